What follows belongs to an exercise in optimizing a design on an open flow for small area and a short achievable clock period; a production flow would make more cautious choices. At most, simulation tests tie the RTL to the original design; equivalence was not proved. The runs stand in the order in which they began. Some may have run side by side, so a run need not build on the results above it, and the first need not be the original design. Not every run is shown, and edits may drop behaviour that the tests do not exercise. Function not checked in runs 2, 4 to 6, 8, 15 to 17 and 21: the RTL went through the layout flow alone. Power is estimated from default activity; no workload was simulated.

--- constraint.sdc ---
create_clock -name core_clock -period 5.0 [get_ports {clk}]
set_input_delay 1.0000 -clock core_clock [delete_from_list [all_inputs] [get_ports {clk}]]
set_output_delay 1.0000 -clock core_clock [all_outputs]
set_load 0.01 [all_outputs]
--- run.sh ---
#!/bin/bash
# synth_recipe.tcl (not shown) runs the flow's synth.tcl, then flattens the netlist and writes it again
# the make line also repeats each setting of config.mk as NAME=value (left out here)
make -C /OpenROAD-flow-scripts/flow DESIGN_CONFIG=/design/flow/config.mk WORK_HOME=/design/flow/orfs CLKGATE_MAP_FILE= SYNTH_SCRIPT=/design/flow/synth_recipe.tcl finish
--- config.mk ---
export PLATFORM = sky130hd
export DESIGN_NAME = bsmac_array
export DESIGN_NICKNAME = bsmac_array
export VERILOG_FILES = /design/flow/design.v
export SDC_FILE = /design/flow/constraint.sdc
export NUM_CORES = 4
export LEC_CHECK = 0
export CAP_MARGIN = 20
export CORE_MARGIN = 2
export CORE_UTILIZATION = 40
export SLEW_MARGIN = 20
--- design.v ---
`timescale 1ns / 1ps
module fullAdder(Sum,Cout,Cin,In1,In2);
   input wire In1,In2,Cin;
   output wire Sum,Cout;
   assign Cout = (In1&In2)|(In1&Cin)|(In2&Cin);
   assign Sum = In1^In2^Cin;
endmodule
module j_mac #(
  parameter WEIGHT_RESET_VAL = 8'b00100011,
  parameter SHARED_W         = 0
) (
  input             clk               ,
  input             reset             ,
  input             accumulation      ,
  input             plus_one          ,
  input             clear_accu_control,
  input             dataflow_in       ,  
  input             control1          ,  
  input             update_w          ,
  input             mac_en            ,
  input       [7:0] shared_W          ,
  output reg        result            ,
  output wire       input_accu_adder
);
  wire       dd2        ;
  wire       dd1,dd3,dd4;
  wire [7:0] Sum        ;
  wire [7:0] B          ;
  wire [7:0] transferC  ;
  wire       Cout,cc_in;
  reg  [7:0] W          ;
  reg        p0         ;
  reg        p1         ;
  reg        p2         ;
  reg        p3         ;
  reg        p4         ;
  reg        p5         ;
  reg        p6         ;
  reg        p7         ;
  reg        f_in       ;
  reg        q2         ;
  reg        Sum0_reg   ;
  reg        result_d   ;
  reg        Cin_adder  ;
  reg        Cin_adder_d;
  wire       z0,z1,z2,z3,z4,z5,z6,z7;
  wire       Sum0_dummy ;
  generate if(SHARED_W == 0) begin: g_W
      always @(posedge clk) begin : proc_W
        if(reset) begin
          W <= WEIGHT_RESET_VAL;
        end else if(update_w) begin
          W <= {dataflow_in, W[7:1]};
        end
      end
    end
    else begin
      always @(*) begin : proc_W
        W = shared_W;
      end
    end
  endgenerate
  assign cc_in = f_in;
  assign Sum0_dummy = Sum0_reg;
  assign dd1        = ~dd2;
  assign dd2        = Sum[0];
  assign dd3        = dd2;
  wire Cin_adder_d_mask = Cin_adder_d & ~clear_accu_control;
  assign dd4 = mac_en ? (dd1 ^ plus_one ^ Cin_adder_d_mask) : 1'b0;
  assign z0 = W[0] & dataflow_in  ;
  assign z1 = W[1] & dataflow_in  ;
  assign z2 = W[2] & dataflow_in  ;
  assign z3 = W[3] & dataflow_in  ;
  assign z4 = W[4] & dataflow_in  ;
  assign z5 = W[5] & dataflow_in  ;
  assign z6 = W[6] & dataflow_in  ;
  assign z7 = W[7] & dataflow_in  ;
  assign B[0] = p0 & ~clear_accu_control;
  assign B[1] = p1 & ~clear_accu_control;
  assign B[2] = p2 & ~clear_accu_control;
  assign B[3] = p3 & ~clear_accu_control;
  assign B[4] = p4 & ~clear_accu_control;
  assign B[5] = p5 & ~clear_accu_control;
  assign B[6] = p6 & ~clear_accu_control;
  assign B[7] = p7 & ~clear_accu_control;
  assign input_accu_adder = (~control1&dd4)|(control1&dd3);
  fullAdder FA1 (
    .In1 (z0          ),
    .In2 (B[0]        ),
    .Cin (1'b0        ),
    .Sum (Sum[0]      ),
    .Cout(transferC[0])
  );
  fullAdder FA2 (
    .In1 (z1          ),
    .In2 (B[1]        ),
    .Cin (transferC[0]),
    .Sum (Sum[1]      ),
    .Cout(transferC[1])
  );
  fullAdder FA3 (
    .In1 (z2          ),
    .In2 (B[2]        ),
    .Cin (transferC[1]),
    .Sum (Sum[2]      ),
    .Cout(transferC[2])
  );
  fullAdder FA4 (
    .In1 (z3          ),
    .In2 (B[3]        ),
    .Cin (transferC[2]),
    .Sum (Sum[3]      ),
    .Cout(transferC[3])
  );
  fullAdder FA5 (
    .In1 (z4          ),
    .In2 (B[4]        ),
    .Cin (transferC[3]),
    .Sum (Sum[4]      ),
    .Cout(transferC[4])
  );
  fullAdder FA6 (
    .In1 (z5          ),
    .In2 (B[5]        ),
    .Cin (transferC[4]),
    .Sum (Sum[5]      ),
    .Cout(transferC[5])
  );
  fullAdder FA7 (
    .In1 (z6          ),
    .In2 (B[6]        ),
    .Cin (transferC[5]),
    .Sum (Sum[6]      ),
    .Cout(transferC[6])
  );
  fullAdder FA8 (
    .In1 (z7          ),
    .In2 (B[7]        ),
    .Cin (transferC[6]),
    .Sum (Sum[7]      ),
    .Cout(Cout        )
  );
  always@(posedge clk)
    if(reset) begin
      p0   <= 0;
      p1   <= 0;
      p2   <= 0;
      p3   <= 0;
      p4   <= 0;
      p5   <= 0;
      p6   <= 0;
      p7   <= 0;
      f_in <= 0;
    end
    else if(mac_en) begin
      p0   <= Sum[1];
      p1   <= Sum[2];
      p2   <= Sum[3];
      p3   <= Sum[4];
      p4   <= Sum[5];
      p5   <= Sum[6];
      p6   <= Sum[7];
      p7   <= Cout;
      f_in <= dataflow_in;
    end
  always@(posedge clk) begin
    if(reset) begin
      q2       <= 0;
      Sum0_reg <= 0;
    end
    else if(mac_en) begin
      q2       <= dd2;
      Sum0_reg <= Sum[0];
    end
  end
  wire Cin_adder_mask = Cin_adder & ~clear_accu_control                                                                          ;
  wire result_nxt     = input_accu_adder ^ accumulation ^ (Cin_adder_mask)                                                       ;  
  wire Cin_adder_nxt  = (input_accu_adder & Cin_adder_mask) | (accumulation & Cin_adder_mask) | (input_accu_adder & accumulation);
  always@(posedge clk)
    if(reset) begin
      Cin_adder <= 0;
    end
    else if(mac_en) begin
      Cin_adder <= Cin_adder_nxt;   
    end
  always@(posedge clk)
    if(reset) begin
      result <= 0;
    end
    else if(mac_en) begin
      result <= result_nxt;
    end
  wire Cin_adder_d_nxt = (dd1 & Cin_adder_d_mask) | (plus_one & Cin_adder_d_mask) | (dd1 & plus_one);
  always@(posedge clk)
    if(reset) begin
      result_d    <= 0;
      Cin_adder_d <= 0;
    end
    else if (mac_en) begin
      result_d    <= dd1 ^ plus_one ^ Cin_adder_d_mask;   
      Cin_adder_d <= Cin_adder_d_nxt;   
    end
  reg  [5:0] timer    ;
  wire [5:0] timer_nxt;
  assign timer_nxt = mac_en             ? timer + 1 :
    0;
  always @(posedge clk) begin : proc_timer
    if(reset) begin
      timer <= 0;
    end else begin
      timer <= timer_nxt;
    end
  end
endmodule
`timescale 1ns / 1ps
module bsmac_array #(
  parameter ROWS = 8,
  parameter COLS = 8
) (
  input             clk               ,
  input             reset             ,
  input  [ROWS-1:0] data_in           ,
  input  [COLS-1:0] acc_in            ,
  input             plus_one          ,
  input             clear_accu_control,
  input             control1          ,
  input             update_w          ,
  input             mac_en            ,
  output [COLS-1:0] acc_out
);
  wire [ROWS*COLS-1:0]     data_w;
  reg  [ROWS*COLS-1:0]     data_r;
  wire [(ROWS+1)*COLS-1:0] acc_w;
  wire [7:0]               unused_w = 8'b0;
  assign acc_w[COLS-1:0] = acc_in;
  assign acc_out         = acc_w[ROWS*COLS +: COLS];
  genvar r, c;
  generate
    for (r = 0; r < ROWS; r = r + 1) begin : g_row
      for (c = 0; c < COLS; c = c + 1) begin : g_col
        if (c == 0) begin : g_first
          assign data_w[r*COLS+c] = data_in[r];
        end else begin : g_next
          assign data_w[r*COLS+c] = data_r[r*COLS+c-1];
        end
        always @(posedge clk) begin
          if (reset) begin
            data_r[r*COLS+c] <= 1'b0;
          end else begin
            data_r[r*COLS+c] <= data_w[r*COLS+c];
          end
        end
        j_mac #(.WEIGHT_RESET_VAL(8'b00100011), .SHARED_W(0)) u_mac (
          .clk               (clk               ),
          .reset             (reset             ),
          .accumulation      (acc_w[r*COLS+c]       ),
          .plus_one          (plus_one          ),
          .clear_accu_control(clear_accu_control),
          .dataflow_in       (data_w[r*COLS+c]      ),
          .control1          (control1          ),
          .update_w          (update_w          ),
          .mac_en            (mac_en            ),
          .shared_W          (unused_w          ),
          .result            (acc_w[(r+1)*COLS+c]     ),
          .input_accu_adder  (                  )
        );
      end
    end
  endgenerate
endmodule
==> results by group, run 1 <==
Placement
  – Worst setup timing slack at the placement stage: 0.209 ns
  – Total half-perimeter wirelength after legalization and detailed placement: 71600 µm
  – Number of port buffers: 30
  – RePlAce Congestion: 0.725

Clock network
  – Reg clk slew, reported paths: 0.06 ns
  – Clock sink count: 1272
  – CTS Hold Bufs: 0
  – H-tree level count: 4
  – Post-CTS sizing: 0
  – Cell at the root of the clock tree: sky130_fd_sc_hd__clkbuf_16
  – Number of buffers created by CTS: 146
  – Insertion delay to the later sink of the worst-skew pair: 0.77 ns
  – Post CTS Setup Buffer Count: 0
  – Clk buf depth: 3
  – CTS tree: built

Logic synthesis
  – Proportion of synthesized area in mux cells: 8.85%
  – Portion of the post-synthesis area used by sequential elements: 39.1%
  – Number of instances in the synthesized netlist: 6370
  – Flip-flop and latch count after synthesis: 1272
  – Synthesized area: 65100 µm²
  – Dominant combinational cell family by area after synthesis: adder cells
  – Yosys warns: 2
  – Total nets after synthesis: 7033
  – Netlist cell types: 21
  – Area fraction in compound gates after synthesis: 8.61%
  – Arithmetic-cell share of the synthesized area counting full adders, half adders and majority gates: 18.9%
  – Area fraction in and, or, nand and nor cells after synthesis: 18.6%
  – Parity-gate share of the synthesized area counting xor and xnor cells: 0%
  – Post-synthesis average cell area: 10.2 µm²

Timing
  – RSZ-0062 raised after global routing: no
  – Post-layout minimum cycle time: 3.99 ns
  – Final number of max-transition violations: 0
  – Final Hold Violating Endpoints: 0
  – Final Setup Violations: 0
  – Slew of the pin with the lowest slew margin: 1.03 ns
  – Highest achievable clock rate: 0.251 GHz
  – Post-route fraction of the period consumed by the critical path: 79.8%
  – Setup skew after layout: 0.0324 ns
  – Worst-case headroom to the max-slew limit: 31.6%
  – Final-layout setup total negative slack: 0 ns
  – Crit path setup slack, layout: 1.01 ns

Die
  – Initial core utilization: 40.1%
  – Die area: 166000 µm²
  – I/O pin total: 31
  – Placeable core region: 162000 µm²
  – Floorplan die height: 407 µm
  – Horizontal die dimension: 407 µm
  – Num rows: 148

Worst setup path
  – Critical path startpoint category: input pin
  – Ordered list of cells on the worst path: buf_8, buf_12, buf_4, nand2b_1, fa_1, fa_1, inv_1, fa_1, fa_1, fa_1, fa_1, inv_1, fa_1, a211oi_1
  – Crit path buffers/inverters: 5
  – Delay of the slowest cell on the worst path: 0.40 ns
  – CP startpoint: clear_accu_control
  – Worst Reg-to-Reg Cells: 13
  – Stages on the worst setup path: 14
  – Maximum fanout along the worst path: 46
  – Launch instance of the worst register-to-register path: g_row[3].g_col[1].u_mac.dataflow_in$_SDFF_PP0_
  – Cell seen most often among critical-path stages: sky130_fd_sc_hd__fa_1
  – Kind of cell adding the most delay to the critical path: adder cells
  – Reg2reg setup slack: 1.36 ns
  – Worst setup path class: input pin to flip-flop
  – Required time of the worst setup path: 5.66 ns
  – Sort of element at the end of the critical path: flip-flop
  – Endpoint of the most critical register-to-register path: g_row[3].g_col[1].u_mac.p6$_SDFFE_PP0P_
  – Critical path destination: g_row[0].g_col[3].u_mac.p6$_SDFFE_PP0P_
  – Slowest-stage cell, CP: sky130_fd_sc_hd__fa_1
  – Arr. time, crit path: 4.65 ns

Layout
  – Commonest cells after routing, fill and taps aside: 1272 x sky130_fd_sc_hd__dfxtp_1, 1024 x sky130_fd_sc_hd__nor2_1, 576 x sky130_fd_sc_hd__mux2i_1, 576 x sky130_fd_sc_hd__fa_1, 564 x sky130_fd_sc_hd__nor2b_1
  – Fraction of layout cells with a size suffix above 1: 5.89%
  – Final core utilization: 44.2%
  – Synthesis-to-layout area growth: 10.1%
  – Leading cell type in the layout, fill and taps excluded: sky130_fd_sc_hd__dfxtp_1
  – Nets: 6848

Min path
  – Worst min path class: flip-flop to flip-flop
  – Hold Crit Depth: 2

Pwr
  – Maximum ir drop on the vdd rail: 322 µV
  – Static leakage: 28.7 nW
  – Power density over the cells: 333 nW/µm²

Route
  – Via/cell ratio: 4.78
  – Avg WL per Cell: 13.4 µm
  – Drt initial violations: 1894
  – Detailed Routing Iterations Pass 1: 5
  – Final ANT Viol Nets: 0
  – DRC violation count after routing: 0
  – Vias: 40500
  – Drt total wl: 114000 µm

Global route
  – Initial antenna violation count: 2
  – Global route overflow: 0
  – Total global-route track usage: 14.1%
  – Global-route wire length before repair: 200000 µm
  – Maximum number of pins on one net before global-route repair: 172
  – Via count of the first global-routing pass: 40700

Status
  – Status: no timing/DRC/antenna violations

Job
  – Maximum capacitance violations: 0
cell type report:
class / count / area [µm²]
Sequential cell: 1272 / 25500
Timing Repair Buffer: 163 / 1730
Fill cell: 15400 / 90500
Multi-Input combinational cell: 4345 / 35800
Inverter: 257 / 968
Clock buffer: 213 / 4300
Clock inverter: 50 / 646
Tap cell: 2175 / 2720
Antenna cell: 1 / 2.50
metal layers:
metal  part of all wire, %  global-route usage [%]  up-vias  wire length [µm]
li1                      -                       -    20400                 -
met1                    50                    19.1    19700             56500
met2                    46                    23.2      284             52100
met3                   2.8                    2.33      153              3160
met4                   1.9                    3.84        0              2190
met5                     0                       0        -                 0
logic make-up after synthesis:
group                    after synthesis
AO/OA/AOI/OAI                        704
adder cells (fa/ha/maj)              640
buffers and inverters                753
flip-flops                          1272
multiplexers                         576
AND/OR/NAND/NOR                     2425
state kept, by name, summed over array words and instances (netlist names):
register and cells:
g_row.g_col.u_mac.W 512, g_row.g_col.u_mac.Cin_adder 64, g_row.g_col.u_mac.Cin_adder_d 64, g_row.g_col.u_mac.p0 64
g_row.g_col.u_mac.p1 64, g_row.g_col.u_mac.p2 64, g_row.g_col.u_mac.p3 64, g_row.g_col.u_mac.p4 64
g_row.g_col.u_mac.p5 64, g_row.g_col.u_mac.p6 64, g_row.g_col.u_mac.p7 64, g_row.g_col.u_mac.result 64
g_row.g_col.u_mac.dataflow_in 56
where the power goes:
part | switching (mW) | internal, mW
clock | 4.33 | 6.55
sequential | 0.279 | 10.6
combinational | 1.18 | 0.940
worst min-delay path by stage:
stage / slack (ns) / from / end
after floorplan: 0.45 / g_row[4].g_col[5].u_mac.W[6]$_SDFFE_PP0P_ / g_row[4].g_col[5].u_mac.W[5]$_SDFFE_PP1P_
after global placement: 0.46 / g_row[3].g_col[0].u_mac.p0$_SDFFE_PP0P_ / g_row[3].g_col[0].u_mac.p0$_SDFFE_PP0P_
after detailed placement: 0.46 / g_row[7].g_col[6].u_mac.p6$_SDFFE_PP0P_ / g_row[7].g_col[6].u_mac.p6$_SDFFE_PP0P_
after CTS: 0.47 / g_row[3].g_col[3].u_mac.p0$_SDFFE_PP0P_ / g_row[3].g_col[3].u_mac.p0$_SDFFE_PP0P_
after global routing: 0.48 / g_row[3].g_col[3].u_mac.p0$_SDFFE_PP0P_ / g_row[3].g_col[3].u_mac.p0$_SDFFE_PP0P_
final: 0.47 / g_row[5].g_col[4].u_mac.p6$_SDFFE_PP0P_ / g_row[5].g_col[4].u_mac.p6$_SDFFE_PP0P_
synthesized netlist by cell type:
library cell,number,area [µm²]
sky130_fd_sc_hd__nor2_1,1024,3840
sky130_fd_sc_hd__nand2b_1,321,2010
sky130_fd_sc_hd__buf_1,21,78.8
sky130_fd_sc_hd__nand2_1,192,721
sky130_fd_sc_hd__fa_1,576,11500
sky130_fd_sc_hd__a211oi_1,448,3360
sky130_fd_sc_hd__buf_6,21,236
sky130_fd_sc_hd__mux2i_1,576,5770
sky130_fd_sc_hd__nor2b_1,564,3530
sky130_fd_sc_hd__buf_8,4,60.1
sky130_fd_sc_hd__buf_12,29,581
sky130_fd_sc_hd__and2_1,320,2000
sky130_fd_sc_hd__a211o_1,192,1680
sky130_fd_sc_hd__buf_4,39,293
sky130_fd_sc_hd__inv_1,257,965
sky130_fd_sc_hd__ha_1,64,801
sky130_fd_sc_hd__clkbuf_1,251,942
sky130_fd_sc_hd__and2b_1,4,30.0
sky130_fd_sc_hd__buf_2,131,656
sky130_fd_sc_hd__dfxtp_1,1272,25500
sky130_fd_sc_hd__a2bb2oi_1,64,561
worst reg2reg max path, delay by kind of cell, from the launching register on:
family | cells | cell delay (ns)
AOI/OAI and AO/OA | 1 | 0.24
buffers and inverters | 3 | 0.19
and+or+nand+nor | 1 | 0.22
DFF | 1 | 0.42
adders and majority gates | 8 | 2.49
stage by stage:
stage               instance area, µm²  hold slack (ns)  total power [mW]  cells
floorplan                        65100            0.452              12.8   6370
global placement                 66700            0.459              13.2   8212
detailed placement               66700            0.464              13.3   8212
CTS                              71700            0.472              24.3   8475
global route                     71700            0.481              25.0   8475
finish                           71700            0.471              23.9   8476
==> run 2: changes to the inputs <==
==> design.v (replaced) <==
`timescale 1ns / 1ps
module fullAdder(Sum,Cout,Cin,In1,In2);
   input wire In1,In2,Cin;
   output wire Sum,Cout;
   assign Cout = (In1&In2)|(In1&Cin)|(In2&Cin);
   assign Sum = In1^In2^Cin;
endmodule
`timescale 1ns / 1ps
module j_mac #(
  parameter WEIGHT_RESET_VAL = 8'b00100011
) (
  input      clk     ,
  input      reset   ,
  input      acc     ,   
  input      din     ,   
  input      plus_one,
  input      clr     ,   
  input      control1,
  input      update_w,
  input      mac_en  ,
  output reg result
);
  reg  [7:0] W;
  reg  [7:0] P;
  reg        C, Cd;
  always @(posedge clk) begin
    if (reset)
      W <= WEIGHT_RESET_VAL;
    else if (update_w)
      W <= {din, W[7:1]};
  end
  wire [8:0] sum_w = {1'b0, P} + {1'b0, W};
  wire [8:0] sum   = din ? sum_w : {1'b0, P};
  wire [8:0] z     = {1'b0, W & {8{din}}};
  wire [8:0] s     = clr ? z : sum;
  wire prod  = s[0];                
  wire Cm    = C & ~clr;
  wire Cdm   = Cd & ~clr;
  wire nprod = ~prod;
  wire iaa   = control1 ? prod : (nprod ^ plus_one ^ Cdm);
  always @(posedge clk) begin
    if (mac_en) begin
      P  <= s[8:1];
      C  <= (iaa & Cm) | (acc & Cm) | (iaa & acc);
      Cd <= (nprod & Cdm) | (plus_one & Cdm) | (nprod & plus_one);
    end
  end
  always @(posedge clk) begin
    if (reset)
      result <= 1'b0;
    else if (mac_en)
      result <= iaa ^ acc ^ Cm;
  end
endmodule
`timescale 1ns / 1ps
module bsmac_array #(
  parameter ROWS = 8,
  parameter COLS = 8
) (
  input             clk               ,
  input             reset             ,
  input  [ROWS-1:0] data_in           ,
  input  [COLS-1:0] acc_in            ,
  input             plus_one          ,
  input             clear_accu_control,
  input             control1          ,
  input             update_w          ,
  input             mac_en            ,
  output [COLS-1:0] acc_out
);
  wire [ROWS*COLS-1:0]     data_w;
  reg  [ROWS*COLS-1:0]     data_r;
  wire [(ROWS+1)*COLS-1:0] acc_w;
  reg  zero_pc;
  always @(posedge clk) begin
    if (reset)
      zero_pc <= 1'b1;
    else if (mac_en)
      zero_pc <= 1'b0;
  end
  wire clr = clear_accu_control | zero_pc;
  assign acc_w[COLS-1:0] = acc_in;
  assign acc_out         = acc_w[ROWS*COLS +: COLS];
  genvar r, c;
  generate
    for (r = 0; r < ROWS; r = r + 1) begin : g_row
      for (c = 0; c < COLS; c = c + 1) begin : g_col
        if (c == 0) begin : g_first
          assign data_w[r*COLS+c] = data_in[r];
        end else begin : g_next
          assign data_w[r*COLS+c] = data_r[r*COLS+c-1];
        end
        always @(posedge clk) begin
          if (reset) begin
            data_r[r*COLS+c] <= 1'b0;
          end else begin
            data_r[r*COLS+c] <= data_w[r*COLS+c];
          end
        end
        j_mac #(.WEIGHT_RESET_VAL(8'b00100011)) u_mac (
          .clk     (clk                ),
          .reset   (reset              ),
          .acc     (acc_w[r*COLS+c]    ),
          .din     (data_w[r*COLS+c]   ),
          .plus_one(plus_one           ),
          .clr     (clr                ),
          .control1(control1           ),
          .update_w(update_w           ),
          .mac_en  (mac_en             ),
          .result  (acc_w[(r+1)*COLS+c])
        );
      end
    end
  endgenerate
endmodule
==> run 2 against run 1 <==
Effect of this change: first-iteration DRC count increased by 79%; sequential share of layout area grew 2.3 points; routed wire length is 48% higher; register-to-register slack better by 0.56 ns; maximum frequency increased by 13%; synthesized cell count rose by 26%; non-clock buffer count shrank 3; via count grew 42%; flip-flop and latch count increased by 1; cell count rose by 24%; combinational power up 75%; sequential power increased by 11%.
==> results by group, run 2 <==
Global route
  – Total global-route track usage: 17.2% (+3.2 points)
  – Global-route wire length before repair: 284000 µm (+42%)
  – Initial antenna violation count: 1 (-1)
  – Maximum number of pins on one net before global-route repair: 139 (-19%)
  – Global route overflow: 0 (unchanged)
  – Via count of the first global-routing pass: 55500 (+36%)

Layout
  – FF/Latch Area: 31900 µm² (+25%)
  – Non-filler cells in the finished layout: 10500 (+24%)
  – Number of antenna diodes: 0 (-1)
  – Number of filler cells placed in the layout: 17800 (+15%)
  – Nets: 8587 (+25%)
  – Leading cell type in the layout, fill and taps excluded: sky130_fd_sc_hd__nand2_1
  – Final core utilization: 44.4% (+0.25 points)
  – Fraction of layout cells with a size suffix above 1: 4.81% (-1.1 points)
  – Post-layout instance area: 84300 µm² (+18%)
  – Commonest cells after routing, fill and taps aside: 1246 x sky130_fd_sc_hd__nand2_1, 896 x sky130_fd_sc_hd__nor2_1, 640 x sky130_fd_sc_hd__edfxtp_1, 633 x sky130_fd_sc_hd__dfxtp_1, 574 x sky130_fd_sc_hd__mux2i_1
  – Registers with the most flip-flops: g_row.g_col.u_mac.P (512), g_row.g_col.u_mac.W (512)
  – Synthesis-to-layout area growth: 10.7%
  – Multi-input logic area: 42100 µm² (+17%)

Pwr
  – Total Power: 27.7 mW (+16%)
  – Maximum ir drop on the vdd rail: 344 µV (+6.7%)
  – Static leakage: 34.7 nW (+21%)
  – Power density over the cells: 328 nW/µm² (-1.6%)

Die
  – Placeable core region: 190000 µm² (+17%)
  – Horizontal die dimension: 440 µm (+8.1%)
  – Die area: 194000 µm² (+17%)
  – Initial core utilization: 40.2% (about the same)
  – Num rows: 160 (+8.1%)
  – Floorplan die height: 440 µm (+8.1%)
  – I/O pin total: 31 (unchanged)

Timing
  – Final Hold Violating Endpoints: 0 (unchanged)
  – Minimum hold slack: 0.504 ns (+0.0336 ns)
  – RSZ-0062 raised after global routing: no
  – Final Setup Violations: 0 (unchanged)
  – Crit path setup slack, layout: 1.47 ns (+0.464 ns)
  – Post-layout minimum cycle time: 3.53 ns (-0.464 ns)
  – Final-layout setup total negative slack: 0 ns (unchanged)
  – Slew of the pin with the lowest slew margin: 0.959 ns (-0.0673 ns)
  – Highest achievable clock rate: 0.284 GHz (+13%)
  – Setup skew after layout: 0.0257 ns (-0.00672 ns)
  – Worst-case headroom to the max-slew limit: 36.1% (+4.5 points)
  – Final number of max-transition violations: 0 (unchanged)
  – Post-route fraction of the period consumed by the critical path: 70.5% (-9.3 points)

Logic synthesis
  – Most repeated cell in the gate-level netlist after synthesis: sky130_fd_sc_hd__nand2_1
  – Cells taking the most area after synthesis: sky130_fd_sc_hd__edfxtp_1 25%, sky130_fd_sc_hd__dfxtp_1 17%, sky130_fd_sc_hd__ha_1 8.4%
  – Flip-flop and latch count after synthesis: 1273 (+0.079%)
  – Post-synthesis average cell area: 9.49 µm² (-7.1%)
  – Top cell types by occurrence after synthesis: 1246 x sky130_fd_sc_hd__nand2_1, 896 x sky130_fd_sc_hd__nor2_1, 640 x sky130_fd_sc_hd__edfxtp_1
  – Most area-hungry cell type in the Yosys netlist: sky130_fd_sc_hd__edfxtp_1
  – Post-synth top area share: 25.2% (-14 points)
  – Number of instances in the synthesized netlist: 8027 (+26%)
  – Netlist cell types: 41 (+95%)
  – Share of flip-flops with an asynchronous set or reset after synthesis: 0% (unchanged)
  – Main flop type after synthesis: sky130_fd_sc_hd__edfxtp_1
  – Yosys warns: 2 (unchanged)
  – Portion of the post-synthesis area used by sequential elements: 41.9% (+2.7 points)
  – Total nets after synthesis: 8754 (+24%)
  – Synthesized area: 76200 µm² (+17%)
  – Number of enable-type register cells in the synthesized netlist: 640 (+640)

Clock network
  – CTS Hold Bufs: 0 (unchanged)
  – Number of buffers created by CTS: 154 (+5.5%)
  – Post CTS Setup Buffer Count: 0 (unchanged)
  – Cell at the root of the clock tree: sky130_fd_sc_hd__clkbuf_16
  – H-tree level count: 4 (unchanged)
  – Clk buf depth: 3 (unchanged)
  – Clock sink count: 1273 (+0.079%)
  – Post-CTS sizing: 0 (unchanged)
  – CTS tree: built
  – Reg clk slew, reported paths: 0.06 ns (about the same)
  – Insertion delay to the later sink of the worst-skew pair: 0.77 ns (about the same)

Status
  – Status: no timing/DRC/antenna violations

Placement
  – Placed Cells: 10200 (+24%)
  – Worst setup timing slack at the placement stage: 0.658 ns (+0.449 ns)
  – Total half-perimeter wirelength after legalization and detailed placement: 106000 µm (+48%)
  – DP Area: 78900 µm² (+18%)
  – RePlAce Congestion: 0.800 (+10%)
  – Number of port buffers: 30 (unchanged)

Worst setup path
  – Arr. time, crit path: 4.15 ns (-0.50 ns)
  – Sort of element at the end of the critical path: flip-flop
  – Required time of the worst setup path: 5.63 ns (-0.03 ns)
  – Worst setup path class: input pin to flip-flop
  – Maximum fanout along the worst path: 64 (+39%)
  – Critical path startpoint category: input pin

Route
  – DRC violation count after routing: 0 (unchanged)
  – Vias: 57700 (+42%)
  – Final ANT Viol Nets: 0 (unchanged)
  – Drt total wl: 169000 µm (+48%)
  – Via/cell ratio: 5.50 (+15%)
  – Drt initial violations: 3398 (+79%)
  – Detailed Routing Iterations Pass 1: 6 (+1)
  – Avg WL per Cell: 16.1 µm (+20%)

Job
  – Maximum capacitance violations: 0 (unchanged)

Min path
  – Worst min path class: flip-flop to flip-flop
[run 2: cell count changes after synthesis, moves of 241 or more]
cell / previous run / this run
sky130_fd_sc_hd__nor2b_1: 564 / 58
sky130_fd_sc_hd__nand2_1: 192 / 1246
sky130_fd_sc_hd__a21oi_1: 0 / 390
sky130_fd_sc_hd__edfxtp_1: 0 / 640
sky130_fd_sc_hd__nand2b_1: 321 / 0
sky130_fd_sc_hd__dfxtp_1: 1272 / 633
sky130_fd_sc_hd__o21ai_0: 0 / 354
sky130_fd_sc_hd__fa_1: 576 / 192
sky130_fd_sc_hd__a31oi_1: 0 / 378
sky130_fd_sc_hd__inv_1: 257 / 16
sky130_fd_sc_hd__a211oi_1: 448 / 128
sky130_fd_sc_hd__ha_1: 64 / 512
[run 2: final cells by class]
type                            count  area share [%]
Multi-Input combinational cell   6255            49.9
Sequential cell                  1273            37.8
Clock buffer                      227            5.42
Tap cell                         2511            3.73
Timing Repair Buffer              160            2.10
Clock inverter                     60           0.962
Inverter                           16          0.0801
[run 2: path summary, 6_finish.rpt]
path,startpoint,to,slack [ns],cells after the start
min,g_row[4].g_col[6].u_mac.W[0]$_SDFFE_PP1P_,g_row[4].g_col[6].u_mac.W[0]$_SDFFE_PP1P_,0.50,2
max reg2reg,zero_pc$_SDFFE_PP1P_,g_row[1].g_col[5].u_mac.result$_SDFFE_PP0P_,1.92,12
max,clear_accu_control,g_row[1].g_col[2].u_mac.result$_SDFFE_PP0P_,1.47,12
min reg2reg,g_row[4].g_col[6].u_mac.W[0]$_SDFFE_PP1P_,g_row[4].g_col[6].u_mac.W[0]$_SDFFE_PP1P_,0.50,2
[run 2: where the power goes]
group	switching (mW)	internal, mW
Combinational	2.14	1.58
Sequential	0.531	11.6
Clock	4.56	7.27
[run 2: metal layers]
metal	up-vias	global-route usage (%)	part of all wire, %
met5	-	0	0
met4	0	4.31	1.9
met3	228	2.18	3.1
met2	753	29.4	47
met1	27700	23.1	48
li1	29000	-	-
[run 2: logic make-up (layout without fill, tap and decap cells)]
| family | after synthesis | count (layout) | synth area share (%) |
|---|---|---|---|
| compound gates | 1807 | 1807 | 14.8 |
| xor+xnor | 128 | 128 | 1.47 |
| fa+ha+maj | 704 | 704 | 13.5 |
| buf+inv | 499 | 463 | 2.95 |
| flops | 1273 | 1273 | 41.9 |
| mux | 574 | 574 | 7.54 |
| simple gates | 3042 | 3042 | 17.9 |
[run 2: critical path, cell delays in order]
cell and delay (ns):
sky130_fd_sc_hd__clkdlybuf4s50_1 0.60, sky130_fd_sc_hd__or2_4 0.46, sky130_fd_sc_hd__buf_12 0.39, sky130_fd_sc_hd__nand2_1 0.09
sky130_fd_sc_hd__a21oi_1 0.15, sky130_fd_sc_hd__a31oi_1 0.09, sky130_fd_sc_hd__fa_1 0.51, sky130_fd_sc_hd__nor2_1 0.04
sky130_fd_sc_hd__a21oi_1 0.15, sky130_fd_sc_hd__fa_1 0.43, sky130_fd_sc_hd__mux2i_1 0.14, sky130_fd_sc_hd__nor2_1 0.05
==> run 3: changes to the inputs <==
==> design.v: back to that of run 1 <==
--- a/config.mk
+++ b/config.mk
@@ -8,4 +8,5 @@
 export CAP_MARGIN = 20
 export CORE_MARGIN = 2
 export CORE_UTILIZATION = 40
+export SETUP_SLACK_MARGIN = 2.5
 export SLEW_MARGIN = 20
==> run 3 against run 2 <==
Effect of this change: still clean on timing, DRC and antenna; clock skew increased by 0.0030 ns; hold slack got worse by 0.032 ns; total power decreased by 12%; combinational power decreased by 25%; synthesized area decreased by 15%; core utilization increased by 4.1 points.
==> results by group, run 3 <==
Status
  – Status: no timing/DRC/antenna violations

Timing
  – Minimum hold slack: 0.472 ns (-0.0322 ns)
  – Worst-case headroom to the max-slew limit: 39.4% (+3.3 points)
  – Post-layout minimum cycle time: 3.64 ns (+0.117 ns)
  – Final-layout setup total negative slack: 0 ns (unchanged)
  – Highest achievable clock rate: 0.274 GHz (-3.2%)
  – Crit path setup slack, layout: 1.36 ns (-0.117 ns)
  – Final number of max-transition violations: 0 (unchanged)
  – RSZ-0062 raised after global routing: yes
  – Setup skew after layout: 0.0287 ns (+0.00304 ns)
  – Post-route fraction of the period consumed by the critical path: 72.9% (+2.3 points)
  – Final Hold Violating Endpoints: 0 (unchanged)
  – Slew of the pin with the lowest slew margin: 0.910 ns (-0.0489 ns)
  – Final Setup Violations: 0 (unchanged)

Clock network
  – Number of buffers created by CTS: 148 (-3.9%)
  – Cell at the root of the clock tree: sky130_fd_sc_hd__clkbuf_16
  – Reg clk slew, reported paths: 0.06 ns (about the same)
  – Clk buf depth: 3 (unchanged)
  – Insertion delay to the later sink of the worst-skew pair: 0.78 ns (about the same)
  – Clock sink count: 1272 (-0.079%)
  – H-tree level count: 4 (unchanged)
  – CTS tree: built

Layout
  – Nets: 7024 (-18%)
  – FF/Latch Area: 25600 µm² (-20%)
  – Fraction of layout cells with a size suffix above 1: 27.2% (+22 points)
  – Commonest cells after routing, fill and taps aside: 1226 x sky130_fd_sc_hd__dfxtp_1, 1024 x sky130_fd_sc_hd__nor2_1, 576 x sky130_fd_sc_hd__mux2i_1, 506 x sky130_fd_sc_hd__nor2b_1, 497 x sky130_fd_sc_hd__fa_2
  – Reg with most FFs: g_row.g_col.u_mac.W
  – Synthesis-to-layout area growth: 21.0%
  – Number of filler cells placed in the layout: 14800 (-17%)
  – Multi-input logic area: 40300 µm² (-4.1%)
  – Non-filler cells in the finished layout: 8646 (-18%)
  – Number of flip-flops under the largest register name: 512
  – Post-layout instance area: 78800 µm² (-6.6%)
  – Leading cell type in the layout, fill and taps excluded: sky130_fd_sc_hd__dfxtp_1
  – Final core utilization: 48.6% (+4.1 points)

Worst setup path
  – Arr. time, crit path: 4.34 ns (+0.19 ns)
  – Sort of element at the end of the critical path: flip-flop
  – Worst Reg-to-Reg Cells: 13 (+1)
  – Required time of the worst setup path: 5.69 ns (+0.06 ns)
  – Launch instance of the worst register-to-register path: g_row[7].g_col[2].u_mac.dataflow_in$_SDFF_PP0_
  – Reg2reg setup slack: 1.54 ns (-0.38 ns)
  – Worst setup path class: input pin to flip-flop
  – Critical path startpoint category: input pin
  – Maximum fanout along the worst path: 9 (-86%)
  – Endpoint of the most critical register-to-register path: g_row[7].g_col[2].u_mac.p6$_SDFFE_PP0P_

Die
  – Die area: 166000 µm² (-14%)
  – Placeable core region: 162000 µm² (-15%)
  – I/O pin total: 31 (unchanged)
  – Horizontal die dimension: 407 µm (-7.5%)
  – Num rows: 148 (-7.5%)
  – Floorplan die height: 407 µm (-7.5%)
  – Initial core utilization: 40.1% (about the same)

Min path
  – Hold Crit Depth: 1 (-1)
  – Origin of the worst min-delay path: g_row[6].g_col[4].u_mac.W[6]$_SDFFE_PP0P_
  – Capture endpoint of the worst hold path: g_row[6].g_col[4].u_mac.W[5]$_SDFFE_PP1P_
  – Worst min path class: flip-flop to flip-flop

Route
  – Vias: 42000 (-27%)
  – Final ANT Viol Nets: 0 (unchanged)
  – DRC violation count after routing: 0 (unchanged)
  – Via/cell ratio: 4.86 (-12%)
  – Drt total wl: 129000 µm (-24%)
  – Drt initial violations: 1789 (-47%)
  – Avg WL per Cell: 14.9 µm (-7.5%)
  – Detailed Routing Iterations Pass 1: 4 (-2)

Placement
  – DP Area: 67800 µm² (-14%)
  – Placed Cells: 8199 (-20%)
  – Worst setup timing slack at the placement stage: 0.121 ns (-0.537 ns)
  – Number of port buffers: 30 (unchanged)
  – RePlAce Congestion: 0.704 (-12%)
  – Total half-perimeter wirelength after legalization and detailed placement: 72500 µm (-31%)

Logic synthesis
  – Total nets after synthesis: 7033 (-20%)
  – Cells taking the most area after synthesis: sky130_fd_sc_hd__dfxtp_1 39%, sky130_fd_sc_hd__fa_1 18%, sky130_fd_sc_hd__mux2i_1 8.9%
  – Number of instances in the synthesized netlist: 6370 (-21%)
  – Portion of the post-synthesis area used by sequential elements: 39.1% (-2.7 points)
  – Most repeated cell in the gate-level netlist after synthesis: sky130_fd_sc_hd__dfxtp_1
  – Number of enable-type register cells in the synthesized netlist: 0 (-100%)
  – Synthesized area: 65100 µm² (-15%)
  – Main flop type after synthesis: sky130_fd_sc_hd__dfxtp_1
  – Top cell types by occurrence after synthesis: 1272 x sky130_fd_sc_hd__dfxtp_1, 1024 x sky130_fd_sc_hd__nor2_1, 576 x sky130_fd_sc_hd__fa_1, 576 x sky130_fd_sc_hd__mux2i_1, 564 x sky130_fd_sc_hd__nor2b_1
  – Share of flip-flops with an asynchronous set or reset after synthesis: 0% (unchanged)
  – Post-synthesis average cell area: 10.2 µm² (+7.7%)
  – Flip-flop and latch count after synthesis: 1272 (-0.079%)
  – Yosys warns: 2 (unchanged)
  – Most area-hungry cell type in the Yosys netlist: sky130_fd_sc_hd__dfxtp_1
  – Post-synth top area share: 39.1% (+14 points)
  – Netlist cell types: 21 (-49%)

Global route
  – Met1 demand-to-capacity share in global routing: 21.0% (-2.2 points)
  – Global Route met2 Usage: 24.8% (-4.6 points)
  – Global-route wire length before repair: 213000 µm (-25%)
  – Met3 layer usage reported by global route: 2.44% (+0.26 points)
  – Initial antenna violation count: 4 (+3)
  – Via count of the first global-routing pass: 41800 (-25%)
  – GRT Max-Usage Layer: met2
  – Global route overflow: 0 (unchanged)
  – Total global-route track usage: 15.2% (-2.0 points)
  – Maximum number of pins on one net before global-route repair: 204 (+47%)

Pwr
  – Maximum ir drop on the vdd rail: 330 µV (-3.9%)
  – Switching power: 6.13 mW (-15%)
  – Part of the power in registers: 44.9% (+1.1 points)
  – Total Power: 24.3 mW (-12%)
  – Power density over the cells: 309 nW/µm² (-6.0%)
  – Share of total power in combinational logic: 11.5% (-1.9 points)
  – Internal Pwr Total: 18.2 mW (-11%)
  – Static leakage: 30.2 nW (-13%)
  – Fraction of power consumed by the clock network: 43.6% (+0.9 points)
  – Share of total power consumed by net switching: 25.2% (-0.90 points)

Job
  – Maximum capacitance violations: 0 (unchanged)
==> run 3: layer usage <==
layer	up-vias	wire (µm)
li1	20800	-
met3	179	3580
met4	0	2570
met1	20700	62500
met5	-	0
met2	328	60000
==> run 3: kinds of logic (layout without fill, tap and decap cells) <==
| group | Yosys count | in the layout | synth area share (%) |
|---|---|---|---|
| and+or+nand+nor | 2425 | 2425 | 18.6 |
| DFF | 1272 | 1272 | 39.1 |
| buffers and inverters | 753 | 853 | 5.85 |
| AOI/OAI and AO/OA | 704 | 704 | 8.61 |
| adders and majority gates | 640 | 640 | 18.9 |
| muxes | 576 | 576 | 8.85 |
| other | 0 | 1 | 0 |
==> run 3: final cells by class <==
type | instances | area share [%]
well taps | 2175 | 3.46
clock inverters | 39 | 0.527
inverters | 257 | 1.23
diodes | 1 | 0.00318
multi-input cells | 4345 | 51.2
clock buffers | 220 | 5.58
repair buffers | 337 | 5.53
flip-flops and latches | 1272 | 32.5
==> run 3: worst max-delay path, stage by stage <==
cell	delay, ns
sky130_fd_sc_hd__buf_16	0.15
sky130_fd_sc_hd__buf_4	0.14
sky130_fd_sc_hd__buf_4	0.12
sky130_fd_sc_hd__buf_16	0.13
sky130_fd_sc_hd__buf_6	0.13
sky130_fd_sc_hd__nand2b_4	0.13
sky130_fd_sc_hd__fa_2	0.20
sky130_fd_sc_hd__fa_2	0.19
sky130_fd_sc_hd__inv_2	0.04
sky130_fd_sc_hd__fa_2	0.34
sky130_fd_sc_hd__fa_2	0.34
sky130_fd_sc_hd__fa_2	0.34
sky130_fd_sc_hd__fa_1	0.36
sky130_fd_sc_hd__inv_1	0.08
sky130_fd_sc_hd__fa_2	0.43
sky130_fd_sc_hd__a211oi_2	0.21
==> run 3: power by group through the flow <==
stage               registers [mW]  clock network [mW]  logic [mW]
floorplan                     11.0                   0        1.90
global placement              11.1                   0        2.24
detailed placement            11.1                   0        2.29
CTS                           10.9                11.0        2.58
global route                  11.0                11.4        3.09
finish                        10.9                10.6        2.80
==> run 3: repair_timing <==
item | CTS | global route
pin swaps | 156 | 209
buffers inserted | 76 | 85
cloned | 19 | 7
hold buffers | 0 | 0
resized for setup | 619 | 560
endpoints found under the setup margin | 509 | 493
==> run 3: worst max path at each step <==
stage / to / start / cells after the start
after global placement: g_row[7].g_col[0].u_mac.p6$_SDFFE_PP0P_ / data_in[7] / 14
after detailed placement: g_row[7].g_col[0].u_mac.p6$_SDFFE_PP0P_ / data_in[7] / 14
after floorplan: g_row[0].g_col[7].u_mac.p6$_SDFFE_PP0P_ / clear_accu_control / 14
after CTS: g_row[3].g_col[7].u_mac.p6$_SDFFE_PP0P_ / clear_accu_control / 14
final: g_row[2].g_col[7].u_mac.p6$_SDFFE_PP0P_ / clear_accu_control / 16
after global routing: g_row[6].g_col[3].u_mac.p6$_SDFFE_PP0P_ / clear_accu_control / 17
==> run 4: changes to the inputs <==
==> design.v: back to that of run 2 <==
==> run 4 against run 3 <==
Effect of this change: still clean; via count rose by 41%; first-iteration DRC count is 95% higher; design area is 12% higher; flip-flop and latch count grew 1; critical path type unchanged; critical endpoint is now g_row[0].g_col[4].u_mac.result$_SDFFE_PP0P_; largest power group unchanged.
==> results by group, run 4 <==
Placement
  – Placed Cells: 10200 (+24%)
  – Number of port buffers: 30 (unchanged)
  – Total half-perimeter wirelength after legalization and detailed placement: 105000 µm (+44%)
  – RePlAce Congestion: 0.799 (+13%)
  – Worst setup timing slack at the placement stage: 0.796 ns (+0.675 ns)

Min path
  – Hold Crit Depth: 2 (+1)
  – Origin of the worst min-delay path: g_row[2].g_col[7].u_mac.W[0]$_SDFFE_PP1P_
  – Capture endpoint of the worst hold path: g_row[2].g_col[7].u_mac.W[0]$_SDFFE_PP1P_
  – Worst min path class: flip-flop to flip-flop

Layout
  – Leading cell type in the layout, fill and taps excluded: sky130_fd_sc_hd__nand2_1
  – Synthesis-to-layout area growth: 15.8%
  – Fraction of layout cells with a size suffix above 1: 10.5% (-17 points)
  – Registers with the most flip-flops: g_row.g_col.u_mac.P (512), g_row.g_col.u_mac.W (512)
  – Nets: 8742 (+24%)
  – FF/Latch Area: 31900 µm² (+25%)
  – Number of filler cells placed in the layout: 17500 (+18%)
  – Number of antenna diodes: 0 (-1)
  – Final core utilization: 46.5% (-2.1 points)
  – Non-filler cells in the finished layout: 10700 (+23%)
  – Multi-input logic area: 43600 µm² (+8.0%)
  – Commonest cells after routing, fill and taps aside: 1161 x sky130_fd_sc_hd__nand2_1, 850 x sky130_fd_sc_hd__nor2_1, 640 x sky130_fd_sc_hd__edfxtp_1, 625 x sky130_fd_sc_hd__dfxtp_1, 574 x sky130_fd_sc_hd__mux2i_1

Worst setup path
  – Kind of cell adding the most delay to the critical path: adder cells
  – Required time of the worst setup path: 5.65 ns (-0.04 ns)
  – Endpoint of the most critical register-to-register path: g_row[0].g_col[4].u_mac.result$_SDFFE_PP0P_
  – Maximum fanout along the worst path: 12 (+3)
  – Worst setup path class: input pin to flip-flop
  – Ordered list of cells on the worst path: buf_6, nor2_4, buf_12, buf_12, buf_16, clkbuf_16, nand2_1, nand2_4, a21oi_4, fa_1, nor2_1, a21oi_1, fa_2, mux2i_1, nor2_1
  – Worst Reg-to-Reg Cells: 14 (+1)
  – Critical path startpoint category: input pin
  – Crit path buffers/inverters: 5 (-2)
  – Sort of element at the end of the critical path: flip-flop
  – Slowest-stage cell, CP: sky130_fd_sc_hd__fa_1
  – Delay of the slowest cell on the worst path: 0.57 ns (+0.14 ns)
  – Arr. time, crit path: 3.51 ns (-0.83 ns)
  – Reg2reg setup slack: 2.16 ns (+0.62 ns)
  – Launch instance of the worst register-to-register path: zero_pc$_SDFFE_PP1P_

Global route
  – Global-route wire length before repair: 296000 µm (+39%)
  – Total global-route track usage: 18.3% (+3.1 points)
  – Global route overflow: 0 (unchanged)
  – Maximum number of pins on one net before global-route repair: 122 (-40%)
  – Initial antenna violation count: 0 (-4)
  – Via count of the first global-routing pass: 56700 (+36%)

Die
  – Placeable core region: 190000 µm² (+17%)
  – I/O pin total: 31 (unchanged)
  – Die area: 194000 µm² (+17%)
  – Num rows: 160 (+8.1%)
  – Horizontal die dimension: 440 µm (+8.1%)
  – Floorplan die height: 440 µm (+8.1%)
  – Initial core utilization: 40.2% (about the same)

Logic synthesis
  – Netlist cell types: 41 (+95%)
  – Share of flip-flops with an asynchronous set or reset after synthesis: 0% (unchanged)
  – Most repeated cell in the gate-level netlist after synthesis: sky130_fd_sc_hd__nand2_1
  – Portion of the post-synthesis area used by sequential elements: 41.9% (+2.7 points)
  – Total nets after synthesis: 8754 (+24%)
  – Top cell types by occurrence after synthesis: 1246 x sky130_fd_sc_hd__nand2_1, 896 x sky130_fd_sc_hd__nor2_1, 640 x sky130_fd_sc_hd__edfxtp_1
  – Cells taking the most area after synthesis: sky130_fd_sc_hd__edfxtp_1 25%, sky130_fd_sc_hd__dfxtp_1 17%, sky130_fd_sc_hd__ha_1 8.4%
  – Main flop type after synthesis: sky130_fd_sc_hd__edfxtp_1
  – Number of enable-type register cells in the synthesized netlist: 640 (+640)
  – Post-synth top area share: 25.2% (-14 points)
  – Number of instances in the synthesized netlist: 8027 (+26%)
  – Post-synthesis average cell area: 9.49 µm² (-7.1%)
  – Most area-hungry cell type in the Yosys netlist: sky130_fd_sc_hd__edfxtp_1
  – Flip-flop and latch count after synthesis: 1273 (+0.079%)
  – Synthesized area: 76200 µm² (+17%)
  – Yosys warns: 2 (unchanged)

Route
  – DRC violation count after routing: 0 (unchanged)
  – Detailed Routing Iterations Pass 1: 6 (+2)
  – Avg WL per Cell: 17.5 µm (+17%)
  – Vias: 59400 (+41%)
  – Final ANT Viol Nets: 0 (unchanged)
  – Drt initial violations: 3496 (+95%)
  – Via/cell ratio: 5.57 (+15%)
  – Drt total wl: 186000 µm (+44%)

Timing
  – Worst-case headroom to the max-slew limit: 30.5% (-8.9 points)
  – Slew of the pin with the lowest slew margin: 1.04 ns (+0.134 ns)
  – Setup skew after layout: 0.0318 ns (+0.00310 ns)
  – Final-layout setup total negative slack: 0 ns (unchanged)
  – Final Hold Violating Endpoints: 0 (unchanged)
  – Crit path setup slack, layout: 2.14 ns (+0.784 ns)
  – Final number of max-transition violations: 0 (unchanged)
  – RSZ-0062 raised after global routing: yes
  – Post-route fraction of the period consumed by the critical path: 57.2% (-16 points)
  – Minimum hold slack: 0.504 ns (+0.0323 ns)
  – Highest achievable clock rate: 0.350 GHz (+27%)
  – Post-layout minimum cycle time: 2.86 ns (-0.784 ns)
  – Final Setup Violations: 0 (unchanged)

Pwr
  – Internal Pwr Total: 20.2 mW (+11%)
  – Fraction of power consumed by the clock network: 40.9% (-2.7 points)
  – Power density over the cells: 314 nW/µm² (+1.6%)
  – Static leakage: 36.1 nW (+20%)
  – Share of total power consumed by net switching: 27.0% (+1.8 points)
  – Switching power: 7.48 mW (+22%)
  – Part of the power in registers: 44.0% (-0.9 points)
  – Maximum ir drop on the vdd rail: 371 µV (+12%)
  – Share of total power in combinational logic: 15.2% (+3.7 points)

Clock network
  – Clock sink count: 1273 (+0.079%)
  – Reg clk slew, reported paths: 0.06 ns (about the same)
  – Number of buffers created by CTS: 149 (+0.68%)
  – Cell at the root of the clock tree: sky130_fd_sc_hd__clkbuf_16
  – H-tree level count: 4 (unchanged)
  – CTS tree: built
  – Insertion delay to the later sink of the worst-skew pair: 0.80 ns (+0.02 ns)
  – Clk buf depth: 3 (unchanged)

Status
  – Status: no timing/DRC/antenna violations

Job
  – Maximum capacitance violations: 0 (unchanged)
run 4: changes by cell type in the layout (fill, tap and decap cells not counted), moves of 278 or more:
cell | previous run | this run
sky130_fd_sc_hd__edfxtp_1 | 0 | 640
sky130_fd_sc_hd__nor2b_1 | 506 | 58
sky130_fd_sc_hd__dfxtp_1 | 1226 | 625
sky130_fd_sc_hd__nand2_1 | 191 | 1161
sky130_fd_sc_hd__o21ai_0 | 0 | 353
sky130_fd_sc_hd__a21oi_1 | 0 | 278
sky130_fd_sc_hd__fa_2 | 497 | 62
sky130_fd_sc_hd__a31oi_1 | 0 | 376
sky130_fd_sc_hd__ha_1 | 4 | 512
run 4: power by group through the flow:
stage               logic (mW)  clock network, mW  registers, mW
CTS                       3.99               11.6           12.2
global route              4.72               12.0           12.2
global placement          3.62                  0           12.4
finish                    4.20               11.3           12.2
floorplan                 2.91                  0           12.1
detailed placement        3.74                  0           12.4
run 4: metrics by stage:
step	instance area, µm²	power (mW)
after floorplan	76600	15.1
after global placement	79100	16.0
after detailed placement	79100	16.1
after CTS	86200	27.8
after global routing	88200	28.9
final	88200	27.7
run 4: cells by family after synthesis:
family	share of synthesized area, %
AOI/OAI and AO/OA	14.8
xor gates and xnor gates	1.47
adders and majority gates	13.5
buffers and inverters	2.95
DFF	41.9
muxes	7.54
and+or+nand+nor	17.9
run 4: how the worst max path moves through the flow:
stage	startpoint	to	slack [ns]	depth (start not counted)
final	clear_accu_control	g_row[0].g_col[4].u_mac.result$_SDFFE_PP0P_	2.14	15
after global routing	zero_pc$_SDFFE_PP1P_	g_row[1].g_col[2].u_mac.result$_SDFFE_PP0P_	2.06	14
after CTS	zero_pc$_SDFFE_PP1P_	g_row[3].g_col[4].u_mac.result$_SDFFE_PP0P_	2.22	13
after detailed placement	clear_accu_control	g_row[6].g_col[5].u_mac.result$_SDFFE_PP0P_	0.80	12
after global placement	clear_accu_control	g_row[0].g_col[4].u_mac.result$_SDFFE_PP0P_	0.85	13
after floorplan	clear_accu_control	g_row[6].g_col[5].u_mac.result$_SDFFE_PP0P_	1.76	13
run 4: metal layers:
layer  up-vias  GRT usage, %  routed length (µm)  share of wire, %
met2       850          31.0               87800                47
met3       273          2.29                6310               3.4
li1      29300             -                   -                 -
met1     28900          24.7               87300                47
met4         0          4.90                4530               2.4
met5         -             0                   0                 0
run 4: worst reg2reg max path, stage by stage, from the launching register on:
cell	delay, ns
sky130_fd_sc_hd__dfxtp_4	0.35
sky130_fd_sc_hd__nor2_4	0.09
sky130_fd_sc_hd__buf_12	0.16
sky130_fd_sc_hd__buf_12	0.12
sky130_fd_sc_hd__buf_16	0.15
sky130_fd_sc_hd__clkbuf_16	0.18
sky130_fd_sc_hd__nand2_1	0.10
sky130_fd_sc_hd__nand2_4	0.08
sky130_fd_sc_hd__a21oi_4	0.06
sky130_fd_sc_hd__fa_1	0.57
sky130_fd_sc_hd__nor2_1	0.04
sky130_fd_sc_hd__a21oi_1	0.17
sky130_fd_sc_hd__fa_2	0.45
sky130_fd_sc_hd__mux2i_1	0.13
sky130_fd_sc_hd__nor2_1	0.05
run 4: timing repair:
action	4_1_cts	5_1_grt
hold buffers	0	0
gates resized for setup	146	256
cloned	33	20
pin swaps	42	107
setup buffers	63	63
endpoints found under the setup margin	173	132
run 4: cell type report:
cell class	count	area share (%)
flip-flops and latches	1273	36.2
well taps	2511	3.56
clock inverters	60	0.804
multi-input cells	6256	49.4
repair buffers	319	5.08
clock buffers	218	4.92
inverters	16	0.0766
==> run 5: changes to the inputs <==
--- a/design.v
+++ b/design.v
@@ -15,7 +15,8 @@
   input      din     ,   
   input      plus_one,
   input      clr     ,   
-  input      control1,
+  input      m_0     ,   
+  input      m_1     ,   
   input      update_w,
   input      mac_en  ,
   output reg result
@@ -29,27 +30,47 @@
     else if (update_w)
       W <= {din, W[7:1]};
   end
-  wire [8:0] sum_w = {1'b0, P} + {1'b0, W};
-  wire [8:0] sum   = din ? sum_w : {1'b0, P};
-  wire [8:0] z     = {1'b0, W & {8{din}}};
-  wire [8:0] s     = clr ? z : sum;
-  wire prod  = s[0];                
-  wire Cm    = C & ~clr;
-  wire Cdm   = Cd & ~clr;
-  wire nprod = ~prod;
-  wire iaa   = control1 ? prod : (nprod ^ plus_one ^ Cdm);
+  wire [7:0] z = W & {8{din}};
+  wire [7:0] g = P & z;
+  wire [7:0] p = P ^ z;
+  wire G10 = g[1] | (p[1] & g[0]);
+  wire G32 = g[3] | (p[3] & g[2]);  wire P32 = p[3] & p[2];
+  wire G54 = g[5] | (p[5] & g[4]);  wire P54 = p[5] & p[4];
+  wire G76 = g[7] | (p[7] & g[6]);  wire P76 = p[7] & p[6];
+  wire G20 = g[2] | (p[2] & G10);
+  wire G30 = G32  | (P32  & G10);
+  wire G64 = g[6] | (p[6] & G54);   wire P64 = p[6] & P54;
+  wire G74 = G76  | (P76  & G54);   wire P74 = P76  & P54;
+  wire G40 = g[4] | (p[4] & G30);
+  wire G50 = G54  | (P54  & G30);
+  wire G60 = G64  | (P64  & G30);
+  wire G70 = G74  | (P74  & G30);
+  wire [8:0] c = {G70, G60, G50, G40, G30, G20, G10, g[0], 1'b0};
+  wire [7:0] s = p ^ c[7:0];
+  wire [7:0] p_nxt = clr ? {1'b0, z[7:1]} : {c[8], s[7:1]};
+  wire prod_0 = z[0] ^ P[0];           
+  wire prod_1 = z[0];                  
+  wire m_c0   = Cd ? m_1 : m_0;        
+  wire iaa_0  = prod_0 ^ m_c0;
+  wire iaa_1  = prod_1 ^ m_0;          
+  wire r_0    = iaa_0 ^ acc ^ C;
+  wire r_1    = iaa_1 ^ acc;
+  wire c_0    = (iaa_0 & acc) | (iaa_0 & C) | (acc & C);
+  wire c_1    = iaa_1 & acc;
+  wire cd_0   = (~prod_0 & plus_one) | (~prod_0 & Cd) | (plus_one & Cd);
+  wire cd_1   = ~prod_1 & plus_one;
   always @(posedge clk) begin
     if (mac_en) begin
-      P  <= s[8:1];
-      C  <= (iaa & Cm) | (acc & Cm) | (iaa & acc);
-      Cd <= (nprod & Cdm) | (plus_one & Cdm) | (nprod & plus_one);
+      P  <= p_nxt;
+      C  <= clr ? c_1 : c_0;
+      Cd <= clr ? cd_1 : cd_0;
     end
   end
   always @(posedge clk) begin
     if (reset)
       result <= 1'b0;
     else if (mac_en)
-      result <= iaa ^ acc ^ Cm;
+      result <= clr ? r_1 : r_0;
   end
 endmodule
 `timescale 1ns / 1ps
@@ -79,6 +100,8 @@
       zero_pc <= 1'b0;
   end
   wire clr = clear_accu_control | zero_pc;
+  wire m_0 = ~control1 & ~plus_one;
+  wire m_1 = ~control1 &  plus_one;
   assign acc_w[COLS-1:0] = acc_in;
   assign acc_out         = acc_w[ROWS*COLS +: COLS];
   genvar r, c;
@@ -104,7 +127,8 @@
           .din     (data_w[r*COLS+c]   ),
           .plus_one(plus_one           ),
           .clr     (clr                ),
-          .control1(control1           ),
+          .m_0     (m_0                ),
+          .m_1     (m_1                ),
           .update_w(update_w           ),
           .mac_en  (mac_en             ),
           .result  (acc_w[(r+1)*COLS+c])
--- a/config.mk
+++ b/config.mk
@@ -8,5 +8,5 @@
 export CAP_MARGIN = 20
 export CORE_MARGIN = 2
 export CORE_UTILIZATION = 40
-export SETUP_SLACK_MARGIN = 2.5
+export SETUP_SLACK_MARGIN = 2.6
 export SLEW_MARGIN = 20
==> run 5 against run 4 <==
Effect of this change: critical path depth fell by 8; first-iteration DRC count fell by 27%; flip-flop and latch count did not move; largest cell class unchanged; total power fell by 7.3%; cell count fell by 7.1%; synthesized area fell by 1.3%; non-clock buffer count fell by 217; still clean; highest routed layer is now met5; worst setup slack improved by 0.46 ns; global-route usage fell by 2.6 points; sequential power barely moved.
==> results by group, run 5 <==
Status
  – Status: no timing/DRC/antenna violations

Logic synthesis
  – Cells taking the most area after synthesis: sky130_fd_sc_hd__edfxtp_1 26%, sky130_fd_sc_hd__dfxtp_1 17%, sky130_fd_sc_hd__ha_1 8.5%
  – Number of instances in the synthesized netlist: 7430 (-7.4%)
  – Synthesized area: 75200 µm² (-1.3%)
  – Portion of the post-synthesis area used by sequential elements: 42.4% (+0.57 points)
  – Yosys warns: 2 (unchanged)
  – Post-synthesis average cell area: 10.1 µm² (+6.6%)
  – Top cell types by occurrence after synthesis: 641 x sky130_fd_sc_hd__inv_1, 640 x sky130_fd_sc_hd__edfxtp_1, 633 x sky130_fd_sc_hd__dfxtp_1
  – Share of flip-flops with an asynchronous set or reset after synthesis: 0% (unchanged)
  – Netlist cell types: 40 (-2.4%)
  – Main flop type after synthesis: sky130_fd_sc_hd__edfxtp_1
  – Number of enable-type register cells in the synthesized netlist: 640 (unchanged)
  – Post-synth top area share: 25.6% (+0.34 points)
  – Most area-hungry cell type in the Yosys netlist: sky130_fd_sc_hd__edfxtp_1
  – Flip-flop and latch count after synthesis: 1273 (unchanged)
  – Total nets after synthesis: 8221 (-6.1%)
  – Most repeated cell in the gate-level netlist after synthesis: sky130_fd_sc_hd__inv_1

Global route
  – Global route overflow: 0 (unchanged)
  – Initial antenna violation count: 2 (+2)
  – Total global-route track usage: 15.7% (-2.6 points)
  – Maximum number of pins on one net before global-route repair: 128 (+4.9%)
  – Global-route wire length before repair: 255000 µm (-14%)
  – Via count of the first global-routing pass: 52000 (-8.4%)

Layout
  – Post-layout instance area: 83900 µm² (-4.9%)
  – Final core utilization: 44.8% (-1.7 points)
  – Commonest cells after routing, fill and taps aside: 640 x sky130_fd_sc_hd__edfxtp_1, 633 x sky130_fd_sc_hd__inv_1, 601 x sky130_fd_sc_hd__nor2_1, 572 x sky130_fd_sc_hd__dfxtp_1, 518 x sky130_fd_sc_hd__nand2_1
  – Synthesis-to-layout area growth: 11.6%
  – Non-filler cells in the finished layout: 9899 (-7.1%)
  – Fraction of layout cells with a size suffix above 1: 11.2% (+0.67 points)
  – Number of filler cells placed in the layout: 17400 (-0.49%)
  – Nets: 8066 (-7.7%)
  – Leading cell type in the layout, fill and taps excluded: sky130_fd_sc_hd__edfxtp_1
  – Registers with the most flip-flops: g_row.g_col.u_mac.P (512), g_row.g_col.u_mac.W (512)

Worst setup path
  – Worst setup path class: input pin to flip-flop
  – Kind of cell adding the most delay to the critical path: buffers and inverters
  – Ordered list of cells on the worst path: clkbuf_8, nor2_4, buf_16, xnor2_1, ha_1, a21oi_2, a211oi_2
  – Slowest-stage cell, CP: sky130_fd_sc_hd__buf_16
  – Arr. time, crit path: 3.05 ns (-0.46 ns)
  – Delay of the slowest cell on the worst path: 0.49 ns (-0.08 ns)
  – Critical path startpoint category: input pin
  – Sort of element at the end of the critical path: flip-flop
  – Required time of the worst setup path: 5.65 ns (about the same)
  – Maximum fanout along the worst path: 62 (+50)
  – Crit path buffers/inverters: 2 (-3)

Die
  – Initial core utilization: 40.2% (about the same)
  – Horizontal die dimension: 438 µm (-0.67%)
  – Placeable core region: 187000 µm² (-1.4%)
  – Die area: 191000 µm² (-1.3%)
  – Num rows: 159 (-0.63%)
  – I/O pin total: 31 (unchanged)
  – Floorplan die height: 438 µm (-0.67%)

Placement
  – DP Area: 78000 µm² (-1.5%)
  – RePlAce Congestion: 0.762 (-4.6%)
  – Placed Cells: 9606 (-5.8%)
  – Worst setup timing slack at the placement stage: 1.40 ns (+0.604 ns)
  – Number of port buffers: 30 (unchanged)
  – Total half-perimeter wirelength after legalization and detailed placement: 93500 µm (-11%)

Clock network
  – CTS tree: built
  – H-tree level count: 4 (unchanged)
  – Number of buffers created by CTS: 148 (-0.67%)
  – Clk buf depth: 3 (unchanged)
  – Reg clk slew, reported paths: 0.06 ns (about the same)
  – Clock sink count: 1273 (unchanged)
  – CTS Hold Bufs: 0 (unchanged)
  – Cell at the root of the clock tree: sky130_fd_sc_hd__clkbuf_16
  – Insertion delay to the later sink of the worst-skew pair: 0.79 ns (about the same)

Route
  – Final ANT Viol Nets: 0 (unchanged)
  – Drt initial violations: 2543 (-27%)
  – Met1 wire length: 70500 µm (-19%)
  – Detail Route met2 WL: 71000 µm (-19%)
  – Via/cell ratio: 5.13 (-8.0%)
  – DRC violation count after routing: 0 (unchanged)
  – Avg WL per Cell: 15.1 µm (-13%)
  – Drt total wl: 150000 µm (-20%)
  – Wire length on met3: 4910 µm (-22%)
  – Detailed Routing Iterations Pass 1: 5 (-1)
  – Vias: 50700 (-15%)
  – Top routing layer in use: met5

Timing
  – Minimum hold slack: 0.469 ns (-0.0351 ns)
  – Final number of max-transition violations: 0 (unchanged)
  – Crit path setup slack, layout: 2.60 ns (+0.456 ns)
  – Final Setup Violations: 0 (unchanged)
  – Highest achievable clock rate: 0.416 GHz (+19%)
  – Slew of the pin with the lowest slew margin: 0.742 ns (-0.301 ns)
  – Post-route fraction of the period consumed by the critical path: 48.1% (-9.1 points)
  – Post-layout minimum cycle time: 2.40 ns (-0.456 ns)
  – Worst-case headroom to the max-slew limit: 50.5% (+20 points)
  – Final-layout setup total negative slack: 0 ns (unchanged)
  – Final Hold Violating Endpoints: 0 (unchanged)
  – Setup skew after layout: 0.0289 ns (-0.00293 ns)
  – RSZ-0062 raised after global routing: yes

Pwr
  – Power density over the cells: 305 nW/µm² (-2.6%)
  – Maximum ir drop on the vdd rail: 385 µV (+3.8%)
  – Total Power: 25.6 mW (-7.3%)
  – Static leakage: 35.4 nW (-1.9%)

Min path
  – Worst min path class: flip-flop to flip-flop

Job
  – Maximum capacitance violations: 0 (unchanged)
==> run 5: changes by cell type after synthesis, sizes merged, moves of 131 or more <==
cell / change
a31oi: -378
and2: +191
mux2i: -254
o211ai: -131
nand3: -200
nor2: -267
nand2: -668
a21oi: -134
inv: +625
nor2b: +190
==> run 5: kinds of logic (layout without fill, tap and decap cells) <==
logic type | count (synthesis) | in the layout | synth area share (%)
simple gates | 2152 | 2154 | 13.9
compound gates | 1419 | 1419 | 12.8
flops | 1273 | 1273 | 42.4
buf+inv | 1050 | 1021 | 5.77
fa+ha+maj | 832 | 832 | 16.2
mux | 384 | 384 | 5.22
xor+xnor | 320 | 320 | 3.73
other cells | 0 | 1 | 0
==> run 5: final cells by class <==
| cell class | count | area (µm²) | area share [%] |
|---|---|---|---|
| Multi-Input combinational cell | 5109 | 40100 | 47.8 |
| Tap cell | 2495 | 3120 | 3.72 |
| Inverter | 641 | 2410 | 2.87 |
| Sequential cell | 1273 | 32000 | 38.1 |
| Clock inverter | 49 | 460 | 0.549 |
| Clock buffer | 229 | 4480 | 5.33 |
| Timing Repair Buffer | 102 | 1340 | 1.60 |
| Antenna cell | 1 | 2.50 | 0.00298 |
==> run 5: metal layers <==
layer / GRT usage, % / up-vias
met1: 20.5 / 24600
li1: - / 25400
met3: 2.49 / 203
met5: 0 / -
met4: 4.28 / 2
met2: 27.0 / 586
==> run 5: where the power goes <==
group / internal (mW) / total (mW) / switching, mW
Combinational: 1.20 / 2.84 / 1.64
Sequential: 11.6 / 11.9 / 0.369
Clock: 6.32 / 10.8 / 4.52
==> run 5: what timing repair did <==
item                       CTS  global route
setup buffers                8             3
cloned                       2             1
setup endpoints to repair  445           294
hold endpoints to repair     0             0
pin swaps                    3             9
gates resized for setup    173           200
==> run 5: path summary, 6_finish.rpt <==
kind	startpoint	endpoint	slack [ns]	cells past startpoint
setup / recovery	control1	g_row[6].g_col[7].u_mac.result$_SDFFE_PP0P_	2.60	7
hold / removal	g_row[7].g_col[4].u_mac.W[1]$_SDFFE_PP1P_	g_row[7].g_col[4].u_mac.W[0]$_SDFFE_PP1P_	0.47	1
setup reg to reg	g_row[0].g_col[7].u_mac.din$_SDFF_PP0_	g_row[0].g_col[7].u_mac.P[3]$_DFFE_PP_	2.69	8
hold reg to reg	g_row[7].g_col[4].u_mac.W[1]$_SDFFE_PP1P_	g_row[7].g_col[4].u_mac.W[0]$_SDFFE_PP1P_	0.47	1
==> run 6: changes to the inputs <==
--- a/design.v
+++ b/design.v
@@ -15,8 +15,7 @@
   input      din     ,   
   input      plus_one,
   input      clr     ,   
-  input      m_0     ,   
-  input      m_1     ,   
+  input      control1,
   input      update_w,
   input      mac_en  ,
   output reg result
@@ -48,29 +47,23 @@
   wire [8:0] c = {G70, G60, G50, G40, G30, G20, G10, g[0], 1'b0};
   wire [7:0] s = p ^ c[7:0];
   wire [7:0] p_nxt = clr ? {1'b0, z[7:1]} : {c[8], s[7:1]};
-  wire prod_0 = z[0] ^ P[0];           
-  wire prod_1 = z[0];                  
-  wire m_c0   = Cd ? m_1 : m_0;        
-  wire iaa_0  = prod_0 ^ m_c0;
-  wire iaa_1  = prod_1 ^ m_0;          
-  wire r_0    = iaa_0 ^ acc ^ C;
-  wire r_1    = iaa_1 ^ acc;
-  wire c_0    = (iaa_0 & acc) | (iaa_0 & C) | (acc & C);
-  wire c_1    = iaa_1 & acc;
-  wire cd_0   = (~prod_0 & plus_one) | (~prod_0 & Cd) | (plus_one & Cd);
-  wire cd_1   = ~prod_1 & plus_one;
+  wire prod  = z[0] ^ (P[0] & ~clr);   
+  wire Cm    = C & ~clr;
+  wire Cdm   = Cd & ~clr;
+  wire nprod = ~prod;
+  wire iaa   = control1 ? prod : (nprod ^ plus_one ^ Cdm);
   always @(posedge clk) begin
     if (mac_en) begin
       P  <= p_nxt;
-      C  <= clr ? c_1 : c_0;
-      Cd <= clr ? cd_1 : cd_0;
+      C  <= (iaa & Cm) | (acc & Cm) | (iaa & acc);
+      Cd <= (nprod & Cdm) | (plus_one & Cdm) | (nprod & plus_one);
     end
   end
   always @(posedge clk) begin
     if (reset)
       result <= 1'b0;
     else if (mac_en)
-      result <= clr ? r_1 : r_0;
+      result <= iaa ^ acc ^ Cm;
   end
 endmodule
 `timescale 1ns / 1ps
@@ -100,8 +93,6 @@
       zero_pc <= 1'b0;
   end
   wire clr = clear_accu_control | zero_pc;
-  wire m_0 = ~control1 & ~plus_one;
-  wire m_1 = ~control1 &  plus_one;
   assign acc_w[COLS-1:0] = acc_in;
   assign acc_out         = acc_w[ROWS*COLS +: COLS];
   genvar r, c;
@@ -127,8 +118,7 @@
           .din     (data_w[r*COLS+c]   ),
           .plus_one(plus_one           ),
           .clr     (clr                ),
-          .m_0     (m_0                ),
-          .m_1     (m_1                ),
+          .control1(control1           ),
           .update_w(update_w           ),
           .mac_en  (mac_en             ),
           .result  (acc_w[(r+1)*COLS+c])
==> run 6 against run 5 <==
Effect of this change: hold slack improved by 0.00057 ns; combinational power decreased by 8.5%; via count shrank 4.9%; non-clock buffer count is 107 higher; synthesized cell count shrank 6.7%; routed wire length decreased by 0.29%; design area fell by 0.58%.
==> results by group, run 6 <==
Status
  – Status: no timing/DRC/antenna violations

Worst setup path
  – CP startpoint: clear_accu_control
  – Worst Reg-to-Reg Cells: 14 (+6)
  – Maximum fanout along the worst path: 8 (-87%)
  – Critical path destination: g_row[3].g_col[0].u_mac.result$_SDFFE_PP0P_
  – Arr. time, crit path: 3.65 ns (+0.60 ns)
  – Endpoint of the most critical register-to-register path: g_row[3].g_col[0].u_mac.result$_SDFFE_PP0P_
  – Required time of the worst setup path: 5.71 ns (+0.06 ns)
  – Critical path startpoint category: input pin
  – Sort of element at the end of the critical path: flip-flop
  – Launch instance of the worst register-to-register path: zero_pc$_SDFFE_PP1P_
  – Reg2reg setup slack: 2.11 ns (-0.58 ns)
  – Worst setup path class: input pin to flip-flop

Die
  – Num rows: 156 (-1.9%)
  – Die area: 184000 µm² (-3.7%)
  – I/O pin total: 31 (unchanged)
  – Horizontal die dimension: 429 µm (-1.8%)
  – Initial core utilization: 40.1% (about the same)
  – Placeable core region: 180000 µm² (-3.7%)
  – Floorplan die height: 429 µm (-1.8%)

Logic synthesis
  – Synthesized area: 72400 µm² (-3.7%)
  – Arithmetic-cell share of the synthesized area counting full adders, half adders and majority gates: 15.5% (-0.71 points)
  – Proportion of synthesized area in mux cells: 7.37% (+2.2 points)
  – Share of flip-flops with an asynchronous set or reset after synthesis: 0% (unchanged)
  – Portion of the post-synthesis area used by sequential elements: 44.0% (+1.6 points)
  – Yosys warns: 2 (unchanged)
  – Number of enable-type register cells in the synthesized netlist: 640 (unchanged)
  – Main flop type after synthesis: sky130_fd_sc_hd__edfxtp_1
  – Flip-flop and latch count after synthesis: 1273 (unchanged)
  – Top cell types by occurrence after synthesis: 640 x sky130_fd_sc_hd__edfxtp_1, 640 x sky130_fd_sc_hd__nand2_1, 633 x sky130_fd_sc_hd__dfxtp_1
  – Total nets after synthesis: 7662 (-6.8%)
  – Post-synth top area share: 26.5% (+0.98 points)
  – Most area-hungry cell type in the Yosys netlist: sky130_fd_sc_hd__edfxtp_1
  – Cells taking the most area after synthesis: sky130_fd_sc_hd__edfxtp_1 27%, sky130_fd_sc_hd__dfxtp_1 18%, sky130_fd_sc_hd__fa_1 8.8%
  – Parity-gate share of the synthesized area counting xor and xnor cells: 2.32% (-1.4 points)
  – Area fraction in and, or, nand and nor cells after synthesis: 15.0% (+1.1 points)
  – Dominant combinational cell family by area after synthesis: adder cells
  – Netlist cell types: 36 (-10%)
  – Area fraction in compound gates after synthesis: 10.7% (-2.0 points)
  – Number of instances in the synthesized netlist: 6935 (-6.7%)
  – Post-synthesis average cell area: 10.4 µm² (+3.2%)

Pwr
  – Part of the power in registers: 46.8% (+0.2 points)
  – Static leakage: 35.9 nW (+1.3%)
  – Power density over the cells: 307 nW/µm² (+0.60%)
  – Maximum ir drop on the vdd rail: 250 µV (-35%)
  – Switching power: 6.30 mW (-3.6%)
  – Fraction of power consumed by the clock network: 43.1% (+0.8 points)
  – Share of total power consumed by net switching: 24.6% (-0.91 points)
  – Share of total power in combinational logic: 10.1% (-1.0 points)
  – Internal Pwr Total: 19.3 mW (+1.2%)

Timing
  – Post-route fraction of the period consumed by the critical path: 58.7% (+11 points)
  – Final Hold Violating Endpoints: 0 (unchanged)
  – Post-layout minimum cycle time: 2.94 ns (+0.533 ns)
  – Highest achievable clock rate: 0.340 GHz (-18%)
  – Minimum hold slack: 0.470 ns (+0.000574 ns)
  – Setup skew after layout: 0.0271 ns (-0.00183 ns)
  – Final Setup Violations: 0 (unchanged)
  – RSZ-0062 raised after global routing: yes
  – Final-layout setup total negative slack: 0 ns (unchanged)
  – Slew of the pin with the lowest slew margin: 0.966 ns (+0.224 ns)
  – Final number of max-transition violations: 0 (unchanged)
  – Worst-case headroom to the max-slew limit: 35.6% (-15 points)

Route
  – Final ANT Viol Nets: 0 (unchanged)
  – Via/cell ratio: 5.12 (about the same)
  – Drt total wl: 149000 µm (-0.29%)
  – Vias: 48300 (-4.9%)
  – Detailed Routing Iterations Pass 1: 7 (+2)
  – DRC violation count after routing: 0 (unchanged)
  – Drt initial violations: 2342 (-7.9%)
  – Avg WL per Cell: 15.8 µm (+4.8%)

Clock network
  – Cell at the root of the clock tree: sky130_fd_sc_hd__clkbuf_16
  – H-tree level count: 4 (unchanged)
  – Reg clk slew, reported paths: 0.06 ns (about the same)
  – Clk buf depth: 3 (unchanged)
  – Clock sink count: 1273 (unchanged)
  – Insertion delay to the later sink of the worst-skew pair: 0.79 ns (about the same)
  – CTS tree: built
  – Number of buffers created by CTS: 148 (unchanged)

Global route
  – Maximum number of pins on one net before global-route repair: 121 (-5.5%)
  – Global route overflow: 0 (unchanged)
  – GRT Max-Usage Layer: met2
  – Initial antenna violation count: 1 (-1)
  – Met1 demand-to-capacity share in global routing: 20.9% (+0.36 points)
  – Global-route wire length before repair: 252000 µm (-1.1%)
  – Via count of the first global-routing pass: 49800 (-4.2%)
  – Total global-route track usage: 16.3% (+0.58 points)
  – Global Route met2 Usage: 28.7% (+1.7 points)
  – Met3 layer usage reported by global route: 2.19% (-0.30 points)

Layout
  – Post-layout instance area: 83400 µm² (-0.58%)
  – Registers with the most flip-flops: g_row.g_col.u_mac.P (512), g_row.g_col.u_mac.W (512)
  – Synthesis-to-layout area growth: 15.2%
  – Commonest cells after routing, fill and taps aside: 640 x sky130_fd_sc_hd__edfxtp_1, 594 x sky130_fd_sc_hd__dfxtp_1, 561 x sky130_fd_sc_hd__nand2_1, 505 x sky130_fd_sc_hd__inv_1, 497 x sky130_fd_sc_hd__nor2_1
  – Leading cell type in the layout, fill and taps excluded: sky130_fd_sc_hd__edfxtp_1
  – Nets: 7653 (-5.1%)
  – Fraction of layout cells with a size suffix above 1: 13.1% (+1.9 points)

Placement
  – RePlAce Congestion: 0.773 (+1.5%)
  – Number of port buffers: 30 (unchanged)
  – Total half-perimeter wirelength after legalization and detailed placement: 91400 µm (-2.3%)
  – DP Area: 75500 µm² (-3.1%)

Job
  – Maximum capacitance violations: 0 (unchanged)

Min path
  – Worst min path class: flip-flop to flip-flop
## run 6: worst min-delay path by stage
stage | start | endpoint | slack [ns] | cells after the start
4_1_cts | g_row[0].g_col[2].u_mac.W[1]$_SDFFE_PP1P_ | g_row[0].g_col[2].u_mac.W[0]$_SDFFE_PP1P_ | 0.47 | 1
6_report | g_row[2].g_col[2].u_mac.W[1]$_SDFFE_PP1P_ | g_row[2].g_col[2].u_mac.W[0]$_SDFFE_PP1P_ | 0.47 | 1
2_1_floorplan | g_row[0].g_col[3].u_mac.W[1]$_SDFFE_PP1P_ | g_row[0].g_col[3].u_mac.W[0]$_SDFFE_PP1P_ | 0.45 | 1
5_1_grt | g_row[0].g_col[2].u_mac.W[1]$_SDFFE_PP1P_ | g_row[0].g_col[2].u_mac.W[0]$_SDFFE_PP1P_ | 0.49 | 1
3_5_place_dp | g_row[0].g_col[6].u_mac.W[1]$_SDFFE_PP1P_ | g_row[0].g_col[6].u_mac.W[0]$_SDFFE_PP1P_ | 0.46 | 1
3_3_place_gp | g_row[4].g_col[3].u_mac.W[1]$_SDFFE_PP1P_ | g_row[4].g_col[3].u_mac.W[0]$_SDFFE_PP1P_ | 0.46 | 1
## run 6: repair_timing
item | in CTS | in global routing
hold buffers | 0 | 0
resized for setup | 209 | 236
pin swaps | 12 | 38
cloned | 21 | 4
endpoints found under the setup margin | 251 | 268
endpoints found under the hold margin | 0 | 0
buffers inserted | 34 | 32
## run 6: per-stage QoR
step / power (mW) / cells / utilization, % / setup slack (ns)
floorplan: 13.8 / 6935 / - / 0.767
global placement: 14.5 / 9055 / 41.9 / 0.605
detailed placement: 14.6 / 9055 / 41.9 / 0.533
CTS: 25.9 / 9385 / 45.5 / 2.08
global route: 26.8 / 9422 / 46.3 / 2.01
finish: 25.6 / 9422 / 46.3 / 2.06
## run 6: metal layers
metal,vias up,wire length (µm)
li1,23900,-
met1,23700,68100
met2,427,74100
met3,198,3740
met4,0,3210
met5,-,0
## run 6: area by class of cell
cell class	instances	area, µm²
tap	2370	2970
multi-input combinational	4780	38700
fill	16700	96900
antenna	1	2.50
clock inverter	49	518
timing repair buffer	209	2860
inverter	514	1930
clock buffer	226	4500
sequential	1273	32000
## run 6: logic make-up after synthesis
kind of cell / count (synthesis)
AOI/OAI and AO/OA: 1168
xor gates and xnor gates: 192
adders and majority gates: 704
buffers and inverters: 882
DFF: 1273
muxes: 512
and+or+nand+nor: 2204
## run 6: worst max-delay path: stages
cell and delay, ns:
sky130_fd_sc_hd__buf_2 0.12, sky130_fd_sc_hd__nor2_4 0.12, sky130_fd_sc_hd__buf_12 0.11, sky130_fd_sc_hd__buf_16 0.14
sky130_fd_sc_hd__buf_16 0.17, sky130_fd_sc_hd__buf_8 0.14, sky130_fd_sc_hd__buf_12 0.10, sky130_fd_sc_hd__nand2_1 0.07
sky130_fd_sc_hd__xor2_2 0.18, sky130_fd_sc_hd__fa_1 0.52, sky130_fd_sc_hd__inv_1 0.04, sky130_fd_sc_hd__mux2_4 0.26
sky130_fd_sc_hd__fa_2 0.52, sky130_fd_sc_hd__mux2i_1 0.06, sky130_fd_sc_hd__nor2_1 0.09
## run 6: power groups by stage
stage,Clock (mW),Combinational (mW),Sequential [mW]
finish,11.0,2.60,12.0
global route,11.8,2.95,12.1
CTS,11.4,2.54,12.0
detailed placement,0,2.38,12.2
global placement,0,2.27,12.2
floorplan,0,1.80,12.0
==> run 7: changes to the inputs <==
--- a/design.v
+++ b/design.v
@@ -47,23 +47,33 @@
   wire [8:0] c = {G70, G60, G50, G40, G30, G20, G10, g[0], 1'b0};
   wire [7:0] s = p ^ c[7:0];
   wire [7:0] p_nxt = clr ? {1'b0, z[7:1]} : {c[8], s[7:1]};
-  wire prod  = z[0] ^ (P[0] & ~clr);   
-  wire Cm    = C & ~clr;
-  wire Cdm   = Cd & ~clr;
-  wire nprod = ~prod;
-  wire iaa   = control1 ? prod : (nprod ^ plus_one ^ Cdm);
+  wire prod_0 = z[0] ^ P[0];
+  wire x_0    = prod_0 ^ acc ^ C;      
+  wire y_0    = x_0 ^ Cd;              
+  wire r_0    = control1 ? x_0 : (plus_one ? y_0 : ~y_0);
+  wire w_0    = prod_0 ^ Cd;           
+  wire u_0    = acc & C;
+  wire v_0    = acc | C;
+  wire iaa_0  = control1 ? prod_0 : (plus_one ? w_0 : ~w_0);
+  wire c_0    = u_0 | (iaa_0 & v_0);
+  wire cd_0   = plus_one ? (~prod_0 | Cd) : (~prod_0 & Cd);
+  wire x_1    = z[0] ^ acc;
+  wire r_1    = (control1 | plus_one) ? x_1 : ~x_1;
+  wire iaa_1  = (control1 | plus_one) ? z[0] : ~z[0];
+  wire c_1    = iaa_1 & acc;
+  wire cd_1   = ~z[0] & plus_one;
   always @(posedge clk) begin
     if (mac_en) begin
       P  <= p_nxt;
-      C  <= (iaa & Cm) | (acc & Cm) | (iaa & acc);
-      Cd <= (nprod & Cdm) | (plus_one & Cdm) | (nprod & plus_one);
+      C  <= clr ? c_1 : c_0;
+      Cd <= clr ? cd_1 : cd_0;
     end
   end
   always @(posedge clk) begin
     if (reset)
       result <= 1'b0;
     else if (mac_en)
-      result <= iaa ^ acc ^ Cm;
+      result <= clr ? r_1 : r_0;
   end
 endmodule
 `timescale 1ns / 1ps
==> run 7 against run 6 <==
Effect of this change: sequential power barely moved; clock-buffer cell count fell by 2; combinational power rose by 16%; hold slack improved by 0.0044 ns; synthesized cell count rose by 12%; die area rose by 6.4%; critical path depth fell by 8; first-iteration DRC count rose by 23%; core utilization fell by 0.94 points; register-to-register slack improved by 0.52 ns; largest cell class unchanged.
==> results by group, run 7 <==
Layout
  – Synthesis-to-layout area growth: 12.9%
  – Registers with the most flip-flops: g_row.g_col.u_mac.P (512), g_row.g_col.u_mac.W (512)
  – Commonest cells after routing, fill and taps aside: 691 x sky130_fd_sc_hd__nand2_1, 640 x sky130_fd_sc_hd__edfxtp_1, 571 x sky130_fd_sc_hd__dfxtp_1, 484 x sky130_fd_sc_hd__inv_1, 483 x sky130_fd_sc_hd__nor2_1
  – FF/Latch Area: 32100 µm² (+0.32%)
  – Final core utilization: 45.3% (-0.94 points)
  – Nets: 8267 (+8.0%)
  – Fraction of layout cells with a size suffix above 1: 12.3% (-0.81 points)
  – Leading cell type in the layout, fill and taps excluded: sky130_fd_sc_hd__nand2_1
  – Number of filler cells placed in the layout: 17800 (+6.3%)
  – Multi-input logic area: 42600 µm² (+10%)

Min path
  – Worst min path class: flip-flop to flip-flop

Logic synthesis
  – Arithmetic-cell share of the synthesized area counting full adders, half adders and majority gates: 12.1% (-3.4 points)
  – Area fraction in compound gates after synthesis: 13.9% (+3.2 points)
  – Share of flip-flops with an asynchronous set or reset after synthesis: 0% (unchanged)
  – Post-synthesis average cell area: 9.95 µm² (-4.7%)
  – Proportion of synthesized area in mux cells: 5.09% (-2.3 points)
  – Dominant combinational cell family by area after synthesis: simple AND/OR/NAND/NOR gates
  – Number of instances in the synthesized netlist: 7744 (+12%)
  – Cells taking the most area after synthesis: sky130_fd_sc_hd__edfxtp_1 25%, sky130_fd_sc_hd__dfxtp_1 16%, sky130_fd_sc_hd__ha_1 6.2%
  – Parity-gate share of the synthesized area counting xor and xnor cells: 6.37% (+4.0 points)
  – Top cell types by occurrence after synthesis: 698 x sky130_fd_sc_hd__nand2_1, 640 x sky130_fd_sc_hd__edfxtp_1, 633 x sky130_fd_sc_hd__dfxtp_1
  – Area fraction in and, or, nand and nor cells after synthesis: 16.3% (+1.3 points)
  – Total nets after synthesis: 8343 (+8.9%)
  – Yosys warns: 2 (unchanged)
  – Main flop type after synthesis: sky130_fd_sc_hd__edfxtp_1
  – Portion of the post-synthesis area used by sequential elements: 41.4% (-2.7 points)
  – Flip-flop and latch count after synthesis: 1273 (unchanged)
  – Most repeated cell in the gate-level netlist after synthesis: sky130_fd_sc_hd__nand2_1
  – Synthesized area: 77100 µm² (+6.4%)
  – Netlist cell types: 53 (+47%)
  – Most area-hungry cell type in the Yosys netlist: sky130_fd_sc_hd__edfxtp_1
  – Number of enable-type register cells in the synthesized netlist: 640 (unchanged)
  – Post-synth top area share: 24.9% (-1.6 points)

Pwr
  – Static leakage: 36.4 nW (+1.4%)
  – Maximum ir drop on the vdd rail: 391 µV (+56%)
  – Total Power: 26.2 mW (+2.2%)
  – Power density over the cells: 301 nW/µm² (-1.9%)

Die
  – Horizontal die dimension: 443 µm (+3.1%)
  – Placeable core region: 192000 µm² (+6.4%)
  – Initial core utilization: 40.1% (about the same)
  – I/O pin total: 31 (unchanged)
  – Num rows: 161 (+3.2%)
  – Floorplan die height: 443 µm (+3.1%)
  – Die area: 196000 µm² (+6.4%)

Timing
  – Post-route fraction of the period consumed by the critical path: 47.4% (-11 points)
  – Worst-case headroom to the max-slew limit: 33.6% (-2.0 points)
  – Post-layout minimum cycle time: 2.37 ns (-0.566 ns)
  – Highest achievable clock rate: 0.422 GHz (+24%)
  – Final-layout setup total negative slack: 0 ns (unchanged)
  – Slew of the pin with the lowest slew margin: 0.996 ns (+0.0297 ns)
  – Final number of max-transition violations: 0 (unchanged)
  – RSZ-0062 raised after global routing: yes
  – Final Hold Violating Endpoints: 0 (unchanged)
  – Setup skew after layout: 0.0406 ns (+0.0136 ns)
  – Final Setup Violations: 0 (unchanged)

Clock network
  – Cell at the root of the clock tree: sky130_fd_sc_hd__clkbuf_16
  – CTS tree: built
  – Insertion delay to the later sink of the worst-skew pair: 0.80 ns (about the same)
  – Number of buffers created by CTS: 150 (+1.4%)
  – Clk buf depth: 3 (unchanged)
  – Clock sink count: 1273 (unchanged)
  – H-tree level count: 4 (unchanged)
  – Reg clk slew, reported paths: 0.06 ns (about the same)

Global route
  – Global-route wire length before repair: 272000 µm (+7.7%)
  – Initial antenna violation count: 1 (unchanged)
  – Via count of the first global-routing pass: 54800 (+10%)
  – Maximum number of pins on one net before global-route repair: 134 (+11%)
  – Global route overflow: 0 (unchanged)
  – Total global-route track usage: 16.3% (-0.062 points)

Placement
  – RePlAce Congestion: 0.768 (-0.65%)
  – Total half-perimeter wirelength after legalization and detailed placement: 100000 µm (+9.6%)
  – Number of port buffers: 30 (unchanged)

Worst setup path
  – Maximum fanout along the worst path: 3 (-5)
  – Sort of element at the end of the critical path: flip-flop
  – Critical path startpoint category: flip-flop
  – Worst setup path class: flip-flop to flip-flop
  – Arr. time, crit path: 2.89 ns (-0.76 ns)
  – Delay of the slowest cell on the worst path: 0.46 ns (-0.06 ns)
  – Required time of the worst setup path: 5.52 ns (-0.19 ns)
  – Slowest-stage cell, CP: sky130_fd_sc_hd__a2111o_1
  – Ordered list of cells on the worst path: and3_4, fa_2, a21o_1, a21o_1, a2111o_1, and3_4, o21a_1

Route
  – Detailed Routing Iterations Pass 1: 8 (+1)
  – Drt total wl: 162000 µm (+8.6%)
  – Via/cell ratio: 5.28 (+3.1%)
  – DRC violation count after routing: 0 (unchanged)
  – Final ANT Viol Nets: 0 (unchanged)
  – Avg WL per Cell: 15.7 µm (-0.91%)
  – Drt initial violations: 2882 (+23%)
  – Vias: 54500 (+13%)

Job
  – Maximum capacitance violations: 0 (unchanged)

Status
  – Status: no timing/DRC/antenna violations
run 7: cell families after synthesis:
family,count (synthesis)
buf+inv,951
compound gates,1596
simple gates,2452
mux,384
fa+ha+maj,640
flops,1273
xor+xnor,448
run 7: worst paths after layout:
path	slack [ns]	end	start	cells after the start
worst max-delay path	2.63	g_row[3].g_col[5].u_mac.P[7]$_SDFFCE_PN0P_	g_row[3].g_col[5].u_mac.P[0]$_DFFE_PP_	7
worst min-delay path	0.47	g_row[3].g_col[7].u_mac.W[0]$_SDFFE_PP1P_	g_row[3].g_col[7].u_mac.W[1]$_SDFFE_PP1P_	1
worst max register to register	2.63	g_row[3].g_col[5].u_mac.P[7]$_SDFFCE_PN0P_	g_row[3].g_col[5].u_mac.P[0]$_DFFE_PP_	7
worst min register to register	0.47	g_row[3].g_col[7].u_mac.W[0]$_SDFFE_PP1P_	g_row[3].g_col[7].u_mac.W[1]$_SDFFE_PP1P_	1
run 7: area by class of cell:
cell class	count	area share [%]
multi-input combinational	5522	48.9
sequential	1273	36.8
clock buffer	224	5.16
tap	2526	3.63
timing repair buffer	235	2.62
inverter	486	2.10
clock inverter	56	0.706
antenna	2	0.00575
run 7: through the flow:
stage          worst slack (ns)  instances  hold WS (ns)  cell area, µm²
3_3_place_gp               1.23       9933         0.457           80100
4_1_cts                    2.60      10300         0.473           86100
6_report                   2.63      10300         0.474           87000
5_1_grt                    2.56      10300         0.492           87000
2_1_floorplan              2.15       7744         0.445           77800
3_5_place_dp               1.20       9933         0.462           80100
run 7: where the power goes:
group          switching [mW]  internal [mW]  leakage [nW]
clock network            4.68           6.51          2.51
registers               0.438           11.6          11.8
logic                    1.67           1.35          22.1
total                    6.79           19.4          36.4
run 7: timing repair:
action | 4_1_cts | 5_1_grt
setup endpoints to repair | 672 | 153
gates resized for setup | 202 | 152
pin swaps | 30 | 113
hold endpoints to repair | 0 | 0
buffers inserted | 60 | 46
cloned | 2 | 1
hold buffers | 0 | 0
run 7: routing by layer:
layer,vias up,global-route usage (%),part of all wire [%]
li1,27200,-,-
met1,26500,21.2,47
met2,633,28.2,48
met3,220,2.32,3.0
met4,0,4.09,2.0
met5,-,0,0
run 7: critical path, delay by kind of cell, from the launching register on:
family | cells | cell delay, ns
AND/OR/NAND/NOR | 2 | 0.40
AO/OA/AOI/OAI | 4 | 0.96
adder cells (fa/ha/maj) | 1 | 0.36
flip-flops | 1 | 0.40
==> run 8: changes to the inputs <==
--- a/design.v
+++ b/design.v
@@ -15,7 +15,8 @@
   input      din     ,   
   input      plus_one,
   input      clr     ,   
-  input      control1,
+  input      m_0     ,   
+  input      m_1     ,   
   input      update_w,
   input      mac_en  ,
   output reg result
@@ -47,21 +48,17 @@
   wire [8:0] c = {G70, G60, G50, G40, G30, G20, G10, g[0], 1'b0};
   wire [7:0] s = p ^ c[7:0];
   wire [7:0] p_nxt = clr ? {1'b0, z[7:1]} : {c[8], s[7:1]};
-  wire prod_0 = z[0] ^ P[0];
-  wire x_0    = prod_0 ^ acc ^ C;      
-  wire y_0    = x_0 ^ Cd;              
-  wire r_0    = control1 ? x_0 : (plus_one ? y_0 : ~y_0);
-  wire w_0    = prod_0 ^ Cd;           
-  wire u_0    = acc & C;
-  wire v_0    = acc | C;
-  wire iaa_0  = control1 ? prod_0 : (plus_one ? w_0 : ~w_0);
-  wire c_0    = u_0 | (iaa_0 & v_0);
-  wire cd_0   = plus_one ? (~prod_0 | Cd) : (~prod_0 & Cd);
-  wire x_1    = z[0] ^ acc;
-  wire r_1    = (control1 | plus_one) ? x_1 : ~x_1;
-  wire iaa_1  = (control1 | plus_one) ? z[0] : ~z[0];
+  wire prod_0 = z[0] ^ P[0];           
+  wire prod_1 = z[0];                  
+  wire m_c0   = Cd ? m_1 : m_0;        
+  wire iaa_0  = prod_0 ^ m_c0;
+  wire iaa_1  = prod_1 ^ m_0;          
+  wire r_0    = iaa_0 ^ acc ^ C;
+  wire r_1    = iaa_1 ^ acc;
+  wire c_0    = (iaa_0 & acc) | (iaa_0 & C) | (acc & C);
   wire c_1    = iaa_1 & acc;
-  wire cd_1   = ~z[0] & plus_one;
+  wire cd_0   = (~prod_0 & plus_one) | (~prod_0 & Cd) | (plus_one & Cd);
+  wire cd_1   = ~prod_1 & plus_one;
   always @(posedge clk) begin
     if (mac_en) begin
       P  <= p_nxt;
@@ -103,6 +100,8 @@
       zero_pc <= 1'b0;
   end
   wire clr = clear_accu_control | zero_pc;
+  wire m_0 = ~control1 & ~plus_one;
+  wire m_1 = ~control1 &  plus_one;
   assign acc_w[COLS-1:0] = acc_in;
   assign acc_out         = acc_w[ROWS*COLS +: COLS];
   genvar r, c;
@@ -128,7 +127,8 @@
           .din     (data_w[r*COLS+c]   ),
           .plus_one(plus_one           ),
           .clr     (clr                ),
-          .control1(control1           ),
+          .m_0     (m_0                ),
+          .m_1     (m_1                ),
           .update_w(update_w           ),
           .mac_en  (mac_en             ),
           .result  (acc_w[(r+1)*COLS+c])
--- a/config.mk
+++ b/config.mk
@@ -5,8 +5,11 @@
 export SDC_FILE = /design/flow/constraint.sdc
 export NUM_CORES = 4
 export LEC_CHECK = 0
+export ABC_AREA = 1
 export CAP_MARGIN = 20
 export CORE_MARGIN = 2
 export CORE_UTILIZATION = 40
+export CTS_CLUSTER_DIAMETER = 100
+export CTS_CLUSTER_SIZE = 22
 export SETUP_SLACK_MARGIN = 2.6
 export SLEW_MARGIN = 20
==> run 8 against run 7 <==
Effect of this change: hold slack worse by 0.012 ns; clock skew is 0.015 ns lower; still clean; largest power group unchanged; synthesized cell count is 17% higher; total power is 19% lower; global-route usage is 0.46 points higher.
==> results by group, run 8 <==
Status
  – Status: no timing/DRC/antenna violations

Pwr
  – Power density over the cells: 267 nW/µm² (-11%)
  – Fraction of power consumed by the clock network: 29.5% (-13 points)
  – Share of total power in combinational logic: 13.4% (+1.9 points)
  – Part of the power in registers: 57.1% (+11 points)
  – Internal Pwr Total: 15.4 mW (-21%)
  – Maximum ir drop on the vdd rail: 270 µV (-31%)
  – Static leakage: 37.4 nW (+2.7%)
  – Switching power: 5.78 mW (-15%)
  – Share of total power consumed by net switching: 27.3% (+1.4 points)

Logic synthesis
  – Most repeated cell in the gate-level netlist after synthesis: sky130_fd_sc_hd__nand2_1
  – Post-synthesis average cell area: 8.18 µm² (-18%)
  – Number of enable-type register cells in the synthesized netlist: 640 (unchanged)
  – Netlist cell types: 26 (-51%)
  – Post-synth top area share: 25.9% (+0.95 points)
  – Share of flip-flops with an asynchronous set or reset after synthesis: 0% (unchanged)
  – Portion of the post-synthesis area used by sequential elements: 43.0% (+1.6 points)
  – Total nets after synthesis: 9862 (+18%)
  – Flip-flop and latch count after synthesis: 1273 (unchanged)
  – Top cell types by occurrence after synthesis: 2351 x sky130_fd_sc_hd__nand2_1, 1353 x sky130_fd_sc_hd__inv_1, 774 x sky130_fd_sc_hd__nor2_1, 774 x sky130_fd_sc_hd__o21ai_0, 640 x sky130_fd_sc_hd__edfxtp_1
  – Synthesized area: 74200 µm² (-3.7%)
  – Cells taking the most area after synthesis: sky130_fd_sc_hd__edfxtp_1 26%, sky130_fd_sc_hd__dfxtp_1 17%, sky130_fd_sc_hd__nand2_1 12%
  – Yosys warns: 2 (unchanged)
  – Main flop type after synthesis: sky130_fd_sc_hd__edfxtp_1
  – Most area-hungry cell type in the Yosys netlist: sky130_fd_sc_hd__edfxtp_1
  – Number of instances in the synthesized netlist: 9071 (+17%)

Timing
  – Final number of max-transition violations: 0 (unchanged)
  – Final Hold Violating Endpoints: 0 (unchanged)
  – Minimum hold slack: 0.462 ns (-0.0119 ns)
  – RSZ-0062 raised after global routing: yes
  – Final-layout setup total negative slack: 0 ns (unchanged)
  – Worst-case headroom to the max-slew limit: 37.1% (+3.5 points)
  – Highest achievable clock rate: 0.407 GHz (-3.5%)
  – Post-route fraction of the period consumed by the critical path: 49.1% (+1.7 points)
  – Slew of the pin with the lowest slew margin: 0.944 ns (-0.0520 ns)
  – Post-layout minimum cycle time: 2.46 ns (+0.0849 ns)
  – Final Setup Violations: 0 (unchanged)
  – Setup skew after layout: 0.0255 ns (-0.0151 ns)

Clock network
  – Cell at the root of the clock tree: sky130_fd_sc_hd__clkbuf_16
  – CTS tree: built
  – Clk buf depth: 3 (unchanged)
  – Number of buffers created by CTS: 67 (-55%)
  – Clock sink count: 1273 (unchanged)
  – Insertion delay to the later sink of the worst-skew pair: 0.69 ns (-0.11 ns)
  – H-tree level count: 3 (-1)
  – Reg clk slew, reported paths: 0.09 ns (+0.03 ns)

Worst setup path
  – Arr. time, crit path: 2.86 ns (-0.03 ns)
  – Crit path buffers/inverters: 3 (+3)
  – Slowest-stage cell, CP: sky130_fd_sc_hd__buf_4
  – Sort of element at the end of the critical path: flip-flop
  – Delay of the slowest cell on the worst path: 0.47 ns (about the same)
  – Launch instance of the worst register-to-register path: g_row[2].g_col[6].u_mac.din$_SDFF_PP0_
  – Ordered list of cells on the worst path: clkdlybuf4s50_1, nor2_4, buf_4, buf_16, o21ai_0
  – Maximum fanout along the worst path: 68 (+65)
  – Kind of cell adding the most delay to the critical path: buffers and inverters
  – CP startpoint: clear_accu_control
  – Required time of the worst setup path: 5.41 ns (-0.11 ns)
  – Critical path startpoint category: input pin
  – Reg2reg setup slack: 2.68 ns (+0.05 ns)
  – Worst setup path class: input pin to flip-flop

Min path
  – Worst min path class: flip-flop to flip-flop
  – Origin of the worst min-delay path: g_row[2].g_col[3].u_mac.W[0]$_SDFFE_PP1P_

Global route
  – Global-route wire length before repair: 269000 µm (-1.1%)
  – Maximum number of pins on one net before global-route repair: 208 (+55%)
  – Via count of the first global-routing pass: 54500 (-0.53%)
  – Initial antenna violation count: 3 (+2)
  – Total global-route track usage: 16.7% (+0.46 points)
  – Global route overflow: 0 (unchanged)

Placement
  – Number of port buffers: 30 (unchanged)
  – RePlAce Congestion: 0.764 (-0.53%)
  – DP Area: 76900 µm² (-4.1%)
  – Total half-perimeter wirelength after legalization and detailed placement: 98400 µm (-1.8%)

Die
  – Placeable core region: 185000 µm² (-3.7%)
  – Num rows: 158 (-1.9%)
  – I/O pin total: 31 (unchanged)
  – Die area: 189000 µm² (-3.6%)
  – Initial core utilization: 40.2% (about the same)
  – Horizontal die dimension: 435 µm (-1.8%)
  – Floorplan die height: 435 µm (-1.8%)

Route
  – Detailed Routing Iterations Pass 1: 6 (-2)
  – Drt total wl: 163000 µm (+0.65%)
  – Vias: 55100 (+1.1%)
  – Drt initial violations: 3326 (+15%)
  – DRC violation count after routing: 0 (unchanged)
  – Final ANT Viol Nets: 0 (unchanged)
  – Avg WL per Cell: 14.4 µm (-8.3%)
  – Via/cell ratio: 4.87 (-7.8%)

Layout
  – Post-layout instance area: 79300 µm² (-8.9%)
  – Fraction of layout cells with a size suffix above 1: 4.51% (-7.8 points)
  – Commonest cells after routing, fill and taps aside: 2334 x sky130_fd_sc_hd__nand2_1, 1342 x sky130_fd_sc_hd__inv_1, 774 x sky130_fd_sc_hd__nor2_1, 741 x sky130_fd_sc_hd__o21ai_0, 640 x sky130_fd_sc_hd__edfxtp_1
  – Number of filler cells placed in the layout: 18100 (+2.1%)
  – Leading cell type in the layout, fill and taps excluded: sky130_fd_sc_hd__nand2_1
  – Registers with the most flip-flops: g_row.g_col.u_mac.P (512), g_row.g_col.u_mac.W (512)
  – Multi-input logic area: 35800 µm² (-16%)
  – Synthesis-to-layout area growth: 6.81%
  – Nets: 9588 (+16%)
  – FF/Latch Area: 32000 µm² (about the same)

Job
  – Maximum capacitance violations: 0 (unchanged)
==> run 8: changes by cell type in the layout (fill, tap and decap cells not counted), moves of 158 or more <==
cell                      delta
sky130_fd_sc_hd__nand2_1  +1643
sky130_fd_sc_hd__inv_1     +858
sky130_fd_sc_hd__nand3_1   +488
sky130_fd_sc_hd__mux2i_1   -320
sky130_fd_sc_hd__and2_1    -306
sky130_fd_sc_hd__o21ai_0   +300
sky130_fd_sc_hd__nor2_1    +291
sky130_fd_sc_hd__nor2b_1   -248
sky130_fd_sc_hd__a211o_1   -193
sky130_fd_sc_hd__xor2_1    -158
==> run 8: final cells by class <==
cell class	count	share of cell area, %
clock buffer	118	2.48
multi-input combinational	6000	45.1
tap	2480	3.91
clock inverter	1	0.0110
sequential	1273	40.4
inverter	1356	6.46
antenna	1	0.00316
timing repair buffer	99	1.62
==> run 8: path summary, 6_finish.rpt <==
path,to,cells past startpoint
hold reg to reg,g_row[2].g_col[3].u_mac.W[0]$_SDFFE_PP1P_,2
hold / removal,g_row[2].g_col[3].u_mac.W[0]$_SDFFE_PP1P_,2
setup / recovery,g_row[1].g_col[3].u_mac.P[0]$_DFFE_PP_,5
setup reg to reg,g_row[2].g_col[6].u_mac.P[3]$_DFFE_PP_,9
==> run 8: repair_timing <==
action                                  CTS  global route
gates cloned                              1             6
hold buffers                              0             0
setup buffers                             1             0
resized for setup                        70           107
pin swaps                                 1             0
endpoints found under the setup margin  281           424
==> run 8: power by group through the flow <==
stage          clock, mW  sequential (mW)  combinational (mW)
2_1_floorplan          0             12.2                2.13
3_3_place_gp           0             12.3                2.68
3_5_place_dp           0             12.3                2.79
4_1_cts             6.52             12.1                2.83
5_1_grt             6.81             12.2                3.29
6_report            6.25             12.1                2.83
==> run 8: cells by family after synthesis <==
group	synth area share [%]
and+or+nand+nor	20.8
buffers and inverters	9.49
DFF	43.0
AOI/OAI and AO/OA	8.24
adders and majority gates	15.5
xor gates and xnor gates	3.02
==> run 8: routing by layer <==
metal | GRT usage [%] | vias to the layer above | share of wire, %
li1 | - | 28200 | -
met1 | 22.2 | 26200 | 47
met2 | 29.5 | 646 | 48
met3 | 1.40 | 151 | 3.0
met4 | 3.71 | 0 | 1.9
met5 | 0 | - | 0
==> run 8: stage by stage <==
stage	util, %	setup slack [ns]	std cells	total power [mW]
2_1_floorplan	-	2.40	9071	14.3
3_3_place_gp	41.6	1.54	11200	15.0
3_5_place_dp	41.6	1.47	11200	15.1
4_1_cts	42.7	2.47	11300	21.5
5_1_grt	42.9	2.49	11300	22.3
6_report	42.9	2.54	11300	21.2
==> run 8: worst register-to-register path, cell delays in order (launching register included) <==
cell and delay, ns:
sky130_fd_sc_hd__dfxtp_2 0.41, sky130_fd_sc_hd__nand2_1 0.14, sky130_fd_sc_hd__inv_1 0.07, sky130_fd_sc_hd__ha_1 0.20, sky130_fd_sc_hd__fa_1 0.44, sky130_fd_sc_hd__nand2_1 0.08
sky130_fd_sc_hd__nand2_1 0.09, sky130_fd_sc_hd__nand2_1 0.11, sky130_fd_sc_hd__fa_1 0.42, sky130_fd_sc_hd__o21ai_0 0.20
==> run 9: changes to the inputs <==
--- a/design.v
+++ b/design.v
@@ -15,8 +15,7 @@
   input      din     ,   
   input      plus_one,
   input      clr     ,   
-  input      m_0     ,   
-  input      m_1     ,   
+  input      control1,
   input      update_w,
   input      mac_en  ,
   output reg result
@@ -48,17 +47,21 @@
   wire [8:0] c = {G70, G60, G50, G40, G30, G20, G10, g[0], 1'b0};
   wire [7:0] s = p ^ c[7:0];
   wire [7:0] p_nxt = clr ? {1'b0, z[7:1]} : {c[8], s[7:1]};
-  wire prod_0 = z[0] ^ P[0];           
-  wire prod_1 = z[0];                  
-  wire m_c0   = Cd ? m_1 : m_0;        
-  wire iaa_0  = prod_0 ^ m_c0;
-  wire iaa_1  = prod_1 ^ m_0;          
-  wire r_0    = iaa_0 ^ acc ^ C;
-  wire r_1    = iaa_1 ^ acc;
-  wire c_0    = (iaa_0 & acc) | (iaa_0 & C) | (acc & C);
+  wire prod_0 = z[0] ^ P[0];
+  wire x_0    = prod_0 ^ acc ^ C;      
+  wire y_0    = x_0 ^ Cd;              
+  wire r_0    = control1 ? x_0 : (plus_one ? y_0 : ~y_0);
+  wire w_0    = prod_0 ^ Cd;           
+  wire u_0    = acc & C;
+  wire v_0    = acc | C;
+  wire iaa_0  = control1 ? prod_0 : (plus_one ? w_0 : ~w_0);
+  wire c_0    = u_0 | (iaa_0 & v_0);
+  wire cd_0   = plus_one ? (~prod_0 | Cd) : (~prod_0 & Cd);
+  wire x_1    = z[0] ^ acc;
+  wire r_1    = (control1 | plus_one) ? x_1 : ~x_1;
+  wire iaa_1  = (control1 | plus_one) ? z[0] : ~z[0];
   wire c_1    = iaa_1 & acc;
-  wire cd_0   = (~prod_0 & plus_one) | (~prod_0 & Cd) | (plus_one & Cd);
-  wire cd_1   = ~prod_1 & plus_one;
+  wire cd_1   = ~z[0] & plus_one;
   always @(posedge clk) begin
     if (mac_en) begin
       P  <= p_nxt;
@@ -100,8 +103,6 @@
       zero_pc <= 1'b0;
   end
   wire clr = clear_accu_control | zero_pc;
-  wire m_0 = ~control1 & ~plus_one;
-  wire m_1 = ~control1 &  plus_one;
   assign acc_w[COLS-1:0] = acc_in;
   assign acc_out         = acc_w[ROWS*COLS +: COLS];
   genvar r, c;
@@ -127,8 +128,7 @@
           .din     (data_w[r*COLS+c]   ),
           .plus_one(plus_one           ),
           .clr     (clr                ),
-          .m_0     (m_0                ),
-          .m_1     (m_1                ),
+          .control1(control1           ),
           .update_w(update_w           ),
           .mac_en  (mac_en             ),
           .result  (acc_w[(r+1)*COLS+c])
==> run 9 against run 8 <==
Effect of this change: critical endpoint is now g_row[4].g_col[2].u_mac.C$_DFFE_PP_; routed wire length increased by 3.7%; largest cell class unchanged; critical path type unchanged; highest routed layer is now met5; hold slack worse by 0.0023 ns; die area is 1.5% higher; clock skew is 0.013 ns higher; still clean on timing, DRC and antenna.
==> results by group, run 9 <==
Status
  – Status: no timing/DRC/antenna violations

Global route
  – Via count of the first global-routing pass: 57500 (+5.5%)
  – Initial antenna violation count: 3 (unchanged)
  – Global-route wire length before repair: 283000 µm (+5.2%)
  – Global route overflow: 0 (unchanged)
  – Maximum number of pins on one net before global-route repair: 185 (-11%)
  – Total global-route track usage: 17.4% (+0.66 points)

Worst setup path
  – Slowest-stage cell, CP: sky130_fd_sc_hd__clkdlybuf4s50_1
  – Required time of the worst setup path: 5.44 ns (+0.03 ns)
  – Ordered list of cells on the worst path: clkdlybuf4s50_1, nor2_4, buf_12, inv_16, buf_16, nor2_1, o21ai_0, o21ai_1
  – Sort of element at the end of the critical path: flip-flop
  – Worst setup path class: input pin to flip-flop
  – Critical path startpoint category: input pin
  – Arr. time, crit path: 2.83 ns (-0.03 ns)
  – Delay of the slowest cell on the worst path: 0.55 ns (+0.08 ns)
  – Maximum fanout along the worst path: 79 (+16%)

Logic synthesis
  – Synthesized area: 75300 µm² (+1.5%)
  – Yosys warns: 2 (unchanged)
  – Post-synth top area share: 25.5% (-0.38 points)
  – Portion of the post-synthesis area used by sequential elements: 42.3% (-0.63 points)
  – Main flop type after synthesis: sky130_fd_sc_hd__edfxtp_1
  – Flip-flop and latch count after synthesis: 1273 (unchanged)
  – Share of flip-flops with an asynchronous set or reset after synthesis: 0% (unchanged)
  – Netlist cell types: 30 (+15%)
  – Cells taking the most area after synthesis: sky130_fd_sc_hd__edfxtp_1 26%, sky130_fd_sc_hd__dfxtp_1 17%, sky130_fd_sc_hd__nand2_1 11%
  – Top cell types by occurrence after synthesis: 2304 x sky130_fd_sc_hd__nand2_1, 1472 x sky130_fd_sc_hd__inv_1, 1022 x sky130_fd_sc_hd__nor2_1
  – Post-synthesis average cell area: 7.78 µm² (-4.9%)
  – Number of instances in the synthesized netlist: 9680 (+6.7%)
  – Number of enable-type register cells in the synthesized netlist: 640 (unchanged)
  – Total nets after synthesis: 10300 (+4.2%)
  – Most repeated cell in the gate-level netlist after synthesis: sky130_fd_sc_hd__nand2_1
  – Most area-hungry cell type in the Yosys netlist: sky130_fd_sc_hd__edfxtp_1

Placement
  – Total half-perimeter wirelength after legalization and detailed placement: 102000 µm (+3.6%)
  – RePlAce Congestion: 0.777 (+1.6%)
  – Worst setup timing slack at the placement stage: 1.37 ns (-0.0952 ns)
  – Number of port buffers: 30 (unchanged)

Clock network
  – Cell at the root of the clock tree: sky130_fd_sc_hd__clkbuf_16
  – Clk buf depth: 3 (unchanged)
  – Reg clk slew, reported paths: 0.09 ns (about the same)
  – Clock sink count: 1273 (unchanged)
  – CTS tree: built
  – CTS Hold Bufs: 0 (unchanged)
  – Number of buffers created by CTS: 69 (+3.0%)
  – Insertion delay to the later sink of the worst-skew pair: 0.70 ns (about the same)
  – H-tree level count: 3 (unchanged)

Timing
  – Setup skew after layout: 0.0389 ns (+0.0134 ns)
  – Post-layout minimum cycle time: 2.39 ns (-0.0635 ns)
  – Slew of the pin with the lowest slew margin: 1.09 ns (+0.143 ns)
  – RSZ-0062 raised after global routing: yes
  – Worst-case headroom to the max-slew limit: 27.5% (-9.5 points)
  – Crit path setup slack, layout: 2.61 ns (+0.0635 ns)
  – Final Setup Violations: 0 (unchanged)
  – Minimum hold slack: 0.460 ns (-0.00227 ns)
  – Final number of max-transition violations: 0 (unchanged)
  – Highest achievable clock rate: 0.418 GHz (+2.7%)
  – Final-layout setup total negative slack: 0 ns (unchanged)
  – Post-route fraction of the period consumed by the critical path: 47.9% (-1.3 points)
  – Final Hold Violating Endpoints: 0 (unchanged)

Route
  – Met1 wire length: 81300 µm (+5.0%)
  – Drt total wl: 169000 µm (+3.7%)
  – Final ANT Viol Nets: 0 (unchanged)
  – DRC violation count after routing: 0 (unchanged)
  – Top routing layer in use: met5
  – Vias: 59100 (+7.2%)
  – Detail Route met2 WL: 78800 µm (+1.7%)
  – Wire length on met3: 6070 µm (+23%)
  – Avg WL per Cell: 14.2 µm (-1.5%)
  – Detailed Routing Iterations Pass 1: 6 (unchanged)
  – Drt initial violations: 3387 (+1.8%)
  – Via/cell ratio: 4.95 (+1.7%)

Die
  – Floorplan die height: 438 µm (+0.73%)
  – Num rows: 159 (+0.63%)
  – Horizontal die dimension: 438 µm (+0.73%)
  – Initial core utilization: 40.2% (about the same)
  – Placeable core region: 187000 µm² (+1.4%)
  – Die area: 192000 µm² (+1.5%)
  – I/O pin total: 31 (unchanged)

Min path
  – Worst min path class: flip-flop to flip-flop

Pwr
  – Power density over the cells: 267 nW/µm² (+0.15%)
  – Maximum ir drop on the vdd rail: 206 µV (-24%)
  – Total Power: 21.5 mW (+1.7%)
  – Static leakage: 38.6 nW (+3.2%)

Layout
  – Synthesis-to-layout area growth: 6.89% (about the same)
  – Leading cell type in the layout, fill and taps excluded: sky130_fd_sc_hd__nand2_1
  – Fraction of layout cells with a size suffix above 1: 4.20% (-0.31 points)
  – Commonest cells after routing, fill and taps aside: 2254 x sky130_fd_sc_hd__nand2_1, 1441 x sky130_fd_sc_hd__inv_1, 1012 x sky130_fd_sc_hd__nor2_1, 956 x sky130_fd_sc_hd__o21ai_0, 640 x sky130_fd_sc_hd__edfxtp_1
  – Registers with the most flip-flops: g_row.g_col.u_mac.P (512), g_row.g_col.u_mac.W (512)
  – Number of filler cells placed in the layout: 18500 (+2.1%)
  – Nets: 9981 (+4.1%)

Job
  – Maximum capacitance violations: 0 (unchanged)
[run 9: worst paths after layout]
check                                               to                                      start  cells past startpoint  slack (ns)
min reg2reg  g_row[4].g_col[1].u_mac.W[0]$_SDFFE_PP1P_  g_row[4].g_col[1].u_mac.W[0]$_SDFFE_PP1P_                      2        0.46
max reg2reg     g_row[7].g_col[3].u_mac.P[4]$_DFFE_PP_     g_row[7].g_col[3].u_mac.din$_SDFF_PP0_                     11        2.73
max                g_row[4].g_col[2].u_mac.C$_DFFE_PP_                         clear_accu_control                      8        2.61
min          g_row[4].g_col[1].u_mac.W[0]$_SDFFE_PP1P_  g_row[4].g_col[1].u_mac.W[0]$_SDFFE_PP1P_                      2        0.46
[run 9: kinds of logic (layout without fill, tap and decap cells)]
group,after synthesis,in the layout,synth area share (%)
XOR/XNOR,312,312,3.63
buffers and inverters,1939,1693,10.2
AND/OR/NAND/NOR,3919,3919,20.5
other,0,1,0
flip-flops,1273,1273,42.3
adder cells (fa/ha/maj),576,576,11.5
AO/OA/AOI/OAI,1661,1661,11.8
[run 9: timing repair]
item | CTS | global route
gates resized for setup | 83 | 106
setup buffers | 3 | 3
gates cloned | 2 | 4
pin swaps | 1 | 0
endpoints found under the setup margin | 568 | 285
[run 9: per-layer routing]
layer  global-route usage (%)  vias up
li1                         -    30300
met1                     23.3    27900
met2                     30.3      782
met3                     1.80      156
met4                     3.41        2
met5                        0        -
[run 9: through the flow]
stage / utilization, % / instances / area (µm²)
floorplan: - / 9680 / 76100
global placement: 41.6 / 11800 / 78000
detailed placement: 41.6 / 11800 / 78000
CTS: 42.8 / 11900 / 80200
global route: 43.0 / 11900 / 80500
finish: 43.0 / 11900 / 80500
[run 9: area by class of cell]
cell class                 count  area, µm²  area share (%)
timing repair buffer          92       1280            1.59
inverter                    1477       5620            6.98
timing repair inverter         1       8.76          0.0109
tap                         2495       3120            3.88
clock buffer                 117       2010            2.50
sequential                  1273      32000            39.8
multi-input combinational   6468      36400            45.2
antenna                        1       2.50         0.00311
clock inverter                 6       55.1          0.0684
[run 9: report_power, final]
group / switching, mW / internal, mW
sequential: 0.485 / 11.7
clock: 3.62 / 2.80
combinational: 1.94 / 1.05
[run 9: worst max-delay path: cells and delay by family]
family / cells / cell delay [ns]
buf+inv: 4 / 1.34
compound gates: 2 / 0.17
simple gates: 2 / 0.16
==> run 10: changes to the inputs <==
==> flow/run.sh (new file) <==
#!/bin/bash
# Layout flow: the standard flow (standard.sh) with two changes made
# through ORFS's own hooks: strong port buffers, and a fan-out limit for the
# resizer's repair_design so that the shared control nets get buffer trees.
F=$(pwd)/flow
export BUFFER_PORTS_ARGS="-buffer_cell sky130_fd_sc_hd__buf_6"
export PRE_RESIZE_TCL=$F/pre_resize.tcl
bash standard.sh > standard.log 2>&1
==> flow/pre_resize.tcl (new file) <==
set_max_fanout 16 [current_design]
==> standard.sh (new file) <==
#!/bin/bash
# synth_recipe.tcl (not shown) runs the flow's synth.tcl, then flattens the netlist and writes it again
# the make line also repeats each setting of config.mk as NAME=value (left out here)
make -C /OpenROAD-flow-scripts/flow DESIGN_CONFIG=/design/flow/config.mk WORK_HOME=/design/flow/orfs CLKGATE_MAP_FILE= SYNTH_SCRIPT=/design/flow/synth_recipe.tcl "${@:-finish}"
removed: run.sh
==> run 10 against run 9 <==
Effect of this change: total power rose by 2.1%; cell count rose by 2.5%; highest routed layer is now met4; non-clock buffer count rose by 303; synthesized area did not move; critical endpoint is now g_row[0].g_col[3].u_mac.W[3]$_SDFFE_PP0P_; hold slack improved by 0.0033 ns; largest cell class unchanged; die area did not move.
==> results by group, run 10 <==
Die
  – Die area: 192000 µm² (unchanged)
  – I/O pin total: 31 (unchanged)
  – Num rows: 159 (unchanged)
  – Floorplan die height: 438 µm (unchanged)
  – Horizontal die dimension: 438 µm (unchanged)
  – Initial core utilization: 40.2% (unchanged)
  – Placeable core region: 187000 µm² (unchanged)

Timing
  – Highest achievable clock rate: 0.421 GHz (+0.67%)
  – Final number of max-transition violations: 0 (unchanged)
  – Worst-case headroom to the max-slew limit: 41.9% (+14 points)
  – Final-layout setup total negative slack: 0 ns (unchanged)
  – Final Hold Violating Endpoints: 0 (unchanged)
  – Setup skew after layout: 0.0504 ns (+0.0115 ns)
  – Post-layout minimum cycle time: 2.38 ns (-0.0159 ns)
  – Final Setup Violations: 0 (unchanged)
  – Slew of the pin with the lowest slew margin: 0.869 ns (-0.218 ns)
  – RSZ-0062 raised after global routing: yes
  – Post-route fraction of the period consumed by the critical path: 47.5% (-0.32 points)

Pwr
  – Share of total power in combinational logic: 14.7% (+0.9 points)
  – Internal Pwr Total: 15.7 mW (+1.4%)
  – Static leakage: 40.1 nW (+4.0%)
  – Share of total power consumed by net switching: 28.5% (+0.48 points)
  – Part of the power in registers: 55.3% (-1.0 points)
  – Power density over the cells: 265 nW/µm² (-1.0%)
  – Maximum ir drop on the vdd rail: 241 µV (+17%)
  – Switching power: 6.27 mW (+3.8%)
  – Fraction of power consumed by the clock network: 30.0% (+0.2 points)

Logic synthesis
  – Area fraction in and, or, nand and nor cells after synthesis: 20.5% (unchanged)
  – Total nets after synthesis: 10300 (unchanged)
  – Proportion of synthesized area in mux cells: 0% (unchanged)
  – Number of instances in the synthesized netlist: 9680 (unchanged)
  – Yosys warns: 2 (unchanged)
  – Share of flip-flops with an asynchronous set or reset after synthesis: 0% (unchanged)
  – Most area-hungry cell type in the Yosys netlist: sky130_fd_sc_hd__edfxtp_1
  – Arithmetic-cell share of the synthesized area counting full adders, half adders and majority gates: 11.5% (unchanged)
  – Flip-flop and latch count after synthesis: 1273 (unchanged)
  – Area fraction in compound gates after synthesis: 11.8% (unchanged)
  – Number of enable-type register cells in the synthesized netlist: 640 (unchanged)
  – Dominant combinational cell family by area after synthesis: simple AND/OR/NAND/NOR gates
  – Synthesized area: 75300 µm² (unchanged)
  – Most repeated cell in the gate-level netlist after synthesis: sky130_fd_sc_hd__nand2_1
  – Post-synthesis average cell area: 7.78 µm² (unchanged)
  – Post-synth top area share: 25.5% (unchanged)
  – Main flop type after synthesis: sky130_fd_sc_hd__edfxtp_1
  – Top cell types by occurrence after synthesis: 2304 x sky130_fd_sc_hd__nand2_1, 1472 x sky130_fd_sc_hd__inv_1, 1022 x sky130_fd_sc_hd__nor2_1
  – Netlist cell types: 30 (unchanged)
  – Portion of the post-synthesis area used by sequential elements: 42.3% (unchanged)
  – Cells taking the most area after synthesis: sky130_fd_sc_hd__edfxtp_1 26%, sky130_fd_sc_hd__dfxtp_1 17%, sky130_fd_sc_hd__nand2_1 11%
  – Parity-gate share of the synthesized area counting xor and xnor cells: 3.63% (unchanged)

Placement
  – Total half-perimeter wirelength after legalization and detailed placement: 135000 µm (+32%)
  – DP Area: 81100 µm² (+4.0%)
  – Number of port buffers: 30 (unchanged)
  – RePlAce Congestion: 0.768 (-1.1%)

Worst setup path
  – Sort of element at the end of the critical path: flip-flop
  – Ordered list of cells on the worst path: buf_8, buf_2, inv_8, buf_4, buf_6, buf_12, clkdlybuf4s18_2, buf_2, nor2_1, nor2_1
  – Critical path startpoint category: input pin
  – Kind of cell adding the most delay to the critical path: buffers and inverters
  – Arr. time, crit path: 3.05 ns (+0.22 ns)
  – Maximum fanout along the worst path: 16 (-80%)
  – Crit path buffers/inverters: 8 (+4)
  – Worst setup path class: input pin to flip-flop
  – Required time of the worst setup path: 5.67 ns (+0.23 ns)
  – Slowest-stage cell, CP: sky130_fd_sc_hd__clkdlybuf4s18_2
  – Delay of the slowest cell on the worst path: 0.39 ns (-0.16 ns)

Layout
  – Post-layout instance area: 83100 µm² (+3.1%)
  – Final core utilization: 44.3% (+1.3 points)
  – Registers with the most flip-flops: g_row.g_col.u_mac.P (512), g_row.g_col.u_mac.W (512)
  – Nets: 10300 (+3.0%)
  – Fraction of layout cells with a size suffix above 1: 7.08% (+2.9 points)
  – Leading cell type in the layout, fill and taps excluded: sky130_fd_sc_hd__nand2_1
  – Number of filler cells placed in the layout: 18600 (+0.55%)
  – Synthesis-to-layout area growth: 10.2%
  – Commonest cells after routing, fill and taps aside: 2249 x sky130_fd_sc_hd__nand2_1, 1439 x sky130_fd_sc_hd__inv_1, 1010 x sky130_fd_sc_hd__nor2_1, 956 x sky130_fd_sc_hd__o21ai_0, 640 x sky130_fd_sc_hd__edfxtp_1

Clock network
  – Clk buf depth: 3 (unchanged)
  – CTS tree: built
  – H-tree level count: 3 (unchanged)
  – Reg clk slew, reported paths: 0.09 ns (about the same)
  – Cell at the root of the clock tree: sky130_fd_sc_hd__clkbuf_16
  – Clock sink count: 1273 (unchanged)
  – Number of buffers created by CTS: 70 (+1.4%)
  – CTS Hold Bufs: 0 (unchanged)
  – Insertion delay to the later sink of the worst-skew pair: 0.74 ns (+0.04 ns)

Global route
  – Via count of the first global-routing pass: 59200 (+3.1%)
  – Maximum number of pins on one net before global-route repair: 24 (-87%)
  – Total global-route track usage: 19.3% (+1.9 points)
  – Initial antenna violation count: 9 (+6)
  – Global-route wire length before repair: 306000 µm (+8.2%)
  – Global route overflow: 0 (unchanged)

Route
  – Vias: 60800 (+2.9%)
  – Drt total wl: 186000 µm (+9.9%)
  – Detailed Routing Iterations Pass 1: 5 (-1)
  – DRC violation count after routing: 0 (unchanged)
  – Final ANT Viol Nets: 0 (unchanged)
  – Avg WL per Cell: 15.2 µm (+7.2%)
  – Drt initial violations: 3854 (+14%)
  – Via/cell ratio: 4.97 (+0.31%)

Job
  – Maximum capacitance violations: 0 (unchanged)

Status
  – Status: no timing/DRC/antenna violations

Min path
  – Worst min path class: flip-flop to flip-flop
[run 10: power by group through the flow]
stage	combinational [mW]	clock, mW	sequential [mW]
floorplan	2.29	0	12.2
global placement	2.86	0	12.4
detailed placement	3.29	0	12.4
CTS	3.27	6.84	12.2
global route	3.72	7.14	12.2
finish	3.24	6.60	12.2
[run 10: worst min-delay path: stages, from the launching register on]
cell and delay [ns]:
sky130_fd_sc_hd__dfxtp_1 0.34, sky130_fd_sc_hd__nand2_1 0.05, sky130_fd_sc_hd__nand3_1 0.05
[run 10: metal layers]
layer	GRT usage (%)	vias to the layer above	wire, µm
met2	33.1	919	87700
met1	26.1	28800	87400
li1	-	30900	-
met4	4.67	0	4100
met3	1.94	200	6630
met5	0	-	0
[run 10: cell families (layout without fill, tap and decap cells)]
| logic type | Yosys count | after routing |
|---|---|---|
| adder cells (fa/ha/maj) | 576 | 576 |
| AND/OR/NAND/NOR | 3919 | 3919 |
| flip-flops | 1273 | 1273 |
| other | 0 | 1 |
| buffers and inverters | 1939 | 1997 |
| AO/OA/AOI/OAI | 1661 | 1661 |
| XOR/XNOR | 312 | 312 |
[run 10: cell type report]
type	count	area, µm²	share of cell area [%]
antenna	1	2.50	0.00301
clock buffer	115	2050	2.46
clock inverter	10	115	0.139
inverter	1477	5590	6.73
multi-input combinational	6468	36400	43.9
sequential	1273	32000	38.5
tap	2495	3120	3.76
timing repair buffer	395	3750	4.51
[run 10: through the flow]
| step | std cells | hold WS (ns) | total power, mW | worst slack [ns] |
|---|---|---|---|---|
| floorplan | 9680 | 0.429 | 14.5 | 2.53 |
| global placement | 11800 | 0.437 | 15.2 | 1.74 |
| detailed placement | 12100 | 0.443 | 15.7 | -2.47 |
| CTS | 12200 | 0.466 | 22.3 | 2.35 |
| global route | 12200 | 0.486 | 23.1 | 2.56 |
| finish | 12200 | 0.463 | 22.0 | 2.62 |
[run 10: final timing paths]
kind / end / start / slack [ns] / depth (start not counted)
worst max register to register: g_row[6].g_col[1].u_mac.P[0]$_DFFE_PP_ / zero_pc$_SDFFE_PP1P_ / 2.69 / 7
worst min-delay path: g_row[5].g_col[3].u_mac.W[0]$_SDFFE_PP1P_ / g_row[5].g_col[3].u_mac.W[0]$_SDFFE_PP1P_ / 0.46 / 2
worst max-delay path: g_row[0].g_col[3].u_mac.W[3]$_SDFFE_PP0P_ / update_w / 2.62 / 10
worst min register to register: g_row[5].g_col[3].u_mac.W[0]$_SDFFE_PP1P_ / g_row[5].g_col[3].u_mac.W[0]$_SDFFE_PP1P_ / 0.46 / 2
[run 10: timing repair]
action / CTS / global route
setup endpoints to repair: 1745 / 1217
setup buffers: 0 / 2
gates resized for setup: 1072 / 421
==> run 11: changes to the inputs <==
--- a/design.v
+++ b/design.v
@@ -15,7 +15,8 @@
   input      din     ,   
   input      plus_one,
   input      clr     ,   
-  input      control1,
+  input      m_0     ,   
+  input      m_1     ,   
   input      update_w,
   input      mac_en  ,
   output reg result
@@ -47,21 +48,17 @@
   wire [8:0] c = {G70, G60, G50, G40, G30, G20, G10, g[0], 1'b0};
   wire [7:0] s = p ^ c[7:0];
   wire [7:0] p_nxt = clr ? {1'b0, z[7:1]} : {c[8], s[7:1]};
-  wire prod_0 = z[0] ^ P[0];
-  wire x_0    = prod_0 ^ acc ^ C;      
-  wire y_0    = x_0 ^ Cd;              
-  wire r_0    = control1 ? x_0 : (plus_one ? y_0 : ~y_0);
-  wire w_0    = prod_0 ^ Cd;           
-  wire u_0    = acc & C;
-  wire v_0    = acc | C;
-  wire iaa_0  = control1 ? prod_0 : (plus_one ? w_0 : ~w_0);
-  wire c_0    = u_0 | (iaa_0 & v_0);
-  wire cd_0   = plus_one ? (~prod_0 | Cd) : (~prod_0 & Cd);
-  wire x_1    = z[0] ^ acc;
-  wire r_1    = (control1 | plus_one) ? x_1 : ~x_1;
-  wire iaa_1  = (control1 | plus_one) ? z[0] : ~z[0];
-  wire c_1    = iaa_1 & acc;
-  wire cd_1   = ~z[0] & plus_one;
+  wire prod  = z[0] ^ (P[0] & ~clr);   
+  wire Cm    = C & ~clr;
+  wire Cdm   = Cd & ~clr;
+  wire m     = Cdm ? m_1 : m_0;        
+  wire iaa   = prod ^ m;
+  wire c_0   = (iaa & Cm) | (acc & Cm) | (iaa & acc);
+  wire c_1   = c_0;
+  wire cd_0  = (~prod & Cdm) | (plus_one & Cdm) | (~prod & plus_one);
+  wire cd_1  = cd_0;
+  wire r_0   = iaa ^ acc ^ Cm;
+  wire r_1   = r_0;
   always @(posedge clk) begin
     if (mac_en) begin
       P  <= p_nxt;
@@ -103,6 +100,8 @@
       zero_pc <= 1'b0;
   end
   wire clr = clear_accu_control | zero_pc;
+  wire m_0 = ~control1 & ~plus_one;
+  wire m_1 = ~control1 &  plus_one;
   assign acc_w[COLS-1:0] = acc_in;
   assign acc_out         = acc_w[ROWS*COLS +: COLS];
   genvar r, c;
@@ -128,7 +127,8 @@
           .din     (data_w[r*COLS+c]   ),
           .plus_one(plus_one           ),
           .clr     (clr                ),
-          .control1(control1           ),
+          .m_0     (m_0                ),
+          .m_1     (m_1                ),
           .update_w(update_w           ),
           .mac_en  (mac_en             ),
           .result  (acc_w[(r+1)*COLS+c])
==> run.sh (new file) <==
#!/bin/bash
# synth_recipe.tcl (not shown) runs the flow's synth.tcl, then flattens the netlist and writes it again
# the make line also repeats each setting of config.mk as NAME=value (left out here)
make -C /OpenROAD-flow-scripts/flow DESIGN_CONFIG=/design/flow/config.mk WORK_HOME=/design/flow/orfs CLKGATE_MAP_FILE= SYNTH_SCRIPT=/design/flow/synth_recipe.tcl finish
removed: flow/run.sh
removed: flow/pre_resize.tcl
removed: standard.sh
==> run 11 against run 10 <==
Effect of this change: still clean on timing, DRC and antenna; routed wire length shrank 13%; via count shrank 11%; core utilization shrank 0.38 points.
==> results by group, run 11 <==
Worst setup path
  – Reg2reg setup slack: 2.63 ns (-0.06 ns)
  – Cell seen most often among critical-path stages: sky130_fd_sc_hd__buf_12
  – Kind of cell adding the most delay to the critical path: buffers and inverters
  – Worst setup path class: input pin to flip-flop
  – Sort of element at the end of the critical path: flip-flop
  – Maximum fanout along the worst path: 7 (-9)
  – Worst Reg-to-Reg Cells: 13 (+6)
  – Delay of the slowest cell on the worst path: 0.45 ns (+0.06 ns)
  – Endpoint of the most critical register-to-register path: g_row[4].g_col[0].u_mac.result$_SDFFE_PP0P_
  – Launch instance of the worst register-to-register path: zero_pc$_SDFFE_PP1P_
  – Critical path startpoint category: input pin
  – Crit path buffers/inverters: 7 (-1)
  – Arr. time, crit path: 3.05 ns (about the same)
  – Ordered list of cells on the worst path: buf_12, nor2_4, buf_6, buf_16, buf_12, clkbuf_16, buf_12, nand2_2, o21ai_2, xor2_1, inv_1, fa_1, nor2_1, nor2_1
  – Required time of the worst setup path: 5.58 ns (-0.09 ns)
  – Slowest-stage cell, CP: sky130_fd_sc_hd__fa_1

Die
  – I/O pin total: 31 (unchanged)
  – Floorplan die height: 428 µm (-2.3%)
  – Placeable core region: 179000 µm² (-4.7%)
  – Initial core utilization: 40.3% (+0.081 points)
  – Horizontal die dimension: 428 µm (-2.3%)
  – Num rows: 155 (-2.5%)
  – Die area: 183000 µm² (-4.5%)

Logic synthesis
  – Most area-hungry cell type in the Yosys netlist: sky130_fd_sc_hd__edfxtp_1
  – Share of flip-flops with an asynchronous set or reset after synthesis: 0% (unchanged)
  – Flip-flop and latch count after synthesis: 1273 (unchanged)
  – Post-synth top area share: 26.7% (+1.2 points)
  – Yosys warns: 2 (unchanged)
  – Main flop type after synthesis: sky130_fd_sc_hd__edfxtp_1
  – Synthesized area: 72000 µm² (-4.5%)
  – Number of instances in the synthesized netlist: 8917 (-7.9%)
  – Total nets after synthesis: 9580 (-6.8%)
  – Top cell types by occurrence after synthesis: 2365 x sky130_fd_sc_hd__nand2_1, 1272 x sky130_fd_sc_hd__inv_1, 1030 x sky130_fd_sc_hd__nor2_1
  – Portion of the post-synthesis area used by sequential elements: 44.3% (+2.0 points)
  – Most repeated cell in the gate-level netlist after synthesis: sky130_fd_sc_hd__nand2_1
  – Cells taking the most area after synthesis: sky130_fd_sc_hd__edfxtp_1 27%, sky130_fd_sc_hd__dfxtp_1 18%, sky130_fd_sc_hd__nand2_1 12%
  – Netlist cell types: 23 (-23%)
  – Number of enable-type register cells in the synthesized netlist: 640 (unchanged)
  – Post-synthesis average cell area: 8.07 µm² (+3.7%)

Timing
  – Final-layout setup total negative slack: 0 ns (unchanged)
  – Final Hold Violating Endpoints: 0 (unchanged)
  – Worst-case headroom to the max-slew limit: 30.4% (-12 points)
  – Post-layout minimum cycle time: 2.47 ns (+0.0898 ns)
  – Final Setup Violations: 0 (unchanged)
  – Crit path setup slack, layout: 2.53 ns (-0.0898 ns)
  – RSZ-0062 raised after global routing: yes
  – Post-route fraction of the period consumed by the critical path: 49.3% (+1.8 points)
  – Slew of the pin with the lowest slew margin: 1.04 ns (+0.176 ns)
  – Highest achievable clock rate: 0.405 GHz (-3.6%)
  – Minimum hold slack: 0.462 ns (-0.00189 ns)
  – Final number of max-transition violations: 0 (unchanged)
  – Setup skew after layout: 0.0260 ns (-0.0244 ns)

Pwr
  – Static leakage: 37.2 nW (-7.2%)
  – Power density over the cells: 269 nW/µm² (+1.6%)
  – Maximum ir drop on the vdd rail: 205 µV (-15%)

Clock network
  – Number of buffers created by CTS: 68 (-2.9%)
  – CTS tree: built
  – Cell at the root of the clock tree: sky130_fd_sc_hd__clkbuf_16
  – Clock sink count: 1273 (unchanged)
  – Reg clk slew, reported paths: 0.10 ns (about the same)
  – Clk buf depth: 3 (unchanged)
  – H-tree level count: 3 (unchanged)
  – Insertion delay to the later sink of the worst-skew pair: 0.69 ns (-0.05 ns)

Layout
  – Registers with the most flip-flops: g_row.g_col.u_mac.P (512), g_row.g_col.u_mac.W (512)
  – Leading cell type in the layout, fill and taps excluded: sky130_fd_sc_hd__nand2_1
  – Synthesis-to-layout area growth: 9.07%
  – Number of antenna diodes: 0 (-1)
  – Commonest cells after routing, fill and taps aside: 2302 x sky130_fd_sc_hd__nand2_1, 1246 x sky130_fd_sc_hd__inv_1, 1021 x sky130_fd_sc_hd__nor2_1, 690 x sky130_fd_sc_hd__o21ai_0, 640 x sky130_fd_sc_hd__edfxtp_1
  – Nets: 9378 (-8.8%)
  – Fraction of layout cells with a size suffix above 1: 6.08% (-1.0 points)

Placement
  – Total half-perimeter wirelength after legalization and detailed placement: 97700 µm (-28%)
  – Number of port buffers: 30 (unchanged)
  – Worst setup timing slack at the placement stage: 1.09 ns (+3.56 ns)
  – RePlAce Congestion: 0.787 (+2.4%)

Global route
  – Initial antenna violation count: 2 (-7)
  – Maximum number of pins on one net before global-route repair: 158 (+560%)
  – Total global-route track usage: 17.4% (-1.9 points)
  – Via count of the first global-routing pass: 53000 (-11%)
  – Global route overflow: 0 (unchanged)
  – Global-route wire length before repair: 267000 µm (-13%)

Min path
  – Hold Crit Depth: 2 (unchanged)
  – Worst min path class: flip-flop to flip-flop
  – Capture endpoint of the worst hold path: g_row[2].g_col[1].u_mac.W[0]$_SDFFE_PP1P_
  – Origin of the worst min-delay path: g_row[2].g_col[1].u_mac.W[0]$_SDFFE_PP1P_

Job
  – Maximum capacitance violations: 0 (unchanged)

Route
  – Drt total wl: 163000 µm (-13%)
  – Via/cell ratio: 4.85 (-2.3%)
  – Detailed Routing Iterations Pass 1: 5 (unchanged)
  – Final ANT Viol Nets: 0 (unchanged)
  – Drt initial violations: 3248 (-16%)
  – Wire length on met3: 5480 µm (-17%)
  – Vias: 54000 (-11%)
  – Detail Route met2 WL: 76600 µm (-13%)
  – Top routing layer in use: met5
  – DRC violation count after routing: 0 (unchanged)
  – Met1 wire length: 76900 µm (-12%)
  – Avg WL per Cell: 14.6 µm (-3.8%)

Status
  – Status: no timing/DRC/antenna violations
run 11: logic make-up after synthesis:
kind of cell,Yosys count,share of synthesized area (%)
AO/OA/AOI/OAI,1020,7.09
adder cells (fa/ha/maj),640,13.8
XOR/XNOR,256,3.12
AND/OR/NAND/NOR,4030,22.5
buffers and inverters,1698,9.22
flip-flops,1273,44.3
run 11: area by class of cell:
cell class	instances	area (µm²)
clock inverters	4	31.3
fillers	17400	100000
repair buffers	149	2250
well taps	2355	2950
inverters	1276	4830
clock buffers	118	2000
multi-input cells	5947	34500
flip-flops and latches	1273	32000
run 11: what timing repair did:
action / in CTS / in global routing
buffers inserted: 14 / 17
pin swaps: 3 / 37
gates resized for setup: 91 / 150
cloned: 14 / 13
hold buffers: 0 / 0
setup endpoints to repair: 492 / 177
run 11: worst max-delay path by stage:
| stage | from | to | cells past startpoint |
|---|---|---|---|
| after global placement | clear_accu_control | g_row[7].g_col[0].u_mac.result$_SDFFE_PP0P_ | 11 |
| after detailed placement | clear_accu_control | g_row[7].g_col[2].u_mac.result$_SDFFE_PP0P_ | 11 |
| final | clear_accu_control | g_row[4].g_col[0].u_mac.result$_SDFFE_PP0P_ | 14 |
| after global routing | clear_accu_control | g_row[4].g_col[6].u_mac.result$_SDFFE_PP0P_ | 14 |
| after CTS | clear_accu_control | g_row[4].g_col[1].u_mac.P[2]$_DFFE_PP_ | 8 |
| after floorplan | clear_accu_control | g_row[0].g_col[7].u_mac.result$_SDFFE_PP0P_ | 9 |
run 11: per-stage QoR:
stage | cell area (µm²) | utilization, % | instances | power [mW]
floorplan | 72800 | - | 8917 | 14.1
global placement | 74800 | 41.9 | 10900 | 14.8
detailed placement | 74800 | 41.9 | 10900 | 14.9
CTS | 77500 | 43.4 | 11100 | 21.3
global route | 78500 | 43.9 | 11100 | 22.2
finish | 78500 | 43.9 | 11100 | 21.1
run 11: worst min-delay path, delay by kind of cell (launching register included):
family / cells / cell delay (ns)
flip-flops: 1 / 0.33
AND/OR/NAND/NOR: 2 / 0.10
run 11: routing by layer:
layer / track usage [%] / up-vias
li1: - / 27500
met1: 23.3 / 25700
met4: 3.67 / 2
met5: 0 / -
met3: 2.04 / 161
met2: 30.2 / 670
run 11: report_power, final:
group / switching (mW) / internal [mW]
clock: 3.55 / 2.76
sequential: 0.470 / 11.7
combinational: 1.67 / 0.986
==> run 12: changes to the inputs <==
==> flow/run.sh (new file) <==
#!/bin/bash
# Layout flow: the standard flow (standard.sh), with the port buffers
# made strong drivers (buf_6) instead of the resizer's default choice.
export BUFFER_PORTS_ARGS="-buffer_cell sky130_fd_sc_hd__buf_6"
bash standard.sh > standard.log 2>&1
==> standard.sh (new file) <==
#!/bin/bash
# synth_recipe.tcl (not shown) runs the flow's synth.tcl, then flattens the netlist and writes it again
# the make line also repeats each setting of config.mk as NAME=value (left out here)
make -C /OpenROAD-flow-scripts/flow DESIGN_CONFIG=/design/flow/config.mk WORK_HOME=/design/flow/orfs CLKGATE_MAP_FILE= SYNTH_SCRIPT=/design/flow/synth_recipe.tcl "${@:-finish}"
--- a/config.mk
+++ b/config.mk
@@ -8,7 +8,7 @@
 export ABC_AREA = 1
 export CAP_MARGIN = 20
 export CORE_MARGIN = 2
-export CORE_UTILIZATION = 40
+export CORE_UTILIZATION = 60
 export CTS_CLUSTER_DIAMETER = 100
 export CTS_CLUSTER_SIZE = 22
 export SETUP_SLACK_MARGIN = 2.6
removed: run.sh
==> run 12 against run 11 <==
Effect of this change: still clean; flip-flop and latch count did not move; combinational power fell by 2%; synthesized cell count did not move; design area fell by 2.2%; clock skew barely moved; critical path type unchanged; critical endpoint is now g_row[4].g_col[1].u_mac.result$_SDFFE_PP0P_; largest power group unchanged; highest routed layer is now met4.
==> results by group, run 12 <==
Min path
  – Worst min path class: flip-flop to flip-flop
  – Origin of the worst min-delay path: g_row[6].g_col[7].u_mac.W[0]$_SDFFE_PP1P_
  – Hold Crit Depth: 2 (unchanged)

Logic synthesis
  – Most area-hungry cell type in the Yosys netlist: sky130_fd_sc_hd__edfxtp_1
  – Number of instances in the synthesized netlist: 8917 (unchanged)
  – Area fraction in and, or, nand and nor cells after synthesis: 22.5% (unchanged)
  – Parity-gate share of the synthesized area counting xor and xnor cells: 3.12% (unchanged)
  – Post-synth top area share: 26.7% (unchanged)
  – Netlist cell types: 23 (unchanged)
  – Number of enable-type register cells in the synthesized netlist: 640 (unchanged)
  – Cells taking the most area after synthesis: sky130_fd_sc_hd__edfxtp_1 27%, sky130_fd_sc_hd__dfxtp_1 18%, sky130_fd_sc_hd__nand2_1 12%
  – Arithmetic-cell share of the synthesized area counting full adders, half adders and majority gates: 13.8% (unchanged)
  – Main flop type after synthesis: sky130_fd_sc_hd__edfxtp_1
  – Most repeated cell in the gate-level netlist after synthesis: sky130_fd_sc_hd__nand2_1
  – Post-synthesis average cell area: 8.07 µm² (unchanged)
  – Portion of the post-synthesis area used by sequential elements: 44.3% (unchanged)
  – Dominant combinational cell family by area after synthesis: simple AND/OR/NAND/NOR gates
  – Area fraction in compound gates after synthesis: 7.09% (unchanged)
  – Top cell types by occurrence after synthesis: 2365 x sky130_fd_sc_hd__nand2_1, 1272 x sky130_fd_sc_hd__inv_1, 1030 x sky130_fd_sc_hd__nor2_1
  – Yosys warns: 2 (unchanged)
  – Flip-flop and latch count after synthesis: 1273 (unchanged)
  – Synthesized area: 72000 µm² (unchanged)
  – Share of flip-flops with an asynchronous set or reset after synthesis: 0% (unchanged)
  – Proportion of synthesized area in mux cells: 0% (unchanged)
  – Total nets after synthesis: 9580 (unchanged)

Clock network
  – Number of buffers created by CTS: 67 (-1.5%)
  – Reg clk slew, reported paths: 0.10 ns (about the same)
  – CTS Hold Bufs: 0 (unchanged)
  – Clk buf depth: 3 (unchanged)
  – Clock sink count: 1273 (unchanged)
  – Cell at the root of the clock tree: sky130_fd_sc_hd__clkbuf_16
  – Insertion delay to the later sink of the worst-skew pair: 0.67 ns (-0.02 ns)
  – CTS tree: built
  – H-tree level count: 3 (unchanged)

Route
  – Drt total wl: 159000 µm (-2.1%)
  – Detailed Routing Iterations Pass 1: 6 (+1)
  – Via/cell ratio: 5.21 (+7.4%)
  – Vias: 54000 (-0.059%)
  – DRC violation count after routing: 0 (unchanged)
  – Avg WL per Cell: 15.4 µm (+5.2%)
  – Drt initial violations: 4039 (+24%)
  – Final ANT Viol Nets: 0 (unchanged)

Timing
  – Post-route fraction of the period consumed by the critical path: 48.3% (-1.1 points)
  – Highest achievable clock rate: 0.414 GHz (+2.2%)
  – Worst-case headroom to the max-slew limit: 28.7% (-1.6 points)
  – Final Setup Violations: 0 (unchanged)
  – RSZ-0062 raised after global routing: yes
  – Post-layout minimum cycle time: 2.41 ns (-0.0535 ns)
  – Final Hold Violating Endpoints: 0 (unchanged)
  – Setup skew after layout: 0.0263 ns (+0.000217 ns)
  – Final-layout setup total negative slack: 0 ns (unchanged)
  – Slew of the pin with the lowest slew margin: 1.07 ns (+0.0245 ns)
  – Final number of max-transition violations: 0 (unchanged)

Die
  – Initial core utilization: 60.2% (+20 points)
  – Num rows: 127 (-18%)
  – Placeable core region: 119000 µm² (-33%)
  – Horizontal die dimension: 350 µm (-18%)
  – Die area: 123000 µm² (-33%)
  – I/O pin total: 31 (unchanged)
  – Floorplan die height: 350 µm (-18%)

Placement
  – Number of port buffers: 30 (unchanged)
  – RePlAce Congestion: 0.784 (-0.39%)
  – DP Area: 73800 µm² (-1.4%)
  – Total half-perimeter wirelength after legalization and detailed placement: 91600 µm (-6.3%)

Global route
  – Global-route wire length before repair: 256000 µm (-4.1%)
  – Total global-route track usage: 25.3% (+7.9 points)
  – Maximum number of pins on one net before global-route repair: 182 (+15%)
  – Initial antenna violation count: 4 (+2)
  – Via count of the first global-routing pass: 51800 (-2.2%)
  – Global route overflow: 0 (unchanged)

Pwr
  – Power density over the cells: 274 nW/µm² (+1.6%)
  – Maximum ir drop on the vdd rail: 282 µV (+37%)
  – Static leakage: 36.9 nW (-0.95%)

Worst setup path
  – Worst setup path class: input pin to flip-flop
  – Worst Reg-to-Reg Cells: 9 (-4)
  – Ordered list of cells on the worst path: buf_6, nor2_4, buf_4, buf_12, clkbuf_16, nand2_1, xor2_1, xor2_1, inv_1, fa_1, nor2_1, nor2_1
  – CP startpoint: clear_accu_control
  – Launch instance of the worst register-to-register path: g_row[1].g_col[5].u_mac.din$_SDFF_PP0_
  – Critical path startpoint category: input pin
  – Required time of the worst setup path: 5.57 ns (about the same)
  – Arr. time, crit path: 2.98 ns (-0.07 ns)
  – Sort of element at the end of the critical path: flip-flop
  – Maximum fanout along the worst path: 12 (+5)
  – Delay of the slowest cell on the worst path: 0.46 ns (about the same)
  – Slowest-stage cell, CP: sky130_fd_sc_hd__fa_1

Job
  – Maximum capacitance violations: 0 (unchanged)

Status
  – Status: no timing/DRC/antenna violations

Layout
  – Post-layout instance area: 76800 µm² (-2.2%)
  – Commonest cells after routing, fill and taps aside: 2315 x sky130_fd_sc_hd__nand2_1, 1246 x sky130_fd_sc_hd__inv_1, 1021 x sky130_fd_sc_hd__nor2_1, 691 x sky130_fd_sc_hd__o21ai_0, 640 x sky130_fd_sc_hd__edfxtp_1
  – Number of filler cells placed in the layout: 10400 (-40%)
  – Leading cell type in the layout, fill and taps excluded: sky130_fd_sc_hd__nand2_1
  – Fraction of layout cells with a size suffix above 1: 5.20% (-0.88 points)
  – Number of antenna diodes: 0 (unchanged)
  – Synthesis-to-layout area growth: 6.70%
  – Nets: 9350 (-0.30%)
  – Registers with the most flip-flops: g_row.g_col.u_mac.P (512), g_row.g_col.u_mac.W (512)
==> run 12: cell counts after synthesis <==
No cell type changed its count.
==> run 12: logic make-up (layout without fill, tap and decap cells) <==
group,after synthesis,count (layout)
and+or+nand+nor,4030,4033
buffers and inverters,1698,1515
DFF,1273,1273
AOI/OAI and AO/OA,1020,1020
adders and majority gates,640,640
xor gates and xnor gates,256,256
==> run 12: stage by stage <==
stage / setup slack (ns) / util (%) / hold slack (ns) / power, mW / instances
global placement: 1.25 / 61.7 / 0.438 / 14.7 / 10200
global route: 2.54 / 64.3 / 0.481 / 22.0 / 10300
floorplan: 2.43 / - / 0.429 / 14.1 / 8917
finish: 2.59 / 64.3 / 0.464 / 21.0 / 10300
detailed placement: 1.12 / 61.7 / 0.442 / 14.8 / 10200
CTS: 2.55 / 63.7 / 0.466 / 21.1 / 10300
==> run 12: report_power, final <==
group	switching (mW)	internal, mW	total (mW)
clock	3.49	2.76	6.25
sequential	0.459	11.7	12.1
combinational	1.67	0.942	2.61
==> run 12: area by class of cell <==
cell class	count	area, µm²	share of cell area, %
clock buffer	119	2010	2.62
inverter	1276	4840	6.30
tap	1612	2020	2.63
multi-input combinational	5949	34300	44.6
timing repair inverter	3	31.3	0.0407
timing repair buffer	117	1680	2.19
sequential	1273	31900	41.6
==> run 12: layer usage <==
metal	routed length [µm]	track usage, %	share of wire [%]
met1	75700	35.2	48
met2	73000	42.8	46
met3	7430	2.87	4.7
met4	2910	5.14	1.8
met5	0	0	0
==> run 12: final timing paths <==
check                                                                   end  slack, ns
worst max-delay path            g_row[4].g_col[1].u_mac.result$_SDFFE_PP0P_       2.59
worst min-delay path              g_row[6].g_col[7].u_mac.W[0]$_SDFFE_PP1P_       0.46
worst max register to register       g_row[1].g_col[5].u_mac.P[4]$_DFFE_PP_       2.66
worst min register to register    g_row[6].g_col[7].u_mac.W[0]$_SDFFE_PP1P_       0.46
==> run 12: repair_timing <==
item	CTS	global route
gates cloned	8	16
endpoints found under the hold margin	0	0
gates resized for setup	15	89
buffers inserted	8	9
pin swaps	3	4
setup endpoints to repair	175	157
==> run 12: worst max-delay path, delay by kind of cell <==
family        cells  cell delay (ns)
buf+inv           5             0.71
fa+ha+maj         1             0.46
xor+xnor          2             0.40
simple gates      4             0.37
==> run 13: changes to the inputs <==
--- a/config.mk
+++ b/config.mk
@@ -8,7 +8,7 @@
 export ABC_AREA = 1
 export CAP_MARGIN = 20
 export CORE_MARGIN = 2
-export CORE_UTILIZATION = 60
+export CORE_UTILIZATION = 40
 export CTS_CLUSTER_DIAMETER = 100
 export CTS_CLUSTER_SIZE = 22
 export SETUP_SLACK_MARGIN = 2.6
==> run 13 against run 12 <==
Effect of this change: still clean on timing, DRC and antenna; total power is 0.19% lower; clock power hardly changed; non-clock buffer count is 17 lower; design area is 0.82% higher; register-to-register slack worse by 0.02 ns; via count is 0.22% lower; sequential share of layout area is 0.30 points lower; critical path depth stayed put; die area is 49% higher; sequential power hardly changed; largest cell class unchanged; highest routed layer is now met5.
==> results by group, run 13 <==
Worst setup path
  – Maximum fanout along the worst path: 16 (+4)
  – Cell seen most often among critical-path stages: sky130_fd_sc_hd__nor2_1
  – Reg2reg setup slack: 2.64 ns (-0.02 ns)
  – CP startpoint: clear_accu_control
  – Worst Reg-to-Reg Cells: 11 (+2)
  – Arr. time, crit path: 3.06 ns (+0.08 ns)
  – Required time of the worst setup path: 5.63 ns (+0.06 ns)
  – Ordered list of cells on the worst path: buf_6, nor2_4, buf_4, clkbuf_16, buf_16, nand2_1, o21ai_1, xor2_1, inv_1, fa_1, nor2_1, nor2_1
  – Endpoint of the most critical register-to-register path: g_row[4].g_col[6].u_mac.result$_SDFFE_PP0P_
  – Delay of the slowest cell on the worst path: 0.54 ns (+0.08 ns)
  – Slowest-stage cell, CP: sky130_fd_sc_hd__fa_1
  – Critical path startpoint category: input pin
  – Launch instance of the worst register-to-register path: zero_pc$_SDFFE_PP1P_
  – Worst setup path class: input pin to flip-flop
  – Sort of element at the end of the critical path: flip-flop

Placement
  – Number of port buffers: 30 (unchanged)
  – RePlAce Congestion: 0.777 (-0.84%)
  – Total half-perimeter wirelength after legalization and detailed placement: 96500 µm (+5.3%)

Pwr
  – Static leakage: 36.7 nW (-0.42%)
  – Maximum ir drop on the vdd rail: 180 µV (-36%)
  – Switching power: 5.64 mW (+0.39%)
  – Power density over the cells: 271 nW/µm² (-1.0%)
  – Share of total power in combinational logic: 12.2% (-0.2 points)
  – Part of the power in registers: 57.9% (about the same)
  – Share of total power consumed by net switching: 26.9% (+0.15 points)
  – Fraction of power consumed by the clock network: 29.9% (about the same)
  – Internal Pwr Total: 15.3 mW (-0.40%)

Clock network
  – Reg clk slew, reported paths: 0.09 ns (about the same)
  – CTS Hold Bufs: 0 (unchanged)
  – Clock sink count: 1273 (unchanged)
  – Clk buf depth: 3 (unchanged)
  – Cell at the root of the clock tree: sky130_fd_sc_hd__clkbuf_16
  – Insertion delay to the later sink of the worst-skew pair: 0.69 ns (+0.02 ns)
  – H-tree level count: 3 (unchanged)
  – CTS tree: built
  – Number of buffers created by CTS: 68 (+1.5%)

Layout
  – Leading cell type in the layout, fill and taps excluded: sky130_fd_sc_hd__nand2_1
  – FF/Latch Area: 32000 µm² (about the same)
  – Registers with the most flip-flops: g_row.g_col.u_mac.P (512), g_row.g_col.u_mac.W (512)
  – Nets: 9329 (-0.22%)
  – Fraction of layout cells with a size suffix above 1: 5.12% (-0.080 points)
  – Multi-input logic area: 34200 µm² (-0.19%)
  – Synthesis-to-layout area growth: 7.58%
  – Final core utilization: 43.3% (-21 points)
  – Commonest cells after routing, fill and taps aside: 2310 x sky130_fd_sc_hd__nand2_1, 1246 x sky130_fd_sc_hd__inv_1, 1022 x sky130_fd_sc_hd__nor2_1, 691 x sky130_fd_sc_hd__o21ai_0, 640 x sky130_fd_sc_hd__edfxtp_1
  – Number of antenna diodes: 0 (unchanged)
  – Number of filler cells placed in the layout: 17600 (+70%)

Timing
  – Worst-case headroom to the max-slew limit: 35.0% (+6.2 points)
  – Final Setup Violations: 0 (unchanged)
  – Highest achievable clock rate: 0.412 GHz (-0.62%)
  – Post-route fraction of the period consumed by the critical path: 48.6% (+0.30 points)
  – Final number of max-transition violations: 0 (unchanged)
  – Final Hold Violating Endpoints: 0 (unchanged)
  – Slew of the pin with the lowest slew margin: 0.975 ns (-0.0936 ns)
  – Setup skew after layout: 0.0270 ns (+0.000703 ns)
  – Final-layout setup total negative slack: 0 ns (unchanged)
  – Post-layout minimum cycle time: 2.43 ns (+0.0149 ns)
  – RSZ-0062 raised after global routing: yes

Die
  – Die area: 183000 µm² (+49%)
  – Placeable core region: 179000 µm² (+49%)
  – Horizontal die dimension: 428 µm (+22%)
  – Floorplan die height: 428 µm (+22%)
  – Initial core utilization: 40.3% (-20 points)
  – Num rows: 155 (+22%)
  – I/O pin total: 31 (unchanged)

Global route
  – Initial antenna violation count: 1 (-3)
  – Via count of the first global-routing pass: 52800 (+1.9%)
  – Global route overflow: 0 (unchanged)
  – Global-route wire length before repair: 262000 µm (+2.2%)
  – Maximum number of pins on one net before global-route repair: 182 (unchanged)
  – Total global-route track usage: 16.9% (-8.4 points)

Logic synthesis
  – Flip-flop and latch count after synthesis: 1273 (unchanged)
  – Post-synth top area share: 26.7% (unchanged)
  – Number of instances in the synthesized netlist: 8917 (unchanged)
  – Synthesized area: 72000 µm² (unchanged)
  – Share of flip-flops with an asynchronous set or reset after synthesis: 0% (unchanged)
  – Top cell types by occurrence after synthesis: 2365 x sky130_fd_sc_hd__nand2_1, 1272 x sky130_fd_sc_hd__inv_1, 1030 x sky130_fd_sc_hd__nor2_1
  – Post-synthesis average cell area: 8.07 µm² (unchanged)
  – Number of enable-type register cells in the synthesized netlist: 640 (unchanged)
  – Netlist cell types: 23 (unchanged)
  – Cells taking the most area after synthesis: sky130_fd_sc_hd__edfxtp_1 27%, sky130_fd_sc_hd__dfxtp_1 18%, sky130_fd_sc_hd__nand2_1 12%
  – Main flop type after synthesis: sky130_fd_sc_hd__edfxtp_1
  – Total nets after synthesis: 9580 (unchanged)
  – Yosys warns: 2 (unchanged)
  – Most area-hungry cell type in the Yosys netlist: sky130_fd_sc_hd__edfxtp_1
  – Portion of the post-synthesis area used by sequential elements: 44.3% (unchanged)
  – Most repeated cell in the gate-level netlist after synthesis: sky130_fd_sc_hd__nand2_1

Route
  – Final ANT Viol Nets: 0 (unchanged)
  – Detailed Routing Iterations Pass 1: 6 (unchanged)
  – Drt total wl: 159000 µm (about the same)
  – Drt initial violations: 3611 (-11%)
  – Vias: 53800 (-0.22%)
  – Avg WL per Cell: 14.4 µm (-6.5%)
  – DRC violation count after routing: 0 (unchanged)
  – Via/cell ratio: 4.86 (-6.7%)

Min path
  – Capture endpoint of the worst hold path: g_row[6].g_col[3].u_mac.W[0]$_SDFFE_PP1P_
  – Origin of the worst min-delay path: g_row[6].g_col[3].u_mac.W[0]$_SDFFE_PP1P_
  – Hold Crit Depth: 2 (unchanged)
  – Worst min path class: flip-flop to flip-flop

Job
  – Maximum capacitance violations: 0 (unchanged)

Status
  – Status: no timing/DRC/antenna violations
==> run 13: logic make-up after synthesis <==
kind of cell               share of synthesized area [%]
and+or+nand+nor                                     22.5
buffers and inverters                               9.22
DFF                                                 44.3
AOI/OAI and AO/OA                                   7.09
adders and majority gates                           13.8
xor gates and xnor gates                            3.12
==> run 13: how the worst max path moves through the flow <==
stage                                                       end  slack [ns]
floorplan           g_row[0].g_col[7].u_mac.result$_SDFFE_PP0P_        2.43
CTS                 g_row[4].g_col[6].u_mac.result$_SDFFE_PP0P_        2.56
global route        g_row[3].g_col[3].u_mac.result$_SDFFE_PP0P_        2.48
detailed placement  g_row[4].g_col[6].u_mac.result$_SDFFE_PP0P_        1.37
finish              g_row[4].g_col[6].u_mac.result$_SDFFE_PP0P_        2.57
global placement    g_row[0].g_col[5].u_mac.result$_SDFFE_PP0P_        1.45
==> run 13: layout make-up <==
type / count / share of cell area [%]
clock buffer: 119 / 2.54
clock inverter: 3 / 0.0469
tap: 2355 / 3.81
timing repair buffer: 100 / 1.89
sequential: 1273 / 41.3
multi-input combinational: 5947 / 44.2
inverter: 1276 / 6.24
==> run 13: routing by layer <==
metal  GRT usage (%)  vias up  share of wire, %
met4            3.37        2               1.9
li1                -    27400                 -
met3            1.67      145               2.9
met2            29.2      636                47
met1            22.9    25600                48
met5               0        -            0.0082
==> run 13: critical path, delay by kind of cell <==
family	cells	cell delay, ns
AO/OA/AOI/OAI	1	0.20
AND/OR/NAND/NOR	4	0.43
XOR/XNOR	1	0.19
buffers and inverters	5	0.69
adder cells (fa/ha/maj)	1	0.54
==> run 13: through the flow <==
stage	total power [mW]	hold WS, ns	worst slack, ns	cell area, µm²	std cells
2_1_floorplan	14.1	0.429	2.43	72800	8917
3_3_place_gp	14.8	0.437	1.45	74700	10900
3_5_place_dp	14.9	0.442	1.37	74700	10900
4_1_cts	21.2	0.467	2.56	76900	11100
5_1_grt	22.0	0.488	2.48	77400	11100
6_report	21.0	0.462	2.57	77400	11100
==> run 13: power by group through the flow <==
stage | sequential (mW) | combinational, mW | clock (mW)
floorplan | 12.2 | 1.90 | 0
detailed placement | 12.4 | 2.50 | 0
global route | 12.2 | 2.97 | 6.84
finish | 12.1 | 2.56 | 6.26
CTS | 12.2 | 2.54 | 6.53
global placement | 12.4 | 2.41 | 0
==> run 13: what timing repair did <==
item / in CTS / in global routing
gates resized for setup: 15 / 91
pin swaps: 1 / 5
setup endpoints to repair: 163 / 209
gates cloned: 2 / 10
buffers inserted: 3 / 5
==> run 14: changes to the inputs <==
--- a/config.mk
+++ b/config.mk
@@ -8,8 +8,8 @@
 export ABC_AREA = 1
 export CAP_MARGIN = 20
 export CORE_MARGIN = 2
-export CORE_UTILIZATION = 40
-export CTS_CLUSTER_DIAMETER = 100
-export CTS_CLUSTER_SIZE = 22
-export SETUP_SLACK_MARGIN = 2.6
+export CORE_UTILIZATION = 50
+export CTS_CLUSTER_DIAMETER = 80
+export CTS_CLUSTER_SIZE = 24
+export SETUP_SLACK_MARGIN = 2.7
 export SLEW_MARGIN = 20
==> run 14 against run 13 <==
Effect of this change: still clean; worst setup slack improved by 0.0087 ns; total power up 7.4%; design area increased by 3.4%; cell count fell by 3.1%; critical path depth rose by 1; clock skew shrank 0.0012 ns; maximum frequency rose by 0.36%; critical path type unchanged.
==> results by group, run 14 <==
Status
  – Status: no timing/DRC/antenna violations

Layout
  – Commonest cells after routing, fill and taps aside: 2242 x sky130_fd_sc_hd__nand2_1, 1238 x sky130_fd_sc_hd__inv_1, 1009 x sky130_fd_sc_hd__nor2_1, 675 x sky130_fd_sc_hd__o21ai_0, 640 x sky130_fd_sc_hd__edfxtp_1
  – Leading cell type in the layout, fill and taps excluded: sky130_fd_sc_hd__nand2_1
  – Synthesis-to-layout area growth: 11.2%
  – Number of antenna diodes: 0 (unchanged)
  – Fraction of layout cells with a size suffix above 1: 8.83% (+3.7 points)
  – Nets: 9423 (+1.0%)
  – Non-filler cells in the finished layout: 10700 (-3.1%)
  – Registers with the most flip-flops: g_row.g_col.u_mac.P (512), g_row.g_col.u_mac.W (512)

Placement
  – Placed Cells: 10500 (-4.2%)
  – RePlAce Congestion: 0.769 (-1.0%)
  – Total half-perimeter wirelength after legalization and detailed placement: 92300 µm (-4.3%)
  – Number of port buffers: 30 (unchanged)
  – Worst setup timing slack at the placement stage: 1.26 ns (-0.108 ns)

Die
  – Initial core utilization: 50.2% (+9.9 points)
  – Placeable core region: 143000 µm² (-20%)
  – I/O pin total: 31 (unchanged)
  – Num rows: 139 (-10%)
  – Floorplan die height: 383 µm (-10%)
  – Horizontal die dimension: 383 µm (-10%)
  – Die area: 147000 µm² (-20%)

Worst setup path
  – Arr. time, crit path: 3.05 ns (about the same)
  – Slowest-stage cell, CP: sky130_fd_sc_hd__fa_1
  – Cell seen most often among critical-path stages: sky130_fd_sc_hd__buf_12
  – Endpoint of the most critical register-to-register path: g_row[4].g_col[0].u_mac.result$_SDFFE_PP0P_
  – Worst Reg-to-Reg Cells: 12 (+1)
  – Ordered list of cells on the worst path: buf_8, nor2_4, buf_12, buf_12, buf_12, buf_16, nand2_2, xor2_2, xor2_1, inv_1, fa_1, nor2_1, nor2_1
  – Maximum fanout along the worst path: 6 (-10)
  – Required time of the worst setup path: 5.63 ns (about the same)
  – Worst setup path class: input pin to flip-flop
  – Reg2reg setup slack: 2.65 ns (about the same)
  – Critical path startpoint category: input pin
  – Launch instance of the worst register-to-register path: zero_pc$_SDFFE_PP1P_
  – Delay of the slowest cell on the worst path: 0.53 ns (about the same)
  – Sort of element at the end of the critical path: flip-flop

Clock network
  – CTS tree: built
  – Insertion delay to the later sink of the worst-skew pair: 0.70 ns (about the same)
  – Reg clk slew, reported paths: 0.09 ns (about the same)
  – Clock sink count: 1273 (unchanged)
  – H-tree level count: 3 (unchanged)
  – Number of buffers created by CTS: 79 (+16%)
  – Clk buf depth: 3 (unchanged)
  – Cell at the root of the clock tree: sky130_fd_sc_hd__clkbuf_16
  – CTS Hold Bufs: 0 (unchanged)

Logic synthesis
  – Most area-hungry cell type in the Yosys netlist: sky130_fd_sc_hd__edfxtp_1
  – Share of flip-flops with an asynchronous set or reset after synthesis: 0% (unchanged)
  – Flip-flop and latch count after synthesis: 1273 (unchanged)
  – Cells taking the most area after synthesis: sky130_fd_sc_hd__edfxtp_1 27%, sky130_fd_sc_hd__dfxtp_1 18%, sky130_fd_sc_hd__nand2_1 12%
  – Post-synthesis average cell area: 8.07 µm² (unchanged)
  – Most repeated cell in the gate-level netlist after synthesis: sky130_fd_sc_hd__nand2_1
  – Top cell types by occurrence after synthesis: 2365 x sky130_fd_sc_hd__nand2_1, 1272 x sky130_fd_sc_hd__inv_1, 1030 x sky130_fd_sc_hd__nor2_1
  – Portion of the post-synthesis area used by sequential elements: 44.3% (unchanged)
  – Number of enable-type register cells in the synthesized netlist: 640 (unchanged)
  – Post-synth top area share: 26.7% (unchanged)
  – Synthesized area: 72000 µm² (unchanged)
  – Main flop type after synthesis: sky130_fd_sc_hd__edfxtp_1
  – Netlist cell types: 23 (unchanged)
  – Number of instances in the synthesized netlist: 8917 (unchanged)
  – Total nets after synthesis: 9580 (unchanged)
  – Yosys warns: 2 (unchanged)

Global route
  – Global route overflow: 0 (unchanged)
  – Met1 demand-to-capacity share in global routing: 30.1% (+7.2 points)
  – GRT Max-Usage Layer: met2
  – Global-route wire length before repair: 263000 µm (+0.41%)
  – Initial antenna violation count: 3 (+2)
  – Met3 layer usage reported by global route: 2.31% (+0.64 points)
  – Maximum number of pins on one net before global-route repair: 204 (+12%)
  – Global Route met2 Usage: 36.4% (+7.2 points)
  – Via count of the first global-routing pass: 52300 (-0.83%)
  – Total global-route track usage: 21.6% (+4.7 points)

Timing
  – Post-layout minimum cycle time: 2.42 ns (-0.00869 ns)
  – Worst-case headroom to the max-slew limit: 29.2% (-5.7 points)
  – Crit path setup slack, layout: 2.58 ns (+0.00869 ns)
  – Highest achievable clock rate: 0.413 GHz (+0.36%)
  – Post-route fraction of the period consumed by the critical path: 48.4% (-0.17 points)
  – Slew of the pin with the lowest slew margin: 1.06 ns (+0.0861 ns)
  – Setup skew after layout: 0.0258 ns (-0.00115 ns)
  – Final Hold Violating Endpoints: 0 (unchanged)
  – Final Setup Violations: 0 (unchanged)
  – Final-layout setup total negative slack: 0 ns (unchanged)
  – Final number of max-transition violations: 0 (unchanged)
  – RSZ-0062 raised after global routing: yes

Route
  – Vias: 54200 (+0.73%)
  – Drt total wl: 164000 µm (+2.8%)
  – Detailed Routing Iterations Pass 1: 6 (unchanged)
  – Final ANT Viol Nets: 0 (unchanged)
  – Via/cell ratio: 5.05 (+4.0%)
  – DRC violation count after routing: 0 (unchanged)
  – Drt initial violations: 3190 (-12%)
  – Avg WL per Cell: 15.2 µm (+6.1%)

Pwr
  – Maximum ir drop on the vdd rail: 354 µV (+97%)
  – Power density over the cells: 281 nW/µm² (+3.9%)
  – Static leakage: 38.3 nW (+4.1%)

Job
  – Maximum capacitance violations: 0 (unchanged)

Min path
  – Hold Crit Depth: 2 (unchanged)
  – Capture endpoint of the worst hold path: g_row[4].g_col[2].u_mac.W[0]$_SDFFE_PP1P_
  – Worst min path class: flip-flop to flip-flop
  – Origin of the worst min-delay path: g_row[4].g_col[2].u_mac.W[0]$_SDFFE_PP1P_
-- run 14: cell counts after synthesis --
No cell type changed its count.
-- run 14: layout make-up --
class	instances	area (µm²)
repair inverters	2	22.5
repair buffers	181	2800
inverters	1276	4840
fillers	13000	63300
flip-flops and latches	1273	32000
clock inverters	47	574
clock buffers	101	2260
well taps	1903	2380
multi-input cells	5947	35100
-- run 14: per-layer routing --
metal,share of wire (%),up-vias,wire length [µm]
met4,2.0,2,3320
li1,-,27600,-
met3,3.9,158,6360
met1,48,25700,78400
met2,46,772,75400
met5,0.0067,-,11
-- run 14: timing repair --
action,CTS,global route
pin swaps,5,156
endpoints found under the setup margin,292,286
cloned,16,19
resized for setup,85,305
setup buffers,23,49
-- run 14: cells by family after synthesis --
group	count (synthesis)	synth area share, %
AO/OA/AOI/OAI	1020	7.09
XOR/XNOR	256	3.12
adder cells (fa/ha/maj)	640	13.8
buffers and inverters	1698	9.22
flip-flops	1273	44.3
AND/OR/NAND/NOR	4030	22.5
-- run 14: per-stage QoR --
step,power [mW],utilization (%),area [µm²],hold slack (ns)
after floorplan,14.1,-,72800,0.429
after global placement,14.8,51.7,74100,0.437
after detailed placement,14.9,51.7,74100,0.442
after CTS,22.6,54.4,78000,0.462
after global routing,23.6,55.9,80000,0.484
final,22.5,55.9,80000,0.460
-- run 14: power by group --
part | total [mW] | internal [mW] | switching [mW]
clock | 7.60 | 3.54 | 4.06
sequential | 12.1 | 11.7 | 0.475
combinational | 2.77 | 1.05 | 1.72
-- run 14: worst max path at each step --
| stage | startpoint | end | slack, ns | cells after the start |
|---|---|---|---|---|
| after detailed placement | plus_one | g_row[2].g_col[7].u_mac.result$_SDFFE_PP0P_ | 1.26 | 10 |
| after global routing | clear_accu_control | g_row[3].g_col[6].u_mac.result$_SDFFE_PP0P_ | 2.50 | 13 |
| after floorplan | clear_accu_control | g_row[0].g_col[7].u_mac.result$_SDFFE_PP0P_ | 2.43 | 9 |
| after CTS | zero_pc$_SDFFE_PP1P_ | g_row[0].g_col[4].u_mac.result$_SDFFE_PP0P_ | 2.60 | 9 |
| final | clear_accu_control | g_row[4].g_col[0].u_mac.result$_SDFFE_PP0P_ | 2.58 | 13 |
| after global placement | plus_one | g_row[2].g_col[2].u_mac.result$_SDFFE_PP0P_ | 1.31 | 10 |
-- run 14: critical path, delay by kind of cell --
family | cells | cell delay [ns]
buf+inv | 6 | 0.73
fa+ha+maj | 1 | 0.53
simple gates | 4 | 0.40
xor+xnor | 2 | 0.36
==> run 15: changes to the inputs <==
--- a/design.v
+++ b/design.v
@@ -52,25 +52,19 @@
   wire Cm    = C & ~clr;
   wire Cdm   = Cd & ~clr;
   wire m     = Cdm ? m_1 : m_0;        
-  wire iaa   = prod ^ m;
-  wire c_0   = (iaa & Cm) | (acc & Cm) | (iaa & acc);
-  wire c_1   = c_0;
-  wire cd_0  = (~prod & Cdm) | (plus_one & Cdm) | (~prod & plus_one);
-  wire cd_1  = cd_0;
-  wire r_0   = iaa ^ acc ^ Cm;
-  wire r_1   = r_0;
+  wire iaa   = prod ^ m;               
   always @(posedge clk) begin
     if (mac_en) begin
       P  <= p_nxt;
-      C  <= clr ? c_1 : c_0;
-      Cd <= clr ? cd_1 : cd_0;
+      C  <= (iaa & Cm) | (acc & Cm) | (iaa & acc);
+      Cd <= (~prod & Cdm) | (plus_one & Cdm) | (~prod & plus_one);
     end
   end
   always @(posedge clk) begin
     if (reset)
       result <= 1'b0;
     else if (mac_en)
-      result <= clr ? r_1 : r_0;
+      result <= iaa ^ acc ^ Cm;
   end
 endmodule
 `timescale 1ns / 1ps
==> config.mk (replaced) <==
export PLATFORM = sky130hd
export DESIGN_NAME = bsmac_array
export DESIGN_NICKNAME = bsmac_array
export VERILOG_FILES = /design/flow/design.v
export SDC_FILE = /design/flow/constraint.sdc
export NUM_CORES = 4
export LEC_CHECK = 0
export CAP_MARGIN = 20
export CORE_MARGIN = 2
export CORE_UTILIZATION = 40
export CTS_CLUSTER_DIAMETER = 100
export CTS_CLUSTER_SIZE = 22
export SETUP_SLACK_MARGIN = 2.6
export SLEW_MARGIN = 20
==> run 15 against run 14 <==
Effect of this change: via count is 1.7% lower; maximum frequency is 5.0% lower; non-clock buffer count grew 102; clock skew is 0.015 ns higher; hold slack better by 0.017 ns; core utilization is 11 points lower; clock-buffer cell count grew 16; combinational power increased by 5%; first-iteration DRC count grew 6.8%; flip-flop and latch count unchanged; clock power shrank 14%; critical path type unchanged; critical endpoint is now g_row[1].g_col[4].u_mac.result$_SDFFE_PP0P_; largest cell class unchanged.
==> results by group, run 15 <==
Logic synthesis
  – Yosys warns: 2 (unchanged)
  – Number of instances in the synthesized netlist: 7451 (-16%)
  – Area fraction in compound gates after synthesis: 14.8% (+7.7 points)
  – Area fraction in and, or, nand and nor cells after synthesis: 15.7% (-6.8 points)
  – Synthesized area: 74300 µm² (+3.2%)
  – Flip-flop and latch count after synthesis: 1273 (unchanged)
  – Portion of the post-synthesis area used by sequential elements: 42.9% (-1.4 points)
  – Netlist cell types: 41 (+78%)
  – Dominant combinational cell family by area after synthesis: simple AND/OR/NAND/NOR gates
  – Post-synthesis average cell area: 9.97 µm² (+23%)
  – Total nets after synthesis: 8114 (-15%)
  – Arithmetic-cell share of the synthesized area counting full adders, half adders and majority gates: 13.4% (-0.43 points)
  – Most repeated cell in the gate-level netlist after synthesis: sky130_fd_sc_hd__edfxtp_1
  – Main flop type after synthesis: sky130_fd_sc_hd__edfxtp_1
  – Proportion of synthesized area in mux cells: 6.15% (+6.1 points)
  – Share of flip-flops with an asynchronous set or reset after synthesis: 0% (unchanged)
  – Top cell types by occurrence after synthesis: 640 x sky130_fd_sc_hd__edfxtp_1, 633 x sky130_fd_sc_hd__dfxtp_1, 577 x sky130_fd_sc_hd__nand2_1
  – Most area-hungry cell type in the Yosys netlist: sky130_fd_sc_hd__edfxtp_1
  – Parity-gate share of the synthesized area counting xor and xnor cells: 2.28% (-0.84 points)
  – Cells taking the most area after synthesis: sky130_fd_sc_hd__edfxtp_1 26%, sky130_fd_sc_hd__dfxtp_1 17%, sky130_fd_sc_hd__fa_1 6.9%
  – Post-synth top area share: 25.9% (-0.83 points)
  – Number of enable-type register cells in the synthesized netlist: 640 (unchanged)

Clock network
  – Clock sink count: 1273 (unchanged)
  – Cell at the root of the clock tree: sky130_fd_sc_hd__clkbuf_16
  – Reg clk slew, reported paths: 0.10 ns (about the same)
  – Number of buffers created by CTS: 70 (-11%)
  – CTS Hold Bufs: 0 (unchanged)
  – H-tree level count: 3 (unchanged)
  – Insertion delay to the later sink of the worst-skew pair: 0.71 ns (about the same)
  – CTS tree: built
  – Clk buf depth: 3 (unchanged)

Worst setup path
  – Maximum fanout along the worst path: 7 (+1)
  – CP startpoint: plus_one
  – Worst Reg-to-Reg Cells: 12 (unchanged)
  – Launch instance of the worst register-to-register path: zero_pc$_SDFFE_PP1P_
  – Arr. time, crit path: 3.14 ns (+0.09 ns)
  – Reg2reg setup slack: 2.50 ns (-0.15 ns)
  – Critical path startpoint category: input pin
  – Endpoint of the most critical register-to-register path: g_row[1].g_col[4].u_mac.result$_SDFFE_PP0P_
  – Worst setup path class: input pin to flip-flop
  – Required time of the worst setup path: 5.59 ns (-0.04 ns)
  – Sort of element at the end of the critical path: flip-flop

Min path
  – Capture endpoint of the worst hold path: g_row[7].g_col[1].u_mac.W[0]$_SDFFE_PP1P_
  – Hold Crit Depth: 1 (-1)
  – Origin of the worst min-delay path: g_row[7].g_col[1].u_mac.W[1]$_SDFFE_PP1P_
  – Worst min path class: flip-flop to flip-flop

Layout
  – Commonest cells after routing, fill and taps aside: 640 x sky130_fd_sc_hd__edfxtp_1, 582 x sky130_fd_sc_hd__dfxtp_1, 577 x sky130_fd_sc_hd__nand2_1, 516 x sky130_fd_sc_hd__nor2_1, 500 x sky130_fd_sc_hd__o21ai_0
  – Leading cell type in the layout, fill and taps excluded: sky130_fd_sc_hd__edfxtp_1
  – Number of filler cells placed in the layout: 17100 (+31%)
  – FF/Latch Area: 32000 µm² (-0.25%)
  – Synthesis-to-layout area growth: 12.5%
  – Post-layout instance area: 83500 µm² (+4.4%)
  – Registers with the most flip-flops: g_row.g_col.u_mac.P (512), g_row.g_col.u_mac.W (512)
  – Multi-input logic area: 40700 µm² (+16%)
  – Non-filler cells in the finished layout: 9912 (-7.6%)
  – Fraction of layout cells with a size suffix above 1: 11.4% (+2.5 points)
  – Nets: 8039 (-15%)

Placement
  – RePlAce Congestion: 0.785 (+2.1%)
  – DP Area: 77800 µm² (+4.9%)
  – Placed Cells: 9610 (-8.3%)
  – Number of port buffers: 30 (unchanged)
  – Total half-perimeter wirelength after legalization and detailed placement: 99100 µm (+7.4%)

Timing
  – Setup skew after layout: 0.0407 ns (+0.0149 ns)
  – Final-layout setup total negative slack: 0 ns (unchanged)
  – Post-layout minimum cycle time: 2.55 ns (+0.127 ns)
  – Post-route fraction of the period consumed by the critical path: 50.9% (+2.5 points)
  – Worst-case headroom to the max-slew limit: 36.7% (+7.4 points)
  – RSZ-0062 raised after global routing: yes
  – Final Hold Violating Endpoints: 0 (unchanged)
  – Highest achievable clock rate: 0.393 GHz (-5.0%)
  – Final Setup Violations: 0 (unchanged)
  – Final number of max-transition violations: 0 (unchanged)
  – Slew of the pin with the lowest slew margin: 0.950 ns (-0.111 ns)

Die
  – Die area: 189000 µm² (+29%)
  – Horizontal die dimension: 435 µm (+13%)
  – I/O pin total: 31 (unchanged)
  – Placeable core region: 185000 µm² (+29%)
  – Num rows: 158 (+14%)
  – Initial core utilization: 40.2% (-10 points)
  – Floorplan die height: 435 µm (+13%)

Pwr
  – Power density over the cells: 257 nW/µm² (-8.5%)
  – Static leakage: 34.4 nW (-10%)
  – Maximum ir drop on the vdd rail: 238 µV (-33%)

Status
  – Status: no timing/DRC/antenna violations

Global route
  – Maximum number of pins on one net before global-route repair: 139 (-32%)
  – Global-route wire length before repair: 273000 µm (+3.8%)
  – Global route overflow: 0 (unchanged)
  – Initial antenna violation count: 1 (-2)
  – Via count of the first global-routing pass: 52600 (+0.49%)
  – Total global-route track usage: 17.1% (-4.5 points)

Route
  – Final ANT Viol Nets: 0 (unchanged)
  – Detailed Routing Iterations Pass 1: 5 (-1)
  – Via/cell ratio: 5.38 (+6.5%)
  – Drt initial violations: 3408 (+6.8%)
  – Vias: 53300 (-1.7%)
  – Avg WL per Cell: 17.3 µm (+14%)
  – Drt total wl: 172000 µm (+5.1%)
  – DRC violation count after routing: 0 (unchanged)

Job
  – Maximum capacitance violations: 0 (unchanged)
-- run 15: worst max-delay path, stage by stage --
cell,delay [ns]
sky130_fd_sc_hd__buf_16,0.10
sky130_fd_sc_hd__nor3b_4,0.20
sky130_fd_sc_hd__buf_6,0.19
sky130_fd_sc_hd__buf_6,0.14
sky130_fd_sc_hd__buf_12,0.10
sky130_fd_sc_hd__buf_16,0.13
sky130_fd_sc_hd__buf_4,0.11
sky130_fd_sc_hd__a21oi_2,0.05
sky130_fd_sc_hd__o311ai_2,0.24
sky130_fd_sc_hd__xnor2_1,0.18
sky130_fd_sc_hd__fa_2,0.46
sky130_fd_sc_hd__mux2i_1,0.15
sky130_fd_sc_hd__nor2_1,0.05
-- run 15: kinds of logic after synthesis --
family	Yosys count
simple gates	2342
compound gates	1676
flops	1273
buf+inv	879
fa+ha+maj	640
mux	448
xor+xnor	193
-- run 15: per-stage QoR --
| step | power [mW] | setup slack, ns | hold WS, ns | util (%) |
|---|---|---|---|---|
| floorplan | 14.1 | 2.04 | 0.442 | - |
| global placement | 14.7 | 1.07 | 0.456 | 42.1 |
| detailed placement | 14.8 | 1.03 | 0.460 | 42.1 |
| CTS | 21.6 | 2.52 | 0.486 | 44.0 |
| global route | 22.5 | 2.35 | 0.501 | 45.2 |
| finish | 21.5 | 2.45 | 0.477 | 45.2 |
-- run 15: cell type report --
| type | instances | area share (%) |
|---|---|---|
| Clock inverter | 9 | 0.138 |
| Antenna cell | 2 | 0.00599 |
| Timing Repair Buffer | 283 | 4.65 |
| Clock buffer | 117 | 2.44 |
| Sequential cell | 1273 | 38.3 |
| Multi-Input combinational cell | 5300 | 48.8 |
| Tap cell | 2480 | 3.71 |
| Inverter | 448 | 2.01 |
-- run 15: how the worst max path moves through the flow --
stage	to	slack (ns)
final	g_row[1].g_col[4].u_mac.result$_SDFFE_PP0P_	2.45
after global routing	g_row[2].g_col[4].u_mac.result$_SDFFE_PP0P_	2.35
after floorplan	g_row[3].g_col[0].u_mac.result$_SDFFE_PP0P_	2.04
after detailed placement	g_row[2].g_col[0].u_mac.result$_SDFFE_PP0P_	1.03
after CTS	g_row[0].g_col[4].u_mac.result$_SDFFE_PP0P_	2.52
after global placement	g_row[6].g_col[6].u_mac.result$_SDFFE_PP0P_	1.07
-- run 15: where the power goes --
part           switching (mW)  internal [mW]  total (mW)
Clock                    3.69           2.86        6.54
Sequential              0.488           11.6        12.1
Combinational            1.62           1.28        2.90
Total                    5.79           15.7        21.5
-- run 15: per-layer routing --
metal,up-vias,track usage (%),part of all wire [%]
li1,26100,-,-
met1,26300,22.8,47
met2,741,29.7,48
met3,193,1.75,3.3
met4,0,4.21,2.2
met5,-,0,0
-- run 15: what timing repair did --
| action | 4_1_cts | 5_1_grt |
|---|---|---|
| cloned | 21 | 19 |
| gates resized for setup | 95 | 243 |
| setup buffers | 36 | 98 |
| pin swaps | 39 | 110 |
| setup endpoints to repair | 180 | 282 |
==> run 16: changes to the inputs <==
--- a/config.mk
+++ b/config.mk
@@ -5,10 +5,11 @@
 export SDC_FILE = /design/flow/constraint.sdc
 export NUM_CORES = 4
 export LEC_CHECK = 0
+export ABC_AREA = 1
 export CAP_MARGIN = 20
 export CORE_MARGIN = 2
 export CORE_UTILIZATION = 40
 export CTS_CLUSTER_DIAMETER = 100
 export CTS_CLUSTER_SIZE = 22
-export SETUP_SLACK_MARGIN = 2.6
+export SETUP_SLACK_MARGIN = 2.5
 export SLEW_MARGIN = 20
==> run 16 against run 15 <==
Effect of this change: routed wire length fell by 8.5%; maximum frequency grew 3.0%; highest routed layer unchanged; non-clock buffer count decreased by 186.
==> results by group, run 16 <==
Route
  – Avg WL per Cell: 14.2 µm (-18%)
  – Vias: 53600 (+0.47%)
  – Via/cell ratio: 4.84 (-10%)
  – DRC violation count after routing: 0 (unchanged)
  – Detailed Routing Iterations Pass 1: 6 (+1)
  – Drt total wl: 157000 µm (-8.5%)
  – Final ANT Viol Nets: 0 (unchanged)
  – Drt initial violations: 3234 (-5.1%)

Logic synthesis
  – Share of flip-flops with an asynchronous set or reset after synthesis: 0% (unchanged)
  – Total nets after synthesis: 9578 (+18%)
  – Main flop type after synthesis: sky130_fd_sc_hd__edfxtp_1
  – Synthesized area: 72000 µm² (-3.1%)
  – Post-synthesis average cell area: 8.07 µm² (-19%)
  – Netlist cell types: 23 (-44%)
  – Top cell types by occurrence after synthesis: 2362 x sky130_fd_sc_hd__nand2_1, 1271 x sky130_fd_sc_hd__inv_1, 1030 x sky130_fd_sc_hd__nor2_1
  – Most repeated cell in the gate-level netlist after synthesis: sky130_fd_sc_hd__nand2_1
  – Flip-flop and latch count after synthesis: 1273 (unchanged)
  – Number of instances in the synthesized netlist: 8915 (+20%)
  – Number of enable-type register cells in the synthesized netlist: 640 (unchanged)
  – Yosys warns: 2 (unchanged)
  – Most area-hungry cell type in the Yosys netlist: sky130_fd_sc_hd__edfxtp_1
  – Portion of the post-synthesis area used by sequential elements: 44.3% (+1.4 points)
  – Post-synth top area share: 26.7% (+0.82 points)
  – Cells taking the most area after synthesis: sky130_fd_sc_hd__edfxtp_1 27%, sky130_fd_sc_hd__dfxtp_1 18%, sky130_fd_sc_hd__nand2_1 12%

Timing
  – Highest achievable clock rate: 0.405 GHz (+3.0%)
  – Final number of max-transition violations: 0 (unchanged)
  – Minimum hold slack: 0.461 ns (-0.0161 ns)
  – Post-layout minimum cycle time: 2.47 ns (-0.0747 ns)
  – Final-layout setup total negative slack: 0 ns (unchanged)
  – Final Hold Violating Endpoints: 0 (unchanged)
  – Worst-case headroom to the max-slew limit: 22.4% (-14 points)
  – RSZ-0062 raised after global routing: yes
  – Setup skew after layout: 0.0415 ns (+0.000842 ns)
  – Slew of the pin with the lowest slew margin: 1.16 ns (+0.213 ns)
  – Final Setup Violations: 0 (unchanged)
  – Post-route fraction of the period consumed by the critical path: 49.4% (-1.5 points)

Worst setup path
  – Launch instance of the worst register-to-register path: zero_pc$_SDFFE_PP1P_
  – Slowest-stage cell, CP: sky130_fd_sc_hd__fa_1
  – Delay of the slowest cell on the worst path: 0.53 ns (+0.07 ns)
  – Ordered list of cells on the worst path: buf_6, nor2_4, buf_6, clkbuf_16, nand2_1, xor2_1, xor2_1, inv_1, fa_1, nor2_1, nor2_1
  – Worst setup path class: input pin to flip-flop
  – Worst Reg-to-Reg Cells: 10 (-2)
  – Required time of the worst setup path: 5.63 ns (+0.04 ns)
  – Reg2reg setup slack: 2.55 ns (+0.05 ns)
  – Endpoint of the most critical register-to-register path: g_row[4].g_col[0].u_mac.result$_SDFFE_PP0P_
  – Maximum fanout along the worst path: 38 (+31)
  – Arr. time, crit path: 3.11 ns (-0.03 ns)
  – Critical path startpoint category: input pin
  – Sort of element at the end of the critical path: flip-flop

Layout
  – Synthesis-to-layout area growth: 6.94%
  – Nets: 9326 (+16%)
  – Final core utilization: 43.1% (-2.1 points)
  – Registers with the most flip-flops: g_row.g_col.u_mac.P (512), g_row.g_col.u_mac.W (512)
  – Leading cell type in the layout, fill and taps excluded: sky130_fd_sc_hd__nand2_1
  – Multi-input logic area: 33800 µm² (-17%)
  – Number of filler cells placed in the layout: 17500 (+2.5%)
  – FF/Latch Area: 31900 µm² (-0.16%)
  – Commonest cells after routing, fill and taps aside: 2324 x sky130_fd_sc_hd__nand2_1, 1259 x sky130_fd_sc_hd__inv_1, 1022 x sky130_fd_sc_hd__nor2_1, 650 x sky130_fd_sc_hd__o21ai_0, 640 x sky130_fd_sc_hd__edfxtp_1
  – Fraction of layout cells with a size suffix above 1: 4.07% (-7.3 points)

Placement
  – Total half-perimeter wirelength after legalization and detailed placement: 96900 µm (-2.2%)
  – RePlAce Congestion: 0.763 (-2.8%)
  – Number of port buffers: 30 (unchanged)

Pwr
  – Static leakage: 36.6 nW (+6.4%)
  – Power density over the cells: 274 nW/µm² (+6.6%)
  – Part of the power in registers: 57.4% (+1.3 points)
  – Share of total power in combinational logic: 11.9% (-1.6 points)
  – Switching power: 5.74 mW (-1.0%)
  – Fraction of power consumed by the clock network: 30.7% (+0.3 points)
  – Share of total power consumed by net switching: 27.2% (+0.22 points)
  – Internal Pwr Total: 15.4 mW (-2.1%)
  – Maximum ir drop on the vdd rail: 293 µV (+23%)

Status
  – Status: no timing/DRC/antenna violations

Die
  – Num rows: 155 (-1.9%)
  – Horizontal die dimension: 428 µm (-1.5%)
  – I/O pin total: 31 (unchanged)
  – Floorplan die height: 428 µm (-1.5%)
  – Die area: 183000 µm² (-3.1%)
  – Placeable core region: 179000 µm² (-3.4%)
  – Initial core utilization: 40.3% (+0.12 points)

Clock network
  – Insertion delay to the later sink of the worst-skew pair: 0.72 ns (about the same)
  – Reg clk slew, reported paths: 0.09 ns (about the same)
  – CTS tree: built
  – H-tree level count: 3 (unchanged)
  – Clock sink count: 1273 (unchanged)
  – CTS Hold Bufs: 0 (unchanged)
  – Clk buf depth: 3 (unchanged)
  – Cell at the root of the clock tree: sky130_fd_sc_hd__clkbuf_16
  – Number of buffers created by CTS: 70 (unchanged)

Global route
  – Maximum number of pins on one net before global-route repair: 181 (+30%)
  – Global route overflow: 0 (unchanged)
  – Initial antenna violation count: 3 (+2)
  – Global-route wire length before repair: 264000 µm (-3.1%)
  – Total global-route track usage: 17.1% (about the same)
  – Via count of the first global-routing pass: 53400 (+1.6%)

Min path
  – Worst min path class: flip-flop to flip-flop
  – Capture endpoint of the worst hold path: g_row[6].g_col[1].u_mac.W[0]$_SDFFE_PP1P_
  – Hold Crit Depth: 2 (+1)
  – Origin of the worst min-delay path: g_row[6].g_col[1].u_mac.W[0]$_SDFFE_PP1P_

Job
  – Maximum capacitance violations: 0 (unchanged)
[run 16: cell types whose count changed after synthesis, moves of 192 or more]
cell and change:
sky130_fd_sc_hd__mux2i_1 -384, sky130_fd_sc_hd__nor2_1 +464, sky130_fd_sc_hd__a211o_1 -192, sky130_fd_sc_hd__and2_1 -447, sky130_fd_sc_hd__inv_1 +823, sky130_fd_sc_hd__nor2b_1 -312, sky130_fd_sc_hd__nand2_1 +1785, sky130_fd_sc_hd__nand3_1 +451
[run 16: per-stage QoR]
stage               std cells  cell area, µm²  worst slack (ns)  power (mW)
global placement        10900           74500              1.47        14.7
finish                  11100           77000              2.53        21.1
detailed placement      10900           74500              1.40        14.9
floorplan                8915           72500              2.43        14.1
CTS                     11100           76700              2.51        21.4
global route            11100           77000              2.45        22.2
[run 16: logic make-up after synthesis]
logic type | Yosys count | synth area share [%]
adders and majority gates | 640 | 13.8
xor gates and xnor gates | 256 | 3.12
DFF | 1273 | 44.3
AOI/OAI and AO/OA | 1022 | 7.11
and+or+nand+nor | 4027 | 22.4
buffers and inverters | 1697 | 9.23
[run 16: power by group through the flow]
stage / Clock (mW) / Combinational (mW) / Sequential [mW]
after floorplan: 0 / 1.88 / 12.2
after global placement: 0 / 2.39 / 12.4
after detailed placement: 0 / 2.49 / 12.4
after CTS: 6.75 / 2.53 / 12.1
after global routing: 7.03 / 2.93 / 12.2
final: 6.48 / 2.51 / 12.1
[run 16: worst max-delay path by stage]
stage	slack (ns)	cells after the start	from	to
2_1_floorplan	2.43	10	clear_accu_control	g_row[2].g_col[4].u_mac.result$_SDFFE_PP0P_
3_3_place_gp	1.47	11	clear_accu_control	g_row[2].g_col[7].u_mac.result$_SDFFE_PP0P_
3_5_place_dp	1.40	11	clear_accu_control	g_row[2].g_col[3].u_mac.result$_SDFFE_PP0P_
4_1_cts	2.51	11	clear_accu_control	g_row[7].g_col[2].u_mac.result$_SDFFE_PP0P_
5_1_grt	2.45	10	zero_pc$_SDFFE_PP1P_	g_row[4].g_col[0].u_mac.result$_SDFFE_PP0P_
6_report	2.53	11	clear_accu_control	g_row[4].g_col[0].u_mac.result$_SDFFE_PP0P_
[run 16: critical path, delay by kind of cell]
family | cells | cell delay (ns)
buffers and inverters | 4 | 0.75
adders and majority gates | 1 | 0.53
and+or+nand+nor | 4 | 0.40
xor gates and xnor gates | 2 | 0.39
[run 16: layout make-up]
type | instances | area share (%)
Clock inverter | 11 | 0.158
Antenna cell | 1 | 0.00325
Timing Repair Buffer | 97 | 1.72
Inverter | 1275 | 6.27
Sequential cell | 1273 | 41.5
Tap cell | 2355 | 3.83
Clock buffer | 117 | 2.59
Multi-Input combinational cell | 5946 | 44.0
[run 16: layer usage]
layer	track usage (%)	vias to the layer above	share of wire [%]
met5	0	-	0
met4	3.88	0	2.0
met3	1.94	145	3.2
met2	30.2	617	48
met1	22.4	25400	47
li1	-	27400	-
[run 16: timing repair]
item                       CTS  global route
cloned                       3             4
setup endpoints to repair  122            88
resized for setup            5            34
pin swaps                    2             1
setup buffers                2             3
==> run 17: changes to the inputs <==
--- a/design.v
+++ b/design.v
@@ -41,18 +41,18 @@
   wire G30 = G32  | (P32  & G10);
   wire G64 = g[6] | (p[6] & G54);   wire P64 = p[6] & P54;
   wire G74 = G76  | (P76  & G54);   wire P74 = P76  & P54;
-  wire G40 = g[4] | (p[4] & G30);
   wire G50 = G54  | (P54  & G30);
   wire G60 = G64  | (P64  & G30);
   wire G70 = G74  | (P74  & G30);
-  wire [8:0] c = {G70, G60, G50, G40, G30, G20, G10, g[0], 1'b0};
-  wire [7:0] s = p ^ c[7:0];
+  wire [8:0] c = {G70, G60, G50, 1'b0, G30, G20, G10, g[0], 1'b0};
+  wire s5_0 = p[5] ^ g[4];
+  wire s5_1 = p[5] ^ (P[4] | z[4]);
+  wire [7:0] s = {p[7:6] ^ c[7:6], G30 ? s5_1 : s5_0, p[4:0] ^ c[4:0]};
   wire [7:0] p_nxt = clr ? {1'b0, z[7:1]} : {c[8], s[7:1]};
   wire prod  = z[0] ^ (P[0] & ~clr);   
   wire Cm    = C & ~clr;
   wire Cdm   = Cd & ~clr;
-  wire m     = Cdm ? m_1 : m_0;        
-  wire iaa   = prod ^ m;               
+  wire iaa   = clr ? (z[0] ^ m_0) : (z[0] ^ P[0] ^ (Cd ? m_1 : m_0));
   always @(posedge clk) begin
     if (mac_en) begin
       P  <= p_nxt;
--- a/config.mk
+++ b/config.mk
@@ -11,5 +11,5 @@
 export CORE_UTILIZATION = 40
 export CTS_CLUSTER_DIAMETER = 100
 export CTS_CLUSTER_SIZE = 22
-export SETUP_SLACK_MARGIN = 2.5
+export SETUP_SLACK_MARGIN = 2.6
 export SLEW_MARGIN = 20
==> run 17 against run 16 <==
Effect of this change: still clean on timing, DRC and antenna; total power grew 1.0%; maximum frequency rose by 4.6%; register-to-register slack improved by 0.11 ns; synthesized area up 4.1%; sequential share of layout area shrank 1.7 points; core utilization grew 0.13 points; synthesized cell count is 7.5% higher; clock skew decreased by 0.013 ns; die area up 4.1%; global-route usage rose by 0.50 points; flip-flop and latch count did not move; clock-buffer cell count is 3 lower; critical endpoint is now g_row[7].g_col[4].u_mac.result$_SDFFE_PP0P_; largest cell class unchanged.
==> results by group, run 17 <==
Die
  – Die area: 191000 µm² (+4.1%)
  – Num rows: 158 (+1.9%)
  – Initial core utilization: 40.3% (about the same)
  – Horizontal die dimension: 437 µm (+2.0%)
  – Floorplan die height: 437 µm (+2.0%)
  – Placeable core region: 186000 µm² (+4.0%)
  – I/O pin total: 31 (unchanged)

Pwr
  – Part of the power in registers: 57.0% (-0.4 points)
  – Static leakage: 38.6 nW (+5.6%)
  – Switching power: 5.93 mW (+3.4%)
  – Fraction of power consumed by the clock network: 29.7% (-1.0 points)
  – Total Power: 21.3 mW (+1.0%)
  – Share of total power in combinational logic: 13.3% (+1.4 points)
  – Share of total power consumed by net switching: 27.8% (+0.65 points)
  – Internal Pwr Total: 15.4 mW (+0.12%)
  – Power density over the cells: 266 nW/µm² (-3.2%)
  – Maximum ir drop on the vdd rail: 222 µV (-24%)

Clock network
  – Number of buffers created by CTS: 69 (-1.4%)
  – Insertion delay to the later sink of the worst-skew pair: 0.71 ns (about the same)
  – Cell at the root of the clock tree: sky130_fd_sc_hd__clkbuf_16
  – H-tree level count: 3 (unchanged)
  – CTS Hold Bufs: 0 (unchanged)
  – Reg clk slew, reported paths: 0.10 ns (about the same)
  – Clock sink count: 1273 (unchanged)
  – Clk buf depth: 3 (unchanged)
  – CTS tree: built

Layout
  – Commonest cells after routing, fill and taps aside: 2462 x sky130_fd_sc_hd__nand2_1, 1296 x sky130_fd_sc_hd__inv_1, 987 x sky130_fd_sc_hd__nor2_1, 657 x sky130_fd_sc_hd__o21ai_0, 652 x sky130_fd_sc_hd__nand3_1
  – Synthesis-to-layout area growth: 7.17%
  – Leading cell type in the layout, fill and taps excluded: sky130_fd_sc_hd__nand2_1
  – Fraction of layout cells with a size suffix above 1: 4.95% (+0.88 points)
  – Nets: 10000 (+7.7%)
  – Registers with the most flip-flops: g_row.g_col.u_mac.P (512), g_row.g_col.u_mac.W (512)

Logic synthesis
  – Share of flip-flops with an asynchronous set or reset after synthesis: 0% (unchanged)
  – Number of instances in the synthesized netlist: 9587 (+7.5%)
  – Portion of the post-synthesis area used by sequential elements: 42.6% (-1.8 points)
  – Synthesized area: 74900 µm² (+4.1%)
  – Most repeated cell in the gate-level netlist after synthesis: sky130_fd_sc_hd__nand2_1
  – Top cell types by occurrence after synthesis: 2488 x sky130_fd_sc_hd__nand2_1, 1314 x sky130_fd_sc_hd__inv_1, 1051 x sky130_fd_sc_hd__nor2_1
  – Yosys warns: 2 (unchanged)
  – Cells taking the most area after synthesis: sky130_fd_sc_hd__edfxtp_1 26%, sky130_fd_sc_hd__dfxtp_1 17%, sky130_fd_sc_hd__nand2_1 12%
  – Post-synth top area share: 25.6% (-1.1 points)
  – Main flop type after synthesis: sky130_fd_sc_hd__edfxtp_1
  – Number of enable-type register cells in the synthesized netlist: 640 (unchanged)
  – Most area-hungry cell type in the Yosys netlist: sky130_fd_sc_hd__edfxtp_1
  – Total nets after synthesis: 10300 (+7.7%)
  – Flip-flop and latch count after synthesis: 1273 (unchanged)
  – Post-synthesis average cell area: 7.82 µm² (-3.2%)
  – Netlist cell types: 28 (+22%)

Worst setup path
  – CP startpoint: plus_one
  – Sort of element at the end of the critical path: flip-flop
  – Worst setup path class: input pin to flip-flop
  – Delay of the slowest cell on the worst path: 0.42 ns (-0.11 ns)
  – Ordered list of cells on the worst path: buf_16, buf_16, nor2_4, buf_12, bufbuf_16, a21oi_1, o21ai_0, nand2_1, inv_1, fa_1, nor2_1, nor2_1
  – Stages on the worst setup path: 12 (+1)
  – Required time of the worst setup path: 5.59 ns (-0.04 ns)
  – Crit path buffers/inverters: 5 (+1)
  – Critical path startpoint category: input pin
  – Endpoint of the most critical register-to-register path: g_row[7].g_col[1].u_mac.result$_SDFFE_PP0P_
  – Reg2reg setup slack: 2.66 ns (+0.11 ns)
  – Critical path destination: g_row[7].g_col[4].u_mac.result$_SDFFE_PP0P_
  – Slowest-stage cell, CP: sky130_fd_sc_hd__bufbuf_16
  – Worst Reg-to-Reg Cells: 8 (-2)
  – Kind of cell adding the most delay to the critical path: buffers and inverters
  – Arr. time, crit path: 2.95 ns (-0.16 ns)
  – Launch instance of the worst register-to-register path: zero_pc$_SDFFE_PP1P_
  – Maximum fanout along the worst path: 37 (-2.6%)

Min path
  – Worst min path class: flip-flop to flip-flop

Status
  – Status: no timing/DRC/antenna violations

Route
  – Drt initial violations: 3675 (+14%)
  – Via/cell ratio: 4.91 (+1.4%)
  – Vias: 58100 (+8.5%)
  – Detailed Routing Iterations Pass 1: 5 (-1)
  – Drt total wl: 170000 µm (+7.9%)
  – Final ANT Viol Nets: 0 (unchanged)
  – Avg WL per Cell: 14.3 µm (+0.84%)
  – DRC violation count after routing: 0 (unchanged)

Timing
  – Worst-case headroom to the max-slew limit: 26.3% (+3.9 points)
  – RSZ-0062 raised after global routing: yes
  – Slew of the pin with the lowest slew margin: 1.11 ns (-0.0579 ns)
  – Setup skew after layout: 0.0290 ns (-0.0126 ns)
  – Crit path setup slack, layout: 2.64 ns (+0.108 ns)
  – Final number of max-transition violations: 0 (unchanged)
  – Post-layout minimum cycle time: 2.36 ns (-0.108 ns)
  – Post-route fraction of the period consumed by the critical path: 47.3% (-2.2 points)
  – Final Hold Violating Endpoints: 0 (unchanged)
  – Final-layout setup total negative slack: 0 ns (unchanged)
  – Final Setup Violations: 0 (unchanged)
  – Highest achievable clock rate: 0.423 GHz (+4.6%)

Global route
  – Initial antenna violation count: 1 (-2)
  – Total global-route track usage: 17.6% (+0.50 points)
  – Maximum number of pins on one net before global-route repair: 218 (+20%)
  – Via count of the first global-routing pass: 56900 (+6.5%)
  – Global route overflow: 0 (unchanged)
  – Global-route wire length before repair: 284000 µm (+7.4%)

Placement
  – Total half-perimeter wirelength after legalization and detailed placement: 103000 µm (+6.1%)
  – RePlAce Congestion: 0.800 (+4.9%)
  – Number of port buffers: 30 (unchanged)
  – Worst setup timing slack at the placement stage: 1.36 ns (-0.0482 ns)

Job
  – Maximum capacitance violations: 0 (unchanged)
run 17: changes by cell type after synthesis, moves of 64 or more:
| cell | before | now |
|---|---|---|
| sky130_fd_sc_hd__nand2_1 | 2362 | 2488 |
| sky130_fd_sc_hd__nand3_1 | 514 | 661 |
| sky130_fd_sc_hd__o21ai_1 | 117 | 207 |
| sky130_fd_sc_hd__ha_1 | 384 | 512 |
| sky130_fd_sc_hd__o21ai_0 | 655 | 736 |
| sky130_fd_sc_hd__a21oi_1 | 250 | 377 |
| sky130_fd_sc_hd__fa_1 | 256 | 192 |
run 17: area by class of cell:
class,instances,area (µm²)
clock inverter,10,113
sequential,1273,31900
multi-input combinational,6543,36600
inverter,1317,4990
antenna,1,2.50
fill,18300,106000
tap,2480,3100
timing repair buffer,112,1650
clock buffer,114,1920
run 17: timing repair:
action	4_1_cts	5_1_grt
buffers inserted	12	3
resized for setup	18	41
gates cloned	5	4
endpoints found under the setup margin	350	121
pin swaps	4	0
run 17: kinds of logic after synthesis:
kind of cell,share of synthesized area (%)
and+or+nand+nor,23.0
AOI/OAI and AO/OA,9.04
adders and majority gates,13.7
buffers and inverters,9.42
xor gates and xnor gates,2.28
DFF,42.6
run 17: worst min path at each step:
stage                                              start                                         to  slack, ns  depth (start not counted)
6_report       g_row[2].g_col[2].u_mac.W[0]$_SDFFE_PP1P_  g_row[2].g_col[2].u_mac.W[0]$_SDFFE_PP1P_       0.46                          2
5_1_grt        g_row[5].g_col[5].u_mac.W[0]$_SDFFE_PP1P_  g_row[5].g_col[5].u_mac.W[0]$_SDFFE_PP1P_       0.49                          2
4_1_cts        g_row[4].g_col[1].u_mac.W[0]$_SDFFE_PP1P_  g_row[4].g_col[1].u_mac.W[0]$_SDFFE_PP1P_       0.47                          2
3_5_place_dp   g_row[7].g_col[3].u_mac.W[0]$_SDFFE_PP1P_  g_row[7].g_col[3].u_mac.W[0]$_SDFFE_PP1P_       0.44                          2
3_3_place_gp   g_row[7].g_col[5].u_mac.W[0]$_SDFFE_PP1P_  g_row[7].g_col[5].u_mac.W[0]$_SDFFE_PP1P_       0.44                          2
2_1_floorplan  g_row[1].g_col[6].u_mac.W[0]$_SDFFE_PP1P_  g_row[1].g_col[6].u_mac.W[0]$_SDFFE_PP1P_       0.43                          2
run 17: power by group through the flow:
stage	sequential, mW	clock, mW	combinational (mW)
finish	12.2	6.33	2.84
global route	12.2	6.92	3.30
CTS	12.2	6.62	2.84
detailed placement	12.4	0	2.77
global placement	12.4	0	2.68
floorplan	12.2	0	2.13
run 17: stage by stage:
stage	hold slack (ns)	instance area (µm²)	instances	util, %
after floorplan	0.429	75900	9587	-
after global placement	0.438	77700	11700	41.8
after detailed placement	0.443	77700	11700	41.8
after CTS	0.465	80100	11800	43.1
after global routing	0.487	80300	11900	43.2
final	0.462	80300	11900	43.2
run 17: worst reg2reg max path: stages, from the launching register on:
cell                      delay, ns
sky130_fd_sc_hd__dfxtp_1       0.42
sky130_fd_sc_hd__nor2_4        0.07
sky130_fd_sc_hd__buf_12        0.16
sky130_fd_sc_hd__inv_16        0.38
sky130_fd_sc_hd__buf_12        0.49
sky130_fd_sc_hd__nor2_2        0.09
sky130_fd_sc_hd__fa_1          0.51
sky130_fd_sc_hd__nor2_1        0.04
sky130_fd_sc_hd__nor2_1        0.14
run 17: metal layers:
metal	track usage, %	vias up	wire, µm
li1	-	29900	-
met1	23.8	27400	82400
met2	30.6	742	79200
met3	1.52	143	5150
met4	3.90	0	2910
met5	0	-	0
==> run 18: changes to the inputs <==
--- a/design.v
+++ b/design.v
@@ -41,13 +41,12 @@
   wire G30 = G32  | (P32  & G10);
   wire G64 = g[6] | (p[6] & G54);   wire P64 = p[6] & P54;
   wire G74 = G76  | (P76  & G54);   wire P74 = P76  & P54;
+  wire G40 = g[4] | (p[4] & G30);
   wire G50 = G54  | (P54  & G30);
   wire G60 = G64  | (P64  & G30);
   wire G70 = G74  | (P74  & G30);
-  wire [8:0] c = {G70, G60, G50, 1'b0, G30, G20, G10, g[0], 1'b0};
-  wire s5_0 = p[5] ^ g[4];
-  wire s5_1 = p[5] ^ (P[4] | z[4]);
-  wire [7:0] s = {p[7:6] ^ c[7:6], G30 ? s5_1 : s5_0, p[4:0] ^ c[4:0]};
+  wire [8:0] c = {G70, G60, G50, G40, G30, G20, G10, g[0], 1'b0};
+  wire [7:0] s = p ^ c[7:0];
   wire [7:0] p_nxt = clr ? {1'b0, z[7:1]} : {c[8], s[7:1]};
   wire prod  = z[0] ^ (P[0] & ~clr);   
   wire Cm    = C & ~clr;
==> run 18 against run 17 <==
Effect of this change: cell count shrank 3.1%; register-to-register slack gained 0.06 ns; die area shrank 1.6%; total power shrank 0.91%; maximum frequency grew 1.0%; synthesized cell count shrank 3.6%; largest power group unchanged; critical endpoint is now g_row[0].g_col[3].u_mac.result$_SDFFE_PP0P_; largest cell class unchanged; design area shrank 1.4%; sequential share of layout area grew 0.73 points.
==> results by group, run 18 <==
Global route
  – Global-route wire length before repair: 267000 µm (-6.1%)
  – Via count of the first global-routing pass: 54000 (-5.0%)
  – Initial antenna violation count: 3 (+2)
  – Maximum number of pins on one net before global-route repair: 181 (-17%)
  – Total global-route track usage: 16.9% (-0.72 points)
  – Global route overflow: 0 (unchanged)

Die
  – I/O pin total: 31 (unchanged)
  – Horizontal die dimension: 433 µm (-0.82%)
  – Initial core utilization: 40.3% (-0.066 points)
  – Num rows: 157 (-0.63%)
  – Floorplan die height: 433 µm (-0.82%)
  – Die area: 188000 µm² (-1.6%)
  – Placeable core region: 183000 µm² (-1.5%)

Clock network
  – Reg clk slew, reported paths: 0.09 ns (about the same)
  – CTS tree: built
  – Cell at the root of the clock tree: sky130_fd_sc_hd__clkbuf_16
  – CTS Hold Bufs: 0 (unchanged)
  – Number of buffers created by CTS: 68 (-1.4%)
  – Clock sink count: 1273 (unchanged)
  – Insertion delay to the later sink of the worst-skew pair: 0.70 ns (about the same)
  – H-tree level count: 3 (unchanged)
  – Clk buf depth: 3 (unchanged)

Timing
  – Post-route fraction of the period consumed by the critical path: 46.8% (-0.49 points)
  – Worst-case headroom to the max-slew limit: 30.8% (+4.5 points)
  – Setup skew after layout: 0.0211 ns (-0.00781 ns)
  – RSZ-0062 raised after global routing: yes
  – Post-layout minimum cycle time: 2.34 ns (-0.0245 ns)
  – Final Hold Violating Endpoints: 0 (unchanged)
  – Final-layout setup total negative slack: 0 ns (unchanged)
  – Highest achievable clock rate: 0.427 GHz (+1.0%)
  – Slew of the pin with the lowest slew margin: 1.04 ns (-0.0671 ns)
  – Crit path setup slack, layout: 2.66 ns (+0.0245 ns)
  – Final number of max-transition violations: 0 (unchanged)
  – Minimum hold slack: 0.463 ns (+0.00102 ns)
  – Final Setup Violations: 0 (unchanged)

Worst setup path
  – Worst Reg-to-Reg Cells: 9 (+1)
  – Worst setup path class: input pin to flip-flop
  – Endpoint of the most critical register-to-register path: g_row[6].g_col[7].u_mac.P[3]$_DFFE_PP_
  – CP startpoint: clear_accu_control
  – Critical path startpoint category: input pin
  – Maximum fanout along the worst path: 99 (+170%)
  – Sort of element at the end of the critical path: flip-flop
  – Required time of the worst setup path: 5.58 ns (about the same)
  – Reg2reg setup slack: 2.72 ns (+0.06 ns)
  – Arr. time, crit path: 2.92 ns (-0.03 ns)
  – Launch instance of the worst register-to-register path: g_row[6].g_col[7].u_mac.din$_SDFF_PP0_

Layout
  – Leading cell type in the layout, fill and taps excluded: sky130_fd_sc_hd__nand2_1
  – Commonest cells after routing, fill and taps aside: 2398 x sky130_fd_sc_hd__nand2_1, 1236 x sky130_fd_sc_hd__inv_1, 978 x sky130_fd_sc_hd__nor2_1, 847 x sky130_fd_sc_hd__o21ai_0, 640 x sky130_fd_sc_hd__edfxtp_1
  – Post-layout instance area: 79200 µm² (-1.4%)
  – Fraction of layout cells with a size suffix above 1: 5.13% (+0.18 points)
  – Non-filler cells in the finished layout: 11500 (-3.1%)
  – Nets: 9698 (-3.4%)
  – Final core utilization: 43.3% (about the same)
  – Registers with the most flip-flops: g_row.g_col.u_mac.P (512), g_row.g_col.u_mac.W (512)
  – Synthesis-to-layout area growth: 7.43%

Route
  – Avg WL per Cell: 13.8 µm (-3.5%)
  – Final ANT Viol Nets: 0 (unchanged)
  – Drt total wl: 159000 µm (-6.5%)
  – Via/cell ratio: 4.82 (-1.7%)
  – Detailed Routing Iterations Pass 1: 6 (+1)
  – Drt initial violations: 3329 (-9.4%)
  – DRC violation count after routing: 0 (unchanged)
  – Vias: 55400 (-4.8%)

Pwr
  – Internal Pwr Total: 15.4 mW (+0.22%)
  – Maximum ir drop on the vdd rail: 196 µV (-12%)
  – Share of total power in combinational logic: 12.5% (-0.8 points)
  – Total Power: 21.1 mW (-0.91%)
  – Part of the power in registers: 57.4% (+0.4 points)
  – Share of total power consumed by net switching: 27.0% (-0.82 points)
  – Power density over the cells: 267 nW/µm² (+0.50%)
  – Fraction of power consumed by the clock network: 30.1% (+0.4 points)
  – Static leakage: 37.5 nW (-3.0%)
  – Switching power: 5.70 mW (-3.8%)

Logic synthesis
  – Total nets after synthesis: 9971 (-3.3%)
  – Top cell types by occurrence after synthesis: 2441 x sky130_fd_sc_hd__nand2_1, 1261 x sky130_fd_sc_hd__inv_1, 1012 x sky130_fd_sc_hd__nor2_1
  – Flip-flop and latch count after synthesis: 1273 (unchanged)
  – Portion of the post-synthesis area used by sequential elements: 43.3% (+0.71 points)
  – Yosys warns: 2 (unchanged)
  – Main flop type after synthesis: sky130_fd_sc_hd__edfxtp_1
  – Number of enable-type register cells in the synthesized netlist: 640 (unchanged)
  – Synthesized area: 73700 µm² (-1.6%)
  – Share of flip-flops with an asynchronous set or reset after synthesis: 0% (unchanged)
  – Most area-hungry cell type in the Yosys netlist: sky130_fd_sc_hd__edfxtp_1
  – Most repeated cell in the gate-level netlist after synthesis: sky130_fd_sc_hd__nand2_1
  – Netlist cell types: 24 (-14%)
  – Post-synth top area share: 26.1% (+0.43 points)
  – Number of instances in the synthesized netlist: 9244 (-3.6%)
  – Post-synthesis average cell area: 7.97 µm² (+2.0%)
  – Cells taking the most area after synthesis: sky130_fd_sc_hd__edfxtp_1 26%, sky130_fd_sc_hd__dfxtp_1 17%, sky130_fd_sc_hd__nand2_1 12%

Placement
  – RePlAce Congestion: 0.787 (-1.7%)
  – DP Area: 76400 µm² (-1.6%)
  – Total half-perimeter wirelength after legalization and detailed placement: 99300 µm (-3.4%)
  – Placed Cells: 11300 (-3.0%)
  – Worst setup timing slack at the placement stage: 1.44 ns (+0.0836 ns)
  – Number of port buffers: 30 (unchanged)

Min path
  – Origin of the worst min-delay path: g_row[5].g_col[3].u_mac.W[0]$_SDFFE_PP1P_
  – Worst min path class: flip-flop to flip-flop
  – Hold Crit Depth: 2 (unchanged)
  – Capture endpoint of the worst hold path: g_row[5].g_col[3].u_mac.W[0]$_SDFFE_PP1P_

Job
  – Maximum capacitance violations: 0 (unchanged)

Status
  – Status: no timing/DRC/antenna violations
==> run 18: what timing repair did <==
action / CTS / global route
setup buffers: 5 / 9
gates resized for setup: 45 / 140
pin swaps: 2 / 2
cloned: 0 / 5
endpoints found under the setup margin: 157 / 208
==> run 18: how the worst max path moves through the flow <==
stage | slack [ns] | to | cells past startpoint
global placement | 1.47 | g_row[6].g_col[6].u_mac.result$_SDFFE_PP0P_ | 11
CTS | 2.56 | g_row[5].g_col[7].u_mac.result$_SDFFE_PP0P_ | 11
detailed placement | 1.44 | g_row[5].g_col[7].u_mac.result$_SDFFE_PP0P_ | 11
floorplan | 2.36 | g_row[5].g_col[4].u_mac.result$_SDFFE_PP0P_ | 12
global route | 2.52 | g_row[1].g_col[4].u_mac.P[4]$_DFFE_PP_ | 10
finish | 2.66 | g_row[0].g_col[3].u_mac.result$_SDFFE_PP0P_ | 10
==> run 18: area by class of cell <==
| cell class | count | area [µm²] |
|---|---|---|
| flip-flops and latches | 1273 | 32000 |
| multi-input cells | 6252 | 35700 |
| clock inverters | 4 | 56.3 |
| clock buffers | 117 | 1990 |
| inverters | 1263 | 4790 |
| repair buffers | 113 | 1550 |
| fillers | 18100 | 104000 |
| well taps | 2464 | 3080 |
| diodes | 1 | 2.50 |
==> run 18: per-layer routing <==
layer	share of wire (%)	vias to the layer above	track usage, %
li1	-	28600	-
met1	48	25900	22.4
met2	47	693	29.2
met3	3.3	152	1.59
met4	2.4	0	4.83
met5	0	-	0
==> run 18: power by group through the flow <==
stage | combinational [mW] | sequential, mW | clock, mW
floorplan | 1.98 | 12.2 | 0
global placement | 2.52 | 12.4 | 0
detailed placement | 2.62 | 12.4 | 0
CTS | 2.64 | 12.1 | 6.66
global route | 3.10 | 12.2 | 6.94
finish | 2.65 | 12.1 | 6.35
==> run 18: cell families (layout without fill, tap and decap cells) <==
logic type	after synthesis	after routing	share of synthesized area, %
simple gates	4131	4132	22.5
other cells	0	1	0
flops	1273	1273	43.3
buf+inv	1720	1497	9.08
compound gates	1224	1224	8.33
fa+ha+maj	704	704	14.6
xor+xnor	192	192	2.28
==> run 18: worst max-delay path: stages <==
cell                      delay [ns]
sky130_fd_sc_hd__buf_6          0.11
sky130_fd_sc_hd__nor2_4         0.16
sky130_fd_sc_hd__buf_12         0.21
sky130_fd_sc_hd__buf_16         0.31
sky130_fd_sc_hd__nand2_1        0.11
sky130_fd_sc_hd__o21ai_0        0.18
sky130_fd_sc_hd__inv_1          0.08
sky130_fd_sc_hd__fa_1           0.43
sky130_fd_sc_hd__nor2_1         0.11
sky130_fd_sc_hd__nor2_1         0.06
==> run 19: changes to the inputs <==
--- a/config.mk
+++ b/config.mk
@@ -8,8 +8,8 @@
 export ABC_AREA = 1
 export CAP_MARGIN = 20
 export CORE_MARGIN = 2
-export CORE_UTILIZATION = 40
+export CORE_UTILIZATION = 50
 export CTS_CLUSTER_DIAMETER = 100
-export CTS_CLUSTER_SIZE = 22
+export CTS_CLUSTER_SIZE = 26
 export SETUP_SLACK_MARGIN = 2.6
 export SLEW_MARGIN = 20
==> run 19 against run 18 <==
Effect of this change: core utilization increased by 10 points; design area is 0.94% lower; critical path depth increased by 1; clock power decreased by 6.5%; clock-buffer cell count down 20; sequential share of layout area up 0.37 points; hold slack lost 0.00050 ns; highest routed layer unchanged.
==> results by group, run 19 <==
Status
  – Status: no timing/DRC/antenna violations

Placement
  – Total half-perimeter wirelength after legalization and detailed placement: 97900 µm (-1.4%)
  – Worst setup timing slack at the placement stage: 1.31 ns (-0.132 ns)
  – RePlAce Congestion: 0.772 (-1.9%)
  – Placed Cells: 10800 (-4.8%)
  – Number of port buffers: 30 (unchanged)
  – DP Area: 75800 µm² (-0.84%)

Layout
  – Non-filler cells in the finished layout: 10900 (-4.7%)
  – Commonest cells after routing, fill and taps aside: 2415 x sky130_fd_sc_hd__nand2_1, 1236 x sky130_fd_sc_hd__inv_1, 978 x sky130_fd_sc_hd__nor2_1, 846 x sky130_fd_sc_hd__o21ai_0, 640 x sky130_fd_sc_hd__edfxtp_1
  – Fraction of layout cells with a size suffix above 1: 5.08% (-0.048 points)
  – Synthesis-to-layout area growth: 6.42%
  – Final core utilization: 53.7% (+10 points)
  – Registers with the most flip-flops: g_row.g_col.u_mac.P (512), g_row.g_col.u_mac.W (512)
  – Nets: 9706 (+0.082%)
  – Post-layout instance area: 78400 µm² (-0.94%)
  – Leading cell type in the layout, fill and taps excluded: sky130_fd_sc_hd__nand2_1

Worst setup path
  – Sort of element at the end of the critical path: flip-flop
  – Required time of the worst setup path: 5.67 ns (+0.09 ns)
  – Maximum fanout along the worst path: 44 (-56%)
  – Slowest-stage cell, CP: sky130_fd_sc_hd__fa_1
  – Ordered list of cells on the worst path: buf_16, nor2_4, buf_12, buf_4, buf_12, o21ai_0, o21ai_0, inv_1, fa_1, nor2_1, nor2_1
  – Delay of the slowest cell on the worst path: 0.53 ns (+0.10 ns)
  – Arr. time, crit path: 3.06 ns (+0.14 ns)
  – Worst setup path class: input pin to flip-flop
  – Critical path startpoint category: input pin

Global route
  – Total global-route track usage: 21.0% (+4.1 points)
  – Maximum number of pins on one net before global-route repair: 193 (+6.6%)
  – Via count of the first global-routing pass: 53700 (-0.60%)
  – Global-route wire length before repair: 266000 µm (about the same)
  – Global route overflow: 0 (unchanged)
  – Initial antenna violation count: 5 (+2)

Logic synthesis
  – Synthesized area: 73700 µm² (unchanged)
  – Post-synth top area share: 26.1% (unchanged)
  – Share of flip-flops with an asynchronous set or reset after synthesis: 0% (unchanged)
  – Number of instances in the synthesized netlist: 9244 (unchanged)
  – Netlist cell types: 24 (unchanged)
  – Main flop type after synthesis: sky130_fd_sc_hd__edfxtp_1
  – Flip-flop and latch count after synthesis: 1273 (unchanged)
  – Total nets after synthesis: 9971 (unchanged)
  – Cells taking the most area after synthesis: sky130_fd_sc_hd__edfxtp_1 26%, sky130_fd_sc_hd__dfxtp_1 17%, sky130_fd_sc_hd__nand2_1 12%
  – Most area-hungry cell type in the Yosys netlist: sky130_fd_sc_hd__edfxtp_1
  – Top cell types by occurrence after synthesis: 2441 x sky130_fd_sc_hd__nand2_1, 1261 x sky130_fd_sc_hd__inv_1, 1012 x sky130_fd_sc_hd__nor2_1
  – Post-synthesis average cell area: 7.97 µm² (unchanged)
  – Portion of the post-synthesis area used by sequential elements: 43.3% (unchanged)
  – Yosys warns: 2 (unchanged)
  – Number of enable-type register cells in the synthesized netlist: 640 (unchanged)
  – Most repeated cell in the gate-level netlist after synthesis: sky130_fd_sc_hd__nand2_1

Route
  – Detailed Routing Iterations Pass 1: 5 (-1)
  – Drt initial violations: 3502 (+5.2%)
  – DRC violation count after routing: 0 (unchanged)
  – Final ANT Viol Nets: 0 (unchanged)
  – Vias: 55700 (+0.53%)
  – Drt total wl: 165000 µm (+3.9%)
  – Avg WL per Cell: 15.1 µm (+9.0%)
  – Via/cell ratio: 5.09 (+5.5%)

Job
  – Maximum capacitance violations: 0 (unchanged)

Die
  – Placeable core region: 146000 µm² (-20%)
  – Num rows: 140 (-11%)
  – Die area: 151000 µm² (-20%)
  – Floorplan die height: 388 µm (-10%)
  – I/O pin total: 31 (unchanged)
  – Horizontal die dimension: 388 µm (-10%)
  – Initial core utilization: 50.5% (+10 points)

Timing
  – Slew of the pin with the lowest slew margin: 1.06 ns (+0.0262 ns)
  – Post-layout minimum cycle time: 2.39 ns (+0.0513 ns)
  – RSZ-0062 raised after global routing: yes
  – Final-layout setup total negative slack: 0 ns (unchanged)
  – Crit path setup slack, layout: 2.61 ns (-0.0513 ns)
  – Final Hold Violating Endpoints: 0 (unchanged)
  – Worst-case headroom to the max-slew limit: 29.0% (-1.7 points)
  – Final number of max-transition violations: 0 (unchanged)
  – Highest achievable clock rate: 0.418 GHz (-2.1%)
  – Setup skew after layout: 0.0355 ns (+0.0143 ns)
  – Final Setup Violations: 0 (unchanged)
  – Post-route fraction of the period consumed by the critical path: 47.8% (+1.0 points)

Pwr
  – Power density over the cells: 265 nW/µm² (-0.76%)
  – Maximum ir drop on the vdd rail: 299 µV (+53%)
  – Static leakage: 37.5 nW (about the same)

Clock network
  – CTS Hold Bufs: 0 (unchanged)
  – H-tree level count: 2 (-1)
  – Insertion delay to the later sink of the worst-skew pair: 0.73 ns (+0.03 ns)
  – Clk buf depth: 3 (unchanged)
  – Cell at the root of the clock tree: sky130_fd_sc_hd__clkbuf_16
  – Number of buffers created by CTS: 58 (-15%)
  – Clock sink count: 1273 (unchanged)
  – Reg clk slew, reported paths: 0.11 ns (+0.02 ns)
  – CTS tree: built

Min path
  – Worst min path class: flip-flop to flip-flop
-- run 19: cell counts after synthesis --
Identical to the previous run, type by type.
-- run 19: power by group --
group	internal (mW)	switching, mW	total, mW	leakage (nW)
Combinational	0.976	1.73	2.70	24.8
Sequential	11.7	0.471	12.1	11.8
Clock	2.40	3.54	5.94	0.872
Total	15.0	5.74	20.8	37.5
-- run 19: path summary, 6_finish.rpt --
check	depth (start not counted)	startpoint	slack, ns	to
setup / recovery	11	plus_one	2.61	g_row[7].g_col[4].u_mac.result$_SDFFE_PP0P_
setup reg to reg	9	g_row[7].g_col[4].u_mac.din$_SDFF_PP0_	2.73	g_row[7].g_col[4].u_mac.P[3]$_DFFE_PP_
hold / removal	2	g_row[2].g_col[5].u_mac.W[0]$_SDFFE_PP1P_	0.46	g_row[2].g_col[5].u_mac.W[0]$_SDFFE_PP1P_
hold reg to reg	2	g_row[2].g_col[5].u_mac.W[0]$_SDFFE_PP1P_	0.46	g_row[2].g_col[5].u_mac.W[0]$_SDFFE_PP1P_
-- run 19: stage by stage --
stage	hold slack (ns)	power, mW
2_1_floorplan	0.429	14.2
3_3_place_gp	0.437	14.9
3_5_place_dp	0.442	15.0
4_1_cts	0.460	21.0
5_1_grt	0.486	21.9
6_report	0.463	20.8
-- run 19: area by class of cell --
class	instances	area (µm²)
tap	1917	2400
multi-input combinational	6252	35600
clock buffer	97	1700
fill	13800	67600
clock inverter	12	119
timing repair buffer	130	1780
inverter	1263	4800
sequential	1273	32000
timing repair inverter	1	11.3
antenna	2	5.00
-- run 19: cell families after synthesis --
group / count (synthesis) / synth area share, %
AND/OR/NAND/NOR: 4131 / 22.5
buffers and inverters: 1720 / 9.08
flip-flops: 1273 / 43.3
AO/OA/AOI/OAI: 1224 / 8.33
adder cells (fa/ha/maj): 704 / 14.6
XOR/XNOR: 192 / 2.28
-- run 19: routing by layer --
layer  up-vias  GRT usage, %  share of wire [%]
met5         -             0                  0
met4         0          3.54                1.4
met3       113          1.98                3.7
met2       735          35.8                 46
met1     26200          29.5                 49
li1      28700             -                  -
-- run 19: repair_timing --
item / in CTS / in global routing
pin swaps: 1 / 3
cloned: 2 / 13
setup buffers: 5 / 10
endpoints found under the setup margin: 286 / 188
resized for setup: 35 / 121
-- run 19: worst max-delay path: cells and delay by family --
family | cells | cell delay, ns
buf+inv | 5 | 0.92
compound gates | 2 | 0.21
fa+ha+maj | 1 | 0.53
simple gates | 3 | 0.33
==> run 20: changes to the inputs <==
--- a/config.mk
+++ b/config.mk
@@ -8,8 +8,8 @@
 export ABC_AREA = 1
 export CAP_MARGIN = 20
 export CORE_MARGIN = 2
-export CORE_UTILIZATION = 50
+export CORE_UTILIZATION = 60
 export CTS_CLUSTER_DIAMETER = 100
-export CTS_CLUSTER_SIZE = 26
+export CTS_CLUSTER_SIZE = 22
 export SETUP_SLACK_MARGIN = 2.6
 export SLEW_MARGIN = 20
==> run 20 against run 19 <==
Effect of this change: clock skew down 0.017 ns; hold slack better by 0.0013 ns; sequential power about the same; first-iteration DRC count up 14%; still clean; critical path type unchanged; cell count down 2.6%; sequential share of layout area about the same; flip-flop and latch count unchanged; synthesized cell count unchanged; synthesized area unchanged; clock power up 6.1%; core utilization up 11 points.
==> results by group, run 20 <==
Global route
  – Maximum number of pins on one net before global-route repair: 162 (-16%)
  – Via count of the first global-routing pass: 54300 (+1.1%)
  – Total global-route track usage: 25.4% (+4.4 points)
  – Global route overflow: 0 (unchanged)
  – Initial antenna violation count: 2 (-3)
  – Global-route wire length before repair: 267000 µm (+0.15%)

Layout
  – Number of antenna diodes: 0 (-2)
  – Post-layout instance area: 78400 µm² (-0.11%)
  – Commonest cells after routing, fill and taps aside: 2411 x sky130_fd_sc_hd__nand2_1, 1235 x sky130_fd_sc_hd__inv_1, 978 x sky130_fd_sc_hd__nor2_1, 852 x sky130_fd_sc_hd__o21ai_0, 640 x sky130_fd_sc_hd__edfxtp_1
  – Fraction of layout cells with a size suffix above 1: 5.09% (about the same)
  – Synthesis-to-layout area growth: 6.30%
  – Non-filler cells in the finished layout: 10700 (-2.6%)
  – Final core utilization: 64.3% (+11 points)
  – Registers with the most flip-flops: g_row.g_col.u_mac.P (512), g_row.g_col.u_mac.W (512)
  – Multi-input logic area: 35600 µm² (+0.12%)
  – FF/Latch Area: 32000 µm² (unchanged)
  – Nets: 9714 (+0.082%)
  – Leading cell type in the layout, fill and taps excluded: sky130_fd_sc_hd__nand2_1
  – Number of filler cells placed in the layout: 10500 (-24%)

Logic synthesis
  – Cells taking the most area after synthesis: sky130_fd_sc_hd__edfxtp_1 26%, sky130_fd_sc_hd__dfxtp_1 17%, sky130_fd_sc_hd__nand2_1 12%
  – Number of instances in the synthesized netlist: 9244 (unchanged)
  – Number of enable-type register cells in the synthesized netlist: 640 (unchanged)
  – Post-synth top area share: 26.1% (unchanged)
  – Total nets after synthesis: 9971 (unchanged)
  – Portion of the post-synthesis area used by sequential elements: 43.3% (unchanged)
  – Top cell types by occurrence after synthesis: 2441 x sky130_fd_sc_hd__nand2_1, 1261 x sky130_fd_sc_hd__inv_1, 1012 x sky130_fd_sc_hd__nor2_1
  – Synthesized area: 73700 µm² (unchanged)
  – Post-synthesis average cell area: 7.97 µm² (unchanged)
  – Most repeated cell in the gate-level netlist after synthesis: sky130_fd_sc_hd__nand2_1
  – Most area-hungry cell type in the Yosys netlist: sky130_fd_sc_hd__edfxtp_1
  – Share of flip-flops with an asynchronous set or reset after synthesis: 0% (unchanged)
  – Main flop type after synthesis: sky130_fd_sc_hd__edfxtp_1
  – Flip-flop and latch count after synthesis: 1273 (unchanged)
  – Netlist cell types: 24 (unchanged)
  – Yosys warns: 2 (unchanged)

Timing
  – Post-layout minimum cycle time: 2.34 ns (-0.0481 ns)
  – Final Hold Violating Endpoints: 0 (unchanged)
  – Final number of max-transition violations: 0 (unchanged)
  – Worst-case headroom to the max-slew limit: 42.6% (+14 points)
  – Minimum hold slack: 0.464 ns (+0.00130 ns)
  – Slew of the pin with the lowest slew margin: 0.860 ns (-0.204 ns)
  – Final Setup Violations: 0 (unchanged)
  – Highest achievable clock rate: 0.427 GHz (+2.1%)
  – RSZ-0062 raised after global routing: yes
  – Crit path setup slack, layout: 2.66 ns (+0.0481 ns)
  – Post-route fraction of the period consumed by the critical path: 46.9% (-0.96 points)
  – Setup skew after layout: 0.0184 ns (-0.0171 ns)
  – Final-layout setup total negative slack: 0 ns (unchanged)

Worst setup path
  – Required time of the worst setup path: 5.62 ns (-0.05 ns)
  – Maximum fanout along the worst path: 44 (unchanged)
  – Worst setup path class: input pin to flip-flop
  – Sort of element at the end of the critical path: flip-flop
  – Critical path startpoint category: input pin
  – Arr. time, crit path: 2.96 ns (-0.10 ns)

Die
  – Placeable core region: 122000 µm² (-17%)
  – Die area: 126000 µm² (-17%)
  – Initial core utilization: 60.5% (+10 points)
  – I/O pin total: 31 (unchanged)
  – Horizontal die dimension: 355 µm (-8.6%)
  – Floorplan die height: 355 µm (-8.6%)
  – Num rows: 128 (-8.6%)

Placement
  – Number of port buffers: 30 (unchanged)
  – Total half-perimeter wirelength after legalization and detailed placement: 97700 µm (-0.20%)
  – Placed Cells: 10500 (-2.8%)
  – DP Area: 75400 µm² (-0.49%)
  – Worst setup timing slack at the placement stage: 1.38 ns (+0.0756 ns)
  – RePlAce Congestion: 0.786 (+1.9%)

Clock network
  – Number of buffers created by CTS: 67 (+16%)
  – Insertion delay to the later sink of the worst-skew pair: 0.68 ns (-0.05 ns)
  – Reg clk slew, reported paths: 0.09 ns (-0.02 ns)
  – CTS tree: built
  – H-tree level count: 3 (+1)
  – Clk buf depth: 3 (unchanged)
  – Cell at the root of the clock tree: sky130_fd_sc_hd__clkbuf_16
  – Clock sink count: 1273 (unchanged)
  – CTS Hold Bufs: 0 (unchanged)

Pwr
  – Static leakage: 37.6 nW (+0.33%)
  – Maximum ir drop on the vdd rail: 251 µV (-16%)
  – Power density over the cells: 270 nW/µm² (+1.9%)
  – Total Power: 21.2 mW (+1.8%)

Job
  – Maximum capacitance violations: 0 (unchanged)

Status
  – Status: no timing/DRC/antenna violations

Route
  – Final ANT Viol Nets: 0 (unchanged)
  – Avg WL per Cell: 15.3 µm (+1.5%)
  – Drt initial violations: 3989 (+14%)
  – Vias: 56300 (+1.2%)
  – DRC violation count after routing: 0 (unchanged)
  – Detailed Routing Iterations Pass 1: 6 (+1)
  – Via/cell ratio: 5.28 (+3.8%)
  – Drt total wl: 163000 µm (-1.1%)

Min path
  – Worst min path class: flip-flop to flip-flop
run 20: worst paths after layout:
kind	start	depth (start not counted)	end	slack, ns
worst max-delay path	clear_accu_control	10	g_row[6].g_col[6].u_mac.result$_SDFFE_PP0P_	2.66
worst min-delay path	g_row[6].g_col[1].u_mac.W[0]$_SDFFE_PP1P_	2	g_row[6].g_col[1].u_mac.W[0]$_SDFFE_PP1P_	0.46
worst max register to register	zero_pc$_SDFFE_PP1P_	9	g_row[6].g_col[6].u_mac.result$_SDFFE_PP0P_	2.71
worst min register to register	g_row[6].g_col[1].u_mac.W[0]$_SDFFE_PP1P_	2	g_row[6].g_col[1].u_mac.W[0]$_SDFFE_PP1P_	0.46
run 20: cell families after synthesis:
family	count (synthesis)	share of synthesized area, %
xor+xnor	192	2.28
compound gates	1224	8.33
fa+ha+maj	704	14.6
flops	1273	43.3
buf+inv	1720	9.08
simple gates	4131	22.5
run 20: timing repair:
item / 4_1_cts / 5_1_grt
gates resized for setup: 46 / 108
pin swaps: 3 / 2
cloned: 5 / 12
setup endpoints to repair: 188 / 225
hold endpoints to repair: 0 / 0
buffers inserted: 10 / 8
run 20: layer usage:
layer / vias up / GRT usage (%) / routed length (µm)
met1: 26500 / 35.5 / 77300
met4: 0 / 4.85 / 2400
met2: 955 / 43.4 / 75900
met5: - / 0 / 0
li1: 28700 / - / -
met3: 153 / 2.41 / 7280
run 20: final cells by class:
type / count / share of cell area, %
repair buffers: 129 / 2.35
well taps: 1625 / 2.59
inverters: 1263 / 6.11
clock buffers: 122 / 2.58
flip-flops and latches: 1273 / 40.9
multi-input cells: 6253 / 45.5
run 20: critical path, cell delays in order:
cell and delay (ns):
sky130_fd_sc_hd__buf_6 0.11, sky130_fd_sc_hd__nor2_4 0.15, sky130_fd_sc_hd__buf_4 0.26, sky130_fd_sc_hd__buf_6 0.34
sky130_fd_sc_hd__nand2_1 0.09, sky130_fd_sc_hd__o21ai_0 0.17, sky130_fd_sc_hd__inv_1 0.09, sky130_fd_sc_hd__fa_1 0.54
sky130_fd_sc_hd__nor2_1 0.05, sky130_fd_sc_hd__nor2_1 0.10
run 20: where the power goes:
| group | switching [mW] | leakage (nW) | total [mW] | internal, mW |
|---|---|---|---|---|
| registers | 0.478 | 11.8 | 12.1 | 11.7 |
| logic | 1.73 | 24.8 | 2.71 | 0.981 |
| clock network | 3.53 | 0.963 | 6.30 | 2.77 |
==> run 21: changes to the inputs <==
--- a/design.v
+++ b/design.v
@@ -48,22 +48,23 @@
   wire [8:0] c = {G70, G60, G50, G40, G30, G20, G10, g[0], 1'b0};
   wire [7:0] s = p ^ c[7:0];
   wire [7:0] p_nxt = clr ? {1'b0, z[7:1]} : {c[8], s[7:1]};
-  wire prod  = z[0] ^ (P[0] & ~clr);   
-  wire Cm    = C & ~clr;
-  wire Cdm   = Cd & ~clr;
-  wire iaa   = clr ? (z[0] ^ m_0) : (z[0] ^ P[0] ^ (Cd ? m_1 : m_0));
+  wire prod_0 = z[0] ^ P[0];
+  wire iaa_0  = prod_0 ^ (Cd ? m_1 : m_0);
+  wire iaa_1  = z[0] ^ m_0;
   always @(posedge clk) begin
     if (mac_en) begin
       P  <= p_nxt;
-      C  <= (iaa & Cm) | (acc & Cm) | (iaa & acc);
-      Cd <= (~prod & Cdm) | (plus_one & Cdm) | (~prod & plus_one);
+      C  <= clr ? (iaa_1 & acc)
+                : ((iaa_0 & C) | (acc & C) | (iaa_0 & acc));
+      Cd <= clr ? (~z[0] & plus_one)
+                : ((~prod_0 & Cd) | (plus_one & Cd) | (~prod_0 & plus_one));
     end
   end
   always @(posedge clk) begin
     if (reset)
       result <= 1'b0;
     else if (mac_en)
-      result <= iaa ^ acc ^ Cm;
+      result <= clr ? (iaa_1 ^ acc) : (iaa_0 ^ acc ^ C);
   end
 endmodule
 `timescale 1ns / 1ps
--- a/config.mk
+++ b/config.mk
@@ -8,7 +8,7 @@
 export ABC_AREA = 1
 export CAP_MARGIN = 20
 export CORE_MARGIN = 2
-export CORE_UTILIZATION = 60
+export CORE_UTILIZATION = 40
 export CTS_CLUSTER_DIAMETER = 100
 export CTS_CLUSTER_SIZE = 22
 export SETUP_SLACK_MARGIN = 2.6
==> run 21 against run 20 <==
Effect of this change: maximum frequency rose by 0.32%; largest cell class unchanged; global-route usage shrank 8.6 points; register-to-register slack is essentially flat; clock power up 3%; sequential power hardly changed; first-iteration DRC count fell by 27%; still clean; design area increased by 1.6%.
==> results by group, run 21 <==
Status
  – Status: no timing/DRC/antenna violations

Layout
  – Final core utilization: 43.4% (-21 points)
  – Fraction of layout cells with a size suffix above 1: 5.89% (+0.80 points)
  – Synthesis-to-layout area growth: 7.45%
  – Nets: 9531 (-1.9%)
  – Registers with the most flip-flops: g_row.g_col.u_mac.P (512), g_row.g_col.u_mac.W (512)
  – Non-filler cells in the finished layout: 11300 (+5.6%)
  – Commonest cells after routing, fill and taps aside: 2340 x sky130_fd_sc_hd__nand2_1, 1268 x sky130_fd_sc_hd__inv_1, 738 x sky130_fd_sc_hd__o21ai_0, 709 x sky130_fd_sc_hd__nor2_1, 640 x sky130_fd_sc_hd__edfxtp_1
  – Post-layout instance area: 79600 µm² (+1.6%)
  – Leading cell type in the layout, fill and taps excluded: sky130_fd_sc_hd__nand2_1

Die
  – Floorplan die height: 434 µm (+23%)
  – I/O pin total: 31 (unchanged)
  – Die area: 189000 µm² (+50%)
  – Num rows: 157 (+23%)
  – Initial core utilization: 40.4% (-20 points)
  – Horizontal die dimension: 434 µm (+23%)
  – Placeable core region: 184000 µm² (+51%)

Logic synthesis
  – Most area-hungry cell type in the Yosys netlist: sky130_fd_sc_hd__edfxtp_1
  – Post-synthesis average cell area: 8.23 µm² (+3.2%)
  – Proportion of synthesized area in mux cells: 0% (unchanged)
  – Yosys warns: 2 (unchanged)
  – Post-synth top area share: 25.9% (-0.14 points)
  – Arithmetic-cell share of the synthesized area counting full adders, half adders and majority gates: 15.6% (+1.0 points)
  – Cells taking the most area after synthesis: sky130_fd_sc_hd__edfxtp_1 26%, sky130_fd_sc_hd__dfxtp_1 17%, sky130_fd_sc_hd__nand2_1 12%
  – Area fraction in and, or, nand and nor cells after synthesis: 21.1% (-1.4 points)
  – Netlist cell types: 26 (+8.3%)
  – Number of instances in the synthesized netlist: 9009 (-2.5%)
  – Share of flip-flops with an asynchronous set or reset after synthesis: 0% (unchanged)
  – Main flop type after synthesis: sky130_fd_sc_hd__edfxtp_1
  – Synthesized area: 74100 µm² (+0.55%)
  – Number of enable-type register cells in the synthesized netlist: 640 (unchanged)
  – Most repeated cell in the gate-level netlist after synthesis: sky130_fd_sc_hd__nand2_1
  – Flip-flop and latch count after synthesis: 1273 (unchanged)
  – Total nets after synthesis: 9800 (-1.7%)
  – Area fraction in compound gates after synthesis: 8.23% (-0.11 points)
  – Parity-gate share of the synthesized area counting xor and xnor cells: 3.03% (+0.74 points)
  – Dominant combinational cell family by area after synthesis: simple AND/OR/NAND/NOR gates
  – Top cell types by occurrence after synthesis: 2355 x sky130_fd_sc_hd__nand2_1, 1290 x sky130_fd_sc_hd__inv_1, 772 x sky130_fd_sc_hd__o21ai_0
  – Portion of the post-synthesis area used by sequential elements: 43.0% (-0.24 points)

Placement
  – Placed Cells: 11100 (+5.8%)
  – Total half-perimeter wirelength after legalization and detailed placement: 98800 µm (+1.1%)
  – DP Area: 77100 µm² (+2.2%)
  – Number of port buffers: 30 (unchanged)
  – RePlAce Congestion: 0.765 (-2.7%)
  – Worst setup timing slack at the placement stage: 1.34 ns (-0.0450 ns)

Global route
  – Initial antenna violation count: 2 (unchanged)
  – Total global-route track usage: 16.8% (-8.6 points)
  – Maximum number of pins on one net before global-route repair: 216 (+33%)
  – Global-route wire length before repair: 266000 µm (-0.21%)
  – Global route overflow: 0 (unchanged)
  – Via count of the first global-routing pass: 54800 (+0.85%)

Timing
  – Highest achievable clock rate: 0.428 GHz (+0.32%)
  – Final-layout setup total negative slack: 0 ns (unchanged)
  – Worst-case headroom to the max-slew limit: 38.0% (-4.6 points)
  – Post-layout minimum cycle time: 2.34 ns (-0.00751 ns)
  – Crit path setup slack, layout: 2.66 ns (+0.00751 ns)
  – Setup skew after layout: 0.0338 ns (+0.0154 ns)
  – Final Setup Violations: 0 (unchanged)
  – RSZ-0062 raised after global routing: yes
  – Slew of the pin with the lowest slew margin: 0.930 ns (+0.0693 ns)
  – Final number of max-transition violations: 0 (unchanged)
  – Final Hold Violating Endpoints: 0 (unchanged)
  – Post-route fraction of the period consumed by the critical path: 46.7% (-0.15 points)

Worst setup path
  – Ordered list of cells on the worst path: buf_16, buf_6, or2_4, a21oi_2, xnor2_1, fa_1, o211ai_1, o211ai_1, inv_1
  – Worst setup path class: input pin to flip-flop
  – Arr. time, crit path: 3.00 ns (+0.04 ns)
  – Maximum fanout along the worst path: 53 (+20%)
  – Launch instance of the worst register-to-register path: g_row[6].g_col[6].u_mac.din$_SDFF_PP0_
  – Slowest-stage cell, CP: sky130_fd_sc_hd__fa_1
  – Worst Reg-to-Reg Cells: 9 (unchanged)
  – Endpoint of the most critical register-to-register path: g_row[6].g_col[6].u_mac.P[3]$_DFFE_PP_
  – CP startpoint: plus_one
  – Delay of the slowest cell on the worst path: 0.45 ns (-0.09 ns)
  – Critical path startpoint category: input pin
  – Reg2reg setup slack: 2.70 ns (about the same)
  – Required time of the worst setup path: 5.66 ns (+0.04 ns)
  – Cell seen most often among critical-path stages: sky130_fd_sc_hd__o211ai_1
  – Sort of element at the end of the critical path: flip-flop

Clock network
  – Clk buf depth: 3 (unchanged)
  – CTS tree: built
  – Reg clk slew, reported paths: 0.09 ns (about the same)
  – Number of buffers created by CTS: 69 (+3.0%)
  – H-tree level count: 3 (unchanged)
  – Cell at the root of the clock tree: sky130_fd_sc_hd__clkbuf_16
  – Clock sink count: 1273 (unchanged)
  – Insertion delay to the later sink of the worst-skew pair: 0.72 ns (+0.04 ns)

Route
  – Vias: 55200 (-2.0%)
  – Drt total wl: 161000 µm (-1.3%)
  – DRC violation count after routing: 0 (unchanged)
  – Avg WL per Cell: 14.3 µm (-6.5%)
  – Final ANT Viol Nets: 0 (unchanged)
  – Via/cell ratio: 4.90 (-7.2%)
  – Detailed Routing Iterations Pass 1: 7 (+1)
  – Drt initial violations: 2925 (-27%)

Min path
  – Hold Crit Depth: 2 (unchanged)
  – Capture endpoint of the worst hold path: g_row[7].g_col[2].u_mac.W[0]$_SDFFE_PP1P_
  – Worst min path class: flip-flop to flip-flop
  – Origin of the worst min-delay path: g_row[7].g_col[2].u_mac.W[0]$_SDFFE_PP1P_

Pwr
  – Static leakage: 37.4 nW (-0.58%)
  – Maximum ir drop on the vdd rail: 204 µV (-19%)
  – Power density over the cells: 269 nW/µm² (-0.47%)

Job
  – Maximum capacitance violations: 0 (unchanged)
[run 21: routing by layer]
metal / vias up / wire (µm) / track usage (%) / part of all wire, %
met2: 582 / 78000 / 30.2 / 49
met3: 163 / 4920 / 2.02 / 3.1
met5: - / 0 / 0 / 0
li1: 28100 / - / - / -
met1: 26400 / 74500 / 21.4 / 46
met4: 0 / 3400 / 4.10 / 2.1
[run 21: cell families (layout without fill, tap and decap cells)]
logic type      Yosys count  after routing
buf+inv                1735           1521
simple gates           3823           3823
compound gates         1154           1154
xor+xnor                256            256
other cells               0              3
flops                  1273           1273
fa+ha+maj               768            768
[run 21: per-stage QoR]
step	power, mW	hold slack (ns)
after floorplan	14.3	0.429
after global placement	15.0	0.438
after detailed placement	15.2	0.442
after CTS	21.7	0.465
after global routing	22.5	0.480
final	21.4	0.462
[run 21: timing repair]
item                                    4_1_cts  5_1_grt
setup buffers                                 1       10
endpoints found under the setup margin      234      236
resized for setup                            42       99
hold buffers                                  0        0
pin swaps                                     1        0
cloned                                        0        4
[run 21: where the power goes]
part	leakage, nW	internal [mW]	switching [mW]	total, mW
registers	11.8	11.6	0.439	12.1
logic	24.6	1.08	1.77	2.86
clock network	1.00	2.80	3.65	6.46
[run 21: worst max-delay path: cells and delay by family]
kind,cells,cell delay (ns)
XOR/XNOR,1,0.17
adder cells (fa/ha/maj),1,0.45
AO/OA/AOI/OAI,3,0.45
AND/OR/NAND/NOR,1,0.25
buffers and inverters,3,0.53
[run 21: worst max-delay path by stage]
stage,slack (ns),endpoint,cells past startpoint
detailed placement,1.34,g_row[2].g_col[2].u_mac.result$_SDFFE_PP0P_,9
finish,2.66,g_row[2].g_col[2].u_mac.result$_SDFFE_PP0P_,9
global placement,1.39,g_row[2].g_col[2].u_mac.result$_SDFFE_PP0P_,9
CTS,2.60,g_row[3].g_col[1].u_mac.P[4]$_DFFE_PP_,10
global route,2.48,g_row[6].g_col[1].u_mac.P[4]$_DFFE_PP_,10
floorplan,2.39,g_row[7].g_col[0].u_mac.P[3]$_DFFE_PP_,10
[run 21: cell type report]
class / instances / area, µm²
fillers: 18200 / 104000
multi-input cells: 6001 / 36200
flip-flops and latches: 1273 / 32100
inverters: 1293 / 4880
well taps: 2464 / 3080
clock buffers: 118 / 2010
repair buffers: 102 / 1340
clock inverters: 8 / 93.8
diodes: 3 / 7.51
==> run 22: changes to the inputs <==
--- a/design.v
+++ b/design.v
@@ -48,23 +48,22 @@
   wire [8:0] c = {G70, G60, G50, G40, G30, G20, G10, g[0], 1'b0};
   wire [7:0] s = p ^ c[7:0];
   wire [7:0] p_nxt = clr ? {1'b0, z[7:1]} : {c[8], s[7:1]};
-  wire prod_0 = z[0] ^ P[0];
-  wire iaa_0  = prod_0 ^ (Cd ? m_1 : m_0);
-  wire iaa_1  = z[0] ^ m_0;
+  wire prod  = z[0] ^ (P[0] & ~clr);   
+  wire Cm    = C & ~clr;
+  wire Cdm   = Cd & ~clr;
+  wire iaa   = clr ? (z[0] ^ m_0) : (z[0] ^ P[0] ^ (Cd ? m_1 : m_0));
   always @(posedge clk) begin
     if (mac_en) begin
       P  <= p_nxt;
-      C  <= clr ? (iaa_1 & acc)
-                : ((iaa_0 & C) | (acc & C) | (iaa_0 & acc));
-      Cd <= clr ? (~z[0] & plus_one)
-                : ((~prod_0 & Cd) | (plus_one & Cd) | (~prod_0 & plus_one));
+      C  <= (iaa & Cm) | (acc & Cm) | (iaa & acc);
+      Cd <= (~prod & Cdm) | (plus_one & Cdm) | (~prod & plus_one);
     end
   end
   always @(posedge clk) begin
     if (reset)
       result <= 1'b0;
     else if (mac_en)
-      result <= clr ? (iaa_1 ^ acc) : (iaa_0 ^ acc ^ C);
+      result <= iaa ^ acc ^ Cm;
   end
 endmodule
 `timescale 1ns / 1ps
--- a/config.mk
+++ b/config.mk
@@ -9,6 +9,7 @@
 export CAP_MARGIN = 20
 export CORE_MARGIN = 2
 export CORE_UTILIZATION = 40
+export CTS_BUF_LIST = sky130_fd_sc_hd__clkbuf_8 sky130_fd_sc_hd__clkbuf_16
 export CTS_CLUSTER_DIAMETER = 100
 export CTS_CLUSTER_SIZE = 22
 export SETUP_SLACK_MARGIN = 2.6
==> run 22 against run 21 <==
Effect of this change: flip-flop and latch count is the same; sequential power is essentially flat; largest cell class unchanged; still clean on timing, DRC and antenna; combinational power shrank 7.3%; largest power group unchanged; non-clock buffer count grew 11; synthesized cell count grew 2.6%; first-iteration DRC count grew 13%; core utilization shrank 0.11 points; global-route usage grew 0.071 points; hold slack is essentially flat; cell count grew 2.0%; via count grew 0.29%; routed wire length shrank 1.3%; critical path type unchanged; highest routed layer unchanged.
==> results by group, run 22 <==
Logic synthesis
  – Number of instances in the synthesized netlist: 9244 (+2.6%)
  – Post-synthesis average cell area: 7.97 µm² (-3.1%)
  – Number of enable-type register cells in the synthesized netlist: 640 (unchanged)
  – Share of flip-flops with an asynchronous set or reset after synthesis: 0% (unchanged)
  – Most repeated cell in the gate-level netlist after synthesis: sky130_fd_sc_hd__nand2_1
  – Portion of the post-synthesis area used by sequential elements: 43.3% (+0.24 points)
  – Post-synth top area share: 26.1% (+0.14 points)
  – Netlist cell types: 24 (-7.7%)
  – Total nets after synthesis: 9971 (+1.7%)
  – Yosys warns: 2 (unchanged)
  – Flip-flop and latch count after synthesis: 1273 (unchanged)
  – Synthesized area: 73700 µm² (-0.55%)
  – Cells taking the most area after synthesis: sky130_fd_sc_hd__edfxtp_1 26%, sky130_fd_sc_hd__dfxtp_1 17%, sky130_fd_sc_hd__nand2_1 12%
  – Most area-hungry cell type in the Yosys netlist: sky130_fd_sc_hd__edfxtp_1
  – Top cell types by occurrence after synthesis: 2441 x sky130_fd_sc_hd__nand2_1, 1261 x sky130_fd_sc_hd__inv_1, 1012 x sky130_fd_sc_hd__nor2_1
  – Main flop type after synthesis: sky130_fd_sc_hd__edfxtp_1

Worst setup path
  – Crit path buffers/inverters: 4 (+1)
  – Sort of element at the end of the critical path: flip-flop
  – CP startpoint: clear_accu_control
  – Launch instance of the worst register-to-register path: g_row[6].g_col[7].u_mac.din$_SDFF_PP0_
  – Critical path startpoint category: input pin
  – Worst Reg-to-Reg Cells: 9 (unchanged)
  – Maximum fanout along the worst path: 37 (-30%)
  – Required time of the worst setup path: 5.61 ns (-0.05 ns)
  – Worst setup path class: input pin to flip-flop
  – Arr. time, crit path: 2.95 ns (-0.05 ns)
  – Reg2reg setup slack: 2.72 ns (+0.02 ns)
  – Slowest-stage cell, CP: sky130_fd_sc_hd__fa_1
  – Endpoint of the most critical register-to-register path: g_row[6].g_col[7].u_mac.P[3]$_DFFE_PP_
  – Kind of cell adding the most delay to the critical path: buffers and inverters
  – Ordered list of cells on the worst path: buf_6, nor2_4, buf_12, buf_6, nand2_1, o21ai_0, inv_1, fa_1, nor2_1, nor2_1
  – Delay of the slowest cell on the worst path: 0.53 ns (+0.08 ns)

Die
  – I/O pin total: 31 (unchanged)
  – Horizontal die dimension: 433 µm (-0.27%)
  – Die area: 188000 µm² (-0.54%)
  – Floorplan die height: 433 µm (-0.27%)
  – Initial core utilization: 40.3% (-0.093 points)
  – Num rows: 157 (unchanged)
  – Placeable core region: 183000 µm² (-0.32%)

Layout
  – Fraction of layout cells with a size suffix above 1: 5.12% (-0.77 points)
  – Leading cell type in the layout, fill and taps excluded: sky130_fd_sc_hd__nand2_1
  – Post-layout instance area: 79200 µm² (-0.57%)
  – Nets: 9698 (+1.8%)
  – Commonest cells after routing, fill and taps aside: 2398 x sky130_fd_sc_hd__nand2_1, 1280 x sky130_fd_sc_hd__inv_1, 978 x sky130_fd_sc_hd__nor2_1, 847 x sky130_fd_sc_hd__o21ai_0, 640 x sky130_fd_sc_hd__edfxtp_1
  – FF/Latch Area: 32000 µm² (about the same)
  – Registers with the most flip-flops: g_row.g_col.u_mac.P (512), g_row.g_col.u_mac.W (512)
  – Number of filler cells placed in the layout: 18100 (-0.35%)
  – Synthesis-to-layout area growth: 7.42% (about the same)
  – Multi-input logic area: 35700 µm² (-1.4%)

Global route
  – Total global-route track usage: 16.9% (+0.071 points)
  – Maximum number of pins on one net before global-route repair: 181 (-16%)
  – Global route overflow: 0 (unchanged)
  – Via count of the first global-routing pass: 54000 (-1.3%)
  – Initial antenna violation count: 3 (+1)
  – Global-route wire length before repair: 267000 µm (+0.12%)

Placement
  – Number of port buffers: 30 (unchanged)
  – DP Area: 76400 µm² (-0.85%)
  – RePlAce Congestion: 0.787 (+2.8%)
  – Worst setup timing slack at the placement stage: 1.44 ns (+0.101 ns)
  – Total half-perimeter wirelength after legalization and detailed placement: 99300 µm (+0.53%)

Timing
  – Final Hold Violating Endpoints: 0 (unchanged)
  – Final-layout setup total negative slack: 0 ns (unchanged)
  – Post-route fraction of the period consumed by the critical path: 46.7% (about the same)
  – Final number of max-transition violations: 0 (unchanged)
  – Setup skew after layout: 0.0198 ns (-0.0141 ns)
  – Worst-case headroom to the max-slew limit: 30.2% (-7.8 points)
  – Highest achievable clock rate: 0.428 GHz (about the same)
  – Final Setup Violations: 0 (unchanged)
  – Post-layout minimum cycle time: 2.34 ns (+0.000450 ns)
  – Slew of the pin with the lowest slew margin: 1.05 ns (+0.117 ns)
  – RSZ-0062 raised after global routing: yes
  – Crit path setup slack, layout: 2.66 ns (-0.000450 ns)

Clock network
  – Clk buf depth: 3 (unchanged)
  – Insertion delay to the later sink of the worst-skew pair: 0.69 ns (-0.03 ns)
  – CTS tree: built
  – Cell at the root of the clock tree: sky130_fd_sc_hd__clkbuf_16
  – Clock sink count: 1273 (unchanged)
  – H-tree level count: 3 (unchanged)
  – Number of buffers created by CTS: 68 (-1.4%)
  – Reg clk slew, reported paths: 0.10 ns (about the same)

Route
  – Avg WL per Cell: 13.8 µm (-3.3%)
  – Detailed Routing Iterations Pass 1: 8 (+1)
  – Drt initial violations: 3299 (+13%)
  – Vias: 55400 (+0.29%)
  – Drt total wl: 159000 µm (-1.3%)
  – Via/cell ratio: 4.82 (-1.7%)
  – Final ANT Viol Nets: 0 (unchanged)
  – DRC violation count after routing: 0 (unchanged)

Pwr
  – Maximum ir drop on the vdd rail: 194 µV (-4.8%)
  – Static leakage: 37.7 nW (+0.73%)
  – Total Power: 21.1 mW (-1.6%)
  – Power density over the cells: 266 nW/µm² (-1.0%)

Min path
  – Capture endpoint of the worst hold path: g_row[4].g_col[7].u_mac.W[0]$_SDFFE_PP1P_
  – Worst min path class: flip-flop to flip-flop
  – Origin of the worst min-delay path: g_row[4].g_col[7].u_mac.W[0]$_SDFFE_PP1P_
  – Hold Crit Depth: 2 (unchanged)

Job
  – Maximum capacitance violations: 0 (unchanged)

Status
  – Status: no timing/DRC/antenna violations
## run 22: cell count changes in the layout (fill, tap and decap cells not counted), moves of 36 or more
cell,before,now
sky130_fd_sc_hd__o211ai_1,128,7
sky130_fd_sc_hd__o21ai_1,35,71
sky130_fd_sc_hd__a21oi_2,64,0
sky130_fd_sc_hd__xor2_1,128,192
sky130_fd_sc_hd__nand2_1,2340,2398
sky130_fd_sc_hd__o21ai_0,738,847
sky130_fd_sc_hd__a21oi_1,187,299
sky130_fd_sc_hd__xnor2_1,128,0
sky130_fd_sc_hd__clkbuf_1,44,0
sky130_fd_sc_hd__ha_1,501,438
sky130_fd_sc_hd__or2_4,64,0
sky130_fd_sc_hd__nor2_1,709,978
## run 22: area by class of cell
class	instances	area share [%]
antenna	1	0.00316
sequential	1273	40.5
timing repair buffer	113	1.95
clock inverter	48	0.280
multi-input combinational	6252	45.0
tap	2464	3.89
clock buffer	73	2.31
inverter	1263	6.05
## run 22: logic make-up after synthesis
family / share of synthesized area, %
compound gates: 8.33
xor+xnor: 2.28
fa+ha+maj: 14.6
buf+inv: 9.08
flops: 43.3
simple gates: 22.5
## run 22: worst max-delay path by stage
stage | endpoint | slack, ns | cells past startpoint
finish | g_row[5].g_col[7].u_mac.result$_SDFFE_PP0P_ | 2.66 | 10
global route | g_row[1].g_col[4].u_mac.P[4]$_DFFE_PP_ | 2.52 | 10
CTS | g_row[5].g_col[7].u_mac.result$_SDFFE_PP0P_ | 2.56 | 11
detailed placement | g_row[5].g_col[7].u_mac.result$_SDFFE_PP0P_ | 1.44 | 11
global placement | g_row[6].g_col[6].u_mac.result$_SDFFE_PP0P_ | 1.47 | 11
floorplan | g_row[5].g_col[4].u_mac.result$_SDFFE_PP0P_ | 2.36 | 12
## run 22: power by group
part	leakage (nW)	switching, mW	internal [mW]
Sequential	11.8	0.471	11.7
Combinational	24.7	1.69	0.962
Clock	1.16	3.55	2.72
Total	37.7	5.71	15.3
## run 22: repair_timing
item / 4_1_cts / 5_1_grt
pin swaps: 2 / 2
setup endpoints to repair: 156 / 208
hold buffers: 0 / 0
setup buffers: 5 / 9
cloned: 0 / 5
resized for setup: 45 / 139
## run 22: routing by layer
layer	vias to the layer above	share of wire [%]	global-route usage [%]
met3	154	3.3	1.59
met5	-	0	0
met4	0	2.4	4.83
met2	692	47	29.2
li1	28600	-	-
met1	25900	48	22.4
## run 22: tightest hold or removal path: stages, from the launching register on
cell	delay, ns
sky130_fd_sc_hd__dfxtp_1	0.34
sky130_fd_sc_hd__nand2_1	0.05
sky130_fd_sc_hd__nand3_1	0.05
## run 22: metrics by stage
| step | util [%] | hold WS [ns] | std cells |
|---|---|---|---|
| floorplan | - | 0.429 | 9244 |
| global placement | 41.7 | 0.437 | 11300 |
| detailed placement | 41.7 | 0.442 | 11300 |
| CTS | 42.9 | 0.466 | 11500 |
| global route | 43.2 | 0.486 | 11500 |
| finish | 43.2 | 0.463 | 11500 |
==> run 23: changes to the inputs <==
--- a/config.mk
+++ b/config.mk
@@ -9,8 +9,8 @@
 export CAP_MARGIN = 20
 export CORE_MARGIN = 2
 export CORE_UTILIZATION = 40
-export CTS_BUF_LIST = sky130_fd_sc_hd__clkbuf_8 sky130_fd_sc_hd__clkbuf_16
 export CTS_CLUSTER_DIAMETER = 100
 export CTS_CLUSTER_SIZE = 22
+export GPL_ROUTABILITY_DRIVEN = 0
 export SETUP_SLACK_MARGIN = 2.6
 export SLEW_MARGIN = 20
==> run 23 against run 22 <==
Effect of this change: total power is 0.38% higher; design area hardly changed; sequential share of layout area hardly changed; largest cell class unchanged; critical endpoint is now g_row[0].g_col[3].u_mac.result$_SDFFE_PP0P_; maximum frequency is 0.16% lower; largest power group unchanged; global-route usage hardly changed; core utilization hardly changed; still clean.
==> results by group, run 23 <==
Layout
  – Nets: 9698 (unchanged)
  – Registers with the most flip-flops: g_row.g_col.u_mac.P (512), g_row.g_col.u_mac.W (512)
  – Leading cell type in the layout, fill and taps excluded: sky130_fd_sc_hd__nand2_1
  – Commonest cells after routing, fill and taps aside: 2398 x sky130_fd_sc_hd__nand2_1, 1236 x sky130_fd_sc_hd__inv_1, 978 x sky130_fd_sc_hd__nor2_1, 847 x sky130_fd_sc_hd__o21ai_0, 640 x sky130_fd_sc_hd__edfxtp_1
  – Fraction of layout cells with a size suffix above 1: 5.13% (+0.011 points)
  – Synthesis-to-layout area growth: 7.43% (about the same)
  – Non-filler cells in the finished layout: 11500 (unchanged)
  – Number of filler cells placed in the layout: 18100 (+0.0055%)

Pwr
  – Power density over the cells: 267 nW/µm² (+0.37%)
  – Share of total power in combinational logic: 12.5% (about the same)
  – Maximum ir drop on the vdd rail: 196 µV (+0.90%)
  – Internal Pwr Total: 15.4 mW (+0.58%)
  – Fraction of power consumed by the clock network: 30.1% (+0.3 points)
  – Switching power: 5.70 mW (-0.14%)
  – Share of total power consumed by net switching: 27.0% (-0.14 points)
  – Static leakage: 37.5 nW (-0.47%)
  – Part of the power in registers: 57.4% (-0.2 points)

Logic synthesis
  – Top cell types by occurrence after synthesis: 2441 x sky130_fd_sc_hd__nand2_1, 1261 x sky130_fd_sc_hd__inv_1, 1012 x sky130_fd_sc_hd__nor2_1
  – Number of enable-type register cells in the synthesized netlist: 640 (unchanged)
  – Post-synth top area share: 26.1% (unchanged)
  – Share of flip-flops with an asynchronous set or reset after synthesis: 0% (unchanged)
  – Total nets after synthesis: 9971 (unchanged)
  – Yosys warns: 2 (unchanged)
  – Synthesized area: 73700 µm² (unchanged)
  – Most area-hungry cell type in the Yosys netlist: sky130_fd_sc_hd__edfxtp_1
  – Flip-flop and latch count after synthesis: 1273 (unchanged)
  – Portion of the post-synthesis area used by sequential elements: 43.3% (unchanged)
  – Number of instances in the synthesized netlist: 9244 (unchanged)
  – Netlist cell types: 24 (unchanged)
  – Post-synthesis average cell area: 7.97 µm² (unchanged)
  – Cells taking the most area after synthesis: sky130_fd_sc_hd__edfxtp_1 26%, sky130_fd_sc_hd__dfxtp_1 17%, sky130_fd_sc_hd__nand2_1 12%
  – Main flop type after synthesis: sky130_fd_sc_hd__edfxtp_1
  – Most repeated cell in the gate-level netlist after synthesis: sky130_fd_sc_hd__nand2_1

Placement
  – Total half-perimeter wirelength after legalization and detailed placement: 99300 µm (unchanged)
  – Placed Cells: 11300 (unchanged)
  – Number of port buffers: 30 (unchanged)

Worst setup path
  – Sort of element at the end of the critical path: flip-flop
  – Ordered list of cells on the worst path: buf_6, nor2_4, buf_12, buf_16, nand2_1, o21ai_0, inv_1, fa_1, nor2_1, nor2_1
  – Crit path buffers/inverters: 4 (unchanged)
  – Delay of the slowest cell on the worst path: 0.43 ns (-0.10 ns)
  – Maximum fanout along the worst path: 99 (+170%)
  – Kind of cell adding the most delay to the critical path: buffers and inverters
  – Slowest-stage cell, CP: sky130_fd_sc_hd__fa_1
  – Arr. time, crit path: 2.92 ns (-0.03 ns)
  – Cell seen most often among critical-path stages: sky130_fd_sc_hd__nor2_1
  – Required time of the worst setup path: 5.58 ns (-0.03 ns)
  – Worst setup path class: input pin to flip-flop
  – Critical path startpoint category: input pin

Global route
  – Global-route wire length before repair: 267000 µm (about the same)
  – Via count of the first global-routing pass: 54000 (+0.0019%)
  – Global route overflow: 0 (unchanged)
  – Total global-route track usage: 16.9% (about the same)
  – Initial antenna violation count: 3 (unchanged)
  – Maximum number of pins on one net before global-route repair: 181 (unchanged)

Min path
  – Worst min path class: flip-flop to flip-flop

Job
  – Maximum capacitance violations: 0 (unchanged)

Clock network
  – CTS Hold Bufs: 0 (unchanged)
  – H-tree level count: 3 (unchanged)
  – Number of buffers created by CTS: 68 (unchanged)
  – Clock sink count: 1273 (unchanged)
  – CTS tree: built
  – Clk buf depth: 3 (unchanged)
  – Reg clk slew, reported paths: 0.09 ns (about the same)
  – Cell at the root of the clock tree: sky130_fd_sc_hd__clkbuf_16
  – Insertion delay to the later sink of the worst-skew pair: 0.70 ns (about the same)

Timing
  – Worst-case headroom to the max-slew limit: 30.8% (+0.54 points)
  – Final Setup Violations: 0 (unchanged)
  – Setup skew after layout: 0.0211 ns (+0.00138 ns)
  – Final Hold Violating Endpoints: 0 (unchanged)
  – Final-layout setup total negative slack: 0 ns (unchanged)
  – Highest achievable clock rate: 0.427 GHz (-0.16%)
  – Post-layout minimum cycle time: 2.34 ns (+0.00383 ns)
  – Slew of the pin with the lowest slew margin: 1.04 ns (-0.00818 ns)
  – RSZ-0062 raised after global routing: yes
  – Post-route fraction of the period consumed by the critical path: 46.8% (+0.077 points)
  – Final number of max-transition violations: 0 (unchanged)

Die
  – Horizontal die dimension: 433 µm (unchanged)
  – Placeable core region: 183000 µm² (unchanged)
  – Floorplan die height: 433 µm (unchanged)
  – Initial core utilization: 40.3% (unchanged)
  – I/O pin total: 31 (unchanged)
  – Num rows: 157 (unchanged)
  – Die area: 188000 µm² (unchanged)

Route
  – Drt initial violations: 3329 (+0.91%)
  – Drt total wl: 159000 µm (about the same)
  – Final ANT Viol Nets: 0 (unchanged)
  – Detailed Routing Iterations Pass 1: 6 (-2)
  – Vias: 55400 (+0.047%)
  – Via/cell ratio: 4.82 (about the same)
  – DRC violation count after routing: 0 (unchanged)
  – Avg WL per Cell: 13.8 µm (about the same)

Status
  – Status: no timing/DRC/antenna violations
## run 23: changes by cell type in the layout (fill, tap and decap cells not counted)
| cell | before | now |
|---|---|---|
| sky130_fd_sc_hd__nand3_2 | 4 | 5 |
| sky130_fd_sc_hd__nand3_1 | 560 | 559 |
| sky130_fd_sc_hd__inv_1 | 1280 | 1236 |
| sky130_fd_sc_hd__clkbuf_1 | 0 | 44 |
## run 23: cell families after synthesis
logic type | Yosys count | share of synthesized area, %
fa+ha+maj | 704 | 14.6
xor+xnor | 192 | 2.28
simple gates | 4131 | 22.5
flops | 1273 | 43.3
compound gates | 1224 | 8.33
buf+inv | 1720 | 9.08
## run 23: metrics by stage
stage | setup slack (ns) | area, µm² | hold WS (ns) | total power [mW] | util (%)
floorplan | 2.36 | 74400 | 0.429 | 14.2 | -
global placement | 1.47 | 76400 | 0.437 | 14.9 | 41.7
detailed placement | 1.44 | 76400 | 0.442 | 15.0 | 41.7
CTS | 2.56 | 78600 | 0.466 | 21.5 | 42.9
global route | 2.52 | 79200 | 0.486 | 22.3 | 43.3
finish | 2.66 | 79200 | 0.463 | 21.1 | 43.3
## run 23: routing by layer
layer | vias up | track usage [%] | wire (µm)
met5 | - | 0 | 0
li1 | 28600 | - | -
met3 | 152 | 1.59 | 5190
met2 | 693 | 29.2 | 74100
met1 | 25900 | 22.4 | 75500
met4 | 0 | 4.83 | 3820
## run 23: layout make-up
type	count	area, µm²	share of cell area [%]
Antenna cell	1	2.50	0.00316
Clock buffer	117	1990	2.52
Clock inverter	4	56.3	0.0711
Inverter	1263	4790	6.05
Multi-Input combinational cell	6252	35700	45.0
Sequential cell	1273	32000	40.5
Tap cell	2464	3080	3.89
Timing Repair Buffer	113	1550	1.95
## run 23: power by group through the flow
stage | Sequential (mW) | Clock, mW | Combinational, mW
global route | 12.2 | 6.94 | 3.10
detailed placement | 12.4 | 0 | 2.62
global placement | 12.4 | 0 | 2.52
finish | 12.1 | 6.35 | 2.65
CTS | 12.1 | 6.66 | 2.64
floorplan | 12.2 | 0 | 1.98
## run 23: final timing paths
| check | slack, ns | cells after the start | start | end |
|---|---|---|---|---|
| max | 2.66 | 10 | clear_accu_control | g_row[0].g_col[3].u_mac.result$_SDFFE_PP0P_ |
| min | 0.46 | 2 | g_row[5].g_col[3].u_mac.W[0]$_SDFFE_PP1P_ | g_row[5].g_col[3].u_mac.W[0]$_SDFFE_PP1P_ |
| max reg2reg | 2.72 | 9 | g_row[6].g_col[7].u_mac.din$_SDFF_PP0_ | g_row[6].g_col[7].u_mac.P[3]$_DFFE_PP_ |
| min reg2reg | 0.46 | 2 | g_row[5].g_col[3].u_mac.W[0]$_SDFFE_PP1P_ | g_row[5].g_col[3].u_mac.W[0]$_SDFFE_PP1P_ |
## run 23: timing repair
action / 4_1_cts / 5_1_grt
endpoints found under the hold margin: 0 / 0
cloned: 0 / 5
pin swaps: 2 / 2
setup endpoints to repair: 157 / 208
buffers inserted: 5 / 9
gates resized for setup: 45 / 140
## run 23: worst reg2reg max path, cell delays in order, from the launching register on
cell and delay (ns):
sky130_fd_sc_hd__dfxtp_4 0.39, sky130_fd_sc_hd__nand2_2 0.11, sky130_fd_sc_hd__inv_1 0.05, sky130_fd_sc_hd__ha_1 0.19, sky130_fd_sc_hd__fa_1 0.43, sky130_fd_sc_hd__nand3_1 0.13, sky130_fd_sc_hd__nand3_2 0.12, sky130_fd_sc_hd__inv_1 0.10
sky130_fd_sc_hd__fa_1 0.41, sky130_fd_sc_hd__o21ai_1 0.18

[re-timing with driven ports]
The flow's constraints put no driver on any port. The routed layouts listed below were extracted and timed again, unchanged, in two steps.
Step 1: set_driving_cell puts a clkbuf_16 on clk and a buf_2 on each other input, an assumption about the parent block.
Step 2 times the ports against the registers' clock, not the clock port: input delays grow and output delays shrink by t, the midpoint of the rising clock arrivals with the driver on.
Slacks: no drivers / after step 1 / after step 2; pairs: no drivers / after step 1.
run	t, ns	setup slack, ns	worst register clock-pin slew, ns	worst slew at a driven data input, ns
run 1	0.829	1.009 / 1.031 / 0.202	0.06 / 0.06	0.05
run 2	0.843	1.474 / 1.537 / 0.695	0.06 / 0.06	0.07
run 3	0.839	1.356 / 1.112 / 0.272	0.06 / 0.06	0.35
run 4	0.862	2.140 / 2.140 / 1.278	0.06 / 0.06	0.11
run 5	0.857	2.595 / 2.520 / 1.664	0.06 / 0.06	0.25
run 6	0.853	2.063 / 2.112 / 1.269	0.06 / 0.06	0.08
run 7	0.860	2.629 / 2.569 / 1.709	0.06 / 0.06	0.25
run 8	0.758	2.544 / 2.544 / 1.785	0.10 / 0.10	0.28
run 9	0.774	2.607 / 2.587 / 1.894	0.11 / 0.11	0.12
run 10	0.807	2.623 / 2.541 / 1.868	0.10 / 0.10	0.13
run 11	0.763	2.533 / 2.569 / 1.806	0.10 / 0.10	0.25
run 12	0.736	2.587 / 2.631 / 1.895	0.10 / 0.10	0.09
run 13	0.759	2.572 / 2.585 / 1.857	0.10 / 0.10	0.08
run 14	0.765	2.580 / 2.593 / 1.828	0.10 / 0.10	0.13
run 15	0.772	2.453 / 2.293 / 1.521	0.10 / 0.10	0.26
run 16	0.772	2.528 / 2.543 / 1.772	0.10 / 0.10	0.11
run 17	0.764	2.636 / 2.623 / 1.859	0.10 / 0.10	0.12
run 18	0.767	2.660 / 2.608 / 1.841	0.10 / 0.10	0.22
run 19	0.780	2.609 / 2.484 / 1.704	0.12 / 0.12	0.29
run 20	0.751	2.657 / 2.574 / 1.823	0.10 / 0.10	0.23
run 21	0.785	2.665 / 2.518 / 1.733	0.10 / 0.10	0.28
run 22	0.767	2.664 / 2.608 / 1.841	0.10 / 0.10	0.22
run 23	0.767	2.660 / 2.608 / 1.841	0.10 / 0.10	0.22
After both steps every run listed still meets setup and hold. For run 3, which loses most, drivers alone change the setup slack by -0.244 ns; drivers and shift together by -1.084 ns.
